What follows belongs to an exercise in optimizing a design on an open flow for small area; a production flow would make more cautious choices. RTL that was checked went through simulation tests only; none was proved equivalent to the original. The runs stand in the order in which they began. Some may have run side by side, so a run need not build on the results above it, and the first need not be the original design. The series may have gaps, and a smaller design here may also do less where the tests do not look. Function not checked in runs 1 to 3, 10 and 13 to 15: the RTL went through the layout flow alone.

===== flow/design.v =====
module altitude_reflex_chip (
    input wire clk,
    input wire rst_n,
    input wire signed [15:0] altitude_current,     
    input wire signed [15:0] altitude_target,      
    input wire signed [15:0] velocity_z,           
    input wire signed [15:0] accel_z,              
    input wire [7:0] compliance,       
    input wire signed [15:0] pid_kp,   
    input wire signed [15:0] pid_ki,   
    input wire signed [15:0] pid_kd,   
    output reg signed [15:0] thrust_output,    
    output reg control_valid                    
);
reg signed [15:0] error;
reg signed [31:0] integral;
reg signed [15:0] derivative;
reg signed [15:0] last_error;
always @(*) begin
    error = altitude_target - altitude_current;
end
always @(posedge clk or negedge rst_n) begin
    if (!rst_n) begin
        integral <= 0;
        last_error <= 0;
        derivative <= 0;
    end else begin
        integral <= integral + error;
        if (integral > 32767) integral <= 32767;
        if (integral < -32768) integral <= -32768;
        derivative <= error - last_error;
        last_error <= error;
    end
end
wire signed [31:0] pid_p = (error * pid_kp) >>> 8;
wire signed [31:0] pid_i = (integral * pid_ki) >>> 16;
wire signed [31:0] pid_d = (derivative * pid_kd) >>> 8;
wire signed [31:0] pid_output_raw = pid_p + pid_i + pid_d;
wire signed [15:0] pid_output = (pid_output_raw > 1000) ? 1000 :
                                 (pid_output_raw < -1000) ? -1000 :
                                 pid_output_raw[15:0];
wire signed [15:0] npu_input_error = error >>> 2;       
wire signed [15:0] npu_input_vel = velocity_z >>> 4;    
wire signed [15:0] npu_input_acc = accel_z >>> 6;       
wire signed [31:0] npu_layer1 = npu_input_error * 16 + npu_input_vel * 8 + npu_input_acc * 4;
wire signed [15:0] npu_activation = (npu_layer1 > 500) ? 500 :
                                     (npu_layer1 < -500) ? -500 :
                                     npu_layer1[15:0];
wire signed [15:0] npu_output = (npu_activation * 80) >>> 7;   
wire [15:0] inv_compliance = 255 - compliance;
wire signed [31:0] pid_scaled = (pid_output * $signed({1'b0, inv_compliance}));
wire signed [31:0] npu_scaled = (npu_output * $signed({1'b0, compliance}));
wire signed [31:0] mixed_output = (pid_scaled + npu_scaled) >>> 8;
always @(posedge clk or negedge rst_n) begin
    if (!rst_n) begin
        thrust_output <= 0;
        control_valid <= 0;
    end else begin
        if (mixed_output > 1000) begin
            thrust_output <= 1000;
        end else if (mixed_output < -1000) begin
            thrust_output <= -1000;
        end else begin
            thrust_output <= mixed_output[15:0];
        end
        control_valid <= 1;
    end
end
endmodule

===== flow/run.sh =====
#!/bin/bash
# synth_recipe.tcl (not shown) runs the flow's synth.tcl, then flattens the netlist and writes it again
# the make line also repeats each setting of config.mk as NAME=value (left out here)
make -C /OpenROAD-flow-scripts/flow DESIGN_CONFIG=/design/flow/config.mk WORK_HOME=/design/flow/orfs CLKGATE_MAP_FILE= SYNTH_SCRIPT=/design/flow/synth_recipe.tcl finish

===== flow/config.mk =====
export PLATFORM = sky130hd
export DESIGN_NAME = altitude_reflex_chip
export DESIGN_NICKNAME = altitude_reflex_chip
export VERILOG_FILES = /design/flow/design.v
export SDC_FILE = /design/flow/constraint.sdc
export NUM_CORES = 4
export LEC_CHECK = 0
export CAP_MARGIN = 20
export CORE_MARGIN = 2
export CORE_UTILIZATION = 40
export SLEW_MARGIN = 20

===== flow/constraint.sdc =====
create_clock -name core_clock -period 25.0 [get_ports {clk}]
set_input_delay 5.0000 -clock core_clock [delete_from_list [all_inputs] [get_ports {clk}]]
set_output_delay 5.0000 -clock core_clock [all_outputs]
set_load 0.01 [all_outputs]

==> results of run 1 <==
==> final cells by class <==
class / instances / area (µm²) / area share, %
Sequential cell: 81 / 2030 / 3.82
Timing Repair Buffer: 203 / 1850 / 3.48
Tap cell: 1625 / 2030 / 3.83
Clock inverter: 7 / 111 / 0.210
Clock buffer: 9 / 225 / 0.424
Multi-Input combinational cell: 3858 / 41500 / 78.1
Antenna cell: 3 / 7.51 / 0.0141
Inverter: 1436 / 5390 / 10.1
==> worst max-delay path, delay by kind of cell <==
kind / cells / cell delay [ns]
adders and majority gates: 18 / 8.25
and+or+nand+nor: 23 / 4.77
AOI/OAI and AO/OA: 15 / 3.99
buffers and inverters: 10 / 1.05
xor gates and xnor gates: 3 / 0.80
muxes: 1 / 0.40
==> final timing paths <==
path	startpoint	endpoint	slack, ns	cells past startpoint
min in group asynchronous	rst_n	control_valid	4.60	1
max in group asynchronous	rst_n	derivative[14]	19.31	2
min reg2reg	last_error[0]	derivative[0]	0.51	2
max reg2reg	integral[5]	thrust_output[0]	6.63	60
max	altitude_current[1]	thrust_output[0]	1.05	70
min	last_error[0]	derivative[0]	0.51	2
==> flip-flops by register name (all words and copies together) (netlist names) <==
name           cells
integral          32
control_valid      1
last_error        16
thrust_output     16
derivative        16
==> stage by stage <==
step | cell area, µm² | util [%] | hold WS, ns
floorplan | 49400 | - | 0.481
global placement | 52700 | 43.1 | 0.493
detailed placement | 52700 | 43.1 | 0.508
CTS | 53000 | 43.4 | 0.518
global route | 53100 | 43.5 | 0.536
finish | 53100 | 43.5 | 0.514
==> metal layers <==
metal  vias up  wire (µm)  global-route usage (%)
met5         -          0                       0
met1     18353      54900                    27.9
met2       794      57900                    33.6
met4         0       2150                    3.75
met3       121       5950                    2.31
li1      16639          -                       -
==> cells by family (layout without fill, tap and decap cells) <==
group | Yosys count | after routing | synth area share [%]
xor+xnor | 213 | 213 | 3.78
buf+inv | 1616 | 1655 | 12.3
flops | 81 | 81 | 4.10
compound gates | 487 | 487 | 6.62
fa+ha+maj | 1613 | 1613 | 57.6
mux | 8 | 8 | 0.172
other cells | 1 | 4 | 0.00759
simple gates | 1536 | 1536 | 15.5
==> repair_timing <==
| action | CTS | global route |
|---|---|---|
| setup endpoints to repair | 0 | 10 |
| resized for setup | 0 | 7 |
| setup buffers | 0 | 1 |
==> layout by cell type (no fill, tap or decap), types with 20 or more instances in the layout <==
cell,netlist,final
inv_1,1435,1435
fa_1,1101,1101
nand2_1,649,649
ha_1,512,512
and2_1,390,390
nor2_1,150,150
xnor2_1,146,137
a21oi_1,132,131
clkdlybuf4s50_1,0,127
o21ai_0,97,96
dfrtp_1,81,81
nand2b_1,76,76
buf_4,0,75
xor2_1,67,62
nor2b_1,45,45
a21o_1,44,44
nor3_1,41,41
o21a_1,36,36
nand3_1,31,31
o21bai_1,29,29
or2_2,24,24
nand4_1,20,20
==> results.cfg, run 1 <==
[floorplanning]
start_util_pct = 40.4
core-area_um2 = 122000
pin_count = 139
dieArea_um2 = 126000
die_h_um = 355
fp.dieW_um = 355
rows = 128

[cells_and_area]
fin_cells = 7222
area_growth_syn_to_layout_pct = 7.50
layout-drive-gt1-share_pct = 3.07
layout.nets = 7324
fill_cells = 12048

[timing]
setup_ws_ns = 1.05
worst_slew_pin_slew_ns = 1.05
post-route-period-util_pct = 95.8
setup_viol = 0
timing.fmax_mhz = 41.8
rsz0062_at_grt = false
max_slew_margin_pct = 29.5
finalHoldViolations = 0
finClkSkew_ns = 0.0236
slew_viol_final = 0
final.min_clock_period_ns = 23.95
fin_tns_setup_ns = 0

[grt]
antenna_found_initial = 2
grt_pass1_vias = 38448
grt_pass1_wl_mm = 203
gr-total-overflow = 0
grt_max_degree = 44
grt_use_total_pct = 20.0

[logic_synthesis]
synthFlopType = dfrtp_1
synth_seq_area_share_pct = 4.10
synth_common_cells = inv_1, fa_1, nand2_1
async_flop_share_pct = 100
synth_top_area_share_pct = 44.6
ys_types = 84
synthesis.instances = 5555
yosys-top-cells-area = fa_1, ha_1, inv_1, and2_1, nand2_1
synth_edf_count = 0
syn-cell-area_um2 = 49400
yosys_warnings = 1
yosysTopAreaCell = fa_1
synth_seq_cells = 81
synth.most_common_cell = inv_1
postSynthAreaPerCell_um2 = 8.89

[place]
gp_congestion = 0.879
placed_cells = 7201
post-dp-hpwl_mm = 99.8
port_buffers = 128
post-place-ws_ns = 0.398

[clocking]
hold_buffers = 0
cts_buffer_depth = 2
htreeDepth = 3
clkTransAtPathRegs_ns = 0.08
root_buffer = clkbuf_16
clk_latency_ns = 0.40
cts_buffers = 9
cts_tree = done
clock-sinks = 81

[detailed_routing]
first_pass_iters = 6
drtIter0Drc = 1928
via_count = 35907
wl_mm = 121
vias_per_cell = 4.97
ant_nets = 0
routedWlPerCell_um = 16.7
drc = 0

[setup_path]
cp.required_ns = 25.31
worst_setup_path_start_kind = primary input
critPathMaxFanout = 9
crit_type = in2reg
crit_path_top_delay_cell = fa_1
crit_top_cell = fa_1
max_stage_delay_ns = 0.55
critPathCaptureType = register
crit_arrival_ns = 24.26

[run]
maxCapViolCount = 0

[run_status]
status = timing/DRC/antenna clean

[worst_hold_path]
worstHoldPathType = reg2reg
Power of run 1 is not shown: default switching activity piles up to over one toggle a cycle in this logic, so the estimate is an artifact.
--- run 2: outline of the changes from run 1 ---
flow/design.v: 69 -> 2310 lines; modules unchanged: 0
  altitude_reflex_chip: edited, 69 -> 2302 lines, shown in part
  reflex_fa: new, 4 lines
  reflex_ha: new, 4 lines
==> module altitude_reflex_chip, changes in run 2, first 52 of 2357 lines <==
@@ -1,69 +1,2302 @@
 module altitude_reflex_chip (
     input wire clk,
     input wire rst_n,
-    input wire signed [15:0] altitude_current,     
-    input wire signed [15:0] altitude_target,      
-    input wire signed [15:0] velocity_z,           
-    input wire signed [15:0] accel_z,              
-    input wire [7:0] compliance,       
-    input wire signed [15:0] pid_kp,   
-    input wire signed [15:0] pid_ki,   
-    input wire signed [15:0] pid_kd,   
-    output reg signed [15:0] thrust_output,    
-    output reg control_valid                    
+    input wire signed [15:0] altitude_current,
+    input wire signed [15:0] altitude_target,
+    input wire signed [15:0] velocity_z,
+    input wire signed [15:0] accel_z,
+    input wire [7:0] compliance,
+    input wire signed [15:0] pid_kp,
+    input wire signed [15:0] pid_ki,
+    input wire signed [15:0] pid_kd,
+    output wire signed [15:0] thrust_output,
+    output reg control_valid
 );
-reg signed [15:0] error;
-reg signed [31:0] integral;
-reg signed [15:0] derivative;
-reg signed [15:0] last_error;
-always @(*) begin
-    error = altitude_target - altitude_current;
-end
+reg [16:0] integral;
+reg [15:0] derivative;
+reg [15:0] last_error;
+reg [10:0] thrust;
+wire n0 = ~altitude_current[0];
+wire n1 = ~altitude_current[1];
+wire n2 = ~altitude_current[2];
+wire n3 = ~altitude_current[3];
+wire n4 = ~altitude_current[4];
+wire n5 = ~altitude_current[5];
+wire n6 = ~altitude_current[6];
+wire n7 = ~altitude_current[7];
+wire n8 = ~altitude_current[8];
+wire n9 = ~altitude_current[9];
+wire n10 = ~altitude_current[10];
+wire n11 = ~altitude_current[11];
+wire n12 = ~altitude_current[12];
+wire n13 = ~altitude_current[13];
+wire n14 = ~altitude_current[14];
+wire n15 = ~altitude_current[15];
==> module reflex_fa as of run 2 <==
module reflex_fa (input wire a, input wire b, input wire c, output wire s, output wire co);
assign s = a ^ b ^ c;
assign co = (a & b) | (a & c) | (b & c);
endmodule
==> module reflex_ha as of run 2 <==
module reflex_ha (input wire a, input wire b, output wire s, output wire co);
assign s = a ^ b;
assign co = a & b;
endmodule
--- a/flow/config.mk
+++ b/flow/config.mk
@@ -5,7 +5,10 @@
 export SDC_FILE = /design/flow/constraint.sdc
 export NUM_CORES = 4
 export LEC_CHECK = 0
+export ABC_AREA = 1
 export CAP_MARGIN = 20
 export CORE_MARGIN = 2
 export CORE_UTILIZATION = 40
+export GPL_TIMING_DRIVEN = 0
 export SLEW_MARGIN = 20
+export SYNTH_HIERARCHICAL = 1
==> run 2 against run 1 <==
Against the previous run: still clean; clock-buffer cell count unchanged; synthesized cell count decreased by 58%; non-clock buffer count rose by 153; critical path depth fell by 3; first-iteration DRC count down 17%; largest cell class unchanged.
==> results.cfg, run 2 <==
[detailed_routing]
via_count = 18481
routedWlPerCell_um = 23.5
wl_mm = 76.8
first_pass_iters = 7
ant_nets = 0
drc = 0
drtIter0Drc = 1607
vias_per_cell = 5.66

[logic_synthesis]
yosysTopAreaCell = fa_1
postSynthAreaPerCell_um2 = 9.66
synth_seq_cells = 61
synthFlopType = dfrtp_1
yosys_warnings = 7
synth_common_cells = fa_1, xor2_1, o22ai_1
async_flop_share_pct = 100
yosys-top-cells-area = fa_1, xor2_1, o22ai_1, dfrtp_1, nand2_1
syn-cell-area_um2 = 22400
synth_top_area_share_pct = 46.5
ys_types = 36
synthesis.instances = 2321
synth.most_common_cell = fa_1
synth_seq_area_share_pct = 6.81
synth_edf_count = 0

[clocking]
root_buffer = clkbuf_16
clk_latency_ns = 0.35
htreeDepth = 3
clock-sinks = 61
cts_buffer_depth = 2
cts_buffers = 9
hold_buffers = 0
clkTransAtPathRegs_ns = 0.06
cts_tree = done

[timing]
final.min_clock_period_ns = 24.75
slew_viol_final = 0
finalHoldViolations = 0
max_slew_margin_pct = 35.0
hold_ws_ns = 0.519
timing.fmax_mhz = 40.4
post-route-period-util_pct = 99.0
worst_slew_pin_slew_ns = 0.974
setup_viol = 0
rsz0062_at_grt = true
finClkSkew_ns = 0.0140

[floorplanning]
rows = 86
start_util_pct = 40.6
pin_count = 139
die_h_um = 241
fp.dieW_um = 241
core-area_um2 = 55200
dieArea_um2 = 57900

[setup_path]
crit_arrival_ns = 25.03
critPathCaptureType = register
crit_top_cell = fa_2
max_stage_delay_ns = 0.56
critPathMaxFanout = 10
worst_setup_path_start_kind = primary input
crit_path_top_delay_cell = fa_1
cp.required_ns = 25.28
crit_type = in2reg

[cells_and_area]
layout.nets = 3209
largest_register_ffs = 17
mostFrequentLayoutCell = fa_1
largest-register = integral
diodes = 0
fill_cells = 5192
area_growth_syn_to_layout_pct = 18.8
layout-drive-gt1-share_pct = 17.0
final_cell_mix = fa_1, xor2_1, o22ai_1
top_regs = integral x17, derivative x16, last_error x16
utilization_pct = 48.2

[run_status]
status = timing/DRC/antenna clean

[place]
port_buffers = 118
post-dp-hpwl_mm = 63.4
gp_congestion = 1.01

[grt]
antenna_found_initial = 1
grt_use_total_pct = 27.0
gr-total-overflow = 0
grt_pass1_wl_mm = 117
grt_max_degree = 46
grt_pass1_vias = 19373

[run]
maxCapViolCount = 0

[worst_hold_path]
worstHoldPathType = reg2reg
-- run 2: through the flow --
stage	TNS [ns]	setup WS [ns]	std cells	area [µm²]
6_report	0	0.250	3267	26600
5_1_grt	-0.644	-0.379	3267	26600
4_1_cts	-0.117	-0.117	3238	25900
3_5_place_dp	-7.87	-1.97	3188	24700
3_3_place_gp	-7.49	-1.91	3187	24600
2_1_floorplan	0	0.0235	2321	22500
-- run 2: worst paths after layout --
check	startpoint	to	slack (ns)	depth (start not counted)
hold reg to reg	last_error[0]	derivative[0]	0.52	2
min in group asynchronous	rst_n	last_error[7]	4.54	1
setup reg to reg	integral[1]	thrust[9]	3.76	72
setup / recovery	pid_kd[6]	thrust[9]	0.25	67
hold / removal	last_error[0]	derivative[0]	0.52	2
max in group asynchronous	rst_n	derivative[0]	19.93	2
-- run 2: cell families (layout without fill, tap and decap cells) --
group	count (synthesis)	after routing	share of synthesized area, %
AND/OR/NAND/NOR	381	381	7.01
adder cells (fa/ha/maj)	573	573	49.4
other	1	1	0.0167
AO/OA/AOI/OAI	523	523	14.0
XOR/XNOR	389	389	15.3
flip-flops	61	61	6.81
buffers and inverters	393	591	7.49
-- run 2: layout make-up --
class | instances | area (µm²) | share of cell area (%)
clock inverter | 7 | 56.3 | 0.212
tap | 748 | 936 | 3.52
timing repair buffer | 187 | 1730 | 6.51
clock buffer | 9 | 225 | 0.846
multi-input combinational | 1867 | 20200 | 75.9
sequential | 61 | 1530 | 5.73
buffer | 169 | 1050 | 3.95
inverter | 219 | 881 | 3.31
-- run 2: repair_timing --
action,CTS,global route
endpoints found under the setup margin,6,4
hold endpoints to repair,0,0
pin swaps,70,95
setup buffers,38,29
resized for setup,211,163
cloned,0,1
-- run 2: routing by layer --
layer / part of all wire [%] / up-vias / track usage, % / wire length (µm)
met3: 7.4 / 131 / 4.24 / 5680
met1: 43 / 9515 / 38.1 / 32700
met5: 0.0091 / - / 0 / 7
met2: 47 / 819 / 43.6 / 36300
met4: 2.8 / 2 / 6.70 / 2150
li1: - / 8014 / - / -
-- run 2: Yosys stat by module (local to each module, per instance) --
module	copies in the design	flops+latches
reflex_fa	520	0
reflex_ha	24	0
altitude_reflex_chip	1	61
-- run 2: worst max-delay path: cells and delay by family --
family	cells	cell delay, ns
adder cells (fa/ha/maj)	46	17.00
AND/OR/NAND/NOR	12	1.19
buffers and inverters	4	0.89
AO/OA/AOI/OAI	4	0.65
XOR/XNOR	1	0.25
Power of run 2 is left out for the same reason.
==> run 3: changes to the inputs <==
--- a/flow/design.v
+++ b/flow/design.v
@@ -15,7 +15,9 @@
 reg [16:0] integral;
 reg [15:0] derivative;
 reg [15:0] last_error;
-reg [10:0] thrust;
+reg [10:0] pid_c_q;
+reg [7:0] l1c_q;
+reg [7:0] comp_q;
 wire n0 = ~altitude_current[0];
 wire n1 = ~altitude_current[1];
 wire n2 = ~altitude_current[2];
@@ -2008,22 +2010,22 @@
 wire l1_hi = ~l1[16] & (l1[15:0] > 16'd125);
 wire l1_lo = l1[16] & (l1[15:0] < 16'hFF83);
 wire [7:0] l1c = l1_hi ? 8'd125 : l1_lo ? 8'h83 : l1[7:0];
-wire n1984 = ~l1c[7];
-wire n1985 = ~l1c[7];
-wire n1986 = ~(l1c[5] ^ n1985);
-wire n1987 = l1c[5] | n1985;
-wire n1988 = ~(l1c[6] ^ n1987);
-wire n1989 = l1c[6] | n1987;
+wire n1984 = ~l1c_q[7];
+wire n1985 = ~l1c_q[7];
+wire n1986 = ~(l1c_q[5] ^ n1985);
+wire n1987 = l1c_q[5] | n1985;
+wire n1988 = ~(l1c_q[6] ^ n1987);
+wire n1989 = l1c_q[6] | n1987;
 wire s1990, c1991;
-reflex_ha us1990 (.a(l1c[0]), .b(l1c[2]), .s(s1990), .co(c1991));
+reflex_ha us1990 (.a(l1c_q[0]), .b(l1c_q[2]), .s(s1990), .co(c1991));
 wire s1992, c1993;
-reflex_fa us1992 (.a(l1c[1]), .b(l1c[3]), .c(c1991), .s(s1992), .co(c1993));
+reflex_fa us1992 (.a(l1c_q[1]), .b(l1c_q[3]), .c(c1991), .s(s1992), .co(c1993));
 wire s1994, c1995;
-reflex_fa us1994 (.a(l1c[2]), .b(l1c[4]), .c(c1993), .s(s1994), .co(c1995));
+reflex_fa us1994 (.a(l1c_q[2]), .b(l1c_q[4]), .c(c1993), .s(s1994), .co(c1995));
 wire s1996, c1997;
-reflex_fa us1996 (.a(l1c[3]), .b(l1c[5]), .c(c1995), .s(s1996), .co(c1997));
+reflex_fa us1996 (.a(l1c_q[3]), .b(l1c_q[5]), .c(c1995), .s(s1996), .co(c1997));
 wire s1998, c1999;
-reflex_fa us1998 (.a(l1c[4]), .b(l1c[6]), .c(c1997), .s(s1998), .co(c1999));
+reflex_fa us1998 (.a(l1c_q[4]), .b(l1c_q[6]), .c(c1997), .s(s1998), .co(c1999));
 wire s2000, c2001;
 reflex_ha us2000 (.a(n1986), .b(c1999), .s(s2000), .co(c2001));
 wire s2002, c2003;
@@ -2031,101 +2033,101 @@
 wire s2004, c2005;
 reflex_fa us2004 (.a(n1984), .b(n1989), .c(c2003), .s(s2004), .co(c2005));
 wire n2006 = ~c2005;
-wire n2007 = compliance[0] ? l1c[1] : pid_c[0];
-wire n2008 = compliance[0] ? s1990 : pid_c[1];
-wire n2009 = compliance[0] ? s1992 : pid_c[2];
-wire n2010 = compliance[0] ? s1994 : pid_c[3];
-wire n2011 = compliance[0] ? s1996 : pid_c[4];
-wire n2012 = compliance[0] ? s1998 : pid_c[5];
-wire n2013 = compliance[0] ? s2000 : pid_c[6];
-wire n2014 = compliance[0] ? s2002 : pid_c[7];
-wire n2015 = compliance[0] ? s2004 : pid_c[8];
-wire n2016 = compliance[0] ? n2006 : pid_c[9];
-wire n2017 = compliance[0] ? n2006 : pid_c[10];
+wire n2007 = comp_q[0] ? l1c_q[1] : pid_c_q[0];
+wire n2008 = comp_q[0] ? s1990 : pid_c_q[1];
+wire n2009 = comp_q[0] ? s1992 : pid_c_q[2];
+wire n2010 = comp_q[0] ? s1994 : pid_c_q[3];
+wire n2011 = comp_q[0] ? s1996 : pid_c_q[4];
+wire n2012 = comp_q[0] ? s1998 : pid_c_q[5];
+wire n2013 = comp_q[0] ? s2000 : pid_c_q[6];
+wire n2014 = comp_q[0] ? s2002 : pid_c_q[7];
+wire n2015 = comp_q[0] ? s2004 : pid_c_q[8];
+wire n2016 = comp_q[0] ? n2006 : pid_c_q[9];
+wire n2017 = comp_q[0] ? n2006 : pid_c_q[10];
 wire n2018 = ~n2017;
-wire n2019 = compliance[1] ? l1c[1] : pid_c[0];
-wire n2020 = compliance[1] ? s1990 : pid_c[1];
-wire n2021 = compliance[1] ? s1992 : pid_c[2];
-wire n2022 = compliance[1] ? s1994 : pid_c[3];
-wire n2023 = compliance[1] ? s1996 : pid_c[4];
-wire n2024 = compliance[1] ? s1998 : pid_c[5];
-wire n2025 = compliance[1] ? s2000 : pid_c[6];
-wire n2026 = compliance[1] ? s2002 : pid_c[7];
-wire n2027 = compliance[1] ? s2004 : pid_c[8];
-wire n2028 = compliance[1] ? n2006 : pid_c[9];
-wire n2029 = compliance[1] ? n2006 : pid_c[10];
+wire n2019 = comp_q[1] ? l1c_q[1] : pid_c_q[0];
+wire n2020 = comp_q[1] ? s1990 : pid_c_q[1];
+wire n2021 = comp_q[1] ? s1992 : pid_c_q[2];
+wire n2022 = comp_q[1] ? s1994 : pid_c_q[3];
+wire n2023 = comp_q[1] ? s1996 : pid_c_q[4];
+wire n2024 = comp_q[1] ? s1998 : pid_c_q[5];
+wire n2025 = comp_q[1] ? s2000 : pid_c_q[6];
+wire n2026 = comp_q[1] ? s2002 : pid_c_q[7];
+wire n2027 = comp_q[1] ? s2004 : pid_c_q[8];
+wire n2028 = comp_q[1] ? n2006 : pid_c_q[9];
+wire n2029 = comp_q[1] ? n2006 : pid_c_q[10];
 wire n2030 = ~n2029;
-wire n2031 = compliance[2] ? l1c[1] : pid_c[0];
-wire n2032 = compliance[2] ? s1990 : pid_c[1];
-wire n2033 = compliance[2] ? s1992 : pid_c[2];
-wire n2034 = compliance[2] ? s1994 : pid_c[3];
-wire n2035 = compliance[2] ? s1996 : pid_c[4];
-wire n2036 = compliance[2] ? s1998 : pid_c[5];
-wire n2037 = compliance[2] ? s2000 : pid_c[6];
-wire n2038 = compliance[2] ? s2002 : pid_c[7];
-wire n2039 = compliance[2] ? s2004 : pid_c[8];
-wire n2040 = compliance[2] ? n2006 : pid_c[9];
-wire n2041 = compliance[2] ? n2006 : pid_c[10];
+wire n2031 = comp_q[2] ? l1c_q[1] : pid_c_q[0];
+wire n2032 = comp_q[2] ? s1990 : pid_c_q[1];
+wire n2033 = comp_q[2] ? s1992 : pid_c_q[2];
+wire n2034 = comp_q[2] ? s1994 : pid_c_q[3];
+wire n2035 = comp_q[2] ? s1996 : pid_c_q[4];
+wire n2036 = comp_q[2] ? s1998 : pid_c_q[5];
+wire n2037 = comp_q[2] ? s2000 : pid_c_q[6];
+wire n2038 = comp_q[2] ? s2002 : pid_c_q[7];
+wire n2039 = comp_q[2] ? s2004 : pid_c_q[8];
+wire n2040 = comp_q[2] ? n2006 : pid_c_q[9];
+wire n2041 = comp_q[2] ? n2006 : pid_c_q[10];
 wire n2042 = ~n2041;
-wire n2043 = compliance[3] ? l1c[1] : pid_c[0];
-wire n2044 = compliance[3] ? s1990 : pid_c[1];
-wire n2045 = compliance[3] ? s1992 : pid_c[2];
-wire n2046 = compliance[3] ? s1994 : pid_c[3];
-wire n2047 = compliance[3] ? s1996 : pid_c[4];
-wire n2048 = compliance[3] ? s1998 : pid_c[5];
-wire n2049 = compliance[3] ? s2000 : pid_c[6];
-wire n2050 = compliance[3] ? s2002 : pid_c[7];
-wire n2051 = compliance[3] ? s2004 : pid_c[8];
-wire n2052 = compliance[3] ? n2006 : pid_c[9];
-wire n2053 = compliance[3] ? n2006 : pid_c[10];
+wire n2043 = comp_q[3] ? l1c_q[1] : pid_c_q[0];
+wire n2044 = comp_q[3] ? s1990 : pid_c_q[1];
+wire n2045 = comp_q[3] ? s1992 : pid_c_q[2];
+wire n2046 = comp_q[3] ? s1994 : pid_c_q[3];
+wire n2047 = comp_q[3] ? s1996 : pid_c_q[4];
+wire n2048 = comp_q[3] ? s1998 : pid_c_q[5];
+wire n2049 = comp_q[3] ? s2000 : pid_c_q[6];
+wire n2050 = comp_q[3] ? s2002 : pid_c_q[7];
+wire n2051 = comp_q[3] ? s2004 : pid_c_q[8];
+wire n2052 = comp_q[3] ? n2006 : pid_c_q[9];
+wire n2053 = comp_q[3] ? n2006 : pid_c_q[10];
 wire n2054 = ~n2053;
-wire n2055 = compliance[4] ? l1c[1] : pid_c[0];
-wire n2056 = compliance[4] ? s1990 : pid_c[1];
-wire n2057 = compliance[4] ? s1992 : pid_c[2];
-wire n2058 = compliance[4] ? s1994 : pid_c[3];
-wire n2059 = compliance[4] ? s1996 : pid_c[4];
-wire n2060 = compliance[4] ? s1998 : pid_c[5];
-wire n2061 = compliance[4] ? s2000 : pid_c[6];
-wire n2062 = compliance[4] ? s2002 : pid_c[7];
-wire n2063 = compliance[4] ? s2004 : pid_c[8];
-wire n2064 = compliance[4] ? n2006 : pid_c[9];
-wire n2065 = compliance[4] ? n2006 : pid_c[10];
+wire n2055 = comp_q[4] ? l1c_q[1] : pid_c_q[0];
+wire n2056 = comp_q[4] ? s1990 : pid_c_q[1];
+wire n2057 = comp_q[4] ? s1992 : pid_c_q[2];
+wire n2058 = comp_q[4] ? s1994 : pid_c_q[3];
+wire n2059 = comp_q[4] ? s1996 : pid_c_q[4];
+wire n2060 = comp_q[4] ? s1998 : pid_c_q[5];
+wire n2061 = comp_q[4] ? s2000 : pid_c_q[6];
+wire n2062 = comp_q[4] ? s2002 : pid_c_q[7];
+wire n2063 = comp_q[4] ? s2004 : pid_c_q[8];
+wire n2064 = comp_q[4] ? n2006 : pid_c_q[9];
+wire n2065 = comp_q[4] ? n2006 : pid_c_q[10];
 wire n2066 = ~n2065;
-wire n2067 = compliance[5] ? l1c[1] : pid_c[0];
-wire n2068 = compliance[5] ? s1990 : pid_c[1];
-wire n2069 = compliance[5] ? s1992 : pid_c[2];
-wire n2070 = compliance[5] ? s1994 : pid_c[3];
-wire n2071 = compliance[5] ? s1996 : pid_c[4];
-wire n2072 = compliance[5] ? s1998 : pid_c[5];
-wire n2073 = compliance[5] ? s2000 : pid_c[6];
-wire n2074 = compliance[5] ? s2002 : pid_c[7];
-wire n2075 = compliance[5] ? s2004 : pid_c[8];
-wire n2076 = compliance[5] ? n2006 : pid_c[9];
-wire n2077 = compliance[5] ? n2006 : pid_c[10];
+wire n2067 = comp_q[5] ? l1c_q[1] : pid_c_q[0];
+wire n2068 = comp_q[5] ? s1990 : pid_c_q[1];
+wire n2069 = comp_q[5] ? s1992 : pid_c_q[2];
+wire n2070 = comp_q[5] ? s1994 : pid_c_q[3];
+wire n2071 = comp_q[5] ? s1996 : pid_c_q[4];
+wire n2072 = comp_q[5] ? s1998 : pid_c_q[5];
+wire n2073 = comp_q[5] ? s2000 : pid_c_q[6];
+wire n2074 = comp_q[5] ? s2002 : pid_c_q[7];
+wire n2075 = comp_q[5] ? s2004 : pid_c_q[8];
+wire n2076 = comp_q[5] ? n2006 : pid_c_q[9];
+wire n2077 = comp_q[5] ? n2006 : pid_c_q[10];
 wire n2078 = ~n2077;
-wire n2079 = compliance[6] ? l1c[1] : pid_c[0];
-wire n2080 = compliance[6] ? s1990 : pid_c[1];
-wire n2081 = compliance[6] ? s1992 : pid_c[2];
-wire n2082 = compliance[6] ? s1994 : pid_c[3];
-wire n2083 = compliance[6] ? s1996 : pid_c[4];
-wire n2084 = compliance[6] ? s1998 : pid_c[5];
-wire n2085 = compliance[6] ? s2000 : pid_c[6];
-wire n2086 = compliance[6] ? s2002 : pid_c[7];
-wire n2087 = compliance[6] ? s2004 : pid_c[8];
-wire n2088 = compliance[6] ? n2006 : pid_c[9];
-wire n2089 = compliance[6] ? n2006 : pid_c[10];
+wire n2079 = comp_q[6] ? l1c_q[1] : pid_c_q[0];
+wire n2080 = comp_q[6] ? s1990 : pid_c_q[1];
+wire n2081 = comp_q[6] ? s1992 : pid_c_q[2];
+wire n2082 = comp_q[6] ? s1994 : pid_c_q[3];
+wire n2083 = comp_q[6] ? s1996 : pid_c_q[4];
+wire n2084 = comp_q[6] ? s1998 : pid_c_q[5];
+wire n2085 = comp_q[6] ? s2000 : pid_c_q[6];
+wire n2086 = comp_q[6] ? s2002 : pid_c_q[7];
+wire n2087 = comp_q[6] ? s2004 : pid_c_q[8];
+wire n2088 = comp_q[6] ? n2006 : pid_c_q[9];
+wire n2089 = comp_q[6] ? n2006 : pid_c_q[10];
 wire n2090 = ~n2089;
-wire n2091 = compliance[7] ? l1c[1] : pid_c[0];
-wire n2092 = compliance[7] ? s1990 : pid_c[1];
-wire n2093 = compliance[7] ? s1992 : pid_c[2];
-wire n2094 = compliance[7] ? s1994 : pid_c[3];
-wire n2095 = compliance[7] ? s1996 : pid_c[4];
-wire n2096 = compliance[7] ? s1998 : pid_c[5];
-wire n2097 = compliance[7] ? s2000 : pid_c[6];
-wire n2098 = compliance[7] ? s2002 : pid_c[7];
-wire n2099 = compliance[7] ? s2004 : pid_c[8];
-wire n2100 = compliance[7] ? n2006 : pid_c[9];
-wire n2101 = compliance[7] ? n2006 : pid_c[10];
+wire n2091 = comp_q[7] ? l1c_q[1] : pid_c_q[0];
+wire n2092 = comp_q[7] ? s1990 : pid_c_q[1];
+wire n2093 = comp_q[7] ? s1992 : pid_c_q[2];
+wire n2094 = comp_q[7] ? s1994 : pid_c_q[3];
+wire n2095 = comp_q[7] ? s1996 : pid_c_q[4];
+wire n2096 = comp_q[7] ? s1998 : pid_c_q[5];
+wire n2097 = comp_q[7] ? s2000 : pid_c_q[6];
+wire n2098 = comp_q[7] ? s2002 : pid_c_q[7];
+wire n2099 = comp_q[7] ? s2004 : pid_c_q[8];
+wire n2100 = comp_q[7] ? n2006 : pid_c_q[9];
+wire n2101 = comp_q[7] ? n2006 : pid_c_q[10];
 wire n2102 = ~n2101;
 wire s2103, c2104;
 reflex_fa us2103 (.a(n2009), .b(n2020), .c(n2031), .s(s2103), .co(c2104));
@@ -2291,13 +2293,18 @@
 end
 always @(posedge clk or negedge rst_n) begin
     if (!rst_n) begin
-        thrust <= 11'd0;
+        pid_c_q <= 11'd0;
+        l1c_q <= 8'd0;
+        comp_q <= 8'd0;
         control_valid <= 1'b0;
     end else begin
-        thrust <= {n2253, s2251, s2249, s2247, s2245, s2243, s2241, s2239, s2237, s2235, s2233};
+        pid_c_q <= pid_c;
+        l1c_q <= l1c;
+        comp_q <= compliance;
         control_valid <= 1'b1;
     end
 end
+wire [10:0] thrust = {n2253, s2251, s2249, s2247, s2245, s2243, s2241, s2239, s2237, s2235, s2233};
 assign thrust_output = {{5{thrust[10]}}, thrust};
 endmodule
 module reflex_fa (input wire a, input wire b, input wire c, output wire s, output wire co);
==> run 3 against run 2 <==
Against the previous run: synthesized cell count increased by 4.3%; die area increased by 11%; final area increased by 3.1%; highest routed layer unchanged.
==> results.cfg, run 3 <==
[timing]
finClkSkew_ns = 0.0107
max_slew_margin_pct = 40.5
setup_viol = 0
rsz0062_at_grt = false
post-route-period-util_pct = 81.7
finalHoldViolations = 0
timing.fmax_mhz = 48.9
fin_tns_setup_ns = 0
slew_viol_final = 0
final.min_clock_period_ns = 20.44
worst_slew_pin_slew_ns = 0.885

[setup_path]
max_stage_delay_ns = 0.51
crit_top_cell = fa_1
crit_path_top_delay_cell = clkdlybuf4s50_1
critPathCaptureType = register
worst_setup_path_start_kind = primary input
critPathMaxFanout = 10
crit_arrival_ns = 20.68
crit_type = in2reg
cp_num_buf_inv = 5
cp.required_ns = 25.24
crit_family = adder cells

[grt]
gr-total-overflow = 0
grt_pass1_wl_mm = 121
antenna_found_initial = 3
grt_use_total_pct = 25.0
grt_max_degree = 59
grt_pass1_vias = 20012

[worst_hold_path]
worstHoldPathType = reg2reg

[floorplanning]
pin_count = 139
start_util_pct = 40.3
die_h_um = 253
core-area_um2 = 61600
rows = 91
fp.dieW_um = 253
dieArea_um2 = 64100

[clocking]
clk_latency_ns = 0.35
cts_buffers = 9
cts_tree = done
clkTransAtPathRegs_ns = 0.06
cts_resized = 0
hold_buffers = 0
root_buffer = clkbuf_16
clock-sinks = 77
cts_buffer_depth = 2
htreeDepth = 3
post_cts_buffers = 0

[run]
maxCapViolCount = 0

[logic_synthesis]
ys_types = 39
synth_edf_count = 0
synth_seq_cells = 77
yosys-top-cells-area = fa_1, xor2_1, o22ai_2, dfrtp_1, nand2_1
synth_top_area_share_pct = 41.9
synthFlopType = dfrtp_1
synth_common_cells = fa_1, xor2_1, nand2_1
synth_seq_area_share_pct = 7.76
synthesis.instances = 2420
syn-cell-area_um2 = 24800
postSynthAreaPerCell_um2 = 10.3
synth.most_common_cell = fa_1
yosysTopAreaCell = fa_1
yosys_warnings = 7
async_flop_share_pct = 100

[detailed_routing]
wl_met2_mm = 37.4
vias_per_cell = 5.47
first_pass_iters = 5
drc = 0
dr.max_layer_used = met5
ant_nets = 0
wl_met3_mm = 5.61
routedWlPerCell_um = 23.2
wl_mm = 78.7
via_count = 18564
wl_met1_mm = 33.8
drtIter0Drc = 1280

[cells_and_area]
area_growth_syn_to_layout_pct = 10.5
diodes = 0
finalInstanceArea_um2 = 27400
largest_register_ffs = 17
mostFrequentLayoutCell = fa_1
top_regs = integral x17, derivative x16, last_error x16
fill_cells = 5927
register_area_um2 = 1930
multiInputGateArea_um2 = 20900
final_cell_mix = fa_1, xor2_1, nand2_1
utilization_pct = 44.5
layout.nets = 3249
layout-drive-gt1-share_pct = 18.3
largest-register = integral

[place]
gp_congestion = 0.984
port_buffers = 122
place_area_um2 = 27100
post-dp-hpwl_mm = 66.7

[run_status]
status = timing/DRC/antenna clean
## run 3: modules after synthesis (local to each module, per instance)
module,cells,times used,flip-flops and latches
altitude_reflex_chip,1876,1,77
reflex_fa,1,520,0
reflex_ha,1,24,0
## run 3: tightest hold or removal path, delay by kind of cell, from the launching register on
| family | cells | cell delay, ns |
|---|---|---|
| buffers and inverters | 1 | 0.03 |
| flip-flops | 1 | 0.33 |
| adder cells (fa/ha/maj) | 1 | 0.13 |
## run 3: metrics by stage
| stage | worst slack (ns) | std cells | hold slack, ns |
|---|---|---|---|
| after detailed placement | 4.26 | 3380 | 0.517 |
| after floorplan | 6.06 | 2420 | 0.493 |
| after CTS | 4.59 | 3396 | 0.523 |
| after global routing | 4.05 | 3396 | 0.567 |
| after global placement | 4.33 | 3379 | 0.507 |
| final | 4.56 | 3396 | 0.521 |
## run 3: cell families after synthesis
| family | count (synthesis) | share of synthesized area [%] |
|---|---|---|
| DFF | 77 | 7.76 |
| buffers and inverters | 411 | 8.30 |
| adders and majority gates | 573 | 44.6 |
| and+or+nand+nor | 502 | 9.35 |
| other | 1 | 0.0151 |
| AOI/OAI and AO/OA | 484 | 16.9 |
| xor gates and xnor gates | 372 | 13.1 |
## run 3: layout make-up
class	instances	share of cell area (%)
clock inverter	7	0.292
timing repair buffer	123	4.54
sequential	77	7.02
buffer	191	4.47
multi-input combinational	1932	76.0
clock buffer	9	0.821
inverter	220	3.05
tap	837	3.82
## run 3: routing by layer
layer | up-vias | global-route usage [%]
met3 | 94 | 3.92
li1 | 8125 | -
met4 | 2 | 6.32
met1 | 9673 | 34.5
met2 | 670 | 41.1
met5 | - | 0
## run 3: path summary, 6_finish.rpt
check,from,to,slack [ns],depth (start not counted)
worst max-delay path,pid_ki[0],pid_c_q[4],4.56,53
worst min-delay path,last_error[0],derivative[0],0.52,2
worst max register to register,integral[1],pid_c_q[4],9.17,52
worst min register to register,last_error[0],derivative[0],0.52,2
max in group asynchronous,rst_n,integral[10],19.85,2
min in group asynchronous,rst_n,comp_q[1],4.54,1
Power of run 3 is left out for the same reason.
--- run 4: outline of the changes from run 3 ---
flow/design.v: 2317 -> 2586 lines; modules unchanged: 2
  altitude_reflex_chip: edited, 2309 -> 2578 lines, shown in part
==> module altitude_reflex_chip as of run 4, first 53 of 2578 lines <==
module altitude_reflex_chip (
    input wire clk,
    input wire rst_n,
    input wire signed [15:0] altitude_current,
    input wire signed [15:0] altitude_target,
    input wire signed [15:0] velocity_z,
    input wire signed [15:0] accel_z,
    input wire [7:0] compliance,
    input wire signed [15:0] pid_kp,
    input wire signed [15:0] pid_ki,
    input wire signed [15:0] pid_kd,
    output wire signed [15:0] thrust_output,
    output reg control_valid
);
reg [16:0] integral;
reg [15:0] derivative;
reg [15:0] last_error;
reg [10:0] thrust;
wire n0 = ~altitude_current[0];
wire n1 = ~altitude_current[1];
wire n2 = ~altitude_current[2];
wire n3 = ~altitude_current[3];
wire n4 = ~altitude_current[4];
wire n5 = ~altitude_current[5];
wire n6 = ~altitude_current[6];
wire n7 = ~altitude_current[7];
wire n8 = ~altitude_current[8];
wire n9 = ~altitude_current[9];
wire n10 = ~altitude_current[10];
wire n11 = ~altitude_current[11];
wire n12 = ~altitude_current[12];
wire n13 = ~altitude_current[13];
wire n14 = ~altitude_current[14];
wire n15 = ~altitude_current[15];
wire n16 = altitude_target[0] & n0;
wire n17 = altitude_target[1] & n1;
wire n18 = altitude_target[2] & n2;
wire n19 = altitude_target[3] & n3;
wire n20 = altitude_target[4] & n4;
wire n21 = altitude_target[5] & n5;
wire n22 = altitude_target[6] & n6;
wire n23 = altitude_target[7] & n7;
wire n24 = altitude_target[8] & n8;
wire n25 = altitude_target[9] & n9;
wire n26 = altitude_target[10] & n10;
wire n27 = altitude_target[11] & n11;
wire n28 = altitude_target[12] & n12;
wire n29 = altitude_target[13] & n13;
wire n30 = altitude_target[14] & n14;
wire n31 = altitude_target[15] & n15;
wire n32 = altitude_target[0] ^ n0;
wire n33 = altitude_target[1] ^ n1;
wire n34 = altitude_target[2] ^ n2;
removed: flow/run.sh
==> flow/flow/run.sh (new file) <==
#!/bin/bash
# The standard layout (standard.sh) with these changes:
#  - synthesis is the standard synthesis (synth_recipe.tcl and ORFS's
#    synth.tcl, unchanged but for one line) with ABC's technology-mapping
#    script replaced by flow/abc_area_amap.script (area-oriented mapping);
#    registers, flattening and renaming are exactly as in the standard synthesis;
#  - every input and output port gets a sky130_fd_sc_hd__buf_1 buffer;
#  - the buffers that synthesis inserted are removed once at floorplan and
#    global placement is not timing driven (the design meets timing with margin);
#  - clock tree synthesis uses clkbuf_4/clkbuf_8 and inserts no dummy loads.
# Each tool's full output is in standard.log (and ORFS's own logs under orfs/logs).
set -o pipefail
HERE=$(pwd)
F=$HERE/flow
sed "s#\$::env(SCRIPTS_DIR)/abc_area.script#$F/abc_area_amap.script#" \
  "$FLOW_HOME/scripts/synth_preamble.tcl" > "$HERE/synth_preamble_amap.tcl"
sed "s#source \$::env(SCRIPTS_DIR)/synth_preamble.tcl#source $HERE/synth_preamble_amap.tcl#" \
  "$FLOW_HOME/scripts/synth.tcl" > "$HERE/synth_amap.tcl"
sed "s#source \$::env(SCRIPTS_DIR)/synth.tcl#source $HERE/synth_amap.tcl#" \
  "$HERE/synth_recipe.tcl" > "$HERE/synth_recipe_amap.tcl"
for f in synth_preamble_amap.tcl synth_amap.tcl synth_recipe_amap.tcl; do
  [ -s "$HERE/$f" ] || { echo "empty $f" > flow_error.log; exit 1; }
done
grep -q "abc_area_amap.script" "$HERE/synth_preamble_amap.tcl" || { echo "preamble edit failed" > flow_error.log; exit 1; }
grep -q "synth_preamble_amap.tcl" "$HERE/synth_amap.tcl" || { echo "synth edit failed" > flow_error.log; exit 1; }
grep -q "synth_amap.tcl" "$HERE/synth_recipe_amap.tcl" || { echo "synth_recipe edit failed" > flow_error.log; exit 1; }
export BUFFER_PORTS_ARGS="-buffer_cell sky130_fd_sc_hd__buf_1"
export CTS_ARGS="-sink_clustering_enable -repair_clock_nets -dont_use_dummy_load -buf_list {sky130_fd_sc_hd__clkbuf_4 sky130_fd_sc_hd__clkbuf_8}"
bash standard.sh SYNTH_SCRIPT="$HERE/synth_recipe_amap.tcl" REMOVE_ABC_BUFFERS=1 GPL_TIMING_DRIVEN=0 > standard.log 2>&1
==> flow/flow/abc_area_amap.script (new file) <==
strash
dch -f
amap
topo
dnsize -c
==> flow/standard.sh (new file) <==
#!/bin/bash
# synth_recipe.tcl (not shown) runs the flow's synth.tcl, then flattens the netlist and writes it again
# the make line also repeats each setting of config.mk as NAME=value (left out here)
make -C /OpenROAD-flow-scripts/flow DESIGN_CONFIG=/design/flow/config.mk WORK_HOME=/design/flow/orfs CLKGATE_MAP_FILE= SYNTH_SCRIPT=/design/flow/synth_recipe.tcl "${@:-finish}"
--- a/flow/config.mk
+++ b/flow/config.mk
@@ -9,6 +9,5 @@
 export CAP_MARGIN = 20
 export CORE_MARGIN = 2
 export CORE_UTILIZATION = 40
-export GPL_TIMING_DRIVEN = 0
 export SLEW_MARGIN = 20
 export SYNTH_HIERARCHICAL = 1
==> run 4 against run 3 <==
Against the previous run: still clean on timing, DRC and antenna; area after synthesis fell by 14%; non-clock buffer count fell by 173; first-iteration DRC count rose by 60%; fmax fell by 15%; flip-flop and latch count fell by 16; worst setup slack got worse by 3.7 ns; clock skew rose by 0.020 ns; routed wire length fell by 0.19%; global-route usage rose by 3.5 points; critical path type unchanged; critical endpoint is now thrust[9]; largest cell class unchanged.
==> results.cfg, run 4 <==
[run_status]
status = timing/DRC/antenna clean

[clocking]
clkTransAtPathRegs_ns = 0.09
cts_buffers = 9
cts_buffer_depth = 2
cts_resized = 0
cts_tree = done
clock-sinks = 61
htreeDepth = 3
post_cts_buffers = 0
root_buffer = clkbuf_8
clk_latency_ns = 0.38
hold_buffers = 0

[detailed_routing]
via_count = 20905
ant_nets = 0
vias_per_cell = 6.33
routedWlPerCell_um = 23.8
drc = 0
first_pass_iters = 8
wl_mm = 78.6
drtIter0Drc = 2044

[setup_path]
crit_top_cell = fa_1
cp_num_buf_inv = 5
crit_family = adder cells
crit_path_top_delay_cell = nor3_1
critPathCaptureType = register
cp.required_ns = 25.23
crit_arrival_ns = 24.34
crit_type = in2reg
max_stage_delay_ns = 0.96
critPathMaxFanout = 17
worst_setup_path_start_kind = primary input

[run]
maxCapViolCount = 0

[floorplanning]
rows = 84
dieArea_um2 = 55400
start_util_pct = 40.6
die_h_um = 235
pin_count = 139
fp.dieW_um = 235
core-area_um2 = 52800

[timing]
final.min_clock_period_ns = 24.10
finalHoldViolations = 0
max_slew_margin_pct = 23.3
setup_viol = 0
slew_viol_final = 0
finClkSkew_ns = 0.0302
timing.fmax_mhz = 41.5
worst_slew_pin_slew_ns = 1.14
rsz0062_at_grt = false
post-route-period-util_pct = 96.4

[logic_synthesis]
async_flop_share_pct = 100
synth_edf_count = 0
yosys_warnings = 7
synthFlopType = dfrtp_1
ys_types = 45
synth_seq_area_share_pct = 7.13
postSynthAreaPerCell_um2 = 8.67
synth_common_cells = fa_1, o22ai_1, nand2_1
synth_top_area_share_pct = 45.0
synthesis.instances = 2470
synth.most_common_cell = fa_1
yosys-top-cells-area = fa_1, o22ai_1, o21ai_0, nand2_1, dfrtp_1
yosysTopAreaCell = fa_1
syn-cell-area_um2 = 21400
synth_seq_cells = 61

[cells_and_area]
finalInstanceArea_um2 = 23100
register_area_um2 = 1530
area_growth_syn_to_layout_pct = 7.90
final_cell_mix = fa_1, o22ai_1, nand2_1
largest_register_ffs = 17
largest-register = integral
layout-drive-gt1-share_pct = 1.72
layout.nets = 3318
fill_cells = 5271
top_regs = integral x17, derivative x16, last_error x16
multiInputGateArea_um2 = 19100
mostFrequentLayoutCell = fa_1

[worst_hold_path]
worstHoldPathType = reg2reg

[grt]
met3_usage_pct = 6.16
grtUsageMet1_pct = 39.5
grt_use_total_pct = 28.6
grt_pass1_vias = 20661
top_usage_layer = met2
grt_max_degree = 41
grt_pass1_wl_mm = 122
antenna_found_initial = 2
grt_use_met2_pct = 44.2
gr-total-overflow = 0

[place]
post-dp-hpwl_mm = 61.7
place_area_um2 = 22900
gp_congestion = 0.940
port_buffers = 128
-- run 4: changes by cell type after synthesis, moves of 61 or more --
| cell | change |
|---|---|
| o22ai_2 | -206 |
| buf_2 | -61 |
| xor2_1 | -372 |
| o22ai_1 | +325 |
| clkinv_1 | +201 |
| o21ai_0 | +313 |
| nand2_1 | +144 |
| inv_1 | -191 |
-- run 4: cells by family (layout without fill, tap and decap cells) --
logic type	count (synthesis)	after routing	share of synthesized area, %
flip-flops	61	61	7.13
adder cells (fa/ha/maj)	580	580	50.7
other	1	3	0.0175
AO/OA/AOI/OAI	1003	1003	27.0
AND/OR/NAND/NOR	609	609	11.2
buffers and inverters	216	360	3.87
-- run 4: final cells by class --
cell class	instances	area share (%)
timing repair buffer	141	2.87
clock buffer	9	0.536
inverter	210	3.44
antenna	2	0.0217
tap	688	3.73
sequential	61	6.61
multi-input combinational	2193	82.8
-- run 4: layer usage --
metal,up-vias,share of wire [%]
met2,1175,44
met5,-,0
met1,10294,41
met4,0,3.9
li1,9270,-
met3,166,11
-- run 4: final timing paths --
path	start	end	slack (ns)	cells after the start
max in group asynchronous	rst_n	derivative[2]	19.89	3
setup / recovery	altitude_target[0]	thrust[9]	0.90	68
min in group asynchronous	rst_n	thrust[4]	4.46	1
hold reg to reg	last_error[0]	derivative[0]	0.56	2
hold / removal	last_error[0]	derivative[0]	0.56	2
setup reg to reg	integral[12]	thrust[9]	7.39	53
-- run 4: per-module statistics from Yosys, one instance, submodules excluded --
| module | copies in the design | area, µm² | flip-flops and latches |
|---|---|---|---|
| reflex_fa | 468 | 20.0 | 0 |
| reflex_ha | 38 | 12.5 | 0 |
| altitude_reflex_chip | 1 | 11600 | 61 |
-- run 4: worst min-delay path, cell delays in order, from the launching register on --
cell	delay (ns)
dfrtp_1	0.35
ha_1	0.14
clkinv_1	0.05
-- run 4: through the flow --
step           utilization (%)  setup slack [ns]  hold WS [ns]  TNS (ns)  instances
6_report                  43.8             0.898         0.557         0       3304
5_1_grt                   43.8            0.0262         0.583         0       3302
4_1_cts                   43.7              1.15         0.559         0       3301
3_5_place_dp              43.5             0.717         0.558         0       3292
3_3_place_gp              43.1            -0.718         0.555     -1.69       3280
2_1_floorplan                -              3.33         0.520         0       2464
Power of run 4 is left out for the same reason.
==> run 5: changes to the inputs <==
--- a/flow/config.mk
+++ b/flow/config.mk
@@ -8,6 +8,6 @@
 export ABC_AREA = 1
 export CAP_MARGIN = 20
 export CORE_MARGIN = 2
-export CORE_UTILIZATION = 40
+export CORE_UTILIZATION = 60
 export SLEW_MARGIN = 20
 export SYNTH_HIERARCHICAL = 1
==> run 5 against run 4 <==
Against the previous run: global-route usage rose by 14 points; highest routed layer is now met5; area after synthesis unchanged; clock skew rose by 0.010 ns; worst setup slack improved by 0.018 ns; critical endpoint unchanged; via count rose by 1.3%; flip-flop and latch count stayed put; routed wire length shrank 2.6%.
==> results.cfg, run 5 <==
[floorplanning]
die_h_um = 193
core-area_um2 = 35400
fp.dieW_um = 193
dieArea_um2 = 37200
rows = 69
start_util_pct = 60.5
pin_count = 139

[detailed_routing]
wl_mm = 76.5
via_count = 21171
routedWlPerCell_um = 24.9
drtIter0Drc = 2494
drc = 0
ant_nets = 0
first_pass_iters = 9
vias_per_cell = 6.88

[logic_synthesis]
synthFlopType = dfrtp_1
ys_types = 45
yosysTopAreaCell = fa_1
postSynthAreaPerCell_um2 = 8.67
synth_seq_area_share_pct = 7.13
yosys_warnings = 7
synth_seq_cells = 61
synth_common_cells = fa_1, o22ai_1, nand2_1
syn-cell-area_um2 = 21400
synthesis.instances = 2470
synth_edf_count = 0
synth_top_area_share_pct = 45.0
yosys-top-cells-area = fa_1, o22ai_1, o21ai_0, nand2_1, dfrtp_1
async_flop_share_pct = 100
synth.most_common_cell = fa_1

[worst_hold_path]
whs_path_depth = 2
worstHoldPathType = reg2reg
hp-start = last_error[12]
min_to = derivative[12]

[cells_and_area]
mostFrequentLayoutCell = fa_1
top_regs = integral x17, derivative x16, last_error x16
layout-drive-gt1-share_pct = 1.61
multiInputGateArea_um2 = 19100
largest-register = integral
area_growth_syn_to_layout_pct = 6.39
final_cell_mix = fa_1, o22ai_1, nand2_1
register_area_um2 = 1530
largest_register_ffs = 17
fill_cells = 3088
layout.nets = 3317

[place]
port_buffers = 128
post-dp-hpwl_mm = 59.2
gp_congestion = 0.973

[timing]
timing.fmax_mhz = 41.5
final.min_clock_period_ns = 24.08
rsz0062_at_grt = false
post-route-period-util_pct = 96.3
slew_viol_final = 0
setup_viol = 0
worst_slew_pin_slew_ns = 1.16
fin_tns_setup_ns = 0
max_slew_margin_pct = 21.9
finalHoldViolations = 0
finClkSkew_ns = 0.0407

[clocking]
clk_latency_ns = 0.38
clkTransAtPathRegs_ns = 0.11
cts_tree = done
cts_buffers = 9
clock-sinks = 61
cts_buffer_depth = 2
hold_buffers = 0
htreeDepth = 3
root_buffer = clkbuf_8

[grt]
grt_pass1_wl_mm = 117
grt_pass1_vias = 20438
gr-total-overflow = 0
antenna_found_initial = 4
grt_max_degree = 41
grt_use_total_pct = 42.4

[setup_path]
crit_type = in2reg
reg2reg_depth = 49
critPathMaxFanout = 17
ff2ff_setup_slack_ns = 7.46
worst_setup_path_start_kind = primary input
max_stage_delay_ns = 0.94
cp.required_ns = 25.22
critPathCaptureType = register
crit_path_top_delay_cell = clkinv_1
crit_top_cell = fa_1
crit_arrival_ns = 24.30
r2r_end = thrust[9]
reg2reg_from = integral[15]

[run_status]
status = timing/DRC/antenna clean

[run]
maxCapViolCount = 0
run 5: changes by cell type in the layout (fill, tap and decap cells not counted), moves of 2 or more:
cell and change:
buf_4 +2, buf_8 -4, clkinv_1 +2, clkinvlp_4 -2
o21ai_0 +2, o21ai_1 -2
run 5: worst max-delay path, delay by kind of cell:
family	cells	cell delay, ns
AND/OR/NAND/NOR	12	2.26
adder cells (fa/ha/maj)	27	11.54
buffers and inverters	5	1.52
AO/OA/AOI/OAI	18	3.95
run 5: worst max-delay path by stage:
stage                        from        end  slack (ns)  depth (start not counted)
2_1_floorplan  altitude_target[0]  thrust[9]        3.33                         59
3_3_place_gp   altitude_target[0]  thrust[9]       -1.13                         60
3_5_place_dp   altitude_target[0]  thrust[9]        0.28                         65
4_1_cts        altitude_target[0]  thrust[9]        0.61                         65
5_1_grt        altitude_target[0]  thrust[9]        0.02                         65
6_report       altitude_target[0]  thrust[9]        0.92                         62
run 5: kinds of logic after synthesis:
logic type | Yosys count | synth area share, %
AOI/OAI and AO/OA | 1003 | 27.0
and+or+nand+nor | 609 | 11.2
adders and majority gates | 580 | 50.7
buffers and inverters | 216 | 3.87
DFF | 61 | 7.13
other | 1 | 0.0175
run 5: layout make-up:
cell class | instances | area share (%)
clock buffers | 9 | 0.544
inverters | 210 | 3.46
diodes | 3 | 0.0329
repair buffers | 140 | 2.76
well taps | 461 | 2.53
multi-input cells | 2193 | 84.0
flip-flops and latches | 61 | 6.70
run 5: modules after synthesis, one instance, submodules excluded:
module | copies in the design | cells inside | flops+latches
altitude_reflex_chip | 1 | 1964 | 61
reflex_fa | 468 | 1 | 0
reflex_ha | 38 | 1 | 0
run 5: what timing repair did:
| item | in CTS | in global routing |
|---|---|---|
| gates resized for setup | 0 | 1 |
| setup endpoints to repair | 0 | 2 |
| setup buffers | 0 | 0 |
run 5: layer usage:
metal / GRT usage, % / wire (µm)
met1: 54.3 / 27800
met2: 65.6 / 33900
met3: 10.7 / 9200
met4: 24.9 / 5510
met5: 0 / 26
run 5: metrics by stage:
| step | area (µm²) | utilization, % | std cells | hold slack [ns] | setup slack [ns] |
|---|---|---|---|---|---|
| 5_1_grt | 22800 | 64.3 | 3074 | 0.610 | 0.0153 |
| 3_5_place_dp | 22600 | 64.0 | 3064 | 0.555 | 0.276 |
| 6_report | 22800 | 64.4 | 3077 | 0.577 | 0.916 |
| 2_1_floorplan | 21400 | - | 2464 | 0.520 | 3.33 |
| 3_3_place_gp | 22400 | 63.4 | 3053 | 0.542 | -1.13 |
| 4_1_cts | 22800 | 64.3 | 3073 | 0.580 | 0.610 |
Power of run 5 is left out for the same reason.
==> run 6: changes to the inputs <==
--- a/flow/config.mk
+++ b/flow/config.mk
@@ -6,8 +6,8 @@
 export NUM_CORES = 4
 export LEC_CHECK = 0
 export ABC_AREA = 1
-export CAP_MARGIN = 20
+export CAP_MARGIN = 5
 export CORE_MARGIN = 2
-export CORE_UTILIZATION = 60
-export SLEW_MARGIN = 20
+export CORE_UTILIZATION = 40
+export SLEW_MARGIN = 5
 export SYNTH_HIERARCHICAL = 1
==> run 6 against run 5 <==
Against the previous run: still clean on timing, DRC and antenna; die area rose by 49%; clock-buffer cell count did not move; final cell count rose by 7.5%; area after synthesis did not move; fmax fell by 0.34%.
==> results.cfg, run 6 <==
[setup_path]
r2r_end = thrust[9]
cp.required_ns = 25.23
critPathMaxFanout = 36
reg2reg_depth = 53
reg2reg_from = integral[8]
critPathCaptureType = register
crit_top_cell = fa_1
crit_path_top_delay_cell = nor3_1
crit_family = adder cells
max_stage_delay_ns = 0.98
crit_arrival_ns = 24.40
ff2ff_setup_slack_ns = 7.37
cp_num_buf_inv = 4
worst_setup_path_start_kind = primary input
crit_type = in2reg

[place]
post-dp-hpwl_mm = 61.6
gp_congestion = 0.940
port_buffers = 128

[detailed_routing]
first_pass_iters = 7
vias_per_cell = 6.30
wl_mm = 78.3
routedWlPerCell_um = 23.7
ant_nets = 0
via_count = 20832
drc = 0
drtIter0Drc = 2101

[floorplanning]
core-area_um2 = 52800
fp.dieW_um = 235
rows = 84
start_util_pct = 40.6
die_h_um = 235
pin_count = 139
dieArea_um2 = 55400

[logic_synthesis]
synth.most_common_cell = fa_1
syn-cell-area_um2 = 21400
yosys-top-cells-area = fa_1, o22ai_1, o21ai_0, nand2_1, dfrtp_1
yosysTopAreaCell = fa_1
synth_seq_area_share_pct = 7.13
synth_common_cells = fa_1, o22ai_1, nand2_1
async_flop_share_pct = 100
synthFlopType = dfrtp_1
postSynthAreaPerCell_um2 = 8.67
synth_top_area_share_pct = 45.0
ys_types = 45
synth_seq_cells = 61
synthesis.instances = 2470
synth_edf_count = 0
yosys_warnings = 7

[grt]
antenna_found_initial = 2
grt_pass1_wl_mm = 122
gr-total-overflow = 0
grt_use_total_pct = 28.5
grt_max_degree = 41
grt_pass1_vias = 20661

[cells_and_area]
layout.nets = 3322
top_regs = integral x17, derivative x16, last_error x16
mostFrequentLayoutCell = fa_1
largest-register = integral
layout-drive-gt1-share_pct = 1.45
final_cell_mix = fa_1, o22ai_1, nand2_1
area_growth_syn_to_layout_pct = 7.75
largest_register_ffs = 17

[worst_hold_path]
hp-start = last_error[0]
min_to = derivative[0]
whs_path_depth = 2
worstHoldPathType = reg2reg

[timing]
worst_slew_pin_slew_ns = 1.31
fin_tns_setup_ns = 0
post-route-period-util_pct = 96.7
finalHoldViolations = 0
max_slew_margin_pct = 12.7
timing.fmax_mhz = 41.4
rsz0062_at_grt = false
final.min_clock_period_ns = 24.17
setup_viol = 0
finClkSkew_ns = 0.0297
slew_viol_final = 0

[clocking]
hold_buffers = 0
cts_buffer_depth = 2
cts_tree = done
htreeDepth = 3
cts_buffers = 9
clk_latency_ns = 0.38
clkTransAtPathRegs_ns = 0.09
root_buffer = clkbuf_8
cts_resized = 0
clock-sinks = 61
post_cts_buffers = 0

[run]
maxCapViolCount = 0

[run_status]
status = timing/DRC/antenna clean
==> run 6: cell counts after synthesis <==
No cell type changed its count.
==> run 6: worst max-delay path by stage <==
stage	end	start	depth (start not counted)	slack [ns]
2_1_floorplan	thrust[9]	altitude_target[0]	59	3.33
3_3_place_gp	thrust[9]	altitude_target[0]	65	-0.72
3_5_place_dp	thrust[9]	pid_ki[9]	57	0.76
4_1_cts	thrust[9]	pid_ki[5]	57	1.17
5_1_grt	thrust[9]	pid_ki[5]	57	0.01
6_report	thrust[9]	pid_ki[5]	57	0.83
==> run 6: cell families (layout without fill, tap and decap cells) <==
| group | after synthesis | after routing | share of synthesized area [%] |
|---|---|---|---|
| AOI/OAI and AO/OA | 1003 | 1003 | 27.0 |
| other | 1 | 4 | 0.0175 |
| buffers and inverters | 216 | 364 | 3.87 |
| DFF | 61 | 61 | 7.13 |
| adders and majority gates | 580 | 580 | 50.7 |
| and+or+nand+nor | 609 | 609 | 11.2 |
==> run 6: tightest hold or removal path, cell delays in order, from the launching register on <==
cell,delay (ns)
dfrtp_1,0.36
ha_1,0.14
clkinv_1,0.05
==> run 6: per-module statistics from Yosys, one instance, submodules excluded <==
module                times used  cells inside  flip-flops and latches  cell area (µm²)
reflex_fa                    468             1                       0             20.0
reflex_ha                     38             1                       0             12.5
altitude_reflex_chip           1          1964                      61            11600
==> run 6: per-stage QoR <==
stage	instances	utilization, %	hold WS [ns]	instance area [µm²]	setup slack (ns)
after floorplan	2464	-	0.520	21400	3.33
after global placement	3280	43.1	0.555	22700	-0.718
after detailed placement	3295	43.5	0.556	22900	0.759
after CTS	3304	43.7	0.563	23100	1.17
after global routing	3306	43.7	0.599	23100	0.0110
final	3309	43.7	0.565	23100	0.835
==> run 6: final cells by class <==
class                           count  area (µm²)
Timing Repair Buffer              145         671
Clock buffer                        9         124
Tap cell                          688         861
Antenna cell                        3        7.51
Inverter                          210         788
Multi-Input combinational cell   2193       19100
Fill cell                        5248       29700
Sequential cell                    61        1530
==> run 6: routing by layer <==
metal / vias to the layer above / part of all wire (%) / global-route usage (%)
li1: 9284 / - / -
met3: 162 / 11 / 6.04
met1: 10213 / 41 / 39.2
met2: 1171 / 45 / 44.5
met5: - / 0.017 / 0
met4: 2 / 3.7 / 10.0
Power of run 6 is left out for the same reason.
## Run 7: large edit since run 6, in outline
flow/design.v: 2586 -> 2567 lines; modules unchanged: 2
  altitude_reflex_chip: edited, 2578 -> 2559 lines, shown in part
==> module altitude_reflex_chip, changes in run 7, first 51 of 4016 lines <==
@@ -276,7 +276,7 @@
 wire n257 = n225 ? integral[16] : n224;
 wire n258 = ~pid_kp[0] & pid_kp[1];
 wire n259 = pid_kp[0] & n127;
-wire n260 = n259 ^ pid_kp[1];
+wire n260 = pid_kp[1] & ~n259;
 wire n261 = (pid_kp[0] & n128) | (n258 & n127);
 wire n262 = n261 ^ pid_kp[1];
 wire n263 = (pid_kp[0] & n129) | (n258 & n128);
@@ -313,7 +313,7 @@
 wire n294 = pid_kp[2] ^ pid_kp[1];
 wire n295 = ~n294 & (pid_kp[3] ^ pid_kp[2]);
 wire n296 = n294 & n127;
-wire n297 = n296 ^ pid_kp[3];
+wire n297 = pid_kp[3] & ~n296;
 wire n298 = (n294 & n128) | (n295 & n127);
 wire n299 = n298 ^ pid_kp[3];
 wire n300 = (n294 & n129) | (n295 & n128);
@@ -350,7 +350,7 @@
 wire n331 = pid_kp[4] ^ pid_kp[3];
 wire n332 = ~n331 & (pid_kp[5] ^ pid_kp[4]);
 wire n333 = n331 & n127;
-wire n334 = n333 ^ pid_kp[5];
+wire n334 = pid_kp[5] & ~n333;
 wire n335 = (n331 & n128) | (n332 & n127);
 wire n336 = n335 ^ pid_kp[5];
 wire n337 = (n331 & n129) | (n332 & n128);
@@ -387,7 +387,7 @@
 wire n368 = pid_kp[6] ^ pid_kp[5];
 wire n369 = ~n368 & (pid_kp[7] ^ pid_kp[6]);
 wire n370 = n368 & n127;
-wire n371 = n370 ^ pid_kp[7];
+wire n371 = pid_kp[7] & ~n370;
 wire n372 = (n368 & n128) | (n369 & n127);
 wire n373 = n372 ^ pid_kp[7];
 wire n374 = (n368 & n129) | (n369 & n128);
@@ -424,7 +424,7 @@
 wire n405 = pid_kp[8] ^ pid_kp[7];
 wire n406 = ~n405 & (pid_kp[9] ^ pid_kp[8]);
 wire n407 = n405 & n127;
-wire n408 = n407 ^ pid_kp[9];
+wire n408 = pid_kp[9] & ~n407;
 wire n409 = (n405 & n128) | (n406 & n127);
 wire n410 = n409 ^ pid_kp[9];
 wire n411 = (n405 & n129) | (n406 & n128);
@@ -461,7 +461,7 @@
 wire n442 = pid_kp[10] ^ pid_kp[9];
 wire n443 = ~n442 & (pid_kp[11] ^ pid_kp[10]);
 wire n444 = n442 & n127;
-wire n445 = n444 ^ pid_kp[11];
+wire n445 = pid_kp[11] & ~n444;
==> run 7 against run 6 <==
Against the previous run: sequential share of layout area barely moved; flip-flop and latch count is the same; final cell count is 0.79% lower; critical path type unchanged; non-clock buffer count grew 1; critical path depth shrank 1; utilization is 0.15 points lower; via count shrank 1.7%; highest routed layer is now met4; now fails the layout checks on max-capacitance violations, max-slew violations; fmax increased by 0.79%; first-iteration DRC count fell by 7.4%; largest cell class unchanged; final area decreased by 0.75%.
==> results.cfg, run 7 <==
[timing]
finClkSkew_ns = 0.0259
slew_viol_final = 2
setup_viol = 0
max_slew_margin_pct = -2.62
final.min_clock_period_ns = 23.98
finalHoldViolations = 0
rsz0062_at_grt = false
timing.fmax_mhz = 41.7
post-route-period-util_pct = 95.9
worst_slew_pin_slew_ns = 1.53

[detailed_routing]
ant_nets = 0
via_count = 20483
first_pass_iters = 6
drc = 0
drtIter0Drc = 1946
wl_mm = 75.8
vias_per_cell = 6.24
routedWlPerCell_um = 23.1

[floorplanning]
pin_count = 139
rows = 84
start_util_pct = 40.4
fp.dieW_um = 234
die_h_um = 234
dieArea_um2 = 54900
core-area_um2 = 52600

[cells_and_area]
fin_cells = 3283
largest-register = integral
layout-drive-gt1-share_pct = 1.58
finalInstanceArea_um2 = 22900
layout.nets = 3286
largest_register_ffs = 17
top_regs = integral x17, derivative x16, last_error x16
mostFrequentLayoutCell = fa_1
final_cell_mix = fa_1, o22ai_1, nand2_1
area_growth_syn_to_layout_pct = 7.90

[logic_synthesis]
synth.most_common_cell = fa_1
yosys-top-cells-area = fa_1, o22ai_1, o21ai_0, dfrtp_1, nand2_1
synth_common_cells = fa_1, o22ai_1, nand2_1
synth_edf_count = 0
synthesis.instances = 2445
yosysTopAreaCell = fa_1
postSynthAreaPerCell_um2 = 8.68
async_flop_share_pct = 100
ys_types = 46
yosys_warnings = 7
syn-cell-area_um2 = 21200
synthFlopType = dfrtp_1
synth_seq_cells = 61
synth_seq_area_share_pct = 7.19
synth_top_area_share_pct = 45.6

[grt]
grt_use_total_pct = 28.4
gr-total-overflow = 0
grt_pass1_vias = 20086
grt_max_degree = 39
grt_pass1_wl_mm = 119
antenna_found_initial = 1

[setup_path]
max_stage_delay_ns = 0.81
critPathCaptureType = register
critPathMaxFanout = 35
crit_arrival_ns = 24.23
cp.required_ns = 25.25
worst_setup_path_start_kind = primary input
crit_path_top_delay_cell = clkinv_1
crit_type = in2reg
crit_top_cell = fa_1

[place]
gp_congestion = 0.945
placed_cells = 3269
place_area_um2 = 22700
post-dp-hpwl_mm = 59.0
port_buffers = 128

[clocking]
clock-sinks = 61
clk_latency_ns = 0.40
clkTransAtPathRegs_ns = 0.09
cts_buffers = 9
root_buffer = clkbuf_8
cts_tree = done
hold_buffers = 0
cts_buffer_depth = 2
htreeDepth = 3

[worst_hold_path]
worstHoldPathType = reg2reg

[run]
maxCapViolCount = 1

[run_status]
status = failed layout checks
checkFailReasons = max-capacitance violations, max-slew violations
run 7: logic make-up (layout without fill, tap and decap cells):
group                    Yosys count  count (layout)  share of synthesized area [%]
AO/OA/AOI/OAI                    979             979                           26.7
adder cells (fa/ha/maj)          568             568                           50.6
buffers and inverters            224             373                           4.05
flip-flops                        61              61                           7.19
other                              1               2                         0.0177
AND/OR/NAND/NOR                  612             612                           11.4
run 7: through the flow:
step | hold WS [ns] | setup WS [ns] | TNS, ns | utilization, %
finish | 0.593 | 1.02 | 0 | 43.6
global route | 0.620 | 0.00235 | 0 | 43.6
CTS | 0.604 | 0.0690 | 0 | 43.5
detailed placement | 0.580 | -0.285 | -0.476 | 43.2
global placement | 0.571 | -1.55 | -5.35 | 42.9
floorplan | 0.520 | 3.44 | 0 | -
run 7: area by class of cell:
class | count | area (µm²)
well taps | 688 | 861
repair buffers | 146 | 679
fillers | 5216 | 29600
clock buffers | 9 | 124
inverters | 218 | 818
flip-flops and latches | 61 | 1530
multi-input cells | 2160 | 18900
diodes | 1 | 2.50
run 7: repair_timing:
action	CTS	global route
gates resized for setup	0	2
setup endpoints to repair	0	5
setup buffers	0	4
run 7: worst paths after layout:
kind,slack [ns],depth (start not counted),to,startpoint
max in group asynchronous,19.64,2,thrust[5],rst_n
hold / removal,0.59,3,derivative[15],last_error[15]
setup reg to reg,7.36,52,thrust[9],integral[5]
min in group asynchronous,4.66,1,derivative[14],rst_n
hold reg to reg,0.59,3,derivative[15],last_error[15]
setup / recovery,1.02,56,thrust[9],pid_ki[7]
run 7: Yosys stat by module (local to each module, per instance):
module / flops+latches / area (µm²) / cells
reflex_fa: 0 / 20.0 / 1
altitude_reflex_chip: 61 / 11500 / 1952
reflex_ha: 0 / 12.5 / 1
run 7: routing by layer:
layer | global-route usage (%) | up-vias | part of all wire [%]
met4 | 15.2 | 0 | 6.2
li1 | - | 9164 | -
met3 | 3.30 | 202 | 7.4
met5 | 0 | - | 0
met1 | 38.2 | 10047 | 40
met2 | 45.2 | 1070 | 46
run 7: critical path: cells and delay by family:
| kind | cells | cell delay, ns |
|---|---|---|
| adders and majority gates | 25 | 10.40 |
| buffers and inverters | 6 | 2.28 |
| and+or+nand+nor | 10 | 2.73 |
| AOI/OAI and AO/OA | 15 | 3.77 |
Power of run 7 is left out for the same reason.
==> run 8: changes to the inputs <==
--- a/flow/config.mk
+++ b/flow/config.mk
@@ -6,8 +6,8 @@
 export NUM_CORES = 4
 export LEC_CHECK = 0
 export ABC_AREA = 1
-export CAP_MARGIN = 5
+export CAP_MARGIN = 12
 export CORE_MARGIN = 2
 export CORE_UTILIZATION = 40
-export SLEW_MARGIN = 5
+export SLEW_MARGIN = 12
 export SYNTH_HIERARCHICAL = 1
==> run 8 against run 7 <==
Against the previous run: now clean on timing, DRC and antenna; clock skew down 0.0012 ns; flip-flop and latch count did not move; final cell count about the same; utilization barely moved; critical path depth unchanged; synthesized cell count unchanged; final area about the same; non-clock buffer count down 5.
==> results.cfg, run 8 <==
[run_status]
status = timing/DRC/antenna clean

[setup_path]
critPathCaptureType = register
cp.required_ns = 25.26
crit_family = adder cells
ff2ff_setup_slack_ns = 7.35
r2r_end = thrust[9]
crit_end = thrust[9]
worstSetupStartpoint = pid_ki[7]
crit_type = in2reg
reg2reg_from = derivative[9]
reg2reg_depth = 51
cp_num_buf_inv = 6
crit_arrival_ns = 24.25
max_stage_delay_ns = 0.80
cp.depth = 56
critPathMaxFanout = 35
crit_path_top_delay_cell = clkinv_1
crit_top_cell = fa_1
worst_setup_path_start_kind = primary input

[timing]
post-route-period-util_pct = 96.0
finClkSkew_ns = 0.0246
timing.fmax_mhz = 41.7
final.min_clock_period_ns = 23.99
fin_tns_setup_ns = 0
finalHoldViolations = 0
slew_viol_final = 0
rsz0062_at_grt = false
max_slew_margin_pct = 21.4
worst_slew_pin_slew_ns = 1.16
setup_viol = 0
hold_ws_ns = 0.592

[cells_and_area]
fill_cells = 5217
layout.nets = 3281
largest_register_ffs = 17
utilization_pct = 43.6
final_cell_mix = fa_1, o22ai_1, nand2_1
register_area_um2 = 1530
top_regs = integral x17, derivative x16, last_error x16
layout-drive-gt1-share_pct = 1.66
mostFrequentLayoutCell = fa_1
largest-register = integral
area_growth_syn_to_layout_pct = 7.91
fin_cells = 3280
multiInputGateArea_um2 = 18900

[logic_synthesis]
synth_seq_area_share_pct = 7.19
synth_seq_cells = 61
synthFlopType = dfrtp_1
syn-cell-area_um2 = 21200
synth.most_common_cell = fa_1
synth_common_cells = fa_1, o22ai_1, nand2_1
synthesis.instances = 2445
ys_types = 46
yosys-top-cells-area = fa_1, o22ai_1, o21ai_0, dfrtp_1, nand2_1
synth_top_area_share_pct = 45.6
yosysTopAreaCell = fa_1
async_flop_share_pct = 100
yosys_warnings = 7
postSynthAreaPerCell_um2 = 8.68
synth_edf_count = 0

[clocking]
cts_buffers = 9
htreeDepth = 3
cts_tree = done
root_buffer = clkbuf_8
clk_latency_ns = 0.40
post_cts_buffers = 0
hold_buffers = 0
cts_buffer_depth = 2
clock-sinks = 61
clkTransAtPathRegs_ns = 0.08

[run]
maxCapViolCount = 0

[floorplanning]
core-area_um2 = 52600
die_h_um = 234
rows = 84
dieArea_um2 = 54900
pin_count = 139
fp.dieW_um = 234
start_util_pct = 40.4

[place]
port_buffers = 128
gp_congestion = 0.945
post-dp-hpwl_mm = 59.1
placed_cells = 3267

[detailed_routing]
vias_per_cell = 6.23
ant_nets = 0
drc = 0
drtIter0Drc = 2018
first_pass_iters = 7
wl_mm = 76.1
via_count = 20443
routedWlPerCell_um = 23.2

[grt]
gr-total-overflow = 0
grt_pass1_vias = 20430
grt_use_total_pct = 28.6
grt_max_degree = 39
antenna_found_initial = 3
grt_pass1_wl_mm = 119

[worst_hold_path]
hp-start = last_error[11]
worstHoldPathType = reg2reg
-- run 8: changes by cell type in the layout (fill, tap and decap cells not counted), sizes merged --
cell	previous run	this run
clkbuf	9	11
clkinvlp	0	1
clkinv	218	217
diode	1	3
buf	146	139
-- run 8: logic make-up (layout without fill, tap and decap cells) --
| logic type | count (synthesis) | in the layout | synth area share, % |
|---|---|---|---|
| AOI/OAI and AO/OA | 979 | 979 | 26.7 |
| and+or+nand+nor | 612 | 612 | 11.4 |
| adders and majority gates | 568 | 568 | 50.6 |
| buffers and inverters | 224 | 368 | 4.05 |
| DFF | 61 | 61 | 7.19 |
| other | 1 | 4 | 0.0177 |
-- run 8: worst min path at each step --
| stage | endpoint | slack [ns] | cells past startpoint |
|---|---|---|---|
| after global routing | derivative[11] | 0.61 | 2 |
| after detailed placement | derivative[8] | 0.59 | 2 |
| after CTS | derivative[8] | 0.61 | 2 |
| final | derivative[11] | 0.59 | 2 |
| after floorplan | derivative[0] | 0.52 | 2 |
| after global placement | derivative[15] | 0.57 | 3 |
-- run 8: Yosys stat by module, one instance, submodules excluded --
module	area [µm²]	copies in the design	cells inside
altitude_reflex_chip	11500	1	1952
reflex_fa	20.0	468	1
reflex_ha	12.5	25	1
-- run 8: cell type report --
class | count | share of cell area, %
multi-input cells | 2160 | 82.6
well taps | 688 | 3.76
flip-flops and latches | 61 | 6.66
diodes | 3 | 0.0328
inverters | 218 | 3.59
repair buffers | 141 | 2.86
clock buffers | 9 | 0.541
-- run 8: what timing repair did --
action	in CTS	in global routing
endpoints found under the setup margin	0	4
hold endpoints to repair	0	0
gates resized for setup	0	3
-- run 8: worst register-to-register path: cells and delay by family, from the launching register on --
family | cells | cell delay, ns
AO/OA/AOI/OAI | 14 | 3.60
buffers and inverters | 4 | 1.25
AND/OR/NAND/NOR | 9 | 1.96
adder cells (fa/ha/maj) | 24 | 10.25
flip-flops | 1 | 0.46
-- run 8: layer usage --
metal / global-route usage [%] / vias to the layer above / wire [µm] / part of all wire, %
met4: 14.6 / 0 / 4240 / 5.6
met1: 38.2 / 10124 / 30600 / 40
met5: 0 / - / 0 / 0
met2: 45.7 / 984 / 35500 / 47
met3: 3.57 / 184 / 5770 / 7.6
li1: - / 9151 / - / -
-- run 8: through the flow --
stage               setup slack, ns  cell area, µm²
floorplan                      3.44           21200
CTS                          0.0651           22900
global route                 0.0216           22900
finish                         1.01           22900
global placement              -1.55           22500
detailed placement           -0.281           22700
Power of run 8 is left out for the same reason.
==> run 9: changes to the inputs <==
--- a/flow/config.mk
+++ b/flow/config.mk
@@ -6,8 +6,8 @@
 export NUM_CORES = 4
 export LEC_CHECK = 0
 export ABC_AREA = 1
-export CAP_MARGIN = 12
+export CAP_MARGIN = 20
 export CORE_MARGIN = 2
 export CORE_UTILIZATION = 40
-export SLEW_MARGIN = 12
+export SLEW_MARGIN = 20
 export SYNTH_HIERARCHICAL = 1
==> run 9 against run 8 <==
Against the previous run: critical path type unchanged; flip-flop and latch count did not move; final cell count fell by 0.21%; die area unchanged; critical endpoint unchanged.
==> results.cfg, run 9 <==
[run_status]
status = timing/DRC/antenna clean

[clocking]
clock-sinks = 61
root_buffer = clkbuf_8
clkTransAtPathRegs_ns = 0.08
htreeDepth = 3
hold_buffers = 0
cts_tree = done
clk_latency_ns = 0.39
cts_buffers = 9
cts_buffer_depth = 2

[floorplanning]
die_h_um = 234
fp.dieW_um = 234
core-area_um2 = 52600
dieArea_um2 = 54900
start_util_pct = 40.4
pin_count = 139
rows = 84

[logic_synthesis]
postSynthAreaPerCell_um2 = 8.68
synthFlopType = dfrtp_1
yosys-top-cells-area = fa_1, o22ai_1, o21ai_0, dfrtp_1, nand2_1
synth_seq_area_share_pct = 7.19
yosys_warnings = 7
syn-cell-area_um2 = 21200
synth_top_family_by_area = adder cells
synth_edf_count = 0
ys_types = 46
synth-adder-area-share_pct = 50.6
synth_common_cells = fa_1, o22ai_1, nand2_1
synthXorXnorAreaFrac_pct = 0
synthesis.instances = 2445
synth_simple_gate_area_share_pct = 11.4
synth_top_area_share_pct = 45.6
yosysTopAreaCell = fa_1
async_flop_share_pct = 100
synth_seq_cells = 61
synth_compound_area_share_pct = 26.7
muxShareOfSynthArea_pct = 0
synth.most_common_cell = fa_1

[setup_path]
critPathCaptureType = register
crit_type = in2reg
r2r_end = thrust[9]
critPathMaxFanout = 35
worstSetupStartpoint = pid_ki[7]
crit_end = thrust[9]
crit_path_top_delay_cell = clkinv_1
reg2reg_depth = 51
crit_top_cell = fa_1
worst_setup_path_start_kind = primary input
crit_arrival_ns = 24.09
ff2ff_setup_slack_ns = 7.47
reg2reg_from = integral[13]
max_stage_delay_ns = 0.81
cp.required_ns = 25.25

[timing]
rsz0062_at_grt = false
max_slew_margin_pct = 32.0
post-route-period-util_pct = 95.3
setup_viol = 0
timing.fmax_mhz = 42.0
slew_viol_final = 0
finalHoldViolations = 0
finClkSkew_ns = 0.0181
final.min_clock_period_ns = 23.84
fin_tns_setup_ns = 0
worst_slew_pin_slew_ns = 1.01

[cells_and_area]
largest-register = integral
finalInstanceArea_um2 = 22900
final_cell_mix = fa_1, o22ai_1, nand2_1
layout-drive-gt1-share_pct = 1.82
largest_register_ffs = 17
mostFrequentLayoutCell = fa_1
area_growth_syn_to_layout_pct = 7.94
layout.nets = 3276
top_regs = integral x17, derivative x16, last_error x16

[detailed_routing]
routedWlPerCell_um = 23.2
vias_per_cell = 6.24
via_count = 20419
drtIter0Drc = 1996
drc = 0
first_pass_iters = 7
wl_mm = 75.9
ant_nets = 0

[place]
place_area_um2 = 22800
post-dp-hpwl_mm = 58.8
gp_congestion = 0.945
port_buffers = 128

[grt]
grt_pass1_wl_mm = 119
antenna_found_initial = 1
grt_pass1_vias = 20306
gr-total-overflow = 0
grt_use_total_pct = 28.6
grt_max_degree = 39

[run]
maxCapViolCount = 0

[worst_hold_path]
worstHoldPathType = reg2reg
## run 9: cell counts after synthesis
No cell type changed its count.
## run 9: cells by family after synthesis
kind of cell    Yosys count
simple gates            612
fa+ha+maj               568
other cells               1
compound gates          979
buf+inv                 224
flops                    61
## run 9: per-module statistics from Yosys, one instance, submodules excluded
module	area, µm²	flops+latches	cells	copies in the design
altitude_reflex_chip	11500	61	1952	1
reflex_fa	20.0	0	1	468
reflex_ha	12.5	0	1	25
## run 9: routing by layer
layer,vias up,part of all wire (%),GRT usage (%)
met5,-,0,0
met4,0,5.7,13.6
met3,210,8.1,4.39
met2,1115,47,46.2
met1,9952,40,37.8
li1,9142,-,-
## run 9: timing repair
action,4_1_cts,5_1_grt
gates resized for setup,0,1
endpoints found under the setup margin,0,1
buffers inserted,0,0
## run 9: worst min path at each step
stage | start | endpoint | slack, ns | cells after the start
after global routing | last_error[11] | derivative[11] | 0.62 | 2
after floorplan | last_error[0] | derivative[0] | 0.52 | 2
after detailed placement | last_error[8] | derivative[8] | 0.58 | 2
after global placement | last_error[15] | derivative[15] | 0.57 | 3
final | last_error[4] | derivative[4] | 0.60 | 2
after CTS | last_error[4] | derivative[4] | 0.61 | 2
## run 9: area by class of cell
cell class	count	area (µm²)
fillers	5217	29600
multi-input cells	2160	19000
flip-flops and latches	61	1530
well taps	688	861
inverters	218	822
repair buffers	136	621
clock buffers	9	124
diodes	1	2.50
## run 9: through the flow
stage | cells | util, % | hold WS, ns | setup WS, ns
after detailed placement | 3263 | 43.3 | 0.584 | 0.176
after CTS | 3272 | 43.5 | 0.606 | 0.505
after floorplan | 2439 | - | 0.520 | 3.44
final | 3273 | 43.6 | 0.601 | 1.16
after global placement | 3255 | 42.9 | 0.571 | -1.55
after global routing | 3273 | 43.6 | 0.621 | 0.0225
## run 9: worst max-delay path, delay by kind of cell
family | cells | cell delay, ns
AOI/OAI and AO/OA | 15 | 3.73
adders and majority gates | 25 | 10.36
buffers and inverters | 6 | 2.24
and+or+nand+nor | 10 | 2.72
Power of run 9 is left out for the same reason.
==> run 10: too many edits to list; what changed since run 9 <==
flow/design.v: 2567 -> 2501 lines; modules unchanged: 2
  altitude_reflex_chip: edited, 2559 -> 2493 lines, shown in part
==> module altitude_reflex_chip as of run 10, first 53 of 2493 lines <==
module altitude_reflex_chip (
    input wire clk,
    input wire rst_n,
    input wire signed [15:0] altitude_current,
    input wire signed [15:0] altitude_target,
    input wire signed [15:0] velocity_z,
    input wire signed [15:0] accel_z,
    input wire [7:0] compliance,
    input wire signed [15:0] pid_kp,
    input wire signed [15:0] pid_ki,
    input wire signed [15:0] pid_kd,
    output wire signed [15:0] thrust_output,
    output reg control_valid
);
reg [16:0] integral;
reg [15:0] derivative;
reg [15:0] last_error;
reg [10:0] thrust;
wire n0 = ~altitude_current[0];
wire n1 = ~altitude_current[1];
wire n2 = ~altitude_current[2];
wire n3 = ~altitude_current[3];
wire n4 = ~altitude_current[4];
wire n5 = ~altitude_current[5];
wire n6 = ~altitude_current[6];
wire n7 = ~altitude_current[7];
wire n8 = ~altitude_current[8];
wire n9 = ~altitude_current[9];
wire n10 = ~altitude_current[10];
wire n11 = ~altitude_current[11];
wire n12 = ~altitude_current[12];
wire n13 = ~altitude_current[13];
wire n14 = ~altitude_current[14];
wire n15 = ~altitude_current[15];
wire n16 = altitude_target[0] & n0;
wire n17 = altitude_target[1] & n1;
wire n18 = altitude_target[2] & n2;
wire n19 = altitude_target[3] & n3;
wire n20 = altitude_target[4] & n4;
wire n21 = altitude_target[5] & n5;
wire n22 = altitude_target[6] & n6;
wire n23 = altitude_target[7] & n7;
wire n24 = altitude_target[8] & n8;
wire n25 = altitude_target[9] & n9;
wire n26 = altitude_target[10] & n10;
wire n27 = altitude_target[11] & n11;
wire n28 = altitude_target[12] & n12;
wire n29 = altitude_target[13] & n13;
wire n30 = altitude_target[14] & n14;
wire n31 = altitude_target[15] & n15;
wire n32 = altitude_target[0] ^ n0;
wire n33 = altitude_target[1] ^ n1;
wire n34 = altitude_target[2] ^ n2;
==> run 10 against run 9 <==
Against the previous run: highest routed layer is now met5; sequential share of layout area hardly changed; final cell count hardly changed; routed wire length up 1.6%; largest cell class unchanged.
==> results.cfg, run 10 <==
[run_status]
status = timing/DRC/antenna clean

[setup_path]
critPathMaxFanout = 16
max_stage_delay_ns = 1.12
crit_top_cell = fa_1
crit_path_top_delay_cell = fa_1
worst_setup_path_start_kind = primary input
ff2ff_setup_slack_ns = 6.99
cp.required_ns = 25.29
crit_type = in2reg
critPathCaptureType = register
crit_arrival_ns = 24.17

[run]
maxCapViolCount = 0

[logic_synthesis]
synth_simple_gate_area_share_pct = 11.5
yosysTopAreaCell = fa_1
synth_compound_area_share_pct = 26.5
synth_top_family_by_area = adder cells
synth.most_common_cell = fa_1
async_flop_share_pct = 100
synth_seq_area_share_pct = 7.22
synth-adder-area-share_pct = 50.8
ys_types = 41
synth_top_area_share_pct = 45.8
synth_seq_cells = 61
synthesis.instances = 2434
synth_common_cells = fa_1, o22ai_1, nand2_1
postSynthAreaPerCell_um2 = 8.69
synth_edf_count = 0
syn-cell-area_um2 = 21100
synthFlopType = dfrtp_1
yosys-top-cells-area = fa_1, o22ai_1, o21ai_0, nand2_1, dfrtp_1
muxShareOfSynthArea_pct = 0
synthXorXnorAreaFrac_pct = 0
yosys_warnings = 7

[clocking]
clock-sinks = 61
cts_tree = done
hold_buffers = 0
cts_buffers = 9
clkTransAtPathRegs_ns = 0.06
cts_buffer_depth = 2
clk_latency_ns = 0.44
htreeDepth = 3
root_buffer = clkbuf_8

[grt]
gr-total-overflow = 0
grt_pass1_vias = 20542
grt_use_total_pct = 29.1
grt_max_degree = 39
antenna_found_initial = 5
grt_pass1_wl_mm = 120

[cells_and_area]
mostFrequentLayoutCell = fa_1
fill_cells = 5236
largest-register = integral
multiInputGateArea_um2 = 18900
final_cell_mix = fa_1, o22ai_1, nand2_1
register_area_um2 = 1530
top_regs = integral x17, derivative x16, last_error x16
largest_register_ffs = 17
finalInstanceArea_um2 = 23000
area_growth_syn_to_layout_pct = 8.55
layout-drive-gt1-share_pct = 2.71
layout.nets = 3272

[place]
post-place-ws_ns = -0.253
place_area_um2 = 22700
port_buffers = 128
gp_congestion = 0.940
post-dp-hpwl_mm = 59.5

[timing]
final.min_clock_period_ns = 23.89
finClkSkew_ns = 0.0270
slew_viol_final = 0
worst_slew_pin_slew_ns = 1.10
timing.fmax_mhz = 41.9
fin_tns_setup_ns = 0
finalHoldViolations = 0
max_slew_margin_pct = 26.9
post-route-period-util_pct = 95.6
setup_viol = 0
setup_ws_ns = 1.11

[floorplanning]
pin_count = 139
die_h_um = 234
rows = 84
start_util_pct = 40.3
fp.dieW_um = 234
core-area_um2 = 52400
dieArea_um2 = 54700

[detailed_routing]
ant_nets = 0
drtIter0Drc = 2049
vias_per_cell = 6.26
drc = 0
via_count = 20474
wl_mm = 77.1
routedWlPerCell_um = 23.6
first_pass_iters = 9

[worst_hold_path]
worstHoldPathType = reg2reg
run 10: changes by cell type after synthesis, sizes merged, moves of 3 or more:
cell / change
nand3: +6
o221ai: +6
o211ai: -3
a211oi: -4
nor3: -3
nand2: +5
o21ai: -4
run 10: worst paths after layout:
check	startpoint	to	cells past startpoint
worst max-delay path	altitude_target[0]	thrust[9]	65
worst min-delay path	last_error[0]	derivative[0]	2
worst max register to register	integral[7]	thrust[9]	58
worst min register to register	last_error[0]	derivative[0]	2
max in group asynchronous	rst_n	thrust[10]	3
min in group asynchronous	rst_n	derivative[9]	1
run 10: cells by family after synthesis:
family          Yosys count
compound gates          967
fa+ha+maj               568
buf+inv                 222
flops                    61
other cells               1
simple gates            615
run 10: final cells by class:
class | count | area share [%]
Clock buffer | 9 | 0.540
Multi-Input combinational cell | 2151 | 82.3
Tap cell | 688 | 3.75
Sequential cell | 61 | 6.65
Inverter | 216 | 3.71
Antenna cell | 3 | 0.0327
Timing Repair Buffer | 142 | 2.98
Timing Repair inverter | 1 | 0.0218
run 10: metrics by stage:
stage / instances / hold WS, ns / utilization (%)
after floorplan: 2428 / 0.520 / -
after global placement: 3244 / 0.538 / 42.8
after detailed placement: 3256 / 0.552 / 43.3
after CTS: 3265 / 0.564 / 43.6
after global routing: 3271 / 0.603 / 43.8
final: 3271 / 0.553 / 43.8
run 10: timing repair:
item	in CTS	in global routing
gates resized for setup	0	19
setup buffers	0	2
setup endpoints to repair	0	3
run 10: modules after synthesis (local to each module, per instance):
| module | area, µm² | flops+latches |
|---|---|---|
| reflex_fa | 20.0 | 0 |
| altitude_reflex_chip | 11500 | 61 |
| reflex_ha | 12.5 | 0 |
run 10: routing by layer:
| layer | track usage, % | share of wire (%) | vias up |
|---|---|---|---|
| li1 | - | - | 9135 |
| met1 | 38.8 | 40 | 10056 |
| met2 | 45.5 | 46 | 1076 |
| met3 | 5.36 | 8.8 | 205 |
| met4 | 14.8 | 5.5 | 2 |
| met5 | 0 | 0.017 | - |
run 10: worst max-delay path: cells and delay by family:
| kind | cells | cell delay [ns] |
|---|---|---|
| buf+inv | 7 | 1.60 |
| fa+ha+maj | 26 | 11.14 |
| compound gates | 19 | 4.14 |
| simple gates | 13 | 2.30 |
Power of run 10 is left out for the same reason.
==> run 11: changes to the inputs <==
==> flow/design.v: back to that of run 7 <==
--- a/flow/config.mk
+++ b/flow/config.mk
@@ -8,6 +8,6 @@
 export ABC_AREA = 1
 export CAP_MARGIN = 20
 export CORE_MARGIN = 2
-export CORE_UTILIZATION = 40
+export CORE_UTILIZATION = 55
 export SLEW_MARGIN = 20
 export SYNTH_HIERARCHICAL = 1
==> run 11 against run 10 <==
Against the previous run: still clean on timing, DRC and antenna; critical path depth shrank 9; utilization is 16 points higher; non-clock buffer count fell by 1; die area shrank 27%; sequential share of layout area rose by 0.070 points; register-to-register slack better by 0.38 ns; via count about the same; synthesized cell count grew 0.45%; worst setup slack worse by 0.049 ns; clock-buffer cell count did not move; area after synthesis up 0.38%; global-route usage up 7.9 points; largest cell class unchanged; highest routed layer is now met4.
==> results.cfg, run 11 <==
[run_status]
status = timing/DRC/antenna clean

[cells_and_area]
final_cell_mix = fa_1, o22ai_1, nand2_1
top_regs = integral x17, derivative x16, last_error x16
area_growth_syn_to_layout_pct = 7.01
largest_register_ffs = 17
mostFrequentLayoutCell = fa_1
utilization_pct = 60.0
layout.nets = 3281
largest-register = integral
layout-drive-gt1-share_pct = 1.93

[logic_synthesis]
synthesis.instances = 2445
synth_seq_area_share_pct = 7.19
synth_common_cells = fa_1, o22ai_1, nand2_1
async_flop_share_pct = 100
yosysTopAreaCell = fa_1
synth_edf_count = 0
synth_top_area_share_pct = 45.6
yosys_warnings = 7
synthFlopType = dfrtp_1
synth_seq_cells = 61
synth.most_common_cell = fa_1
yosys-top-cells-area = fa_1, o22ai_1, o21ai_0, dfrtp_1, nand2_1
syn-cell-area_um2 = 21200
ys_types = 46
postSynthAreaPerCell_um2 = 8.68

[timing]
setup_viol = 0
post-route-period-util_pct = 95.7
max_slew_margin_pct = 20.0
timing.fmax_mhz = 41.8
slew_viol_final = 0
rsz0062_at_grt = false
finalHoldViolations = 0
final.min_clock_period_ns = 23.94
worst_slew_pin_slew_ns = 1.18
finClkSkew_ns = 0.0447
hold_ws_ns = 0.516

[grt]
antenna_found_initial = 2
grt_pass1_vias = 20432
gr-total-overflow = 0
grt_max_degree = 39
grt_pass1_wl_mm = 115
grt_use_total_pct = 37.0

[clocking]
htreeDepth = 3
cts_buffer_depth = 2
cts_buffers = 9
root_buffer = clkbuf_8
clk_latency_ns = 0.44
hold_buffers = 0
cts_tree = done
clock-sinks = 61
clkTransAtPathRegs_ns = 0.11

[floorplanning]
start_util_pct = 56.1
die_h_um = 200
fp.dieW_um = 200
pin_count = 139
dieArea_um2 = 40200
rows = 71
core-area_um2 = 37800

[setup_path]
cp.required_ns = 25.28
critPathCaptureType = register
critPathMaxFanout = 35
crit_arrival_ns = 24.21
crit_top_cell = fa_1
crit_type = in2reg
crit_path_top_delay_cell = nand2_1
worst_setup_path_start_kind = primary input
max_stage_delay_ns = 0.82

[worst_hold_path]
worstHoldPathType = reg2reg

[detailed_routing]
drc = 0
ant_nets = 0
via_count = 20475
wl_mm = 72.2
first_pass_iters = 6
drtIter0Drc = 2304
vias_per_cell = 6.60
routedWlPerCell_um = 23.3

[place]
port_buffers = 128
post-dp-hpwl_mm = 57.0
gp_congestion = 0.971

[run]
maxCapViolCount = 0
## run 11: cell families (layout without fill, tap and decap cells)
logic type	Yosys count	in the layout	share of synthesized area, %
AO/OA/AOI/OAI	979	979	26.7
AND/OR/NAND/NOR	612	612	11.4
adder cells (fa/ha/maj)	568	568	50.6
buffers and inverters	224	368	4.05
flip-flops	61	61	7.19
other	1	2	0.0177
## run 11: repair_timing
action                                  in CTS  in global routing
hold endpoints to repair                     0                  0
setup buffers                                0                  0
gates resized for setup                      0                  4
endpoints found under the setup margin       0                  2
## run 11: cell type report
cell class	instances	area [µm²]
clock buffer	9	124
inverter	218	826
antenna	1	2.50
timing repair buffer	141	658
sequential	61	1530
multi-input combinational	2160	18900
tap	511	639
fill	3453	15100
## run 11: Yosys stat by module (local to each module, per instance)
module | area [µm²] | flip-flops and latches
altitude_reflex_chip | 11500 | 61
reflex_fa | 20.0 | 0
reflex_ha | 12.5 | 0
## run 11: worst paths after layout
path | cells after the start | to | startpoint | slack [ns]
max | 56 | thrust[9] | pid_ki[7] | 1.06
min | 2 | derivative[0] | last_error[0] | 0.52
max reg2reg | 52 | thrust[9] | integral[4] | 7.37
min reg2reg | 2 | derivative[0] | last_error[0] | 0.52
max in group asynchronous | 3 | thrust[0] | rst_n | 19.70
min in group asynchronous | 1 | last_error[7] | rst_n | 4.52
## run 11: stage by stage
stage / setup WS (ns) / std cells / area (µm²) / TNS [ns]
after floorplan: 3.44 / 2439 / 21200 / 0
after global placement: -2.29 / 3078 / 22300 / -10.13
after detailed placement: -0.173 / 3091 / 22600 / -0.268
after CTS: 0.202 / 3100 / 22700 / 0
after global routing: 0.00742 / 3100 / 22700 / 0
final: 1.06 / 3101 / 22700 / 0
## run 11: metal layers
layer | GRT usage (%) | wire (µm) | vias to the layer above
met5 | 0 | 0 | -
met4 | 18.0 | 4080 | 0
met3 | 7.53 | 7080 | 212
met2 | 58.9 | 33000 | 1106
met1 | 48.9 | 28000 | 9985
li1 | - | - | 9172
## run 11: worst max-delay path, delay by kind of cell
family	cells	cell delay (ns)
AO/OA/AOI/OAI	15	3.82
buffers and inverters	6	2.21
AND/OR/NAND/NOR	10	2.77
adder cells (fa/ha/maj)	25	10.39
Power of run 11 is left out for the same reason.
==> run 12: changes to the inputs <==
--- a/flow/flow/run.sh
+++ b/flow/flow/run.sh
@@ -7,7 +7,7 @@
 #  - every input and output port gets a sky130_fd_sc_hd__buf_1 buffer;
 #  - the buffers that synthesis inserted are removed once at floorplan and
 #    global placement is not timing driven (the design meets timing with margin);
-#  - clock tree synthesis uses clkbuf_4/clkbuf_8 and inserts no dummy loads.
+#  - clock tree synthesis uses clkbuf_4/clkbuf_8 and inserts no dummy loads (no sink clustering).
 # Each tool's full output is in standard.log (and ORFS's own logs under orfs/logs).
 set -o pipefail
 HERE=$(pwd)
@@ -25,5 +25,5 @@
 grep -q "synth_preamble_amap.tcl" "$HERE/synth_amap.tcl" || { echo "synth edit failed" > flow_error.log; exit 1; }
 grep -q "synth_amap.tcl" "$HERE/synth_recipe_amap.tcl" || { echo "synth_recipe edit failed" > flow_error.log; exit 1; }
 export BUFFER_PORTS_ARGS="-buffer_cell sky130_fd_sc_hd__buf_1"
-export CTS_ARGS="-sink_clustering_enable -repair_clock_nets -dont_use_dummy_load -buf_list {sky130_fd_sc_hd__clkbuf_4 sky130_fd_sc_hd__clkbuf_8}"
+export CTS_ARGS="-repair_clock_nets -dont_use_dummy_load -buf_list {sky130_fd_sc_hd__clkbuf_4 sky130_fd_sc_hd__clkbuf_8}"
 bash standard.sh SYNTH_SCRIPT="$HERE/synth_recipe_amap.tcl" REMOVE_ABC_BUFFERS=1 GPL_TIMING_DRIVEN=0 > standard.log 2>&1
--- a/flow/config.mk
+++ b/flow/config.mk
@@ -8,6 +8,6 @@
 export ABC_AREA = 1
 export CAP_MARGIN = 20
 export CORE_MARGIN = 2
-export CORE_UTILIZATION = 55
+export CORE_UTILIZATION = 40
 export SLEW_MARGIN = 20
 export SYNTH_HIERARCHICAL = 1
==> run 12 against run 11 <==
Against the previous run: global-route usage down 8.4 points; flip-flop and latch count unchanged; fmax is 0.42% higher; utilization shrank 16 points; register-to-register slack improved by 0.10 ns; sequential share of layout area fell by 0.058 points; worst setup slack gained 0.10 ns; still clean; non-clock buffer count fell by 5; critical path depth is the same; largest cell class unchanged; critical path type unchanged.
==> results.cfg, run 12 <==
[logic_synthesis]
muxShareOfSynthArea_pct = 0
ys_types = 46
synth_seq_area_share_pct = 7.19
synth_compound_area_share_pct = 26.7
postSynthAreaPerCell_um2 = 8.68
async_flop_share_pct = 100
synth.most_common_cell = fa_1
synth_edf_count = 0
synthFlopType = dfrtp_1
yosysTopAreaCell = fa_1
yosys-top-cells-area = fa_1, o22ai_1, o21ai_0, dfrtp_1, nand2_1
synth_top_area_share_pct = 45.6
synth-adder-area-share_pct = 50.6
synth_simple_gate_area_share_pct = 11.4
syn-cell-area_um2 = 21200
yosys_warnings = 7
synth_common_cells = fa_1, o22ai_1, nand2_1
synth_seq_cells = 61
synthXorXnorAreaFrac_pct = 0
synth_top_family_by_area = adder cells
synthesis.instances = 2445

[place]
place_area_um2 = 22800
port_buffers = 128
post-dp-hpwl_mm = 58.8
gp_congestion = 0.945

[cells_and_area]
layout.nets = 3276
mostFrequentLayoutCell = fa_1
top_regs = integral x17, derivative x16, last_error x16
finalInstanceArea_um2 = 22900
layout-drive-gt1-share_pct = 1.82
final_cell_mix = fa_1, o22ai_1, nand2_1
largest-register = integral
largest_register_ffs = 17
area_growth_syn_to_layout_pct = 7.94

[timing]
setup_viol = 0
slew_viol_final = 0
hold_ws_ns = 0.601
final.min_clock_period_ns = 23.84
worst_slew_pin_slew_ns = 1.01
finClkSkew_ns = 0.0181
timing.fmax_mhz = 42.0
post-route-period-util_pct = 95.3
fin_tns_setup_ns = 0
finalHoldViolations = 0
rsz0062_at_grt = false
max_slew_margin_pct = 32.0

[detailed_routing]
wl_mm = 75.9
routedWlPerCell_um = 23.2
first_pass_iters = 7
vias_per_cell = 6.24
ant_nets = 0
drtIter0Drc = 1996
drc = 0
via_count = 20419

[run]
maxCapViolCount = 0

[clocking]
clock-sinks = 61
cts_buffer_depth = 2
clkTransAtPathRegs_ns = 0.08
post_cts_buffers = 0
cts_tree = done
clk_latency_ns = 0.39
root_buffer = clkbuf_8
cts_buffers = 9
htreeDepth = 3

[worst_hold_path]
worstHoldPathType = reg2reg

[floorplanning]
core-area_um2 = 52600
start_util_pct = 40.4
fp.dieW_um = 234
pin_count = 139
die_h_um = 234
dieArea_um2 = 54900
rows = 84

[setup_path]
crit_path_top_delay_cell = clkinv_1
critPathMaxFanout = 35
crit_top_cell = fa_1
crit_arrival_ns = 24.09
cp.required_ns = 25.25
critPathCaptureType = register
crit_type = in2reg
worst_setup_path_start_kind = primary input
max_stage_delay_ns = 0.81

[grt]
antenna_found_initial = 1
grt_use_total_pct = 28.6
grt_max_degree = 39
grt_pass1_vias = 20306
gr-total-overflow = 0
grt_pass1_wl_mm = 119

[run_status]
status = timing/DRC/antenna clean
## run 12: worst paths after layout
path	from	endpoint	slack, ns	depth (start not counted)
max	pid_ki[7]	thrust[9]	1.16	56
min	last_error[4]	derivative[4]	0.60	2
max reg2reg	integral[13]	thrust[9]	7.47	51
min reg2reg	last_error[4]	derivative[4]	0.60	2
max in group asynchronous	rst_n	thrust[10]	19.68	3
min in group asynchronous	rst_n	derivative[6]	4.58	1
## run 12: cells by family after synthesis
kind of cell,count (synthesis)
compound gates,979
fa+ha+maj,568
buf+inv,224
flops,61
other cells,1
simple gates,612
## run 12: worst max-delay path: cells and delay by family
family	cells	cell delay, ns
adders and majority gates	25	10.36
AOI/OAI and AO/OA	15	3.73
and+or+nand+nor	10	2.72
buffers and inverters	6	2.24
## run 12: Yosys stat by module, one instance, submodules excluded
| module | flops+latches | area [µm²] | times used | cells |
|---|---|---|---|---|
| altitude_reflex_chip | 61 | 11500 | 1 | 1952 |
| reflex_fa | 0 | 20.0 | 468 | 1 |
| reflex_ha | 0 | 12.5 | 25 | 1 |
## run 12: area by class of cell
| class | count | area [µm²] |
|---|---|---|
| sequential | 61 | 1530 |
| inverter | 218 | 822 |
| tap | 688 | 861 |
| antenna | 1 | 2.50 |
| timing repair buffer | 136 | 621 |
| clock buffer | 9 | 124 |
| fill | 5217 | 29600 |
| multi-input combinational | 2160 | 19000 |
## run 12: what timing repair did
action                                 CTS  global route
resized for setup                        0             1
setup endpoints to repair                0             1
hold buffers                             0             0
endpoints found under the hold margin    0             0
## run 12: layer usage
layer,vias to the layer above,GRT usage (%),share of wire (%)
met5,-,0,0
met3,210,4.39,8.1
met1,9952,37.8,40
met2,1115,46.2,47
met4,0,13.6,5.7
li1,9142,-,-
## run 12: metrics by stage
stage | setup slack, ns | std cells | util (%)
after floorplan | 3.44 | 2439 | -
after global placement | -1.55 | 3255 | 42.9
after detailed placement | 0.176 | 3263 | 43.3
after CTS | 0.505 | 3272 | 43.5
after global routing | 0.0225 | 3273 | 43.6
final | 1.16 | 3273 | 43.6
Power of run 12 is left out for the same reason.
==> run 13: changes to the inputs <==
--- a/flow/design.v
+++ b/flow/design.v
@@ -2035,506 +2035,464 @@
 wire n2016 = n891 | n552;
 wire s2017, c2018;
 reflex_fa us2017 (.a(c2012), .b(n2015), .c(c2014), .s(s2017), .co(c2018));
-wire n2019 = n1406 & s1439;
-wire n2020 = c1476 & s1511;
-wire n2021 = s1587 & c1550;
-wire n2022 = s1667 & c1628;
-wire n2023 = s1749 & c1710;
-wire n2024 = s1821 & c1788;
-wire n2025 = s1881 & c1854;
-wire n2026 = s1929 & c1908;
-wire n2027 = s1967 & c1950;
-wire n2028 = s1981 & c1968;
-wire n2029 = s2001 & c1994;
-wire n2030 = s2013 & c2010;
-wire n2031 = n2016 & c2018;
-wire n2032 = n1406 ^ s1439;
-wire n2033 = c1476 ^ s1511;
-wire n2034 = s1587 ^ c1550;
-wire n2035 = s1667 ^ c1628;
-wire n2036 = s1749 ^ c1710;
-wire n2037 = s1821 ^ c1788;
-wire n2038 = s1881 ^ c1854;
-wire n2039 = s1929 ^ c1908;
-wire n2040 = s1967 ^ c1950;
-wire n2041 = s1981 ^ c1968;
-wire n2042 = s2001 ^ c1994;
-wire n2043 = s2013 ^ c2010;
-wire n2044 = n2016 ^ c2018;
-wire n2045 = s1475 & n2019;
-wire n2046 = s1475 & n2032;
-wire n2047 = s1549 & n2020;
-wire n2048 = s1549 & n2033;
-wire n2049 = s1627 & n2021;
-wire n2050 = s1627 & n2034;
-wire n2051 = s1709 & n2022;
-wire n2052 = s1709 & n2035;
-wire n2053 = s1787 & n2023;
-wire n2054 = s1787 & n2036;
-wire n2055 = s1853 & n2024;
-wire n2056 = s1853 & n2037;
-wire n2057 = s1907 & n2025;
-wire n2058 = s1907 & n2038;
-wire n2059 = s1949 & n2026;
-wire n2060 = s1949 & n2039;
-wire n2061 = n2041 & n2027;
-wire n2062 = n2028 | n2061;
-wire n2063 = n2041 & n2040;
-wire n2064 = n2042 & s1993;
-wire n2065 = n2043 & s2009;
-wire n2066 = n2044 & s2017;
-wire n2067 = n2048 & n2045;
-wire n2068 = n2047 | n2067;
-wire n2069 = n2048 & n2046;
-wire n2070 = n2052 & n2049;
-wire n2071 = n2051 | n2070;
-wire n2072 = n2052 & n2050;
-wire n2073 = n2056 & n2053;
-wire n2074 = n2055 | n2073;
-wire n2075 = n2056 & n2054;
-wire n2076 = n2060 & n2057;
-wire n2077 = n2059 | n2076;
-wire n2078 = n2060 & n2058;
-wire n2079 = n2064 & n2062;
-wire n2080 = n2029 | n2079;
-wire n2081 = n2064 & n2063;
-wire n2082 = n2066 & n2030;
-wire n2083 = n2031 | n2082;
-wire n2084 = n2066 & n2065;
-wire n2085 = n2072 & n2068;
-wire n2086 = n2071 | n2085;
-wire n2087 = n2072 & n2069;
-wire n2088 = n2078 & n2074;
-wire n2089 = n2077 | n2088;
-wire n2090 = n2078 & n2075;
-wire n2091 = n2084 & n2080;
-wire n2092 = n2083 | n2091;
-wire n2093 = n2084 & n2081;
-wire n2094 = n2090 & n2086;
-wire n2095 = n2089 | n2094;
-wire n2096 = n2090 & n2087;
-wire n2097 = n2093 & n2095;
-wire n2098 = n2092 | n2097;
-wire n2099 = n2093 & n2096;
-wire n2100 = n2075 & n2086;
-wire n2101 = n2074 | n2100;
-wire n2102 = n2075 & n2087;
-wire n2103 = n2081 & n2095;
-wire n2104 = n2080 | n2103;
-wire n2105 = n2081 & n2096;
-wire n2106 = n2050 & n2068;
-wire n2107 = n2049 | n2106;
-wire n2108 = n2050 & n2069;
-wire n2109 = n2054 & n2086;
-wire n2110 = n2053 | n2109;
-wire n2111 = n2054 & n2087;
-wire n2112 = n2058 & n2101;
-wire n2113 = n2057 | n2112;
-wire n2114 = n2058 & n2102;
-wire n2115 = n2063 & n2095;
-wire n2116 = n2062 | n2115;
-wire n2117 = n2063 & n2096;
-wire n2118 = n2065 & n2104;
-wire n2119 = n2030 | n2118;
-wire n2120 = n2065 & n2105;
-wire n2121 = n2033 & n2045;
-wire n2122 = n2020 | n2121;
-wire n2123 = n2033 & n2046;
-wire n2124 = n2034 & n2068;
-wire n2125 = n2021 | n2124;
-wire n2126 = n2034 & n2069;
-wire n2127 = n2035 & n2107;
-wire n2128 = n2022 | n2127;
-wire n2129 = n2035 & n2108;
-wire n2130 = n2036 & n2086;
-wire n2131 = n2023 | n2130;
-wire n2132 = n2036 & n2087;
-wire n2133 = n2037 & n2110;
-wire n2134 = n2024 | n2133;
-wire n2135 = n2037 & n2111;
-wire n2136 = n2038 & n2101;
-wire n2137 = n2025 | n2136;
-wire n2138 = n2038 & n2102;
-wire n2139 = n2039 & n2113;
-wire n2140 = n2026 | n2139;
-wire n2141 = n2039 & n2114;
-wire n2142 = n2040 & n2095;
-wire n2143 = n2027 | n2142;
-wire n2144 = n2040 & n2096;
-wire n2145 = s1993 & n2116;
-wire n2146 = s1993 & n2117;
-wire n2147 = s2009 & n2104;
-wire n2148 = s2009 & n2105;
-wire n2149 = s2017 & n2119;
-wire n2150 = s2017 & n2120;
-wire n2151 = s1475 ^ n2019;
-wire n2152 = n2033 ^ n2045;
-wire n2153 = s1549 ^ n2122;
-wire n2154 = n2034 ^ n2068;
-wire n2155 = s1627 ^ n2125;
-wire n2156 = n2035 ^ n2107;
-wire n2157 = s1709 ^ n2128;
-wire n2158 = n2036 ^ n2086;
-wire n2159 = s1787 ^ n2131;
-wire n2160 = n2037 ^ n2110;
-wire n2161 = s1853 ^ n2134;
-wire n2162 = n2038 ^ n2101;
-wire n2163 = s1907 ^ n2137;
-wire n2164 = n2039 ^ n2113;
-wire n2165 = s1949 ^ n2140;
-wire n2166 = n2040 ^ n2095;
-wire n2167 = n2041 ^ n2143;
-wire n2168 = s1993 ^ n2116;
-wire n2169 = n2042 ^ n2145;
-wire n2170 = s2009 ^ n2104;
-wire n2171 = n2043 ^ n2147;
-wire n2172 = s2017 ^ n2119;
-wire n2173 = n2044 ^ n2149;
-wire n2174 = ~n2098;
-wire [24:0] pid_sum = {n2174, n2173, n2172, n2171, n2170, n2169, n2168, n2167, n2166, n2165, n2164, n2163, n2162, n2161, n2160, n2159, n2158, n2157, n2156, n2155, n2154, n2153, n2152, n2151, n2032};
+wire s2019, c2020;
+reflex_ha us2019 (.a(n1406), .b(s1439), .s(s2019), .co(c2020));
+wire s2021, c2022;
+reflex_ha us2021 (.a(s1475), .b(c2020), .s(s2021), .co(c2022));
+wire s2023, c2024;
+reflex_fa us2023 (.a(c1476), .b(s1511), .c(c2022), .s(s2023), .co(c2024));
+wire s2025, c2026;
+reflex_ha us2025 (.a(s1549), .b(c2024), .s(s2025), .co(c2026));
+wire s2027, c2028;
+reflex_fa us2027 (.a(s1587), .b(c1550), .c(c2026), .s(s2027), .co(c2028));
+wire s2029, c2030;
+reflex_ha us2029 (.a(s1627), .b(c2028), .s(s2029), .co(c2030));
+wire s2031, c2032;
+reflex_fa us2031 (.a(s1667), .b(c1628), .c(c2030), .s(s2031), .co(c2032));
+wire s2033, c2034;
+reflex_ha us2033 (.a(s1709), .b(c2032), .s(s2033), .co(c2034));
+wire s2035, c2036;
+reflex_fa us2035 (.a(s1749), .b(c1710), .c(c2034), .s(s2035), .co(c2036));
+wire n2037 = s1821 & c1788;
+wire n2038 = s1881 & c1854;
+wire n2039 = s1929 & c1908;
+wire n2040 = s1967 & c1950;
+wire n2041 = s1981 & c1968;
+wire n2042 = s2001 & c1994;
+wire n2043 = s2013 & c2010;
+wire n2044 = n2016 & c2018;
+wire n2045 = s1821 ^ c1788;
+wire n2046 = s1881 ^ c1854;
+wire n2047 = s1929 ^ c1908;
+wire n2048 = s1967 ^ c1950;
+wire n2049 = s1981 ^ c1968;
+wire n2050 = s2001 ^ c1994;
+wire n2051 = s2013 ^ c2010;
+wire n2052 = n2016 ^ c2018;
+wire n2053 = s1787 & c2036;
+wire n2054 = n2045 & n2053;
+wire n2055 = n2037 | n2054;
+wire n2056 = n2045 & s1787;
+wire n2057 = n2046 & s1853;
+wire n2058 = n2047 & s1907;
+wire n2059 = n2048 & s1949;
+wire n2060 = s1993 & n2041;
+wire n2061 = s1993 & n2049;
+wire n2062 = s2009 & n2042;
+wire n2063 = s2009 & n2050;
+wire n2064 = s2017 & n2043;
+wire n2065 = s2017 & n2051;
+wire n2066 = n2057 & n2055;
+wire n2067 = n2038 | n2066;
+wire n2068 = n2057 & n2056;
+wire n2069 = n2059 & n2039;
+wire n2070 = n2040 | n2069;
+wire n2071 = n2059 & n2058;
+wire n2072 = n2063 & n2060;
+wire n2073 = n2062 | n2072;
+wire n2074 = n2063 & n2061;
+wire n2075 = n2052 & n2064;
+wire n2076 = n2044 | n2075;
+wire n2077 = n2052 & n2065;
+wire n2078 = n2071 & n2067;
+wire n2079 = n2070 | n2078;
+wire n2080 = n2071 & n2068;
+wire n2081 = n2077 & n2073;
+wire n2082 = n2076 | n2081;
+wire n2083 = n2077 & n2074;
+wire n2084 = n2083 & n2079;
+wire n2085 = n2082 | n2084;
+wire n2086 = n2083 & n2080;
+wire n2087 = n2074 & n2079;
+wire n2088 = n2073 | n2087;
+wire n2089 = n2074 & n2080;
+wire n2090 = n2058 & n2067;
+wire n2091 = n2039 | n2090;
+wire n2092 = n2058 & n2068;
+wire n2093 = n2061 & n2079;
+wire n2094 = n2060 | n2093;
+wire n2095 = n2061 & n2080;
+wire n2096 = n2065 & n2088;
+wire n2097 = n2064 | n2096;
+wire n2098 = n2065 & n2089;
+wire n2099 = s1853 & n2055;
+wire n2100 = s1853 & n2056;
+wire n2101 = s1907 & n2067;
+wire n2102 = s1907 & n2068;
+wire n2103 = s1949 & n2091;
+wire n2104 = s1949 & n2092;
+wire n2105 = n2049 & n2079;
+wire n2106 = n2041 | n2105;
+wire n2107 = n2049 & n2080;
+wire n2108 = n2050 & n2094;
+wire n2109 = n2042 | n2108;
+wire n2110 = n2050 & n2095;
+wire n2111 = n2051 & n2088;
+wire n2112 = n2043 | n2111;
+wire n2113 = n2051 & n2089;
+wire n2114 = n2052 & n2097;
+wire n2115 = n2044 | n2114;
+wire n2116 = n2052 & n2098;
+wire n2117 = s1787 ^ c2036;
+wire n2118 = n2045 ^ n2053;
+wire n2119 = s1853 ^ n2055;
+wire n2120 = n2046 ^ n2099;
+wire n2121 = s1907 ^ n2067;
+wire n2122 = n2047 ^ n2101;
+wire n2123 = s1949 ^ n2091;
+wire n2124 = n2048 ^ n2103;
+wire n2125 = n2049 ^ n2079;
+wire n2126 = s1993 ^ n2106;
+wire n2127 = n2050 ^ n2094;
+wire n2128 = s2009 ^ n2109;
+wire n2129 = n2051 ^ n2088;
+wire n2130 = s2017 ^ n2112;
+wire n2131 = n2052 ^ n2097;
+wire n2132 = ~n2115;
+wire [24:0] pid_sum = {n2132, n2131, n2130, n2129, n2128, n2127, n2126, n2125, n2124, n2123, n2122, n2121, n2120, n2119, n2118, n2117, s2035, s2033, s2031, s2029, s2027, s2025, s2023, s2021, s2019};
 wire pid_hi = ~pid_sum[24] & (pid_sum[23:0] > 24'd1000);
 wire pid_lo = pid_sum[24] & (pid_sum[23:0] < 24'hFFFC18);
 wire [10:0] pid_c = pid_hi ? 11'd1000 : pid_lo ? 11'h418 : pid_sum[10:0];
-wire n2175 = ~n142;
-wire n2176 = ~velocity_z[15];
-wire n2177 = ~accel_z[15];
+wire n2133 = ~n142;
+wire n2134 = ~velocity_z[15];
+wire n2135 = ~accel_z[15];
+wire s2136, c2137;
+reflex_fa us2136 (.a(accel_z[8]), .b(velocity_z[5]), .c(n129), .s(s2136), .co(c2137));
+wire s2138, c2139;
+reflex_fa us2138 (.a(accel_z[9]), .b(velocity_z[6]), .c(n130), .s(s2138), .co(c2139));
+wire s2140, c2141;
+reflex_fa us2140 (.a(accel_z[10]), .b(velocity_z[7]), .c(n131), .s(s2140), .co(c2141));
+wire s2142, c2143;
+reflex_fa us2142 (.a(accel_z[11]), .b(velocity_z[8]), .c(n132), .s(s2142), .co(c2143));
+wire s2144, c2145;
+reflex_fa us2144 (.a(accel_z[12]), .b(velocity_z[9]), .c(n133), .s(s2144), .co(c2145));
+wire s2146, c2147;
+reflex_fa us2146 (.a(accel_z[13]), .b(velocity_z[10]), .c(n134), .s(s2146), .co(c2147));
+wire s2148, c2149;
+reflex_fa us2148 (.a(accel_z[14]), .b(velocity_z[11]), .c(n135), .s(s2148), .co(c2149));
+wire n2150 = ~(velocity_z[12] ^ n2135);
+wire n2151 = velocity_z[12] | n2135;
+wire s2152, c2153;
+reflex_fa us2152 (.a(n2150), .b(n136), .c(c2149), .s(s2152), .co(c2153));
+wire n2154 = ~(velocity_z[13] ^ n2151);
+wire n2155 = velocity_z[13] | n2151;
+wire s2156, c2157;
+reflex_fa us2156 (.a(n2154), .b(n137), .c(c2153), .s(s2156), .co(c2157));
+wire n2158 = ~(velocity_z[14] ^ n2155);
+wire n2159 = velocity_z[14] | n2155;
+wire s2160, c2161;
+reflex_fa us2160 (.a(n138), .b(n2158), .c(c2157), .s(s2160), .co(c2161));
+wire s2162, c2163;
+reflex_fa us2162 (.a(n2134), .b(n139), .c(n2159), .s(s2162), .co(c2163));
+wire n2164 = ~(n140 ^ c2163);
+wire n2165 = n140 | c2163;
+wire n2166 = ~(n141 ^ n2165);
+wire n2167 = n141 | n2165;
+wire s2168, c2169;
+reflex_ha us2168 (.a(accel_z[7]), .b(velocity_z[4]), .s(s2168), .co(c2169));
+wire s2170, c2171;
+reflex_ha us2170 (.a(s2136), .b(c2169), .s(s2170), .co(c2171));
+wire s2172, c2173;
+reflex_fa us2172 (.a(c2137), .b(s2138), .c(c2171), .s(s2172), .co(c2173));
+wire s2174, c2175;
+reflex_fa us2174 (.a(c2139), .b(s2140), .c(c2173), .s(s2174), .co(c2175));
+wire s2176, c2177;
+reflex_fa us2176 (.a(c2141), .b(s2142), .c(c2175), .s(s2176), .co(c2177));
 wire s2178, c2179;
-reflex_fa us2178 (.a(accel_z[8]), .b(velocity_z[5]), .c(n129), .s(s2178), .co(c2179));
+reflex_fa us2178 (.a(c2143), .b(s2144), .c(c2177), .s(s2178), .co(c2179));
 wire s2180, c2181;
-reflex_fa us2180 (.a(accel_z[9]), .b(velocity_z[6]), .c(n130), .s(s2180), .co(c2181));
+reflex_fa us2180 (.a(c2145), .b(s2146), .c(c2179), .s(s2180), .co(c2181));
 wire s2182, c2183;
-reflex_fa us2182 (.a(accel_z[10]), .b(velocity_z[7]), .c(n131), .s(s2182), .co(c2183));
+reflex_fa us2182 (.a(s2148), .b(c2147), .c(c2181), .s(s2182), .co(c2183));
 wire s2184, c2185;
-reflex_fa us2184 (.a(accel_z[11]), .b(velocity_z[8]), .c(n132), .s(s2184), .co(c2185));
+reflex_ha us2184 (.a(s2152), .b(c2183), .s(s2184), .co(c2185));
 wire s2186, c2187;
-reflex_fa us2186 (.a(accel_z[12]), .b(velocity_z[9]), .c(n133), .s(s2186), .co(c2187));
+reflex_ha us2186 (.a(s2156), .b(c2185), .s(s2186), .co(c2187));
 wire s2188, c2189;
-reflex_fa us2188 (.a(accel_z[13]), .b(velocity_z[10]), .c(n134), .s(s2188), .co(c2189));
+reflex_ha us2188 (.a(s2160), .b(c2187), .s(s2188), .co(c2189));
 wire s2190, c2191;
-reflex_fa us2190 (.a(accel_z[14]), .b(velocity_z[11]), .c(n135), .s(s2190), .co(c2191));
-wire n2192 = ~(velocity_z[12] ^ n2177);
-wire n2193 = velocity_z[12] | n2177;
+reflex_fa us2190 (.a(s2162), .b(c2161), .c(c2189), .s(s2190), .co(c2191));
+wire s2192, c2193;
+reflex_ha us2192 (.a(n2164), .b(c2191), .s(s2192), .co(c2193));
 wire s2194, c2195;
-reflex_fa us2194 (.a(n2192), .b(n136), .c(c2191), .s(s2194), .co(c2195));
-wire n2196 = ~(velocity_z[13] ^ n2193);
-wire n2197 = velocity_z[13] | n2193;
-wire s2198, c2199;
-reflex_fa us2198 (.a(n2196), .b(n137), .c(c2195), .s(s2198), .co(c2199));
-wire n2200 = ~(velocity_z[14] ^ n2197);
-wire n2201 = velocity_z[14] | n2197;
-wire s2202, c2203;
-reflex_fa us2202 (.a(n138), .b(n2200), .c(c2199), .s(s2202), .co(c2203));
-wire s2204, c2205;
-reflex_fa us2204 (.a(n2176), .b(n139), .c(n2201), .s(s2204), .co(c2205));
-wire n2206 = ~(n140 ^ c2205);
-wire n2207 = n140 | c2205;
-wire n2208 = ~(n141 ^ n2207);
-wire n2209 = n141 | n2207;
-wire s2210, c2211;
-reflex_ha us2210 (.a(accel_z[7]), .b(velocity_z[4]), .s(s2210), .co(c2211));
-wire s2212, c2213;
-reflex_ha us2212 (.a(s2178), .b(c2211), .s(s2212), .co(c2213));
-wire s2214, c2215;
-reflex_fa us2214 (.a(c2179), .b(s2180), .c(c2213), .s(s2214), .co(c2215));
-wire s2216, c2217;
-reflex_fa us2216 (.a(c2181), .b(s2182), .c(c2215), .s(s2216), .co(c2217));
-wire s2218, c2219;
-reflex_fa us2218 (.a(c2183), .b(s2184), .c(c2217), .s(s2218), .co(c2219));
-wire s2220, c2221;
-reflex_fa us2220 (.a(c2185), .b(s2186), .c(c2219), .s(s2220), .co(c2221));
-wire s2222, c2223;
-reflex_fa us2222 (.a(c2187), .b(s2188), .c(c2221), .s(s2222), .co(c2223));
-wire s2224, c2225;
-reflex_fa us2224 (.a(s2190), .b(c2189), .c(c2223), .s(s2224), .co(c2225));
-wire s2226, c2227;
-reflex_ha us2226 (.a(s2194), .b(c2225), .s(s2226), .co(c2227));
-wire s2228, c2229;
-reflex_ha us2228 (.a(s2198), .b(c2227), .s(s2228), .co(c2229));
-wire s2230, c2231;
-reflex_ha us2230 (.a(s2202), .b(c2229), .s(s2230), .co(c2231));
-wire s2232, c2233;
-reflex_fa us2232 (.a(s2204), .b(c2203), .c(c2231), .s(s2232), .co(c2233));
-wire s2234, c2235;
-reflex_ha us2234 (.a(n2206), .b(c2233), .s(s2234), .co(c2235));
-wire s2236, c2237;
-reflex_ha us2236 (.a(n2208), .b(c2235), .s(s2236), .co(c2237));
-wire s2238, c2239;
-reflex_fa us2238 (.a(n2175), .b(n2209), .c(c2237), .s(s2238), .co(c2239));
-wire n2240 = ~c2239;
-wire [16:0] l1 = {n2240, s2238, s2236, s2234, s2232, s2230, s2228, s2226, s2224, s2222, s2220, s2218, s2216, s2214, s2212, s2210, accel_z[6]};
+reflex_ha us2194 (.a(n2166), .b(c2193), .s(s2194), .co(c2195));
+wire s2196, c2197;
+reflex_fa us2196 (.a(n2133), .b(n2167), .c(c2195), .s(s2196), .co(c2197));
+wire n2198 = ~c2197;
+wire [16:0] l1 = {n2198, s2196, s2194, s2192, s2190, s2188, s2186, s2184, s2182, s2180, s2178, s2176, s2174, s2172, s2170, s2168, accel_z[6]};
 wire l1_hi = ~l1[16] & (l1[15:0] > 16'd125);
 wire l1_lo = l1[16] & (l1[15:0] < 16'hFF83);
 wire [7:0] l1c = l1_hi ? 8'd125 : l1_lo ? 8'h83 : l1[7:0];
-wire n2241 = ~l1c[7];
-wire n2242 = ~l1c[7];
-wire n2243 = ~(l1c[5] ^ n2242);
-wire n2244 = l1c[5] | n2242;
-wire n2245 = ~(l1c[6] ^ n2244);
-wire n2246 = l1c[6] | n2244;
-wire s2247, c2248;
-reflex_ha us2247 (.a(l1c[0]), .b(l1c[2]), .s(s2247), .co(c2248));
-wire s2249, c2250;
-reflex_fa us2249 (.a(l1c[1]), .b(l1c[3]), .c(c2248), .s(s2249), .co(c2250));
-wire s2251, c2252;
-reflex_fa us2251 (.a(l1c[2]), .b(l1c[4]), .c(c2250), .s(s2251), .co(c2252));
-wire s2253, c2254;
-reflex_fa us2253 (.a(l1c[3]), .b(l1c[5]), .c(c2252), .s(s2253), .co(c2254));
-wire s2255, c2256;
-reflex_fa us2255 (.a(l1c[4]), .b(l1c[6]), .c(c2254), .s(s2255), .co(c2256));
-wire s2257, c2258;
-reflex_ha us2257 (.a(n2243), .b(c2256), .s(s2257), .co(c2258));
-wire s2259, c2260;
-reflex_ha us2259 (.a(n2245), .b(c2258), .s(s2259), .co(c2260));
-wire s2261, c2262;
-reflex_fa us2261 (.a(n2241), .b(n2246), .c(c2260), .s(s2261), .co(c2262));
-wire n2263 = ~c2262;
-wire n2264 = compliance[0] ? l1c[1] : pid_c[0];
-wire n2265 = compliance[0] ? s2247 : pid_c[1];
-wire n2266 = compliance[0] ? s2249 : pid_c[2];
-wire n2267 = compliance[0] ? s2251 : pid_c[3];
-wire n2268 = compliance[0] ? s2253 : pid_c[4];
-wire n2269 = compliance[0] ? s2255 : pid_c[5];
-wire n2270 = compliance[0] ? s2257 : pid_c[6];
-wire n2271 = compliance[0] ? s2259 : pid_c[7];
-wire n2272 = compliance[0] ? s2261 : pid_c[8];
-wire n2273 = compliance[0] ? n2263 : pid_c[9];
-wire n2274 = compliance[0] ? n2263 : pid_c[10];
-wire n2275 = ~n2274;
-wire n2276 = compliance[1] ? l1c[1] : pid_c[0];
-wire n2277 = compliance[1] ? s2247 : pid_c[1];
-wire n2278 = compliance[1] ? s2249 : pid_c[2];
-wire n2279 = compliance[1] ? s2251 : pid_c[3];
-wire n2280 = compliance[1] ? s2253 : pid_c[4];
-wire n2281 = compliance[1] ? s2255 : pid_c[5];
-wire n2282 = compliance[1] ? s2257 : pid_c[6];
-wire n2283 = compliance[1] ? s2259 : pid_c[7];
-wire n2284 = compliance[1] ? s2261 : pid_c[8];
-wire n2285 = compliance[1] ? n2263 : pid_c[9];
-wire n2286 = compliance[1] ? n2263 : pid_c[10];
-wire n2287 = ~n2286;
-wire n2288 = compliance[2] ? l1c[1] : pid_c[0];
-wire n2289 = compliance[2] ? s2247 : pid_c[1];
-wire n2290 = compliance[2] ? s2249 : pid_c[2];
-wire n2291 = compliance[2] ? s2251 : pid_c[3];
-wire n2292 = compliance[2] ? s2253 : pid_c[4];
-wire n2293 = compliance[2] ? s2255 : pid_c[5];
-wire n2294 = compliance[2] ? s2257 : pid_c[6];
-wire n2295 = compliance[2] ? s2259 : pid_c[7];
-wire n2296 = compliance[2] ? s2261 : pid_c[8];
-wire n2297 = compliance[2] ? n2263 : pid_c[9];
-wire n2298 = compliance[2] ? n2263 : pid_c[10];
-wire n2299 = ~n2298;
-wire n2300 = compliance[3] ? l1c[1] : pid_c[0];
-wire n2301 = compliance[3] ? s2247 : pid_c[1];
-wire n2302 = compliance[3] ? s2249 : pid_c[2];
-wire n2303 = compliance[3] ? s2251 : pid_c[3];
-wire n2304 = compliance[3] ? s2253 : pid_c[4];
-wire n2305 = compliance[3] ? s2255 : pid_c[5];
-wire n2306 = compliance[3] ? s2257 : pid_c[6];
-wire n2307 = compliance[3] ? s2259 : pid_c[7];
-wire n2308 = compliance[3] ? s2261 : pid_c[8];
-wire n2309 = compliance[3] ? n2263 : pid_c[9];
-wire n2310 = compliance[3] ? n2263 : pid_c[10];
-wire n2311 = ~n2310;
-wire n2312 = compliance[4] ? l1c[1] : pid_c[0];
-wire n2313 = compliance[4] ? s2247 : pid_c[1];
-wire n2314 = compliance[4] ? s2249 : pid_c[2];
-wire n2315 = compliance[4] ? s2251 : pid_c[3];
-wire n2316 = compliance[4] ? s2253 : pid_c[4];
-wire n2317 = compliance[4] ? s2255 : pid_c[5];
-wire n2318 = compliance[4] ? s2257 : pid_c[6];
-wire n2319 = compliance[4] ? s2259 : pid_c[7];
-wire n2320 = compliance[4] ? s2261 : pid_c[8];
-wire n2321 = compliance[4] ? n2263 : pid_c[9];
-wire n2322 = compliance[4] ? n2263 : pid_c[10];
-wire n2323 = ~n2322;
-wire n2324 = compliance[5] ? l1c[1] : pid_c[0];
-wire n2325 = compliance[5] ? s2247 : pid_c[1];
-wire n2326 = compliance[5] ? s2249 : pid_c[2];
-wire n2327 = compliance[5] ? s2251 : pid_c[3];
-wire n2328 = compliance[5] ? s2253 : pid_c[4];
-wire n2329 = compliance[5] ? s2255 : pid_c[5];
-wire n2330 = compliance[5] ? s2257 : pid_c[6];
-wire n2331 = compliance[5] ? s2259 : pid_c[7];
-wire n2332 = compliance[5] ? s2261 : pid_c[8];
-wire n2333 = compliance[5] ? n2263 : pid_c[9];
-wire n2334 = compliance[5] ? n2263 : pid_c[10];
-wire n2335 = ~n2334;
-wire n2336 = compliance[6] ? l1c[1] : pid_c[0];
-wire n2337 = compliance[6] ? s2247 : pid_c[1];
-wire n2338 = compliance[6] ? s2249 : pid_c[2];
-wire n2339 = compliance[6] ? s2251 : pid_c[3];
-wire n2340 = compliance[6] ? s2253 : pid_c[4];
-wire n2341 = compliance[6] ? s2255 : pid_c[5];
-wire n2342 = compliance[6] ? s2257 : pid_c[6];
-wire n2343 = compliance[6] ? s2259 : pid_c[7];
-wire n2344 = compliance[6] ? s2261 : pid_c[8];
-wire n2345 = compliance[6] ? n2263 : pid_c[9];
-wire n2346 = compliance[6] ? n2263 : pid_c[10];
-wire n2347 = ~n2346;
-wire n2348 = compliance[7] ? l1c[1] : pid_c[0];
-wire n2349 = compliance[7] ? s2247 : pid_c[1];
-wire n2350 = compliance[7] ? s2249 : pid_c[2];
-wire n2351 = compliance[7] ? s2251 : pid_c[3];
-wire n2352 = compliance[7] ? s2253 : pid_c[4];
-wire n2353 = compliance[7] ? s2255 : pid_c[5];
-wire n2354 = compliance[7] ? s2257 : pid_c[6];
-wire n2355 = compliance[7] ? s2259 : pid_c[7];
-wire n2356 = compliance[7] ? s2261 : pid_c[8];
-wire n2357 = compliance[7] ? n2263 : pid_c[9];
-wire n2358 = compliance[7] ? n2263 : pid_c[10];
-wire n2359 = ~n2358;
+wire n2199 = ~l1c[7];
+wire n2200 = ~l1c[7];
+wire n2201 = ~(l1c[5] ^ n2200);
+wire n2202 = l1c[5] | n2200;
+wire n2203 = ~(l1c[6] ^ n2202);
+wire n2204 = l1c[6] | n2202;
+wire s2205, c2206;
+reflex_ha us2205 (.a(l1c[0]), .b(l1c[2]), .s(s2205), .co(c2206));
+wire s2207, c2208;
+reflex_fa us2207 (.a(l1c[1]), .b(l1c[3]), .c(c2206), .s(s2207), .co(c2208));
+wire s2209, c2210;
+reflex_fa us2209 (.a(l1c[2]), .b(l1c[4]), .c(c2208), .s(s2209), .co(c2210));
+wire s2211, c2212;
+reflex_fa us2211 (.a(l1c[3]), .b(l1c[5]), .c(c2210), .s(s2211), .co(c2212));
+wire s2213, c2214;
+reflex_fa us2213 (.a(l1c[4]), .b(l1c[6]), .c(c2212), .s(s2213), .co(c2214));
+wire s2215, c2216;
+reflex_ha us2215 (.a(n2201), .b(c2214), .s(s2215), .co(c2216));
+wire s2217, c2218;
+reflex_ha us2217 (.a(n2203), .b(c2216), .s(s2217), .co(c2218));
+wire s2219, c2220;
+reflex_fa us2219 (.a(n2199), .b(n2204), .c(c2218), .s(s2219), .co(c2220));
+wire n2221 = ~c2220;
+wire n2222 = compliance[0] ? l1c[1] : pid_c[0];
+wire n2223 = compliance[0] ? s2205 : pid_c[1];
+wire n2224 = compliance[0] ? s2207 : pid_c[2];
+wire n2225 = compliance[0] ? s2209 : pid_c[3];
+wire n2226 = compliance[0] ? s2211 : pid_c[4];
+wire n2227 = compliance[0] ? s2213 : pid_c[5];
+wire n2228 = compliance[0] ? s2215 : pid_c[6];
+wire n2229 = compliance[0] ? s2217 : pid_c[7];
+wire n2230 = compliance[0] ? s2219 : pid_c[8];
+wire n2231 = compliance[0] ? n2221 : pid_c[9];
+wire n2232 = compliance[0] ? n2221 : pid_c[10];
+wire n2233 = ~n2232;
+wire n2234 = compliance[1] ? l1c[1] : pid_c[0];
+wire n2235 = compliance[1] ? s2205 : pid_c[1];
+wire n2236 = compliance[1] ? s2207 : pid_c[2];
+wire n2237 = compliance[1] ? s2209 : pid_c[3];
+wire n2238 = compliance[1] ? s2211 : pid_c[4];
+wire n2239 = compliance[1] ? s2213 : pid_c[5];
+wire n2240 = compliance[1] ? s2215 : pid_c[6];
+wire n2241 = compliance[1] ? s2217 : pid_c[7];
+wire n2242 = compliance[1] ? s2219 : pid_c[8];
+wire n2243 = compliance[1] ? n2221 : pid_c[9];
+wire n2244 = compliance[1] ? n2221 : pid_c[10];
+wire n2245 = ~n2244;
+wire n2246 = compliance[2] ? l1c[1] : pid_c[0];
+wire n2247 = compliance[2] ? s2205 : pid_c[1];
+wire n2248 = compliance[2] ? s2207 : pid_c[2];
+wire n2249 = compliance[2] ? s2209 : pid_c[3];
+wire n2250 = compliance[2] ? s2211 : pid_c[4];
+wire n2251 = compliance[2] ? s2213 : pid_c[5];
+wire n2252 = compliance[2] ? s2215 : pid_c[6];
+wire n2253 = compliance[2] ? s2217 : pid_c[7];
+wire n2254 = compliance[2] ? s2219 : pid_c[8];
+wire n2255 = compliance[2] ? n2221 : pid_c[9];
+wire n2256 = compliance[2] ? n2221 : pid_c[10];
+wire n2257 = ~n2256;
+wire n2258 = compliance[3] ? l1c[1] : pid_c[0];
+wire n2259 = compliance[3] ? s2205 : pid_c[1];
+wire n2260 = compliance[3] ? s2207 : pid_c[2];
+wire n2261 = compliance[3] ? s2209 : pid_c[3];
+wire n2262 = compliance[3] ? s2211 : pid_c[4];
+wire n2263 = compliance[3] ? s2213 : pid_c[5];
+wire n2264 = compliance[3] ? s2215 : pid_c[6];
+wire n2265 = compliance[3] ? s2217 : pid_c[7];
+wire n2266 = compliance[3] ? s2219 : pid_c[8];
+wire n2267 = compliance[3] ? n2221 : pid_c[9];
+wire n2268 = compliance[3] ? n2221 : pid_c[10];
+wire n2269 = ~n2268;
+wire n2270 = compliance[4] ? l1c[1] : pid_c[0];
+wire n2271 = compliance[4] ? s2205 : pid_c[1];
+wire n2272 = compliance[4] ? s2207 : pid_c[2];
+wire n2273 = compliance[4] ? s2209 : pid_c[3];
+wire n2274 = compliance[4] ? s2211 : pid_c[4];
+wire n2275 = compliance[4] ? s2213 : pid_c[5];
+wire n2276 = compliance[4] ? s2215 : pid_c[6];
+wire n2277 = compliance[4] ? s2217 : pid_c[7];
+wire n2278 = compliance[4] ? s2219 : pid_c[8];
+wire n2279 = compliance[4] ? n2221 : pid_c[9];
+wire n2280 = compliance[4] ? n2221 : pid_c[10];
+wire n2281 = ~n2280;
+wire n2282 = compliance[5] ? l1c[1] : pid_c[0];
+wire n2283 = compliance[5] ? s2205 : pid_c[1];
+wire n2284 = compliance[5] ? s2207 : pid_c[2];
+wire n2285 = compliance[5] ? s2209 : pid_c[3];
+wire n2286 = compliance[5] ? s2211 : pid_c[4];
+wire n2287 = compliance[5] ? s2213 : pid_c[5];
+wire n2288 = compliance[5] ? s2215 : pid_c[6];
+wire n2289 = compliance[5] ? s2217 : pid_c[7];
+wire n2290 = compliance[5] ? s2219 : pid_c[8];
+wire n2291 = compliance[5] ? n2221 : pid_c[9];
+wire n2292 = compliance[5] ? n2221 : pid_c[10];
+wire n2293 = ~n2292;
+wire n2294 = compliance[6] ? l1c[1] : pid_c[0];
+wire n2295 = compliance[6] ? s2205 : pid_c[1];
+wire n2296 = compliance[6] ? s2207 : pid_c[2];
+wire n2297 = compliance[6] ? s2209 : pid_c[3];
+wire n2298 = compliance[6] ? s2211 : pid_c[4];
+wire n2299 = compliance[6] ? s2213 : pid_c[5];
+wire n2300 = compliance[6] ? s2215 : pid_c[6];
+wire n2301 = compliance[6] ? s2217 : pid_c[7];
+wire n2302 = compliance[6] ? s2219 : pid_c[8];
+wire n2303 = compliance[6] ? n2221 : pid_c[9];
+wire n2304 = compliance[6] ? n2221 : pid_c[10];
+wire n2305 = ~n2304;
+wire n2306 = compliance[7] ? l1c[1] : pid_c[0];
+wire n2307 = compliance[7] ? s2205 : pid_c[1];
+wire n2308 = compliance[7] ? s2207 : pid_c[2];
+wire n2309 = compliance[7] ? s2209 : pid_c[3];
+wire n2310 = compliance[7] ? s2211 : pid_c[4];
+wire n2311 = compliance[7] ? s2213 : pid_c[5];
+wire n2312 = compliance[7] ? s2215 : pid_c[6];
+wire n2313 = compliance[7] ? s2217 : pid_c[7];
+wire n2314 = compliance[7] ? s2219 : pid_c[8];
+wire n2315 = compliance[7] ? n2221 : pid_c[9];
+wire n2316 = compliance[7] ? n2221 : pid_c[10];
+wire n2317 = ~n2316;
+wire s2318, c2319;
+reflex_fa us2318 (.a(n2224), .b(n2235), .c(n2246), .s(s2318), .co(c2319));
+wire s2320, c2321;
+reflex_fa us2320 (.a(n2225), .b(n2236), .c(n2247), .s(s2320), .co(c2321));
+wire s2322, c2323;
+reflex_fa us2322 (.a(n2258), .b(c2319), .c(s2320), .s(s2322), .co(c2323));
+wire s2324, c2325;
+reflex_fa us2324 (.a(n2226), .b(n2237), .c(n2248), .s(s2324), .co(c2325));
+wire s2326, c2327;
+reflex_fa us2326 (.a(n2259), .b(n2270), .c(c2321), .s(s2326), .co(c2327));
+wire s2328, c2329;
+reflex_fa us2328 (.a(s2324), .b(c2323), .c(s2326), .s(s2328), .co(c2329));
+wire s2330, c2331;
+reflex_fa us2330 (.a(n2227), .b(n2238), .c(n2249), .s(s2330), .co(c2331));
+wire s2332, c2333;
+reflex_fa us2332 (.a(n2260), .b(n2271), .c(n2282), .s(s2332), .co(c2333));
+wire s2334, c2335;
+reflex_fa us2334 (.a(c2325), .b(s2330), .c(s2332), .s(s2334), .co(c2335));
+wire s2336, c2337;
+reflex_fa us2336 (.a(c2327), .b(s2334), .c(c2329), .s(s2336), .co(c2337));
+wire s2338, c2339;
+reflex_fa us2338 (.a(n2228), .b(n2239), .c(n2250), .s(s2338), .co(c2339));
+wire s2340, c2341;
+reflex_fa us2340 (.a(n2261), .b(n2272), .c(n2283), .s(s2340), .co(c2341));
+wire s2342, c2343;
+reflex_fa us2342 (.a(n2294), .b(c2331), .c(c2333), .s(s2342), .co(c2343));
+wire s2344, c2345;
+reflex_fa us2344 (.a(s2338), .b(s2340), .c(c2335), .s(s2344), .co(c2345));
+wire s2346, c2347;
+reflex_fa us2346 (.a(s2342), .b(s2344), .c(c2337), .s(s2346), .co(c2347));
+wire s2348, c2349;
+reflex_fa us2348 (.a(n2229), .b(n2240), .c(n2251), .s(s2348), .co(c2349));
+wire s2350, c2351;
+reflex_fa us2350 (.a(n2262), .b(n2273), .c(n2284), .s(s2350), .co(c2351));
+wire s2352, c2353;
+reflex_fa us2352 (.a(n2295), .b(n2306), .c(c2339), .s(s2352), .co(c2353));
+wire s2354, c2355;
+reflex_fa us2354 (.a(c2341), .b(s2348), .c(s2350), .s(s2354), .co(c2355));
+wire s2356, c2357;
+reflex_fa us2356 (.a(c2343), .b(s2352), .c(s2354), .s(s2356), .co(c2357));
+wire s2358, c2359;
+reflex_fa us2358 (.a(c2345), .b(s2356), .c(c2347), .s(s2358), .co(c2359));
 wire s2360, c2361;
-reflex_fa us2360 (.a(n2266), .b(n2277), .c(n2288), .s(s2360), .co(c2361));
+reflex_fa us2360 (.a(n2230), .b(n2241), .c(n2252), .s(s2360), .co(c2361));
 wire s2362, c2363;
-reflex_fa us2362 (.a(n2267), .b(n2278), .c(n2289), .s(s2362), .co(c2363));
+reflex_fa us2362 (.a(n2263), .b(n2274), .c(n2285), .s(s2362), .co(c2363));
 wire s2364, c2365;
-reflex_fa us2364 (.a(n2300), .b(c2361), .c(s2362), .s(s2364), .co(c2365));
+reflex_fa us2364 (.a(n2296), .b(n2307), .c(c2349), .s(s2364), .co(c2365));
 wire s2366, c2367;
-reflex_fa us2366 (.a(n2268), .b(n2279), .c(n2290), .s(s2366), .co(c2367));
+reflex_fa us2366 (.a(c2351), .b(s2360), .c(s2362), .s(s2366), .co(c2367));
 wire s2368, c2369;
-reflex_fa us2368 (.a(n2301), .b(n2312), .c(c2363), .s(s2368), .co(c2369));
+reflex_fa us2368 (.a(c2353), .b(c2355), .c(s2364), .s(s2368), .co(c2369));
 wire s2370, c2371;
-reflex_fa us2370 (.a(s2366), .b(c2365), .c(s2368), .s(s2370), .co(c2371));
+reflex_fa us2370 (.a(s2366), .b(c2357), .c(s2368), .s(s2370), .co(c2371));
 wire s2372, c2373;
-reflex_fa us2372 (.a(n2269), .b(n2280), .c(n2291), .s(s2372), .co(c2373));
+reflex_fa us2372 (.a(n2231), .b(n2242), .c(n2253), .s(s2372), .co(c2373));
 wire s2374, c2375;
-reflex_fa us2374 (.a(n2302), .b(n2313), .c(n2324), .s(s2374), .co(c2375));
+reflex_fa us2374 (.a(n2264), .b(n2275), .c(n2286), .s(s2374), .co(c2375));
 wire s2376, c2377;
-reflex_fa us2376 (.a(c2367), .b(s2372), .c(s2374), .s(s2376), .co(c2377));
+reflex_fa us2376 (.a(n2297), .b(n2308), .c(c2361), .s(s2376), .co(c2377));
 wire s2378, c2379;
-reflex_fa us2378 (.a(c2369), .b(s2376), .c(c2371), .s(s2378), .co(c2379));
+reflex_fa us2378 (.a(c2363), .b(s2372), .c(s2374), .s(s2378), .co(c2379));
 wire s2380, c2381;
-reflex_fa us2380 (.a(n2270), .b(n2281), .c(n2292), .s(s2380), .co(c2381));
+reflex_fa us2380 (.a(c2365), .b(c2367), .c(s2376), .s(s2380), .co(c2381));
 wire s2382, c2383;
-reflex_fa us2382 (.a(n2303), .b(n2314), .c(n2325), .s(s2382), .co(c2383));
-wire s2384, c2385;
-reflex_fa us2384 (.a(n2336), .b(c2373), .c(c2375), .s(s2384), .co(c2385));
+reflex_fa us2382 (.a(s2378), .b(c2369), .c(s2380), .s(s2382), .co(c2383));
+wire n2384 = ~(n2243 ^ n2254);
+wire n2385 = n2243 | n2254;
 wire s2386, c2387;
-reflex_fa us2386 (.a(s2380), .b(s2382), .c(c2377), .s(s2386), .co(c2387));
+reflex_fa us2386 (.a(n2265), .b(n2276), .c(n2287), .s(s2386), .co(c2387));
 wire s2388, c2389;
-reflex_fa us2388 (.a(s2384), .b(s2386), .c(c2379), .s(s2388), .co(c2389));
+reflex_fa us2388 (.a(n2298), .b(n2309), .c(n2233), .s(s2388), .co(c2389));
 wire s2390, c2391;
-reflex_fa us2390 (.a(n2271), .b(n2282), .c(n2293), .s(s2390), .co(c2391));
+reflex_fa us2390 (.a(c2373), .b(c2375), .c(n2384), .s(s2390), .co(c2391));
 wire s2392, c2393;
-reflex_fa us2392 (.a(n2304), .b(n2315), .c(n2326), .s(s2392), .co(c2393));
+reflex_fa us2392 (.a(s2386), .b(s2388), .c(c2377), .s(s2392), .co(c2393));
 wire s2394, c2395;
-reflex_fa us2394 (.a(n2337), .b(n2348), .c(c2381), .s(s2394), .co(c2395));
+reflex_fa us2394 (.a(c2379), .b(s2390), .c(c2381), .s(s2394), .co(c2395));
 wire s2396, c2397;
-reflex_fa us2396 (.a(c2383), .b(s2390), .c(s2392), .s(s2396), .co(c2397));
+reflex_fa us2396 (.a(s2392), .b(s2394), .c(c2383), .s(s2396), .co(c2397));
 wire s2398, c2399;
-reflex_fa us2398 (.a(c2385), .b(s2394), .c(s2396), .s(s2398), .co(c2399));
+reflex_fa us2398 (.a(n2255), .b(n2266), .c(n2277), .s(s2398), .co(c2399));
 wire s2400, c2401;
-reflex_fa us2400 (.a(c2387), .b(s2398), .c(c2389), .s(s2400), .co(c2401));
+reflex_fa us2400 (.a(n2288), .b(n2299), .c(n2310), .s(s2400), .co(c2401));
 wire s2402, c2403;
-reflex_fa us2402 (.a(n2272), .b(n2283), .c(n2294), .s(s2402), .co(c2403));
+reflex_fa us2402 (.a(n2245), .b(c2387), .c(n2385), .s(s2402), .co(c2403));
 wire s2404, c2405;
-reflex_fa us2404 (.a(n2305), .b(n2316), .c(n2327), .s(s2404), .co(c2405));
+reflex_fa us2404 (.a(s2398), .b(s2400), .c(c2389), .s(s2404), .co(c2405));
 wire s2406, c2407;
-reflex_fa us2406 (.a(n2338), .b(n2349), .c(c2391), .s(s2406), .co(c2407));
+reflex_fa us2406 (.a(c2391), .b(s2402), .c(s2404), .s(s2406), .co(c2407));
 wire s2408, c2409;
-reflex_fa us2408 (.a(c2393), .b(s2402), .c(s2404), .s(s2408), .co(c2409));
+reflex_fa us2408 (.a(c2393), .b(s2406), .c(c2395), .s(s2408), .co(c2409));
 wire s2410, c2411;
-reflex_fa us2410 (.a(c2395), .b(c2397), .c(s2406), .s(s2410), .co(c2411));
+reflex_fa us2410 (.a(n2267), .b(n2278), .c(n2289), .s(s2410), .co(c2411));
 wire s2412, c2413;
-reflex_fa us2412 (.a(s2408), .b(c2399), .c(s2410), .s(s2412), .co(c2413));
+reflex_fa us2412 (.a(n2300), .b(n2311), .c(n2257), .s(s2412), .co(c2413));
 wire s2414, c2415;
-reflex_fa us2414 (.a(n2273), .b(n2284), .c(n2295), .s(s2414), .co(c2415));
+reflex_fa us2414 (.a(c2399), .b(c2401), .c(s2410), .s(s2414), .co(c2415));
 wire s2416, c2417;
-reflex_fa us2416 (.a(n2306), .b(n2317), .c(n2328), .s(s2416), .co(c2417));
+reflex_fa us2416 (.a(s2412), .b(c2403), .c(s2414), .s(s2416), .co(c2417));
 wire s2418, c2419;
-reflex_fa us2418 (.a(n2339), .b(n2350), .c(c2403), .s(s2418), .co(c2419));
+reflex_fa us2418 (.a(c2405), .b(s2416), .c(c2407), .s(s2418), .co(c2419));
 wire s2420, c2421;
-reflex_fa us2420 (.a(c2405), .b(s2414), .c(s2416), .s(s2420), .co(c2421));
+reflex_fa us2420 (.a(n2279), .b(n2290), .c(n2301), .s(s2420), .co(c2421));
 wire s2422, c2423;
-reflex_fa us2422 (.a(c2407), .b(c2409), .c(s2418), .s(s2422), .co(c2423));
+reflex_fa us2422 (.a(n2312), .b(n2269), .c(c2411), .s(s2422), .co(c2423));
 wire s2424, c2425;
-reflex_fa us2424 (.a(s2420), .b(c2411), .c(s2422), .s(s2424), .co(c2425));
-wire n2426 = ~(n2285 ^ n2296);
-wire n2427 = n2285 | n2296;
+reflex_fa us2424 (.a(s2420), .b(c2413), .c(c2415), .s(s2424), .co(c2425));
+wire s2426, c2427;
+reflex_fa us2426 (.a(s2422), .b(c2417), .c(s2424), .s(s2426), .co(c2427));
 wire s2428, c2429;
-reflex_fa us2428 (.a(n2307), .b(n2318), .c(n2329), .s(s2428), .co(c2429));
+reflex_fa us2428 (.a(n2291), .b(n2302), .c(n2313), .s(s2428), .co(c2429));
 wire s2430, c2431;
-reflex_fa us2430 (.a(n2340), .b(n2351), .c(n2275), .s(s2430), .co(c2431));
+reflex_fa us2430 (.a(n2281), .b(c2421), .c(s2428), .s(s2430), .co(c2431));
 wire s2432, c2433;
-reflex_fa us2432 (.a(c2415), .b(c2417), .c(n2426), .s(s2432), .co(c2433));
+reflex_fa us2432 (.a(c2423), .b(s2430), .c(c2425), .s(s2432), .co(c2433));
 wire s2434, c2435;
-reflex_fa us2434 (.a(s2428), .b(s2430), .c(c2419), .s(s2434), .co(c2435));
+reflex_fa us2434 (.a(n2303), .b(n2314), .c(n2293), .s(s2434), .co(c2435));
 wire s2436, c2437;
-reflex_fa us2436 (.a(c2421), .b(s2432), .c(c2423), .s(s2436), .co(c2437));
+reflex_fa us2436 (.a(c2429), .b(s2434), .c(c2431), .s(s2436), .co(c2437));
 wire s2438, c2439;
-reflex_fa us2438 (.a(s2434), .b(s2436), .c(c2425), .s(s2438), .co(c2439));
-wire s2440, c2441;
-reflex_fa us2440 (.a(n2297), .b(n2308), .c(n2319), .s(s2440), .co(c2441));
-wire s2442, c2443;
-reflex_fa us2442 (.a(n2330), .b(n2341), .c(n2352), .s(s2442), .co(c2443));
-wire s2444, c2445;
-reflex_fa us2444 (.a(n2287), .b(c2429), .c(n2427), .s(s2444), .co(c2445));
-wire s2446, c2447;
-reflex_fa us2446 (.a(s2440), .b(s2442), .c(c2431), .s(s2446), .co(c2447));
+reflex_fa us2438 (.a(n2315), .b(n2305), .c(c2435), .s(s2438), .co(c2439));
+wire n2440 = n2223 & n2234;
+wire n2441 = n2223 | n2234;
+wire n2442 = s2318 & n2440;
+wire n2443 = s2322 & n2442;
+wire n2444 = s2328 & n2443;
+wire n2445 = s2336 & n2444;
+wire n2446 = s2346 & n2445;
+wire n2447 = s2358 & n2446;
 wire s2448, c2449;
-reflex_fa us2448 (.a(c2433), .b(s2444), .c(s2446), .s(s2448), .co(c2449));
+reflex_fa us2448 (.a(s2370), .b(c2359), .c(n2447), .s(s2448), .co(c2449));
 wire s2450, c2451;
-reflex_fa us2450 (.a(c2435), .b(s2448), .c(c2437), .s(s2450), .co(c2451));
+reflex_fa us2450 (.a(c2371), .b(s2382), .c(c2449), .s(s2450), .co(c2451));
 wire s2452, c2453;
-reflex_fa us2452 (.a(n2309), .b(n2320), .c(n2331), .s(s2452), .co(c2453));
+reflex_ha us2452 (.a(s2396), .b(c2451), .s(s2452), .co(c2453));
 wire s2454, c2455;
-reflex_fa us2454 (.a(n2342), .b(n2353), .c(n2299), .s(s2454), .co(c2455));
+reflex_fa us2454 (.a(c2397), .b(s2408), .c(c2453), .s(s2454), .co(c2455));
 wire s2456, c2457;
-reflex_fa us2456 (.a(c2441), .b(c2443), .c(s2452), .s(s2456), .co(c2457));
+reflex_fa us2456 (.a(s2418), .b(c2409), .c(c2455), .s(s2456), .co(c2457));
 wire s2458, c2459;
-reflex_fa us2458 (.a(s2454), .b(c2445), .c(s2456), .s(s2458), .co(c2459));
+reflex_fa us2458 (.a(s2426), .b(c2419), .c(c2457), .s(s2458), .co(c2459));
 wire s2460, c2461;
-reflex_fa us2460 (.a(c2447), .b(s2458), .c(c2449), .s(s2460), .co(c2461));
+reflex_fa us2460 (.a(s2432), .b(c2427), .c(c2459), .s(s2460), .co(c2461));
 wire s2462, c2463;
-reflex_fa us2462 (.a(n2321), .b(n2332), .c(n2343), .s(s2462), .co(c2463));
+reflex_fa us2462 (.a(s2436), .b(c2433), .c(c2461), .s(s2462), .co(c2463));
 wire s2464, c2465;
-reflex_fa us2464 (.a(n2354), .b(n2311), .c(c2453), .s(s2464), .co(c2465));
+reflex_fa us2464 (.a(s2438), .b(c2437), .c(c2463), .s(s2464), .co(c2465));
 wire s2466, c2467;
-reflex_fa us2466 (.a(s2462), .b(c2455), .c(c2457), .s(s2466), .co(c2467));
-wire s2468, c2469;
-reflex_fa us2468 (.a(s2464), .b(c2459), .c(s2466), .s(s2468), .co(c2469));
-wire s2470, c2471;
-reflex_fa us2470 (.a(n2333), .b(n2344), .c(n2355), .s(s2470), .co(c2471));
-wire s2472, c2473;
-reflex_fa us2472 (.a(n2323), .b(c2463), .c(s2470), .s(s2472), .co(c2473));
-wire s2474, c2475;
-reflex_fa us2474 (.a(c2465), .b(s2472), .c(c2467), .s(s2474), .co(c2475));
-wire s2476, c2477;
-reflex_fa us2476 (.a(n2345), .b(n2356), .c(n2335), .s(s2476), .co(c2477));
-wire s2478, c2479;
-reflex_fa us2478 (.a(c2471), .b(s2476), .c(c2473), .s(s2478), .co(c2479));
-wire s2480, c2481;
-reflex_fa us2480 (.a(n2357), .b(n2347), .c(c2477), .s(s2480), .co(c2481));
-wire n2482 = n2265 & n2276;
-wire n2483 = n2265 | n2276;
-wire n2484 = s2360 & n2482;
-wire n2485 = s2364 & n2484;
-wire n2486 = s2370 & n2485;
-wire n2487 = s2378 & n2486;
-wire n2488 = s2388 & n2487;
-wire n2489 = s2400 & n2488;
-wire s2490, c2491;
-reflex_fa us2490 (.a(s2412), .b(c2401), .c(n2489), .s(s2490), .co(c2491));
-wire s2492, c2493;
-reflex_fa us2492 (.a(c2413), .b(s2424), .c(c2491), .s(s2492), .co(c2493));
-wire s2494, c2495;
-reflex_ha us2494 (.a(s2438), .b(c2493), .s(s2494), .co(c2495));
-wire s2496, c2497;
-reflex_fa us2496 (.a(c2439), .b(s2450), .c(c2495), .s(s2496), .co(c2497));
-wire s2498, c2499;
-reflex_fa us2498 (.a(s2460), .b(c2451), .c(c2497), .s(s2498), .co(c2499));
-wire s2500, c2501;
-reflex_fa us2500 (.a(s2468), .b(c2461), .c(c2499), .s(s2500), .co(c2501));
-wire s2502, c2503;
-reflex_fa us2502 (.a(s2474), .b(c2469), .c(c2501), .s(s2502), .co(c2503));
-wire s2504, c2505;
-reflex_fa us2504 (.a(s2478), .b(c2475), .c(c2503), .s(s2504), .co(c2505));
-wire s2506, c2507;
-reflex_fa us2506 (.a(s2480), .b(c2479), .c(c2505), .s(s2506), .co(c2507));
-wire s2508, c2509;
-reflex_fa us2508 (.a(n2359), .b(c2481), .c(c2507), .s(s2508), .co(c2509));
-wire n2510 = ~c2509;
+reflex_fa us2466 (.a(n2317), .b(c2439), .c(c2465), .s(s2466), .co(c2467));
+wire n2468 = ~c2467;
 always @(posedge clk or negedge rst_n) begin
     if (!rst_n) begin
         integral <= 17'd0;
@@ -2551,7 +2509,7 @@
         thrust <= 11'd0;
         control_valid <= 1'b0;
     end else begin
-        thrust <= {n2510, s2508, s2506, s2504, s2502, s2500, s2498, s2496, s2494, s2492, s2490};
+        thrust <= {n2468, s2466, s2464, s2462, s2460, s2458, s2456, s2454, s2452, s2450, s2448};
         control_valid <= 1'b1;
     end
 end
--- a/flow/flow/run.sh
+++ b/flow/flow/run.sh
@@ -7,7 +7,7 @@
 #  - every input and output port gets a sky130_fd_sc_hd__buf_1 buffer;
 #  - the buffers that synthesis inserted are removed once at floorplan and
 #    global placement is not timing driven (the design meets timing with margin);
-#  - clock tree synthesis uses clkbuf_4/clkbuf_8 and inserts no dummy loads (no sink clustering).
+#  - clock tree synthesis uses clkbuf_4/clkbuf_8 and inserts no dummy loads.
 # Each tool's full output is in standard.log (and ORFS's own logs under orfs/logs).
 set -o pipefail
 HERE=$(pwd)
@@ -25,5 +25,5 @@
 grep -q "synth_preamble_amap.tcl" "$HERE/synth_amap.tcl" || { echo "synth edit failed" > flow_error.log; exit 1; }
 grep -q "synth_amap.tcl" "$HERE/synth_recipe_amap.tcl" || { echo "synth_recipe edit failed" > flow_error.log; exit 1; }
 export BUFFER_PORTS_ARGS="-buffer_cell sky130_fd_sc_hd__buf_1"
-export CTS_ARGS="-repair_clock_nets -dont_use_dummy_load -buf_list {sky130_fd_sc_hd__clkbuf_4 sky130_fd_sc_hd__clkbuf_8}"
+export CTS_ARGS="-sink_clustering_enable -repair_clock_nets -dont_use_dummy_load -buf_list {sky130_fd_sc_hd__clkbuf_4 sky130_fd_sc_hd__clkbuf_8}"
 bash standard.sh SYNTH_SCRIPT="$HERE/synth_recipe_amap.tcl" REMOVE_ABC_BUFFERS=1 GPL_TIMING_DRIVEN=0 > standard.log 2>&1
==> run 13 against run 12 <==
Against the previous run: still clean on timing, DRC and antenna; first-iteration DRC count grew 12%; synthesized cell count is 1.2% lower; utilization is 0.19 points higher; non-clock buffer count is 8 higher; critical path depth up 1; worst hold slack worse by 0.036 ns; register-to-register slack worse by 1.1 ns.
==> results.cfg, run 13 <==
[clocking]
hold_buffers = 0
clkTransAtPathRegs_ns = 0.07
htreeDepth = 3
clk_latency_ns = 0.44
cts_buffers = 9
cts_tree = done
clock-sinks = 61
cts_buffer_depth = 2
root_buffer = clkbuf_8

[cells_and_area]
mostFrequentLayoutCell = fa_1
top_regs = integral x17, derivative x16, last_error x16
area_growth_syn_to_layout_pct = 8.72
largest_register_ffs = 17
largest-register = integral
utilization_pct = 43.8
layout-drive-gt1-share_pct = 3.27
final_cell_mix = fa_1, o22ai_1, nand2_1
layout.nets = 3257

[timing]
worst_slew_pin_slew_ns = 1.10
timing.fmax_mhz = 41.5
slew_viol_final = 0
finClkSkew_ns = 0.0422
max_slew_margin_pct = 25.7
post-route-period-util_pct = 96.5
setup_viol = 0
final.min_clock_period_ns = 24.12
finalHoldViolations = 0

[logic_synthesis]
synth_seq_area_share_pct = 7.24
synth.most_common_cell = fa_1
synth_seq_cells = 61
synthesis.instances = 2415
yosys_warnings = 7
synth_top_area_share_pct = 46.1
async_flop_share_pct = 100
yosysTopAreaCell = fa_1
syn-cell-area_um2 = 21100
synthFlopType = dfrtp_1
ys_types = 42
yosys-top-cells-area = fa_1, o22ai_1, o21ai_0, dfrtp_1, nand2_1
postSynthAreaPerCell_um2 = 8.73
synth_common_cells = fa_1, o22ai_1, nand2_1
synth_edf_count = 0

[place]
port_buffers = 128
gp_congestion = 0.950
post-dp-hpwl_mm = 59.0

[floorplanning]
pin_count = 139
rows = 84
fp.dieW_um = 234
die_h_um = 234
dieArea_um2 = 54600
core-area_um2 = 52300
start_util_pct = 40.3

[detailed_routing]
vias_per_cell = 6.22
ant_nets = 0
routedWlPerCell_um = 23.6
first_pass_iters = 7
wl_mm = 76.7
drc = 0
via_count = 20230
drtIter0Drc = 2226

[grt]
gr-total-overflow = 0
grt_max_degree = 39
grt_pass1_wl_mm = 118
antenna_found_initial = 1
grt_pass1_vias = 20115
grt_use_total_pct = 28.8

[setup_path]
crit_top_cell = fa_1
crit_path_top_delay_cell = nor3_2
crit_arrival_ns = 24.40
crit_type = in2reg
cp.depth = 57
critPathMaxFanout = 18
crit_family = adder cells
cp.required_ns = 25.28
max_stage_delay_ns = 0.63
critPathCaptureType = register
reg2reg_depth = 53
worst_setup_path_start_kind = primary input
cp_num_buf_inv = 4

[run]
maxCapViolCount = 0

[worst_hold_path]
whs_path_depth = 2
worstHoldPathType = reg2reg

[run_status]
status = timing/DRC/antenna clean
==> run 13: cell count changes in the layout (fill, tap and decap cells not counted), sizes merged, moves of 3 or more <==
cell and change:
buf +10, a31oi -4, o22a +6, clkinvlp +18
a21oi -5, clkinv -25, or3 -3, nor2 -4
==> run 13: worst reg2reg max path: cells and delay by family (launching register included) <==
family | cells | cell delay (ns)
AO/OA/AOI/OAI | 13 | 3.75
AND/OR/NAND/NOR | 6 | 1.40
buffers and inverters | 2 | 0.63
flip-flops | 1 | 0.41
adder cells (fa/ha/maj) | 32 | 12.36
==> run 13: logic make-up after synthesis <==
group | count (synthesis) | share of synthesized area [%]
AOI/OAI and AO/OA | 968 | 26.7
DFF | 61 | 7.24
other | 1 | 0.0178
adders and majority gates | 567 | 50.9
buffers and inverters | 215 | 3.92
and+or+nand+nor | 603 | 11.2
==> run 13: what timing repair did <==
item | CTS | global route
hold endpoints to repair | 0 | 0
endpoints found under the setup margin | 3 | 4
pin swaps | 0 | 1
gates resized for setup | 5 | 32
gates cloned | 0 | 4
setup buffers | 0 | 3
==> run 13: metrics by stage <==
step | worst slack, ns | instance area [µm²] | cells | TNS [ns] | hold WS, ns
2_1_floorplan | 2.07 | 21000 | 2409 | 0 | 0.520
3_3_place_gp | -2.87 | 22400 | 3225 | -15.59 | 0.552
3_5_place_dp | -1.22 | 22600 | 3238 | -3.60 | 0.562
4_1_cts | 0.0224 | 22800 | 3247 | 0 | 0.573
5_1_grt | -0.0318 | 22900 | 3255 | -0.0318 | 0.598
6_report | 0.883 | 22900 | 3255 | 0 | 0.565
==> run 13: path summary, 6_finish.rpt <==
check,from,to,slack [ns]
min,last_error[0],derivative[0],0.56
max,pid_ki[7],thrust[9],0.88
max in group asynchronous,rst_n,last_error[10],19.83
max reg2reg,derivative[0],thrust[9],6.32
min reg2reg,last_error[0],derivative[0],0.56
min in group asynchronous,rst_n,thrust[5],4.48
==> run 13: final cells by class <==
class                   count  area, µm²
repair inverters            4       20.0
multi-input cells        2139      18900
inverters                 209        847
well taps                 688        861
repair buffers            144        663
flip-flops and latches     61       1530
diodes                      1       2.50
clock buffers               9        124
fillers                  5159      29400
==> run 13: routing by layer <==
layer | part of all wire [%] | GRT usage, %
met2 | 46 | 45.1
met3 | 8.8 | 4.48
met5 | 0 | 0
met1 | 41 | 39.2
met4 | 5.1 | 13.5
==> run 13: Yosys stat by module (local to each module, per instance) <==
module / cells inside / times used
reflex_ha: 1 / 30
altitude_reflex_chip: 1913 / 1
reflex_fa: 1 / 472
Power of run 13 is left out for the same reason.
==> run 14: too many edits to list; what changed since run 13 <==
flow/design.v: 2525 -> 2459 lines; modules unchanged: 2
  altitude_reflex_chip: edited, 2517 -> 2451 lines, shown in part
==> module altitude_reflex_chip as of run 14, first 53 of 2451 lines <==
module altitude_reflex_chip (
    input wire clk,
    input wire rst_n,
    input wire signed [15:0] altitude_current,
    input wire signed [15:0] altitude_target,
    input wire signed [15:0] velocity_z,
    input wire signed [15:0] accel_z,
    input wire [7:0] compliance,
    input wire signed [15:0] pid_kp,
    input wire signed [15:0] pid_ki,
    input wire signed [15:0] pid_kd,
    output wire signed [15:0] thrust_output,
    output reg control_valid
);
reg [16:0] integral;
reg [15:0] derivative;
reg [15:0] last_error;
reg [10:0] thrust;
wire n0 = ~altitude_current[0];
wire n1 = ~altitude_current[1];
wire n2 = ~altitude_current[2];
wire n3 = ~altitude_current[3];
wire n4 = ~altitude_current[4];
wire n5 = ~altitude_current[5];
wire n6 = ~altitude_current[6];
wire n7 = ~altitude_current[7];
wire n8 = ~altitude_current[8];
wire n9 = ~altitude_current[9];
wire n10 = ~altitude_current[10];
wire n11 = ~altitude_current[11];
wire n12 = ~altitude_current[12];
wire n13 = ~altitude_current[13];
wire n14 = ~altitude_current[14];
wire n15 = ~altitude_current[15];
wire n16 = altitude_target[0] & n0;
wire n17 = altitude_target[1] & n1;
wire n18 = altitude_target[2] & n2;
wire n19 = altitude_target[3] & n3;
wire n20 = altitude_target[4] & n4;
wire n21 = altitude_target[5] & n5;
wire n22 = altitude_target[6] & n6;
wire n23 = altitude_target[7] & n7;
wire n24 = altitude_target[8] & n8;
wire n25 = altitude_target[9] & n9;
wire n26 = altitude_target[10] & n10;
wire n27 = altitude_target[11] & n11;
wire n28 = altitude_target[12] & n12;
wire n29 = altitude_target[13] & n13;
wire n30 = altitude_target[14] & n14;
wire n31 = altitude_target[15] & n15;
wire n32 = altitude_target[0] ^ n0;
wire n33 = altitude_target[1] ^ n1;
wire n34 = altitude_target[2] ^ n2;
==> run 14 against run 13 <==
Against the previous run: still clean on timing, DRC and antenna; first-iteration DRC count decreased by 4.5%; worst hold slack improved by 0.0045 ns; clock skew decreased by 0.011 ns; die area decreased by 0.20%; sequential share of layout area about the same.
==> results.cfg, run 14 <==
[logic_synthesis]
yosys-top-cells-area = fa_1, o22ai_1, o21ai_0, nand2_1, dfrtp_1
synth_simple_gate_area_share_pct = 11.5
ys_types = 42
muxShareOfSynthArea_pct = 0
synthesis.instances = 2410
synthFlopType = dfrtp_1
synth_top_family_by_area = adder cells
synth_seq_cells = 61
synth_compound_area_share_pct = 26.3
postSynthAreaPerCell_um2 = 8.73
yosys_warnings = 7
synth-adder-area-share_pct = 51.0
synth_edf_count = 0
yosysTopAreaCell = fa_1
async_flop_share_pct = 100
synth_seq_area_share_pct = 7.26
synth_top_area_share_pct = 46.1
syn-cell-area_um2 = 21000
synth_common_cells = fa_1, o22ai_1, nand2_1
synthXorXnorAreaFrac_pct = 0
synth.most_common_cell = fa_1

[clocking]
cts_buffer_depth = 2
cts_tree = done
clkTransAtPathRegs_ns = 0.09
cts_buffers = 9
clock-sinks = 61
htreeDepth = 3
clk_latency_ns = 0.38
hold_buffers = 0
root_buffer = clkbuf_8

[timing]
setup_ws_ns = 0.868
finClkSkew_ns = 0.0313
setup_viol = 0
slew_viol_final = 0
post-route-period-util_pct = 96.5
timing.fmax_mhz = 41.4
finalHoldViolations = 0
worst_slew_pin_slew_ns = 0.965
max_slew_margin_pct = 35.3
final.min_clock_period_ns = 24.13
hold_ws_ns = 0.569

[place]
gp_congestion = 0.920
post-place-ws_ns = -0.632
port_buffers = 128
post-dp-hpwl_mm = 59.4

[detailed_routing]
ant_nets = 0
vias_per_cell = 6.23
drtIter0Drc = 2125
via_count = 20282
first_pass_iters = 7
routedWlPerCell_um = 23.6
drc = 0
wl_mm = 76.7

[setup_path]
crit_path_top_delay_cell = fa_1
cp.required_ns = 25.23
crit_family = adder cells
cp_num_buf_inv = 5
crit_top_cell = fa_1
critPathMaxFanout = 19
crit_arrival_ns = 24.36
worst_setup_path_start_kind = primary input
critPathCaptureType = register
crit_type = in2reg
max_stage_delay_ns = 0.55

[grt]
grt_pass1_wl_mm = 119
gr-total-overflow = 0
grt_use_total_pct = 28.7
antenna_found_initial = 0
grt_pass1_vias = 20329
grt_max_degree = 39

[floorplanning]
die_h_um = 233
dieArea_um2 = 54400
rows = 84
pin_count = 139
fp.dieW_um = 233
start_util_pct = 40.3
core-area_um2 = 52200

[cells_and_area]
multiInputGateArea_um2 = 18800
area_growth_syn_to_layout_pct = 9.03
fill_cells = 5173
register_area_um2 = 1530
largest-register = integral
final_cell_mix = fa_1, o22ai_1, nand2_1
layout.nets = 3257
layout-drive-gt1-share_pct = 3.43
mostFrequentLayoutCell = fa_1
largest_register_ffs = 17
top_regs = integral x17, derivative x16, last_error x16

[worst_hold_path]
worstHoldPathType = reg2reg

[run_status]
status = timing/DRC/antenna clean

[run]
maxCapViolCount = 0
run 14: cell types whose count changed in the layout (fill, tap and decap cells not counted), sizes merged, moves of 3 or more:
cell / change
buf: +7
o221ai: +6
o22a: -6
nand3: +5
nor3: -4
o211ai: -4
o22ai: -4
clkinv: -3
nand2: +3
run 14: through the flow:
stage | std cells | TNS (ns) | area, µm² | utilization, %
detailed placement | 3234 | -1.39 | 22600 | 43.3
CTS | 3243 | 0 | 22800 | 43.6
global route | 3254 | -0.0589 | 22900 | 43.9
floorplan | 2404 | 0 | 21000 | -
global placement | 3220 | -9.76 | 22300 | 42.8
finish | 3255 | 0 | 22900 | 43.9
run 14: layout make-up:
| type | count | share of cell area [%] |
|---|---|---|
| flip-flops and latches | 61 | 6.65 |
| repair buffers | 151 | 3.25 |
| inverters | 208 | 3.73 |
| clock buffers | 9 | 0.540 |
| repair inverters | 2 | 0.0436 |
| well taps | 688 | 3.75 |
| diodes | 1 | 0.0109 |
| multi-input cells | 2135 | 82.0 |
run 14: kinds of logic after synthesis:
kind of cell    count (synthesis)
buf+inv                       214
flops                          61
simple gates                  610
fa+ha+maj                     567
other cells                     1
compound gates                957
run 14: what timing repair did:
item / in CTS / in global routing
resized for setup: 5 / 29
endpoints found under the setup margin: 2 / 5
gates cloned: 0 / 2
setup buffers: 0 / 8
run 14: per-layer routing:
layer | GRT usage, % | wire length, µm
met5 | 0 | 0
met4 | 12.5 | 3810
met3 | 3.26 | 6110
met2 | 46.4 | 35700
met1 | 38.9 | 31000
run 14: modules after synthesis, one instance, submodules excluded:
module / copies in the design / cell area (µm²) / flip-flops and latches
altitude_reflex_chip: 1 / 11200 / 61
reflex_fa: 472 / 20.0 / 0
reflex_ha: 30 / 12.5 / 0
run 14: worst paths after layout:
path,from,end,slack [ns],depth (start not counted)
worst max-delay path,pid_ki[3],thrust[9],0.87,58
min in group asynchronous,rst_n,thrust[5],4.54,1
worst max register to register,integral[16],thrust[9],6.43,53
max in group asynchronous,rst_n,integral[15],19.79,3
worst min-delay path,last_error[0],derivative[0],0.57,2
worst min register to register,last_error[0],derivative[0],0.57,2
run 14: worst min-delay path, stage by stage (launching register included):
cell	delay (ns)
dfrtp_1	0.35
ha_1	0.14
clkinv_1	0.05
Power of run 14 is left out for the same reason.
## Run 15: large edit since run 14, in outline
flow/design.v: 2459 -> 2306 lines; modules unchanged: 2
  altitude_reflex_chip: edited, 2451 -> 2298 lines, shown in part
==> module altitude_reflex_chip as of run 15, first 51 of 2298 lines <==
module altitude_reflex_chip (
    input wire clk,
    input wire rst_n,
    input wire signed [15:0] altitude_current,
    input wire signed [15:0] altitude_target,
    input wire signed [15:0] velocity_z,
    input wire signed [15:0] accel_z,
    input wire [7:0] compliance,
    input wire signed [15:0] pid_kp,
    input wire signed [15:0] pid_ki,
    input wire signed [15:0] pid_kd,
    output wire signed [15:0] thrust_output,
    output reg control_valid
);
reg [16:0] integral;
reg [15:0] derivative;
reg [15:0] last_error;
reg [10:0] pid_c_q;
reg [7:0] l1c_q;
reg [7:0] comp_q;
wire n0 = ~altitude_current[0];
wire n1 = ~altitude_current[1];
wire n2 = ~altitude_current[2];
wire n3 = ~altitude_current[3];
wire n4 = ~altitude_current[4];
wire n5 = ~altitude_current[5];
wire n6 = ~altitude_current[6];
wire n7 = ~altitude_current[7];
wire n8 = ~altitude_current[8];
wire n9 = ~altitude_current[9];
wire n10 = ~altitude_current[10];
wire n11 = ~altitude_current[11];
wire n12 = ~altitude_current[12];
wire n13 = ~altitude_current[13];
wire n14 = ~altitude_current[14];
wire n15 = ~altitude_current[15];
wire n16 = ~(altitude_target[0] ^ n0);
wire n17 = altitude_target[0] | n0;
wire s18, c19;
reflex_fa us18 (.a(altitude_target[1]), .b(n1), .c(n17), .s(s18), .co(c19));
wire s20, c21;
reflex_fa us20 (.a(altitude_target[2]), .b(n2), .c(c19), .s(s20), .co(c21));
wire s22, c23;
reflex_fa us22 (.a(altitude_target[3]), .b(n3), .c(c21), .s(s22), .co(c23));
wire s24, c25;
reflex_fa us24 (.a(altitude_target[4]), .b(n4), .c(c23), .s(s24), .co(c25));
wire s26, c27;
reflex_fa us26 (.a(altitude_target[5]), .b(n5), .c(c25), .s(s26), .co(c27));
wire s28, c29;
reflex_fa us28 (.a(altitude_target[6]), .b(n6), .c(c27), .s(s28), .co(c29));
wire s30, c31;
==> run 15 against run 14 <==
Against the previous run: final cell count shrank 1.7%; non-clock buffer count down 13; die area up 1.6%; worst hold slack worse by 0.028 ns; worst setup slack improved by 2.6 ns; sequential share of layout area increased by 1.8 points; clock skew is 0.0091 ns lower; flip-flop and latch count grew 16; critical path depth decreased by 12; largest cell class unchanged; highest routed layer is now met5.
==> results.cfg, run 15 <==
[place]
post-dp-hpwl_mm = 54.6
port_buffers = 128
gp_congestion = 0.925

[floorplanning]
die_h_um = 235
fp.dieW_um = 235
pin_count = 139
dieArea_um2 = 55300
start_util_pct = 40.6
core-area_um2 = 52700
rows = 84

[detailed_routing]
routedWlPerCell_um = 21.6
wl_met2_mm = 32.9
wl_met1_mm = 28.9
ant_nets = 0
wl_mm = 69.0
via_count = 19314
dr.max_layer_used = met5
vias_per_cell = 6.04
wl_met3_mm = 5.07
first_pass_iters = 6
drc = 0
drtIter0Drc = 1813

[clocking]
root_buffer = clkbuf_8
cts_buffer_depth = 2
post_cts_buffers = 0
clk_latency_ns = 0.38
cts_tree = done
cts_buffers = 9
cts_resized = 0
htreeDepth = 3
hold_buffers = 0
clock-sinks = 77
clkTransAtPathRegs_ns = 0.08

[cells_and_area]
top_regs = integral x17, derivative x16, last_error x16
fill_cells = 5167
largest_register_ffs = 17
final_cell_mix = fa_1, nand2_1, o22ai_1
largest-register = integral
mostFrequentLayoutCell = fa_1
area_growth_syn_to_layout_pct = 7.18
layout.nets = 3195
register_area_um2 = 1930
multiInputGateArea_um2 = 18700
layout-drive-gt1-share_pct = 1.39

[grt]
grt_max_degree = 39
antenna_found_initial = 2
grt_pass1_wl_mm = 111
grt_pass1_vias = 19757
grt_use_total_pct = 25.1
gr-total-overflow = 0

[setup_path]
cp.required_ns = 25.24
reg2reg_depth = 42
max_stage_delay_ns = 0.73
crit_type = in2reg
critPathCaptureType = register
crit_top_cell = fa_1
critPathMaxFanout = 27
worst_setup_path_start_kind = primary input
crit_arrival_ns = 21.81
crit_path_top_delay_cell = nand2_1

[logic_synthesis]
ys_types = 34
syn-cell-area_um2 = 21400
synth.most_common_cell = fa_1
yosys-top-cells-area = fa_1, o22ai_1, dfrtp_1, o21ai_0, nand2_1
synth_common_cells = fa_1, nand2_1, o22ai_1
synth_top_area_share_pct = 46.3
synthesis.instances = 2379
async_flop_share_pct = 100
yosysTopAreaCell = fa_1
synthFlopType = dfrtp_1
synth_seq_area_share_pct = 9.01
postSynthAreaPerCell_um2 = 8.99
synth_seq_cells = 77
synth_edf_count = 0
yosys_warnings = 7

[timing]
final.min_clock_period_ns = 21.57
setup_viol = 0
timing.fmax_mhz = 46.4
post-route-period-util_pct = 86.3
slew_viol_final = 0
finClkSkew_ns = 0.0222
rsz0062_at_grt = false
worst_slew_pin_slew_ns = 1.14
max_slew_margin_pct = 23.4
fin_tns_setup_ns = 0
finalHoldViolations = 0

[worst_hold_path]
whs_path_depth = 2
worstHoldPathType = reg2reg

[run_status]
status = timing/DRC/antenna clean

[run]
maxCapViolCount = 0
==> run 15: cell count changes in the layout (fill, tap and decap cells not counted), sizes merged, moves of 9 or more <==
cell,change
o22a,+70
ha,-15
clkinvlp,-20
buf,-15
o21ai,-23
fa,+9
dfrtp,+16
o22ai,-69
==> run 15: kinds of logic after synthesis <==
kind of cell	share of synthesized area (%)
adder cells (fa/ha/maj)	50.2
AND/OR/NAND/NOR	11.3
buffers and inverters	3.90
other	0.0175
flip-flops	9.01
AO/OA/AOI/OAI	25.6
==> run 15: critical path: cells and delay by family <==
| family | cells | cell delay [ns] |
|---|---|---|
| and+or+nand+nor | 5 | 1.06 |
| AOI/OAI and AO/OA | 5 | 1.55 |
| adders and majority gates | 32 | 12.28 |
| buffers and inverters | 4 | 1.89 |
==> run 15: final timing paths <==
kind                                     from             to  slack (ns)
min in group asynchronous               rst_n    integral[9]        4.60
max in group asynchronous               rst_n     pid_c_q[8]       19.59
worst min-delay path            last_error[0]  derivative[0]        0.54
worst max register to register    integral[1]     pid_c_q[7]        9.68
worst min register to register  last_error[0]  derivative[0]        0.54
worst max-delay path               pid_ki[11]     pid_c_q[7]        3.43
==> run 15: stage by stage <==
step | std cells | hold slack (ns) | area [µm²] | setup slack (ns) | utilization (%)
after floorplan | 2363 | 0.520 | 21300 | 5.49 | -
after global placement | 3179 | 0.543 | 22600 | 3.22 | 42.9
after detailed placement | 3189 | 0.559 | 22800 | 3.06 | 43.3
after CTS | 3198 | 0.547 | 22900 | 3.44 | 43.5
after global routing | 3199 | 0.578 | 22900 | 2.74 | 43.5
final | 3199 | 0.541 | 22900 | 3.43 | 43.5
==> run 15: layout make-up <==
type                       instances  share of cell area (%)
inverter                         190                    3.11
tap                              688                    3.76
timing repair buffer             138                    2.70
sequential                        77                    8.41
multi-input combinational       2096                    81.5
antenna                            1                  0.0109
clock buffer                       9                   0.541
==> run 15: per-module statistics from Yosys, one instance, submodules excluded <==
module | cells inside | copies in the design
altitude_reflex_chip | 1848 | 1
reflex_fa | 1 | 494
reflex_ha | 1 | 37
==> run 15: metal layers <==
layer	GRT usage [%]	vias to the layer above
li1	-	8847
met1	34.0	9544
met2	41.7	800
met3	4.00	121
met4	7.46	2
met5	0	-
Power of run 15 is left out for the same reason.
==> run 16: changes to the inputs <==
==> flow/design.v: back to that of run 7 <==
--- a/flow/flow/run.sh
+++ b/flow/flow/run.sh
@@ -7,7 +7,7 @@
 #  - every input and output port gets a sky130_fd_sc_hd__buf_1 buffer;
 #  - the buffers that synthesis inserted are removed once at floorplan and
 #    global placement is not timing driven (the design meets timing with margin);
-#  - clock tree synthesis uses clkbuf_4/clkbuf_8 and inserts no dummy loads.
+#  - clock tree synthesis uses a clkbuf_8 root and clkbuf_4 buffers and inserts no dummy loads.
 # Each tool's full output is in standard.log (and ORFS's own logs under orfs/logs).
 set -o pipefail
 HERE=$(pwd)
@@ -25,5 +25,5 @@
 grep -q "synth_preamble_amap.tcl" "$HERE/synth_amap.tcl" || { echo "synth edit failed" > flow_error.log; exit 1; }
 grep -q "synth_amap.tcl" "$HERE/synth_recipe_amap.tcl" || { echo "synth_recipe edit failed" > flow_error.log; exit 1; }
 export BUFFER_PORTS_ARGS="-buffer_cell sky130_fd_sc_hd__buf_1"
-export CTS_ARGS="-sink_clustering_enable -repair_clock_nets -dont_use_dummy_load -buf_list {sky130_fd_sc_hd__clkbuf_4 sky130_fd_sc_hd__clkbuf_8}"
+export CTS_ARGS="-sink_clustering_enable -repair_clock_nets -dont_use_dummy_load -root_buf sky130_fd_sc_hd__clkbuf_8 -buf_list {sky130_fd_sc_hd__clkbuf_4}"
 bash standard.sh SYNTH_SCRIPT="$HERE/synth_recipe_amap.tcl" REMOVE_ABC_BUFFERS=1 GPL_TIMING_DRIVEN=0 > standard.log 2>&1
==> run 16 against run 15 <==
Against the previous run: still clean; global-route usage grew 3.5 points; via count grew 5.7%; critical path depth grew 10; utilization grew 0.085 points; fmax shrank 9.5%; largest cell class unchanged; highest routed layer is now met4.
==> results.cfg, run 16 <==
[floorplanning]
pin_count = 139
die_h_um = 234
dieArea_um2 = 54900
start_util_pct = 40.4
core-area_um2 = 52600
fp.dieW_um = 234
rows = 84

[clocking]
root_buffer = clkbuf_8
clk_latency_ns = 0.39
cts_buffers = 9
hold_buffers = 0
htreeDepth = 3
clock-sinks = 61
cts_tree = done
clkTransAtPathRegs_ns = 0.08
cts_buffer_depth = 2

[timing]
worst_slew_pin_slew_ns = 1.01
post-route-period-util_pct = 95.3
rsz0062_at_grt = false
fin_tns_setup_ns = 0
finalHoldViolations = 0
setup_viol = 0
max_slew_margin_pct = 32.0
timing.fmax_mhz = 42.0
setup_ws_ns = 1.16
finClkSkew_ns = 0.0181
slew_viol_final = 0
final.min_clock_period_ns = 23.84

[place]
gp_congestion = 0.945
port_buffers = 128
post-place-ws_ns = 0.176
post-dp-hpwl_mm = 58.8

[logic_synthesis]
ys_types = 46
syn-cell-area_um2 = 21200
synth_seq_cells = 61
yosys-top-cells-area = fa_1, o22ai_1, o21ai_0, dfrtp_1, nand2_1
yosysTopAreaCell = fa_1
synthesis.instances = 2445
yosys_warnings = 7
synth_edf_count = 0
synth_top_area_share_pct = 45.6
synth_common_cells = fa_1, o22ai_1, nand2_1
postSynthAreaPerCell_um2 = 8.68
synth.most_common_cell = fa_1
synthFlopType = dfrtp_1
async_flop_share_pct = 100
synth_seq_area_share_pct = 7.19

[setup_path]
ff2ff_setup_slack_ns = 7.47
reg2reg_depth = 51
crit_top_cell = fa_1
cp.required_ns = 25.25
r2r_end = thrust[9]
critPathCaptureType = register
reg2reg_from = integral[13]
worst_setup_path_start_kind = primary input
crit_type = in2reg
max_stage_delay_ns = 0.81
crit_path_top_delay_cell = clkinv_1
crit_arrival_ns = 24.09
critPathMaxFanout = 35

[detailed_routing]
via_count = 20419
ant_nets = 0
drtIter0Drc = 1996
first_pass_iters = 7
vias_per_cell = 6.24
drc = 0
routedWlPerCell_um = 23.2
wl_mm = 75.9

[cells_and_area]
utilization_pct = 43.6
mostFrequentLayoutCell = fa_1
largest-register = integral
fill_cells = 5217
top_regs = integral x17, derivative x16, last_error x16
final_cell_mix = fa_1, o22ai_1, nand2_1
largest_register_ffs = 17
layout-drive-gt1-share_pct = 1.82
area_growth_syn_to_layout_pct = 7.94
layout.nets = 3276

[worst_hold_path]
worstHoldPathType = reg2reg
min_to = derivative[4]
whs_path_depth = 2
hp-start = last_error[4]

[grt]
grt_use_total_pct = 28.6
gr-total-overflow = 0
grt_pass1_vias = 20306
antenna_found_initial = 1
grt_pass1_wl_mm = 119
grt_max_degree = 39

[run_status]
status = timing/DRC/antenna clean

[run]
maxCapViolCount = 0
[run 16: cell count changes after synthesis, moves of 5 or more]
| cell | delta |
|---|---|
| o21bai_1 | +5 |
| clkinv_1 | +28 |
| o22a_1 | -70 |
| a31oi_1 | +5 |
| buf_4 | -11 |
| dfrtp_1 | -16 |
| ha_1 | +17 |
| fa_1 | -10 |
| o22ai_1 | +75 |
| nand2_1 | -5 |
| o21ai_0 | +26 |
[run 16: repair_timing]
action                                  CTS  global route
endpoints found under the setup margin    0             1
resized for setup                         0             1
setup buffers                             0             0
[run 16: worst max path at each step]
| stage | start | endpoint |
|---|---|---|
| CTS | pid_ki[7] | thrust[9] |
| global placement | altitude_target[0] | thrust[9] |
| global route | altitude_target[0] | thrust[9] |
| detailed placement | pid_ki[7] | thrust[9] |
| finish | pid_ki[7] | thrust[9] |
| floorplan | altitude_target[0] | thrust[9] |
[run 16: kinds of logic after synthesis]
group | Yosys count | synth area share [%]
AO/OA/AOI/OAI | 979 | 26.7
AND/OR/NAND/NOR | 612 | 11.4
adder cells (fa/ha/maj) | 568 | 50.6
buffers and inverters | 224 | 4.05
flip-flops | 61 | 7.19
other | 1 | 0.0177
[run 16: Yosys stat by module, one instance, submodules excluded]
module | copies in the design | cells inside
altitude_reflex_chip | 1 | 1952
reflex_ha | 25 | 1
reflex_fa | 468 | 1
[run 16: critical path: cells and delay by family]
| kind | cells | cell delay, ns |
|---|---|---|
| compound gates | 15 | 3.73 |
| fa+ha+maj | 25 | 10.36 |
| simple gates | 10 | 2.72 |
| buf+inv | 6 | 2.24 |
[run 16: layout make-up]
cell class	instances	area (µm²)	share of cell area (%)
inverters	218	822	3.59
multi-input cells	2160	19000	82.7
repair buffers	136	621	2.71
clock buffers	9	124	0.541
flip-flops and latches	61	1530	6.66
well taps	688	861	3.76
diodes	1	2.50	0.0109
[run 16: metal layers]
metal  GRT usage, %  share of wire, %  wire length, µm
met5              0                 0                0
met4           13.6               5.7             4350
met1           37.8                40            30100
met2           46.2                47            35300
met3           4.39               8.1             6110
[run 16: through the flow]
stage	hold WS, ns	cell area [µm²]	instances
after floorplan	0.520	21200	2439
after detailed placement	0.584	22800	3263
final	0.601	22900	3273
after global placement	0.571	22500	3255
after global routing	0.621	22900	3273
after CTS	0.606	22900	3272
Power of run 16 is left out for the same reason.

separate check: timing with driven ports:
The flow's constraints put no driver on any port. The routed layouts listed below were extracted and timed again, unchanged, in two steps. Step 1, drivers: a clkbuf_16 drives clk and a buf_2 each remaining input, both assumed. Step 2 moves the port delays by t, midway between the first and last clock arrival at a register: inputs arrive t later, outputs are due t later. That takes back most of the time a late clock gives input paths. a / b / c = ideal / step 1 / step 2; a / b = the first two.
run | shift t [ns] | setup WS [ns] | clock arrival spread, ns
run 1 | 0.438 | 1.054 / 1.078 / 0.641 | 0.027 / 0.027
run 2 | 0.386 | 0.250 / 0.256 / -0.130 | 0.014 / 0.014
run 3 | 0.388 | 4.563 / 4.583 / 4.196 | 0.013 / 0.013
run 4 | 0.414 | 0.898 / 0.926 / 0.512 | 0.036 / 0.036
run 5 | 0.402 | 0.916 / 0.937 / 0.535 | 0.040 / 0.041
run 6 | 0.404 | 0.835 / 0.850 / 0.446 | 0.035 / 0.035
run 7 | 0.438 | 1.023 / 1.048 / 0.610 | 0.026 / 0.026
run 8 | 0.434 | 1.008 / 1.033 / 0.599 | 0.025 / 0.024
run 9 | 0.439 | 1.164 / 1.193 / 0.755 | 0.019 / 0.019
run 10 | 0.474 | 1.112 / 1.141 / 0.668 | 0.027 / 0.027
run 11 | 0.474 | 1.063 / 1.090 / 0.617 | 0.045 / 0.045
run 12 | 0.439 | 1.164 / 1.193 / 0.755 | 0.019 / 0.019
run 13 | 0.465 | 0.883 / 0.906 / 0.441 | 0.043 / 0.042
run 14 | 0.409 | 0.868 / 0.879 / 0.470 | 0.031 / 0.032
run 15 | 0.403 | 3.433 / 3.444 / 3.041 | 0.022 / 0.022
run 16 | 0.439 | 1.164 / 1.193 / 0.755 | 0.019 / 0.019
With both steps, setup timing fails in run 2, where it was met with ideal ports. For run 11, which loses most, drivers alone change the setup slack by +0.027 ns; drivers and shift together by -0.446 ns.
